Context: an optimization exercise on an open-source flow, tuned for a short achievable clock period and few clock cycles. The choices shown serve that exercise and are no tape-out recipe.
Where RTL was checked, it was by simulation tests only, not by an equivalence proof against the original.
Order is by start time. A run may have started before the one above it ended, and the first run may already hold edits.
Not every run is shown, and edits may drop behaviour that the tests do not exercise.
Function not checked in run 3: the RTL went through the layout flow alone.
The flow treats the clock pin as an ideal source, which a real chip does not have.
Power and IR drop assume default switching activity.

--- design/flow/config.mk ---
export PLATFORM = sky130hd
export DESIGN_NAME = CPU_top
export DESIGN_NICKNAME = CPU_top
export VERILOG_FILES = /design/flow/design.v
export SDC_FILE = /design/flow/constraint.sdc
export NUM_CORES = 4
export LEC_CHECK = 0
export CAP_MARGIN = 20
export CORE_MARGIN = 2
export CORE_UTILIZATION = 40
export SETUP_SLACK_MARGIN = 3.0
export SLEW_MARGIN = 20
--- design/flow/constraint.sdc ---
create_clock -name core_clock -period 8.0 [get_ports {CLK}]
set_input_delay 1.6000 -clock core_clock [delete_from_list [all_inputs] [get_ports {CLK}]]
set_output_delay 1.6000 -clock core_clock [all_outputs]
set_load 0.01 [all_outputs]
--- design/flow/design.v ---
`timescale 1ns / 1ps
module ControlUnit(
	input [15:0] Instr,
	output MemtoReg,
	output MemWrite,
	output reg Branch,
	output [3:0] ALUControl,
	output reg ALUSrc,
	output reg RegWrite,
	output Jump,
	output Link,
	output FlagWrite,
	output enable,
	output [2:0] rs,
	output reg [2:0] rt,
	output [2:0] rd,
	output reg [15:0] SignImm16
    );
	wire [3:0] Op;
	assign Op = Instr[15:12];   
	wire Halt = (Op == 4'b1111) && (Instr[11:8] == 4'b1111);
	assign rs = Instr[6:4];
	always@(*)
	begin
		if(Op == 4'b1010)
			rt = Instr[10:8];
		else
			rt = Instr[2:0];
	end
	assign rd = Instr[10:8];
	always@(*)
	begin
		if((Op == 4'b1001)
		 ||(Op == 4'b1010)
		 ||(Op == 4'b0110))
			begin
				SignImm16 = { {12{1'b0}}, Instr[3:0]};
				ALUSrc = 1'b1;
			end
		else if((Op == 4'b1000)
		      ||(Op == 4'b1110)
		      ||(Op == 4'b1101)
		      ||(Op == 4'b1011)
		      ||(Op == 4'b1100))
			begin
				SignImm16 = { {8{1'b0}}, Instr[7:0]};
				ALUSrc = 1'b1;
			end
		else
			begin
				SignImm16 = 16'b0;
				ALUSrc = 1'b0;
			end
	end
	assign ALUControl = Op;
	assign MemtoReg = (Op == 4'b1001);
	assign MemWrite = (Op == 4'b1010);
	assign Jump = (Op == 4'b1110) || (Op == 4'b1101) || ((Op == 4'b1111) && !Halt);
	assign Link = (Op == 4'b1101);
	always@(*)
	begin
		if((Op == 4'b1011)
		 ||(Op == 4'b1100))
			Branch = 1'b1;
		else
			Branch = 1'b0;
	end
	always@(*)
	begin
		if((Op == 4'b0000)
		 ||(Op == 4'b0001)
		 ||(Op == 4'b0010)
		 ||(Op == 4'b0011)
		 ||(Op == 4'b0100)
		 ||(Op == 4'b0101)
		 ||(Op == 4'b0110)
		 ||(Op == 4'b1000)
		 ||(Op == 4'b1001)
		 ||(Op == 4'b1101))
			RegWrite = 1'b1;
		else
			RegWrite = 1'b0;
	end
	assign FlagWrite = RegWrite && !MemtoReg && !Link;
	assign enable = ~Halt;
endmodule
`timescale 1ns / 1ps
module ALU(
	input CLK,
	input [3:0] ALUControl,
	input FlagWrite,
	input [15:0] SrcA,
	input [15:0] SrcB,
	output reg [15:0] ALUResult,
	output reg Flag
    );
	wire ZF_temp;
	reg ZF;
	always@(*)
	begin
		case(ALUControl)
			4'b0000:	ALUResult = ( SrcA + SrcB );
			4'b0001:	ALUResult = ( SrcA - SrcB );
			4'b0010:	ALUResult = ( SrcA & SrcB );
			4'b0011:	ALUResult = ( SrcA | SrcB );
			4'b0100:	ALUResult = ( SrcA ^ SrcB );
			4'b0101:	ALUResult = ( ~SrcA );
			4'b0110:	ALUResult = ( SrcA << SrcB[3:0] );
			4'b1000:	ALUResult = SrcB;
			4'b1001:	ALUResult = ( SrcA + SrcB );
			4'b1010:	ALUResult = ( SrcA + SrcB );
			4'b1011:	ALUResult = SrcB;
			4'b1100:	ALUResult = SrcB;
			4'b1101:	ALUResult = SrcB;
			4'b1110:	ALUResult = SrcB;
			4'b1111:	ALUResult = SrcA;
			default:	ALUResult = 16'b0;
		endcase
	end
	assign ZF_temp = (ALUResult == 0);
	always@(posedge CLK)
	begin
		if(FlagWrite)
			ZF <= ZF_temp;
	end
	always@(*)
	begin
		case(ALUControl)
			4'b1110:	Flag = 1'b1;
			4'b1101:	Flag = 1'b1;
			4'b1111:	Flag = 1'b1;
			4'b1011:	Flag = ZF;
			4'b1100:	Flag = ~ZF;
			default:	Flag = 1'b0;
		endcase
	end
endmodule
`timescale 1ns / 1ps
module RegisterFile(
	input CLK,
	input [2:0] A1,
	input [2:0] A2,
	input [2:0] A3,      
	input [15:0] WD3,    
	input WE3,           
	output [15:0] RD1,
	output [15:0] RD2
    );
	reg [15:0] RFmem [7:0];
	always@(posedge CLK)
	begin
		if(WE3)
			RFmem[A3] <= WD3;
	end
	assign RD1 = RFmem[A1];
	assign RD2 = RFmem[A2];
endmodule
`timescale 1ns / 1ps
module CPU_top(
	input CLK,
	input reset,
	output [7:0] OPT_PC,        
	input [15:0] imem_rdata,    
	output [7:0] dmem_addr,     
	output [15:0] dmem_wdata,   
	output dmem_we,             
	input [15:0] dmem_rdata,    
	output halted
    );
	reg [7:0] PC;
	wire [15:0] Instr;
	wire [2:0] rs;
	wire [2:0] rt;
	wire [2:0] rd;
	wire [15:0] SignImm16;
	wire MemtoReg, MemWrite, Branch, ALUSrc, RegWrite, Jump, Link, FlagWrite;
	wire [3:0] ALUControl;
	wire JorB, PCSrc, Flag;
	wire [15:0] RD1_out;
	wire [15:0] RD2_out;
	wire [15:0] SrcA;
	wire [15:0] SrcB;
	wire [15:0] ALUResult;
	wire [15:0] WriteData;
	wire [15:0] ReadData;
	wire [15:0] Result;
	wire [7:0] NextPC;
	wire [7:0] PCPlus1;
	wire enable;
	assign Instr = imem_rdata;
	ControlUnit CU(
		.Instr(Instr),
		.MemtoReg(MemtoReg),
		.MemWrite(MemWrite),
		.Branch(Branch),
		.ALUControl(ALUControl),
		.ALUSrc(ALUSrc),
		.RegWrite(RegWrite),
		.Jump(Jump),
		.Link(Link),
		.FlagWrite(FlagWrite),
		.enable(enable),
		.rs(rs),
		.rt(rt),
		.rd(rd),
		.SignImm16(SignImm16)
	);
	RegisterFile RF(
		.CLK(CLK),
		.A1(rs),
		.A2(rt),
		.A3(rd),
		.WD3(Result),
		.WE3(RegWrite),
		.RD1(RD1_out),
		.RD2(RD2_out)
	);
	assign SrcA = RD1_out;
	assign SrcB = (ALUSrc) ? SignImm16 : RD2_out;
	ALU alu(
		.CLK(CLK),
		.ALUControl(ALUControl),
		.FlagWrite(FlagWrite),
		.SrcA(SrcA),
		.SrcB(SrcB),
		.ALUResult(ALUResult),
		.Flag(Flag)
	);
	assign WriteData = RD2_out;
	assign dmem_addr = ALUResult[7:0];
	assign dmem_wdata = WriteData;
	assign dmem_we = MemWrite;
	assign ReadData = dmem_rdata;
	assign PCPlus1 = PC + 1'b1;
	assign Result = (MemtoReg) ? ReadData : (Link) ? {8'b0, PCPlus1} : ALUResult;
	assign JorB = ( Jump | Branch );  
	assign PCSrc = ( JorB & Flag );   
	assign NextPC = (PCSrc) ? ALUResult[7:0] : PCPlus1;
	always@(posedge CLK)  
	begin
		if(reset)
			PC <= 0;
		else
		begin
			if(enable)
				PC <= NextPC;
			else
				PC <= PC;
		end
	end
	assign OPT_PC = PC;
	assign halted = ~enable;
endmodule
--- design/flow/run.sh ---
#!/bin/bash
# synth_recipe.tcl (not shown) runs the flow's synth.tcl, then flattens the netlist and writes it again
# the make line also repeats each setting of config.mk as NAME=value (left out here)
make -C /OpenROAD-flow-scripts/flow DESIGN_CONFIG=/design/flow/config.mk WORK_HOME=/design/flow/orfs CLKGATE_MAP_FILE= SYNTH_SCRIPT=/design/flow/synth_recipe.tcl finish
==> summary.md, run 1 <==
| Metric | Value |
|---|---|
| Count of flip-flops with a built-in enable after synthesis | ~130 |
| Startpoint of the most critical register-to-register path | RF.RFmem[6][2] |
| Final worst path period share | 0.868 |
| Pins Over Slew Limit | 0 |
| Setup clock skew after layout | 0.00840 ns |
| Leading area contributor after synthesis | sky130_fd_sc_hd__edfxtp_1 |
| Worst Hold Launch | PC[1] |
| Die outline height | between 150 and 200 um |
| Depth of the CTS H-tree | 4 |
| IO buf count | 67 |
| Worst-path clk slew | roughly 0.07 ns |
| Total internal power | 1.84 mW |
| Destination of the worst register-to-register timing path | RF.RFmem[5][15] |
| Proportion of synthesized chip area in sequential cells | 0.390 |
| Power, Total | roughly 2.9 mW |
| Post-layout min period | between 6 and 7 ns |
| Final Hold Viols | 0 |
| Endpoint class of the critical path | primary output |
| Number of filler instances in the final layout | about 2.1k |
| Hold Buf Count CTS | 0 |
| Launching element of the worst setup path | imem_rdata[14] |
| Reg area | 4030 sq um |
| Die Footprint | around 27,000 sq um |
| Number of antenna violations at the first check in global routing | 0 |
| Required time reported for the critical path endpoint | approximately 6.4 ns |
| R2R Setup Slk | slightly below 3 ns |
| Buffer cell driving the clock tree root | sky130_fd_sc_hd__clkbuf_16 |
| Routed wire per std cell | ~26 um |
| Share of flip-flops with an asynchronous set or reset after synthesis | 0 |
| Synthesis-stage register bit count | about 140 |
| Total wire length after detailed routing | 40,900 um |
| Switching share of total power | 0.357 |
| Largest buffer count on any clock path | 2 |
| Post-layout util | 0.583 |
| Combinational share of power | 0.431 |
| Routability-driven placement congestion ratio | 1.01 |
| TritonCTS clock tree | done |
| Static Leakage | roughly 5.7 nW |
| Post-route standard cell area excluding fillers | between 10,000 and 15,000 sq um |
| First-pass iteration count of the detailed router | 5 |
| Sequential share of power | 0.309 |
| Number of vias after detailed routing | about 10k |
| Top cells by area, synth | sky130_fd_sc_hd__edfxtp_1 (37%), sky130_fd_sc_hd__mux4_2 (7.0%), sky130_fd_sc_hd__mux2i_1 (6.9%) |
| CP max stage cell | sky130_fd_sc_hd__fa_2 |
| Largest net degree at the start of global routing | 34 |
| Post-synth cell types | 79 |
| Antenna cells | 0 |
| CORE AREA | roughly 25,000 sq um |
| Smallest setup slack after layout | 1.05 ns |
| Type of the worst setup path | primary input to primary output |
| Global Route Usage Sum | 0.296 |
| Worst endpoint data arrival time | between 5 and 6 ns |
| Antenna-violating nets left | 0 |
| Die width | roughly 160 um |
| Number of warnings reported in the yosys synthesis log | 4 |
| Area of the mapped netlist | approximately 10,000 sq um |
| Clock Power Share | 0.260 |
| DRC viols | 0 |
| Worst slack on hold paths | roughly 0.56 ns |
| Instance area after placement | 12,000 sq um |
| Total Nets Final | 1,322 |
| Most frequent cell after synthesis | sky130_fd_sc_hd__edfxtp_1 |
| Initial core utilization | 0.410 |
| Total net switching power | a little over 1 mW |
| Worst Reg2Reg Path Length in Cells | 24 |
| Maximum net fanout on the critical path | 5 |
| Pwr/cell area | 195 nW/um^2 |
| Half-perimeter wire length after detailed placement | ~27,000 um |
| Worst Hold End | PC[1] |
| Via count of the first global-routing pass | 9,508 |
| Share of final-layout standard cells stronger than drive strength 1 | 0.388 |
| Multi-input combinational cell area | 7140 sq um |
| Max capacitance violation total | 0 |
| Count of non-filler cells in the finished layout | 1,580 |
| Number of vias per cell | 6.33 |
| Total clock sinks | approximately 140 |
| Result of the run | complete, no violations |
| Remaining Overflow, GRT | 0 |
| Area added between synthesis and finish | 42.3% |
| Row Count | 58 |
| Setup repair after global routing missed its margin | yes |
| Post-Synthesis Cells | 1,017 |
| Synth top area share | 0.374 |
| Post-Syn Nets | about 1.1k |
| Clock insertion delay at the later pin of the skew report | between 0.4 and 0.5 ns |
| Sequence of cells on the critical path | buf_6 > nand4bb_4 > buf_12 > a22oi_2 > mux2i_2 > a32oi_2 > a31oi_4 > ha_4 > mux2_4 > fa_2 > a21o_1 > a21oi_4 > o21ai_2 > nor2_2 > xnor2_2 > a21oi_2 > o31ai_2 > buf_2 |
| Relative slew slack | 0.467 |
| IO Pins | 68 |
| Global-route wire length before repair | about 59,000 um |
| Final setup violation count | 0 |
| Biggest cell delay along the critical path | around 0.39 ns |
| Worst slack after detailed placement | between 0.2 and 0.25 ns |
| Setup crit start kind | primary input |
| First DRT Iteration DRCs | 1,222 |
| Type of the most critical hold path | register to register |
| Cell count of the worst hold path | 2 |
| Most frequently used flop master after synthesis | sky130_fd_sc_hd__edfxtp_1 |
| Maximum clock frequency | 144 MHz |
| Tightest Pin Transition | about 0.8 ns |
| Top post-synthesis cells by count | sky130_fd_sc_hd__edfxtp_1 (129), sky130_fd_sc_hd__nand2_1 (102), sky130_fd_sc_hd__nor2_1 (84) |
| Number of clock buffers inserted by TritonCTS | 17 |
| Total negative setup slack | 0 ns |
| Cell Count Post-Placement | 1,420 |
| Synth Area per Inst | 10.2 sq um |
| Worst ir drop on vdd | roughly 0.00021 V |
worst max path at each step:
stage	endpoint	depth (start not counted)
floorplan	dmem_addr[3]	17
detailed placement	dmem_addr[1]	14
global placement	dmem_addr[7]	18
CTS	dmem_addr[3]	18
finish	dmem_addr[6]	18
global route	dmem_addr[6]	18
cells by family (layout without fill, tap and decap cells):
| group | after synthesis | after routing | synth area share |
|---|---|---|---|
| buffers and inverters | 112 | 344 | 0.0431 |
| multiplexers | 127 | 128 | 0.165 |
| AO/OA/AOI/OAI | 243 | 243 | 0.166 |
| XOR/XNOR | 35 | 35 | 0.0296 |
| flip-flops | 137 | 137 | 0.390 |
| AND/OR/NAND/NOR | 312 | 312 | 0.144 |
| adder cells (fa/ha/maj) | 51 | 51 | 0.0624 |
final cells by class:
cell class	instances	area share
Sequential cell	137	0.274
Multi-Input combinational cell	769	0.485
Clock inverter	15	0.00867
Clock buffer	17	0.0289
Inverter	50	0.0139
Tap cell	330	0.0280
Timing Repair Buffer	262	0.162
power by group through the flow:
stage                     clock (mW)  sequential [mW]  combinational (mW)
after global routing           0.778            0.889                1.30
after detailed placement           0            0.899               0.874
after floorplan                    0            0.892               0.559
final                          0.745            0.886                1.24
after global placement             0            0.899               0.874
after CTS                      0.749            0.885                1.05
cells in the final DEF, fill, tap and decap left out, types with 17 or more instances in the layout:
| cell type | Yosys | layout |
|---|---|---|
| sky130_fd_sc_hd__ha_1 | 50 | 39 |
| sky130_fd_sc_hd__mux2_2 | 21 | 19 |
| sky130_fd_sc_hd__a21oi_1 | 56 | 33 |
| sky130_fd_sc_hd__inv_1 | 43 | 41 |
| sky130_fd_sc_hd__o21ai_0 | 39 | 28 |
| sky130_fd_sc_hd__buf_6 | 0 | 38 |
| sky130_fd_sc_hd__a221oi_1 | 24 | 17 |
| sky130_fd_sc_hd__nand3_1 | 23 | 23 |
| sky130_fd_sc_hd__nand2_1 | 102 | 98 |
| sky130_fd_sc_hd__clkbuf_16 | 0 | 18 |
| sky130_fd_sc_hd__mux2i_1 | 71 | 63 |
| sky130_fd_sc_hd__nor2_1 | 84 | 59 |
| sky130_fd_sc_hd__edfxtp_1 | 129 | 129 |
| sky130_fd_sc_hd__buf_4 | 1 | 145 |
| sky130_fd_sc_hd__mux4_2 | 32 | 32 |
| sky130_fd_sc_hd__xnor2_1 | 29 | 23 |
| sky130_fd_sc_hd__clkdlybuf4s50_1 | 0 | 33 |
per-layer routing:
layer | up-vias | share of wire | wire (um) | track usage
li1 | 4371 | - | - | -
met1 | 4902 | 0.40 | 16400 | 0.395
met2 | 606 | 0.47 | 19100 | 0.474
met3 | 128 | 0.087 | 3560 | 0.0507
met4 | 0 | 0.044 | 1790 | 0.128
met5 | - | 0 | 0 | 0
state kept, by name, summed over array words and instances (netlist names):
register	flops
alu.ZF	1
PC	8
RF.RFmem	128
what timing repair did:
item / in CTS / in global routing
setup endpoints to repair: 153 / 151
resized for setup: 214 / 131
pin swaps: 48 / 70
setup buffers: 70 / 53
cloned: 3 / 1
critical path, delay by kind of cell:
family / cells / cell delay [ns]
xor gates and xnor gates: 1 / 0.09
and+or+nand+nor: 2 / 0.46
muxes: 2 / 0.62
adders and majority gates: 2 / 0.63
AOI/OAI and AO/OA: 8 / 1.49
buffers and inverters: 3 / 0.44
Testbench counts, summed over its fixed seeds: cycles 45,700.
==> inputs of run 2 (changes only) <==
==> design/flow/design.v (replaced) <==
`timescale 1ns / 1ps
module CPU_top(
	input CLK,
	input reset,
	output [7:0] OPT_PC,        
	input [15:0] imem_rdata,    
	output [7:0] dmem_addr,     
	output [15:0] dmem_wdata,   
	output dmem_we,             
	input [15:0] dmem_rdata,    
	output halted
    );
	reg [15:0] RF [7:0];
	reg Z;
	reg [7:0] PC;
	wire [15:0] I = imem_rdata;
	wire [3:0] op = I[15:12];
	wire [2:0] rd = I[10:8];
	wire [2:0] rs = I[6:4];
	wire [2:0] rt = I[2:0];
	reg ev;
	reg e_add, e_sub, e_and, e_or, e_xor, e_not, e_sla, e_pass, e_lw, e_sw, e_halt;
	reg e_wr, e_wz;             
	reg [2:0] erd;
	reg [3:0] eimm4;
	reg [15:0] A, B, D;
	reg e_dfwd;                 
	reg e_bz;                   
	reg m_lw, m_sw;
	reg [2:0] m_rd;
	reg [7:0] maddr;
	reg [15:0] mwdata;
	reg halted_r;
	wire [15:0] sla_res = A << eimm4;
	wire [15:0] e_res =
		({16{e_add}}  & (A + B)) |
		({16{e_sub}}  & (A - B)) |
		({16{e_and}}  & (A & B)) |
		({16{e_or}}   & (A | B)) |
		({16{e_xor}}  & (A ^ B)) |
		({16{e_not}}  & (~A)) |
		({16{e_sla}}  & sla_res) |
		({16{e_pass}} & B);
	wire z_add = ~|((A ^ B) ^ {A[14:0] | B[14:0], 1'b0});
	wire z_eq  = (A == B);
	wire z_and = ~|(A & B);
	wire z_or  = ~|(A | B);
	wire z_not = &A;
	wire z_sla = ~|(A & (16'hFFFF >> eimm4));
	wire e_z = (e_add & z_add) | ((e_sub | e_xor) & z_eq) | (e_and & z_and) |
	           (e_or & z_or) | (e_not & z_not) | (e_sla & z_sla) | (e_pass & e_bz);
	wire e_wr_v = ev & e_wr;
	wire e_wz_v = ev & e_wz;
	wire frz = ev & e_halt;
	wire f_halt = (op == 4'b1111) && (I[11:8] == 4'b1111);
	wire uses_rs = (op <= 4'd6) || (op == 4'b1001) || (op == 4'b1010) || (op == 4'b1111 && !f_halt);
	wire uses_rt = (op <= 4'd4);
	wire stall = ev && e_lw && ((uses_rs && rs == erd) || (uses_rt && rt == erd));
	wire Znew = e_wz_v ? e_z : Z;
	wire [15:0] va = (e_wr_v && erd == rs) ? e_res : (m_lw && m_rd == rs) ? dmem_rdata : RF[rs];
	wire [15:0] vb = (e_wr_v && erd == rt) ? e_res : (m_lw && m_rd == rt) ? dmem_rdata : RF[rt];
	wire [15:0] vd = (e_wr_v && erd == rd) ? e_res : (m_lw && m_rd == rd) ? dmem_rdata : RF[rd];
	wire jr = (op == 4'b1111) && !f_halt;
	wire taken = (op == 4'b1110) || (op == 4'b1101) || (op == 4'b1011 && Znew) || (op == 4'b1100 && !Znew);
	wire [7:0] PC1 = PC + 8'd1;
	wire [7:0] npc = jr ? va[7:0] : taken ? I[7:0] : PC1;
	assign OPT_PC = PC;
	assign dmem_addr = maddr;
	assign dmem_wdata = mwdata;
	assign dmem_we = m_sw;
	assign halted = halted_r;
	always @(posedge CLK) begin
		if (m_lw && !(e_wr_v && erd == m_rd))
			RF[m_rd] <= dmem_rdata;
		if (e_wr_v)
			RF[erd] <= e_res;
		if (e_wz_v)
			Z <= e_z;
	end
	always @(posedge CLK) begin
		if (reset) begin
			PC <= 8'd0;
			ev <= 1'b0;
			m_lw <= 1'b0;
			m_sw <= 1'b0;
			halted_r <= 1'b0;
		end else begin
			m_lw <= ev && e_lw && !frz;
			m_sw <= ev && e_sw && !frz;
			m_rd <= erd;
			maddr <= A[7:0] + {4'b0, eimm4};
			mwdata <= e_dfwd ? dmem_rdata : D;
			halted_r <= frz || (!stall && f_halt && !(ev && e_sw));
			if (frz) begin
			end else if (stall) begin
				ev <= 1'b0;
			end else begin
				if (!f_halt)
					PC <= npc;
				ev <= 1'b1;
				e_add  <= (op == 4'b0000);
				e_sub  <= (op == 4'b0001);
				e_and  <= (op == 4'b0010);
				e_or   <= (op == 4'b0011);
				e_xor  <= (op == 4'b0100);
				e_not  <= (op == 4'b0101);
				e_sla  <= (op == 4'b0110);
				e_pass <= (op == 4'b1000) || (op == 4'b1101);
				e_lw   <= (op == 4'b1001);
				e_sw   <= (op == 4'b1010);
				e_halt <= f_halt;
				e_wr   <= (op <= 4'd6) || (op == 4'b1000) || (op == 4'b1101);
				e_wz   <= (op <= 4'd6) || (op == 4'b1000);
				e_bz   <= (I[7:0] == 8'd0);
				erd    <= rd;
				eimm4  <= I[3:0];
				A      <= va;
				B      <= (op == 4'b1000) ? {8'b0, I[7:0]} : (op == 4'b1101) ? {8'b0, PC1} : vb;
				D      <= vd;
				e_dfwd <= ev && e_lw && (erd == rd);
			end
		end
	end
endmodule
--- a/design/flow/config.mk
+++ b/design/flow/config.mk
@@ -8,5 +8,5 @@
 export CAP_MARGIN = 20
 export CORE_MARGIN = 2
 export CORE_UTILIZATION = 40
-export SETUP_SLACK_MARGIN = 3.0
+export SETUP_SLACK_MARGIN = 5.0
 export SLEW_MARGIN = 20
==> summary.md, run 2 <==
| Metric | Value |
|---|---|
| Bufs and invs on worst path | 3 (unchanged) |
| Largest net degree at the start of global routing | 39 (was 34) |
| Post-synthesis mux area share | 0.230 (was 0.165) |
| Row Count | 76 (was 58) |
| Depth of the CTS H-tree | 1 (was 4) |
| Arithmetic-cell share of the synthesized area counting full adders, half adders and majority gates | 0.0449 (was 0.0624) |
| Switching share of total power | 0.320 (was 0.357) |
| Setup clock skew after layout | 0.0290 ns (was 0.00840 ns) |
| Clock Power Share | 0.295 (was 0.260) |
| Synth top area share | 0.386 (was 0.374) |
| CORE AREA | 43,200 sq um (was 25,300 sq um) |
| Complex-gate fraction of the synthesized area | 0.144 (was 0.166) |
| Number of antenna violations at the first check in global routing | 3 (was 0) |
| Share of flip-flops with an asynchronous set or reset after synthesis | 0 (unchanged) |
| Top post-synthesis cells by count | sky130_fd_sc_hd__edfxtp_1 (225), sky130_fd_sc_hd__nor2_1 (134), sky130_fd_sc_hd__nand2_1 (129) (was sky130_fd_sc_hd__edfxtp_1 (129), sky130_fd_sc_hd__nand2_1 (102), sky130_fd_sc_hd__nor2_1 (84)) |
| Required time reported for the critical path endpoint | 8.28 ns (was 6.40 ns) |
| Final Hold Viols | 0 (unchanged) |
| Result of the run | complete, no violations (unchanged) |
| Remaining Overflow, GRT | 0 (unchanged) |
| Max capacitance violation total | 0 (unchanged) |
| Number of warnings reported in the yosys synthesis log | 1 (was 4) |
| Area of the mapped netlist | 17,500 sq um (was 10,300 sq um) |
| Via count of the first global-routing pass | 14.3k (was 9,508) |
| Number of vias after detailed routing | 15.1k (was 10.0k) |
| Combinational share of power | 0.324 (was 0.431) |
| Worst endpoint data arrival time | 3.68 ns (was 5.35 ns) |
| Post-Synthesis Cells | 1,620 (was 1,017) |
| Final worst path period share | 0.425 (was 0.868) |
| Final setup violation count | 0 (unchanged) |
| Total wire length after detailed routing | 63,400 um (was 40,900 um) |
| Setup repair after global routing missed its margin | yes (unchanged) |
| Most frequent cell after synthesis | sky130_fd_sc_hd__edfxtp_1 (unchanged) |
| Total net switching power | 1.27 mW (was 1.02 mW) |
| Post-synthesis share of cell area spent on xor and xnor gates | 0.0265 (was 0.0296) |
| Static Leakage | 8.44 nW (was 5.66 nW) |
| Type of the worst setup path | register to register (was primary input to primary output) |
| Global-route wire length before repair | 91,100 um (was 58,600 um) |
| Main combinational cell family by area after synthesis | multiplexers (was compound AO/OA/AOI/OAI gates) |
| Total negative setup slack | 0 ns (unchanged) |
| Simple-Gate Fraction of Synth Area | 0.103 (was 0.144) |
| Tightest Pin Transition | 0.988 ns (was 0.800 ns) |
| Half-perimeter wire length after detailed placement | 38,100 um (was 27,100 um) |
| Top cells by area, synth | sky130_fd_sc_hd__edfxtp_1 (39%), sky130_fd_sc_hd__mux4_2 (14%), sky130_fd_sc_hd__mux2i_1 (5.3%) (was sky130_fd_sc_hd__edfxtp_1 (37%), sky130_fd_sc_hd__mux4_2 (7.0%), sky130_fd_sc_hd__mux2i_1 (6.9%)) |
| Pwr/cell area | 174 nW/um^2 (was 195 nW/um^2) |
| Synthesis-stage register bit count | 238 (was 137) |
| Die outline height | 213 um (was 165 um) |
| Synth Area per Inst | 10.8 sq um (was 10.2 sq um) |
| Instance area after placement | 18,800 sq um (was 12,000 sq um) |
| Area added between synthesis and finish | 29.9% (was 42.3%) |
| Total clock sinks | 238 (was 137) |
| CP max stage cell | sky130_fd_sc_hd__edfxtp_1 (was sky130_fd_sc_hd__fa_2) |
| Routability-driven placement congestion ratio | 1.00 (was 1.01) |
| First DRT Iteration DRCs | 2,037 (was 1,222) |
| TritonCTS clock tree | done (unchanged) |
| Post-route standard cell area excluding fillers | 22,800 sq um (was 14,700 sq um) |
| Buffer cell driving the clock tree root | sky130_fd_sc_hd__clkbuf_16 (unchanged) |
| Type of the most critical hold path | register to register (unchanged) |
| Most common cell after layout, fill and taps aside | sky130_fd_sc_hd__edfxtp_1 (was sky130_fd_sc_hd__buf_4) |
| Die width | 213 um (was 165 um) |
| Biggest cell delay along the critical path | 0.54 ns (was 0.39 ns) |
| CP delay by family, top | compound AO/OA/AOI/OAI gates (unchanged) |
| Worst-path clk slew | 0.06 ns (was 0.07 ns) |
| Count of flip-flops with a built-in enable after synthesis | 225 (was 129) |
| Post-Syn Nets | 1,715 (was 1,102) |
| Number of clock buffers inserted by TritonCTS | 26 (was 17) |
| Post-synth cell types | 78 (was 79) |
| Hold Buf Count CTS | 0 (unchanged) |
| Most frequent cells in the layout | sky130_fd_sc_hd__edfxtp_1 (225), sky130_fd_sc_hd__buf_4 (149), sky130_fd_sc_hd__nand2_1 (127) (was sky130_fd_sc_hd__buf_4 (145), sky130_fd_sc_hd__edfxtp_1 (129), sky130_fd_sc_hd__nand2_1 (98)) |
| Proportion of synthesized chip area in sequential cells | 0.401 (was 0.390) |
| Leading area contributor after synthesis | sky130_fd_sc_hd__edfxtp_1 (unchanged) |
| Share of final-layout standard cells stronger than drive strength 1 | 0.355 (was 0.388) |
| Total internal power | 2.69 mW (was 1.84 mW) |
| Number of flip-flops in the largest register | 128 (unchanged) |
| Largest register by flop count | RF (was RF.RFmem) |
| Maximum net fanout on the critical path | 6 (was 5) |
| Initial core utilization | 0.406 (was 0.410) |
| First-pass iteration count of the detailed router | 6 (was 5) |
| Total Nets Final | 1,892 (was 1,322) |
| Die Footprint | 45,500 sq um (was 27,200 sq um) |
| Routed wire per std cell | 26.4 um (was 25.9 um) |
| Antenna-violating nets left | 0 (unchanged) |
| Worst slack after detailed placement | 2.92 ns (was 0.212 ns) |
| DRC viols | 0 (unchanged) |
| Clock insertion delay at the later pin of the skew report | 0.57 ns (was 0.43 ns) |
| IO buf count | 67 (unchanged) |
| Post-layout min period | 3.40 ns (was 6.95 ns) |
| Number of filler instances in the final layout | 3,739 (was 2,053) |
| Worst slack on hold paths | 0.540 ns (was 0.565 ns) |
| Relative slew slack | 0.341 (was 0.467) |
| Worst ir drop on vdd | 0.000134 V (was 0.000208 V) |
| Number of vias per cell | 6.29 (was 6.33) |
| Global Route Usage Sum | 0.270 (was 0.296) |
| Most frequently used flop master after synthesis | sky130_fd_sc_hd__edfxtp_1 (unchanged) |
| Endpoint class of the critical path | register (was primary output) |
| Sequence of cells on the critical path | inv_4 > fa_2 > o21bai_1 > a21oi_2 > o31ai_4 > a221oi_4 > a21oi_2 > a221o_1 > mux2_4 > a221oi_4 > buf_6 > buf_12 > mux2i_1 (was buf_6 > nand4bb_4 > buf_12 > a22oi_2 > mux2i_2 > a32oi_2 > a31oi_4 > ha_4 > mux2_4 > fa_2 > a21o_1 > a21oi_4 > o21ai_2 > nor2_2 > xnor2_2 > a21oi_2 > o31ai_2 > buf_2) |
| Largest buffer count on any clock path | 3 (was 2) |
| Post-layout util | 0.527 (was 0.583) |
| Smallest setup slack after layout | 4.60 ns (was 1.05 ns) |
| IO Pins | 68 (unchanged) |
| Maximum clock frequency | 294 MHz (was 144 MHz) |
| Pins Over Slew Limit | 0 (unchanged) |
| Setup crit start kind | register (was primary input) |
| Sequential share of power | 0.380 (was 0.309) |
run 2: cell types whose count changed after synthesis, sizes merged, moves of 16 or more:
cell | before | now
a221oi | 24 | 6
nand2 | 102 | 129
buf | 27 | 58
inv | 48 | 64
mux4 | 32 | 106
o22ai | 6 | 23
mux2 | 21 | 63
o21ai | 40 | 101
clkbuf | 35 | 91
edfxtp | 129 | 225
mux2i | 74 | 92
a21oi | 56 | 123
nor2 | 87 | 134
run 2: stage by stage:
step / instances / power, mW
3_5_place_dp: 2167 / 2.41
6_report: 2400 / 3.95
5_1_grt: 2399 / 4.08
4_1_cts: 2312 / 3.78
2_1_floorplan: 1620 / 2.14
3_3_place_gp: 2167 / 2.40
run 2: layout make-up:
cell class	instances	area (sq um)	share of cell area
multi-input combinational	1171	10800	0.474
sequential	238	7030	0.309
timing repair buffer	295	3150	0.138
tap	585	732	0.0322
clock buffer	32	704	0.0310
inverter	65	255	0.0112
clock inverter	13	95.1	0.00418
antenna	1	2.50	0.000110
run 2: cell families (layout without fill, tap and decap cells):
family,count (synthesis),after routing
DFF,238,238
muxes,261,261
other,0,1
adders and majority gates,61,61
xor gates and xnor gates,53,53
AOI/OAI and AO/OA,395,395
buffers and inverters,214,405
and+or+nand+nor,398,401
run 2: repair_timing:
| item | 4_1_cts | 5_1_grt |
|---|---|---|
| resized for setup | 242 | 135 |
| endpoints found under the setup margin | 274 | 199 |
| pin swaps | 41 | 45 |
| buffers inserted | 83 | 81 |
| gates cloned | 17 | 5 |
run 2: worst paths after layout:
kind / startpoint / to / slack [ns] / depth (start not counted)
worst max-delay path: A[1] / A[14] / 4.60 / 13
worst min-delay path: D[15] / mwdata[15] / 0.54 / 1
worst min register to register: D[15] / mwdata[15] / 0.54 / 1
worst max register to register: A[1] / A[14] / 4.60 / 13
run 2: power groups by stage:
stage / sequential, mW / combinational, mW / clock (mW)
3_5_place_dp: 1.55 / 0.859 / 0
2_1_floorplan: 1.51 / 0.626 / 0
3_3_place_gp: 1.55 / 0.850 / 0
4_1_cts: 1.50 / 1.10 / 1.18
6_report: 1.50 / 1.28 / 1.17
5_1_grt: 1.51 / 1.35 / 1.22
run 2: metal layers:
metal / up-vias / share of wire / GRT usage
li1: 6523 / - / -
met1: 7422 / 0.38 / 0.351
met2: 915 / 0.47 / 0.439
met3: 225 / 0.096 / 0.0493
met4: 0 / 0.056 / 0.124
met5: - / 0 / 0
Testbench counts for the RTL of run 2, summed over its fixed seeds: cycles 46,893.
==> inputs of run 3 (changes only) <==
==> design/flow/design.v (replaced) <==
`timescale 1ns / 1ps
module KSAdd16(
	input [15:0] X,
	input [15:0] Y,
	input CI,
	output [15:0] S
    );
	wire [15:0] p = X ^ Y;
	wire [15:0] g0 = {X[15:1] & Y[15:1], CI ? (X[0] | Y[0]) : (X[0] & Y[0])};
	wire [15:0] p0 = {p[15:1], 1'b0};
	wire [15:0] g1 = g0 | (p0 & {g0[14:0], 1'b0});
	wire [15:0] p1 = p0 & {p0[14:0], 1'b0};
	wire [15:0] g2 = g1 | (p1 & {g1[13:0], 2'b0});
	wire [15:0] p2 = p1 & {p1[13:0], 2'b0};
	wire [15:0] g3 = g2 | (p2 & {g2[11:0], 4'b0});
	wire [15:0] p3 = p2 & {p2[11:0], 4'b0};
	wire [15:0] g4 = g3 | (p3 & {g3[7:0], 8'b0});
	wire [15:0] c = {g4[14:0], CI};
	assign S = p ^ c;
endmodule
`timescale 1ns / 1ps
module CPU_top(
	input CLK,
	input reset,
	output [7:0] OPT_PC,        
	input [15:0] imem_rdata,    
	output [7:0] dmem_addr,     
	output [15:0] dmem_wdata,   
	output dmem_we,             
	input [15:0] dmem_rdata,    
	output halted
    );
	reg [15:0] r0, r1, r2, r3, r4, r5, r6, r7;
	function [15:0] rsel;
		input [2:0] n;
		input [15:0] x0, x1, x2, x3, x4, x5, x6, x7;
		case (n)
			3'd0: rsel = x0;
			3'd1: rsel = x1;
			3'd2: rsel = x2;
			3'd3: rsel = x3;
			3'd4: rsel = x4;
			3'd5: rsel = x5;
			3'd6: rsel = x6;
			default: rsel = x7;
		endcase
	endfunction
	reg Z;
	reg [7:0] PC;
	wire [15:0] I = imem_rdata;
	wire [3:0] op = I[15:12];
	wire [2:0] rd = I[10:8];
	wire [2:0] rs = I[6:4];
	wire [2:0] rt = I[2:0];
	reg ev;
	reg hs;                     
	reg e_add, e_sub, e_and, e_or, e_xor, e_not, e_sla, e_pass, e_lw, e_sw;
	reg e_wr, e_wz;             
	reg [2:0] erd;
	reg [3:0] eimm4;
	reg [15:0] A, B, D, K;      
	reg e_dfwd;                 
	reg e_kz;                   
	reg w_en;
	reg [2:0] w_rd;
	reg [15:0] R;
	reg m_lw, m_sw;
	reg [2:0] m_rd;
	reg [7:0] maddr;
	reg [15:0] mwdata;
	reg halted_r;
	wire [15:0] a = A;
	wire [15:0] b = B;
	wire [15:0] sum, dif;
	KSAdd16 add_u(.X(a), .Y(b), .CI(1'b0), .S(sum));
	KSAdd16 sub_u(.X(a), .Y(~b), .CI(1'b1), .S(dif));
	wire [15:0] rest =
		({16{e_and}}  & (a & b)) |
		({16{e_or}}   & (a | b)) |
		({16{e_xor}}  & (a ^ b)) |
		({16{e_not}}  & (~a)) |
		({16{e_sla}}  & (a << eimm4)) |
		({16{e_pass}} & K);
	wire [15:0] e_res = ({16{e_add}} & sum) | ({16{e_sub}} & dif) | rest;
	wire z_add = ~|((a ^ b) ^ {a[14:0] | b[14:0], 1'b0});
	wire z_eq  = (a == b);
	wire z_and = ~|(a & b);
	wire z_or  = ~|(a | b);
	wire z_not = &a;
	wire z_sla = ~|(a & (16'hFFFF >> eimm4));
	wire e_z = (e_add & z_add) | ((e_sub | e_xor) & z_eq) | (e_and & z_and) |
	           (e_or & z_or) | (e_not & z_not) | (e_sla & z_sla) | (e_pass & e_kz);
	wire e_wr_v = ev & e_wr;
	wire e_wz_v = ev & e_wz;
	wire f_halt = (op == 4'b1111) && (I[11:8] == 4'b1111);
	wire jr = (op == 4'b1111);      
	wire uses_rs = (op <= 4'd6) || (op == 4'b1001) || (op == 4'b1010) || jr;
	wire uses_rt = (op <= 4'd4);
	wire eA = e_wr_v && erd == rs;
	wire eB = e_wr_v && erd == rt;
	wire eD = e_wr_v && erd == rd;
	wire [15:0] va = eA ? e_res : (w_en && w_rd == rs) ? R : (m_lw && m_rd == rs) ? dmem_rdata : rsel(rs, r0, r1, r2, r3, r4, r5, r6, r7);
	wire [15:0] vb = eB ? e_res : (w_en && w_rd == rt) ? R : (m_lw && m_rd == rt) ? dmem_rdata : rsel(rt, r0, r1, r2, r3, r4, r5, r6, r7);
	wire [15:0] vd = eD ? e_res : (w_en && w_rd == rd) ? R : (m_lw && m_rd == rd) ? dmem_rdata : rsel(rd, r0, r1, r2, r3, r4, r5, r6, r7);
	wire ld_stall = ev && e_lw && ((uses_rs && rs == erd) || (uses_rt && rt == erd));
	wire jr_stall = jr && eA && !e_pass;
	wire stall = ld_stall || jr_stall;
	wire Znew = e_wz_v ? e_z : Z;
	wire taken = (op == 4'b1110) || (op == 4'b1101) || (op == 4'b1011 && Znew) || (op == 4'b1100 && !Znew);
	wire [7:0] PC1 = PC + 8'd1;
	wire [7:0] jrt = eA ? K[7:0] : va[7:0];
	wire [7:0] npc = jr ? jrt : taken ? I[7:0] : PC1;
	assign OPT_PC = PC;
	assign dmem_addr = maddr;
	assign dmem_wdata = mwdata;
	assign dmem_we = m_sw;
	assign halted = halted_r;
	wire [15:0] wdat = m_lw ? dmem_rdata : R;
	always @(posedge CLK) begin
		if (m_lw || w_en) begin
			case (m_lw ? m_rd : w_rd)
				3'd0: r0 <= wdat;
				3'd1: r1 <= wdat;
				3'd2: r2 <= wdat;
				3'd3: r3 <= wdat;
				3'd4: r4 <= wdat;
				3'd5: r5 <= wdat;
				3'd6: r6 <= wdat;
				default: r7 <= wdat;
			endcase
		end
		if (e_wz_v)
			Z <= e_z;
	end
	always @(posedge CLK) begin
		if (reset) begin
			PC <= 8'd0;
			ev <= 1'b0;
			hs <= 1'b0;
			m_lw <= 1'b0;
			m_sw <= 1'b0;
			w_en <= 1'b0;
			halted_r <= 1'b0;
		end else begin
			m_lw <= ev && e_lw;
			m_sw <= ev && e_sw;
			w_en <= e_wr_v;
			hs <= hs || f_halt;
			halted_r <= (hs || f_halt) && !(ev && e_sw);
			ev <= !stall && !f_halt && !hs;
			if (!stall)
				PC <= npc;
		end
	end
	always @(posedge CLK) begin
		R      <= e_res;
		w_rd   <= erd;
		m_rd   <= erd;
		maddr  <= a[7:0] + {4'b0, eimm4};
		mwdata <= e_dfwd ? dmem_rdata : D;
		e_add  <= (op == 4'b0000);
		e_sub  <= (op == 4'b0001);
		e_and  <= (op == 4'b0010);
		e_or   <= (op == 4'b0011);
		e_xor  <= (op == 4'b0100);
		e_not  <= (op == 4'b0101);
		e_sla  <= (op == 4'b0110);
		e_pass <= (op == 4'b1000) || (op == 4'b1101);
		e_lw   <= (op == 4'b1001);
		e_sw   <= (op == 4'b1010);
		e_wr   <= (op <= 4'd6) || (op == 4'b1000) || (op == 4'b1101);
		e_wz   <= (op <= 4'd6) || (op == 4'b1000);
		e_kz   <= (I[7:0] == 8'd0);
		erd    <= rd;
		eimm4  <= I[3:0];
		A      <= va;
		B      <= vb;
		D      <= vd;
		K      <= (op == 4'b1000) ? {8'b0, I[7:0]} : {8'b0, PC1};
		e_dfwd <= ev && e_lw && (erd == rd);
	end
endmodule
==> summary.md, run 3 <==
| Metric | Value |
|---|---|
| Cell count of the worst hold path | 2 (was 1) |
| Buffer cell driving the clock tree root | sky130_fd_sc_hd__clkbuf_16 (unchanged) |
| Maximum net fanout on the critical path | 8 (was 6) |
| Relative slew slack | 0.317 (was 0.341) |
| Pwr/cell area | 206 nW/um^2 (was 174 nW/um^2) |
| Endpoint class of the critical path | register (unchanged) |
| Half-perimeter wire length after detailed placement | 38,500 um (was 38,100 um) |
| Startpoint of the most critical register-to-register path | A[2] (was A[1]) |
| Depth of the CTS H-tree | 1 (unchanged) |
| Largest net degree at the start of global routing | 33 (was 39) |
| Routed wire per std cell | 26.1 um (was 26.4 um) |
| Worst slack after detailed placement | 3.28 ns (was 2.92 ns) |
| Die outline height | 205 um (was 213 um) |
| Global-route wire length before repair | 89,200 um (was 91,100 um) |
| Post-layout min period | 3.29 ns (was 3.40 ns) |
| Type of the most critical hold path | register to register (unchanged) |
| Total internal power | 2.91 mW (was 2.69 mW) |
| Destination of the worst register-to-register timing path | PC[6] (was A[14]) |
| Result of the run | complete, no violations (unchanged) |
| Number of antenna violations at the first check in global routing | 0 (was 3) |
| Tightest Pin Transition | 1.02 ns (was 0.988 ns) |
| Post-layout util | 0.521 (was 0.527) |
| Required time reported for the critical path endpoint | 8.46 ns (was 8.28 ns) |
| Initial core utilization | 0.406 (about the same) |
| Share of flip-flops with an asynchronous set or reset after synthesis | 0 (unchanged) |
| Total clock sinks | 263 (was 238) |
| Static Leakage | 7.92 nW (was 8.44 nW) |
| TritonCTS clock tree | done (unchanged) |
| Number of vias after detailed routing | 14.7k (was 15.1k) |
| Max capacitance violation total | 0 (unchanged) |
| Most frequent cells in the layout | sky130_fd_sc_hd__nor2_1 (134), sky130_fd_sc_hd__edfxtp_1 (128), sky130_fd_sc_hd__buf_4 (113) (was sky130_fd_sc_hd__edfxtp_1 (225), sky130_fd_sc_hd__buf_4 (149), sky130_fd_sc_hd__nand2_1 (127)) |
| Post-Synthesis Cells | 1,641 (was 1,620) |
| Smallest setup slack after layout | 4.71 ns (was 4.60 ns) |
| IO Pins | 68 (unchanged) |
| Setup crit start kind | primary input (was register) |
| Worst Hold Launch | e_sw (was D[15]) |
| Total negative setup slack | 0 ns (unchanged) |
| Final setup violation count | 0 (unchanged) |
| Remaining Overflow, GRT | 0 (unchanged) |
| Reg area | 6620 sq um (was 7030 sq um) |
| Die width | 205 um (was 213 um) |
| Area of the mapped netlist | 16,200 sq um (was 17,500 sq um) |
| Maximum clock frequency | 304 MHz (was 294 MHz) |
| Row Count | 73 (was 76) |
| Power, Total | 4.27 mW (was 3.95 mW) |
| Clock insertion delay at the later pin of the skew report | 0.59 ns (was 0.57 ns) |
| Via count of the first global-routing pass | 14.1k (was 14.3k) |
| Final worst path period share | 0.411 (was 0.425) |
| Number of vias per cell | 6.33 (was 6.29) |
| Worst ir drop on vdd | 0.000139 V (was 0.000134 V) |
| Routability-driven placement congestion ratio | 0.950 (was 1.00) |
| Number of warnings reported in the yosys synthesis log | 1 (unchanged) |
| Post-synth cell types | 81 (was 78) |
| Share of final-layout standard cells stronger than drive strength 1 | 0.275 (was 0.355) |
| Count of flip-flops with a built-in enable after synthesis | 128 (was 225) |
| First DRT Iteration DRCs | 1,958 (was 2,037) |
| Die Footprint | 42,000 sq um (was 45,500 sq um) |
| Clock Power Share | 0.325 (was 0.295) |
| Most frequently used flop master after synthesis | sky130_fd_sc_hd__dfxtp_1 (was sky130_fd_sc_hd__edfxtp_1) |
| Proportion of synthesized chip area in sequential cells | 0.405 (was 0.401) |
| Worst-path clk slew | 0.06 ns (about the same) |
| Most common cell after layout, fill and taps aside | sky130_fd_sc_hd__nor2_1 (was sky130_fd_sc_hd__edfxtp_1) |
| Number of filler instances in the final layout | 3,527 (was 3,739) |
| Sequential share of power | 0.386 (was 0.380) |
| Worst Reg2Reg Path Length in Cells | 10 (was 13) |
| Multi-input combinational cell area | 9730 sq um (was 10,800 sq um) |
| Worst Hold End | m_sw (was mwdata[15]) |
| Worst endpoint data arrival time | 3.75 ns (was 3.68 ns) |
| Synth Area per Inst | 9.85 sq um (was 10.8 sq um) |
| Combinational share of power | 0.289 (was 0.324) |
| Switching share of total power | 0.318 (was 0.320) |
| First-pass iteration count of the detailed router | 8 (was 6) |
| Largest buffer count on any clock path | 3 (unchanged) |
| Top post-synthesis cells by count | sky130_fd_sc_hd__nor2_1 (144), sky130_fd_sc_hd__dfxtp_1 (135), sky130_fd_sc_hd__edfxtp_1 (128) (was sky130_fd_sc_hd__edfxtp_1 (225), sky130_fd_sc_hd__nor2_1 (134), sky130_fd_sc_hd__nand2_1 (129)) |
| Number of clock buffers inserted by TritonCTS | 30 (was 26) |
| Total Nets Final | 1,860 (was 1,892) |
| Leading area contributor after synthesis | sky130_fd_sc_hd__edfxtp_1 (unchanged) |
| R2R Setup Slk | 4.78 ns (was 4.60 ns) |
| Global Route Usage Sum | 0.281 (was 0.270) |
| DRC viols | 0 (unchanged) |
| Area added between synthesis and finish | 28.3% (was 29.9%) |
| CORE AREA | 39,800 sq um (was 43,200 sq um) |
| Type of the worst setup path | primary input to register (was register to register) |
| Total wire length after detailed routing | 60,400 um (was 63,400 um) |
| Total net switching power | 1.36 mW (was 1.27 mW) |
| IO buf count | 67 (unchanged) |
| Setup repair after global routing missed its margin | yes (unchanged) |
| Antenna-violating nets left | 0 (unchanged) |
| Post-Syn Nets | 1,731 (was 1,715) |
| Final Hold Viols | 0 (unchanged) |
| Most frequent cell after synthesis | sky130_fd_sc_hd__nor2_1 (was sky130_fd_sc_hd__edfxtp_1) |
| Antenna cells | 0 (was 1) |
| Synthesis-stage register bit count | 263 (was 238) |
| Setup clock skew after layout | 0.0300 ns (was 0.0290 ns) |
| Synth top area share | 0.238 (was 0.386) |
| Pins Over Slew Limit | 0 (unchanged) |
| Top cells by area, synth | sky130_fd_sc_hd__edfxtp_1 (24%), sky130_fd_sc_hd__dfxtp_1 (17%), sky130_fd_sc_hd__mux4_2 (7.8%) (was sky130_fd_sc_hd__edfxtp_1 (39%), sky130_fd_sc_hd__mux4_2 (14%), sky130_fd_sc_hd__mux2i_1 (5.3%)) |
## run 3: cell count changes after synthesis, moves of 28 or more
cell                       delta
sky130_fd_sc_hd__mux4_2      -50
sky130_fd_sc_hd__buf_2       -29
sky130_fd_sc_hd__edfxtp_1    -97
sky130_fd_sc_hd__mux2i_1     -28
sky130_fd_sc_hd__dfxtp_1    +122
sky130_fd_sc_hd__a211oi_1    +55
## run 3: final cells by class
class                   instances  share of cell area
well taps                     525              0.0317
clock buffers                  43              0.0400
clock inverters                12             0.00760
multi-input cells            1172               0.469
inverters                      85              0.0167
repair buffers                218               0.116
flip-flops and latches        263               0.319
## run 3: logic make-up after synthesis
group,after synthesis,synth area share
AOI/OAI and AO/OA,462,0.192
muxes,171,0.155
adders and majority gates,56,0.0447
xor gates and xnor gates,59,0.0320
and+or+nand+nor,422,0.122
buffers and inverters,208,0.0502
DFF,263,0.405
## run 3: power groups by stage
stage	Sequential, mW	Clock (mW)	Combinational (mW)
after floorplan	1.63	0	0.673
after global placement	1.67	0	0.935
after detailed placement	1.67	0	0.942
after CTS	1.64	1.41	1.11
after global routing	1.66	1.46	1.31
final	1.65	1.39	1.24
## run 3: layer usage
layer  vias up  part of all wire  track usage
li1       6437                 -            -
met1      7066              0.38        0.366
met2       952              0.46        0.456
met3       225             0.094       0.0418
met4         0             0.059        0.140
met5         -                 0            0
## run 3: worst max-delay path, stage by stage
cell	delay, ns
sky130_fd_sc_hd__buf_12	0.12
sky130_fd_sc_hd__buf_12	0.14
sky130_fd_sc_hd__buf_4	0.15
sky130_fd_sc_hd__nor2_1	0.33
sky130_fd_sc_hd__a221oi_1	0.15
sky130_fd_sc_hd__a21oi_1	0.22
sky130_fd_sc_hd__a211oi_2	0.10
sky130_fd_sc_hd__nor3_1	0.22
sky130_fd_sc_hd__a211oi_2	0.07
sky130_fd_sc_hd__buf_4	0.16
sky130_fd_sc_hd__o21a_1	0.19
sky130_fd_sc_hd__a311oi_2	0.28
## run 3: what timing repair did
| item | 4_1_cts | 5_1_grt |
|---|---|---|
| setup endpoints to repair | 111 | 51 |
| cloned | 16 | 3 |
| pin swaps | 30 | 44 |
| gates resized for setup | 258 | 82 |
| setup buffers | 56 | 48 |
| hold buffers | 0 | 0 |
## run 3: metrics by stage
step	hold WS, ns	instance area (sq um)	instances
after CTS	0.451	19900	2267
final	0.446	20800	2318
after global routing	0.463	20800	2318
after detailed placement	0.441	17300	2140
after floorplan	0.397	16600	1641
after global placement	0.437	17300	2140
## run 3: worst max-delay path by stage
stage | cells past startpoint | start | to | slack (ns)
2_1_floorplan | 9 | imem_rdata[14] | PC[3] | 4.73
6_report | 12 | imem_rdata[4] | PC[6] | 4.71
3_3_place_gp | 11 | imem_rdata[5] | PC[3] | 3.37
4_1_cts | 10 | eimm4[0] | PC[6] | 4.84
3_5_place_dp | 11 | imem_rdata[5] | PC[3] | 3.28
5_1_grt | 10 | eimm4[0] | PC[6] | 4.71
==> inputs of run 4 (changes only) <==
--- a/design/flow/design.v
+++ b/design/flow/design.v
@@ -54,6 +54,7 @@
 	wire [2:0] rt = I[2:0];
 	reg ev;
 	reg hs;                     
+	reg e_jr;                   
 	reg e_add, e_sub, e_and, e_or, e_xor, e_not, e_sla, e_pass, e_lw, e_sw;
 	reg e_wr, e_wz;             
 	reg [2:0] erd;
@@ -93,42 +94,46 @@
 	wire e_wr_v = ev & e_wr;
 	wire e_wz_v = ev & e_wz;
 	wire f_halt = (op == 4'b1111) && (I[11:8] == 4'b1111);
-	wire jr = (op == 4'b1111);      
+	wire jr = (op == 4'b1111) && !f_halt;
 	wire uses_rs = (op <= 4'd6) || (op == 4'b1001) || (op == 4'b1010) || jr;
 	wire uses_rt = (op <= 4'd4);
 	wire eA = e_wr_v && erd == rs;
 	wire eB = e_wr_v && erd == rt;
 	wire eD = e_wr_v && erd == rd;
-	wire [15:0] va = eA ? e_res : (w_en && w_rd == rs) ? R : (m_lw && m_rd == rs) ? dmem_rdata : rsel(rs, r0, r1, r2, r3, r4, r5, r6, r7);
-	wire [15:0] vb = eB ? e_res : (w_en && w_rd == rt) ? R : (m_lw && m_rd == rt) ? dmem_rdata : rsel(rt, r0, r1, r2, r3, r4, r5, r6, r7);
-	wire [15:0] vd = eD ? e_res : (w_en && w_rd == rd) ? R : (m_lw && m_rd == rd) ? dmem_rdata : rsel(rd, r0, r1, r2, r3, r4, r5, r6, r7);
+	wire [7:0] wsel = (w_en ? (8'd1 << w_rd) : 8'd0) | (m_lw ? (8'd1 << m_rd) : 8'd0);
+	wire [15:0] wdat = m_lw ? dmem_rdata : R;
+	wire [15:0] n0 = wsel[0] ? wdat : r0;
+	wire [15:0] n1 = wsel[1] ? wdat : r1;
+	wire [15:0] n2 = wsel[2] ? wdat : r2;
+	wire [15:0] n3 = wsel[3] ? wdat : r3;
+	wire [15:0] n4 = wsel[4] ? wdat : r4;
+	wire [15:0] n5 = wsel[5] ? wdat : r5;
+	wire [15:0] n6 = wsel[6] ? wdat : r6;
+	wire [15:0] n7 = wsel[7] ? wdat : r7;
+	wire [15:0] va = eA ? e_res : rsel(rs, n0, n1, n2, n3, n4, n5, n6, n7);
+	wire [15:0] vb = eB ? e_res : rsel(rt, n0, n1, n2, n3, n4, n5, n6, n7);
+	wire [15:0] vd = eD ? e_res : rsel(rd, n0, n1, n2, n3, n4, n5, n6, n7);
 	wire ld_stall = ev && e_lw && ((uses_rs && rs == erd) || (uses_rt && rt == erd));
-	wire jr_stall = jr && eA && !e_pass;
-	wire stall = ld_stall || jr_stall;
+	wire e_jr_v = ev && e_jr;    
+	wire stall = ld_stall;
 	wire Znew = e_wz_v ? e_z : Z;
 	wire taken = (op == 4'b1110) || (op == 4'b1101) || (op == 4'b1011 && Znew) || (op == 4'b1100 && !Znew);
 	wire [7:0] PC1 = PC + 8'd1;
-	wire [7:0] jrt = eA ? K[7:0] : va[7:0];
-	wire [7:0] npc = jr ? jrt : taken ? I[7:0] : PC1;
+	wire [7:0] npc = taken ? I[7:0] : PC1;
 	assign OPT_PC = PC;
 	assign dmem_addr = maddr;
 	assign dmem_wdata = mwdata;
 	assign dmem_we = m_sw;
 	assign halted = halted_r;
-	wire [15:0] wdat = m_lw ? dmem_rdata : R;
 	always @(posedge CLK) begin
-		if (m_lw || w_en) begin
-			case (m_lw ? m_rd : w_rd)
-				3'd0: r0 <= wdat;
-				3'd1: r1 <= wdat;
-				3'd2: r2 <= wdat;
-				3'd3: r3 <= wdat;
-				3'd4: r4 <= wdat;
-				3'd5: r5 <= wdat;
-				3'd6: r6 <= wdat;
-				default: r7 <= wdat;
-			endcase
-		end
+		r0 <= n0;
+		r1 <= n1;
+		r2 <= n2;
+		r3 <= n3;
+		r4 <= n4;
+		r5 <= n5;
+		r6 <= n6;
+		r7 <= n7;
 		if (e_wz_v)
 			Z <= e_z;
 	end
@@ -145,10 +150,12 @@
 			m_lw <= ev && e_lw;
 			m_sw <= ev && e_sw;
 			w_en <= e_wr_v;
-			hs <= hs || f_halt;
-			halted_r <= (hs || f_halt) && !(ev && e_sw);
-			ev <= !stall && !f_halt && !hs;
-			if (!stall)
+			hs <= hs || (f_halt && !e_jr_v);
+			halted_r <= (hs || (f_halt && !e_jr_v)) && !(ev && e_sw);
+			ev <= !stall && !f_halt && !hs && !e_jr_v;
+			if (e_jr_v)
+				PC <= A[7:0];
+			else if (!stall)
 				PC <= npc;
 		end
 	end
@@ -168,6 +175,7 @@
 		e_pass <= (op == 4'b1000) || (op == 4'b1101);
 		e_lw   <= (op == 4'b1001);
 		e_sw   <= (op == 4'b1010);
+		e_jr   <= jr;
 		e_wr   <= (op <= 4'd6) || (op == 4'b1000) || (op == 4'b1101);
 		e_wz   <= (op <= 4'd6) || (op == 4'b1000);
 		e_kz   <= (I[7:0] == 8'd0);
==> summary.md, run 4 <==
| Metric | Value |
|---|---|
| Result of the run | complete, no violations (unchanged) |
| Final Hold Viols | 0 (unchanged) |
| Maximum clock frequency | 325 MHz (was 304 MHz) |
| Biggest cell delay along the critical path | 0.32 ns (was 0.33 ns) |
| Required time reported for the critical path endpoint | 8.43 ns (was 8.46 ns) |
| Proportion of synthesized chip area in sequential cells | 0.344 (was 0.405) |
| Pins Over Slew Limit | 0 (unchanged) |
| IO buf count | 67 (unchanged) |
| Setup repair after global routing missed its margin | yes (unchanged) |
| Share of flip-flops with an asynchronous set or reset after synthesis | 0 (unchanged) |
| Top cells by area, synth | sky130_fd_sc_hd__dfxtp_1 (34%), sky130_fd_sc_hd__mux2i_1 (5.3%), sky130_fd_sc_hd__o21ai_0 (5.3%) (was sky130_fd_sc_hd__edfxtp_1 (24%), sky130_fd_sc_hd__dfxtp_1 (17%), sky130_fd_sc_hd__mux4_2 (7.8%)) |
| First-pass iteration count of the detailed router | 6 (was 8) |
| Number of filler instances in the final layout | 3,522 (was 3,527) |
| Main combinational cell family by area after synthesis | compound AO/OA/AOI/OAI gates (unchanged) |
| Remaining Overflow, GRT | 0 (unchanged) |
| Post-synthesis share of cell area spent on xor and xnor gates | 0.0296 (was 0.0320) |
| Most common cell after layout, fill and taps aside | sky130_fd_sc_hd__dfxtp_1 (was sky130_fd_sc_hd__nor2_1) |
| Half-perimeter wire length after detailed placement | 40,700 um (was 38,500 um) |
| CP max stage cell | sky130_fd_sc_hd__dlygate4sd2_1 (was sky130_fd_sc_hd__nor2_1) |
| Area of the mapped netlist | 15,400 sq um (was 16,200 sq um) |
| Arithmetic-cell share of the synthesized area counting full adders, half adders and majority gates | 0.0471 (was 0.0447) |
| Number of antenna violations at the first check in global routing | 0 (unchanged) |
| Leading area contributor after synthesis | sky130_fd_sc_hd__dfxtp_1 (was sky130_fd_sc_hd__edfxtp_1) |
| Bufs and invs on worst path | 1 (was 4) |
| Dominant cell type by count on the critical path | sky130_fd_sc_hd__mux2_2 |
| Number of vias after detailed routing | 15.5k (was 14.7k) |
| Type of the most critical hold path | register to register (unchanged) |
| Reg area | 5360 sq um (was 6620 sq um) |
| IO Pins | 68 (unchanged) |
| Sequence of cells on the critical path | dlygate4sd2_1 > mux2i_4 > a21oi_1 > mux2_2 > a221oi_1 > o21ai_0 > mux2_2 (was buf_12 > buf_12 > buf_4 > nor2_1 > a221oi_1 > a21oi_1 > a211oi_2 > nor3_1 > a211oi_2 > buf_4 > o21a_1 > a311oi_2) |
| Final worst path period share | 0.385 (was 0.411) |
| Routed wire per std cell | 24.9 um (was 26.1 um) |
| Metal1 wirelength | 24,700 um (was 23,300 um) |
| Die width | 200 um (was 205 um) |
| Die outline height | 200 um (was 205 um) |
| Most frequently used flop master after synthesis | sky130_fd_sc_hd__dfxtp_1 (unchanged) |
| Worst slack on hold paths | 0.447 ns (was 0.446 ns) |
| Worst endpoint data arrival time | 3.51 ns (was 3.75 ns) |
| Count of flip-flops with a built-in enable after synthesis | 0 (was 128) |
| Largest net degree at the start of global routing | 58 (was 33) |
| Most frequent cells in the layout | sky130_fd_sc_hd__dfxtp_1 (237), sky130_fd_sc_hd__nor2_1 (194), sky130_fd_sc_hd__nand2_1 (177) (was sky130_fd_sc_hd__nor2_1 (134), sky130_fd_sc_hd__edfxtp_1 (128), sky130_fd_sc_hd__buf_4 (113)) |
| Static Leakage | 8.07 nW (was 7.92 nW) |
| Depth of the CTS H-tree | 1 (unchanged) |
| Routability-driven placement congestion ratio | 1.03 (was 0.950) |
| Number of vias per cell | 6.14 (was 6.33) |
| Clock insertion delay at the later pin of the skew report | 0.56 ns (was 0.59 ns) |
| Die Footprint | 40,000 sq um (was 42,000 sq um) |
| Routed wl met2 | 28,400 um (was 27,900 um) |
| Antenna-violating nets left | 0 (unchanged) |
| Pwr/cell area | 298 nW/um^2 (was 206 nW/um^2) |
| Area added between synthesis and finish | 27.9% (was 28.3%) |
| Top layer used by detailed routing | met4 (unchanged) |
| CP delay by family, top | multiplexers (was compound AO/OA/AOI/OAI gates) |
| First DRT Iteration DRCs | 1,904 (was 1,958) |
| Max capacitance violation total | 0 (unchanged) |
| Relative slew slack | 0.213 (was 0.317) |
| Setup crit start kind | primary input (unchanged) |
| Power, Total | 5.85 mW (was 4.27 mW) |
| Post-synth cell types | 77 (was 81) |
| Setup clock skew after layout | 0.0182 ns (was 0.0300 ns) |
| Worst ir drop on vdd | 0.000190 V (was 0.000139 V) |
| Synth top area share | 0.344 (was 0.238) |
| Maximum net fanout on the critical path | 7 (was 8) |
| Global Route Usage Sum | 0.304 (was 0.281) |
| Simple-Gate Fraction of Synth Area | 0.148 (was 0.122) |
| Worst-path clk slew | 0.06 ns (about the same) |
| Synthesis-stage register bit count | 264 (was 263) |
| Final setup violation count | 0 (unchanged) |
| Type of the worst setup path | primary input to register (unchanged) |
| Post-Synthesis Cells | 1,893 (was 1,641) |
| Post-Syn Nets | 1,983 (was 1,731) |
| Initial core utilization | 0.407 (was 0.406) |
| Number of clock buffers inserted by TritonCTS | 30 (unchanged) |
| Synth Area per Inst | 8.12 sq um (was 9.85 sq um) |
| Global-route wire length before repair | 91,900 um (was 89,200 um) |
| TritonCTS clock tree | done (unchanged) |
| Endpoint class of the critical path | register (unchanged) |
| Total clock sinks | 264 (was 263) |
| DRC viols | 0 (unchanged) |
| Tightest Pin Transition | 1.17 ns (was 1.02 ns) |
| Total negative setup slack | 0 ns (unchanged) |
| Row Count | 71 (was 73) |
| Buffer cell driving the clock tree root | sky130_fd_sc_hd__clkbuf_16 (unchanged) |
| Number of warnings reported in the yosys synthesis log | 1 (unchanged) |
| Share of final-layout standard cells stronger than drive strength 1 | 0.237 (was 0.275) |
| Total Nets Final | 2,080 (was 1,860) |
| Most frequent cell after synthesis | sky130_fd_sc_hd__dfxtp_1 (was sky130_fd_sc_hd__nor2_1) |
| Largest buffer count on any clock path | 3 (unchanged) |
| Total wire length after detailed routing | 62,700 um (was 60,400 um) |
| Top post-synthesis cells by count | sky130_fd_sc_hd__dfxtp_1 (264), sky130_fd_sc_hd__nor2_1 (203), sky130_fd_sc_hd__nand2_1 (177) (was sky130_fd_sc_hd__nor2_1 (144), sky130_fd_sc_hd__dfxtp_1 (135), sky130_fd_sc_hd__edfxtp_1 (128)) |
| Met3 wire len | 5730 um (was 5680 um) |
| CORE AREA | 37,800 sq um (was 39,800 sq um) |
| Post-synthesis mux area share | 0.117 (was 0.155) |
| Post-layout min period | 3.08 ns (was 3.29 ns) |
| Multi-input combinational cell area | 10,200 sq um (was 9730 sq um) |
| Complex-gate fraction of the synthesized area | 0.246 (was 0.192) |
| Antenna cells | 0 (unchanged) |
| Via count of the first global-routing pass | 14.7k (was 14.1k) |
run 4: cell types whose count changed after synthesis, moves of 21 or more:
cell / delta
sky130_fd_sc_hd__a211oi_1: -40
sky130_fd_sc_hd__a21o_1: +21
sky130_fd_sc_hd__a21oi_1: +27
sky130_fd_sc_hd__dfxtp_1: +129
sky130_fd_sc_hd__edfxtp_1: -128
sky130_fd_sc_hd__inv_1: +50
sky130_fd_sc_hd__mux4_2: -29
sky130_fd_sc_hd__nand2_1: +69
sky130_fd_sc_hd__nor2_1: +59
sky130_fd_sc_hd__o21ai_0: +80
sky130_fd_sc_hd__xor2_1: -22
run 4: cell families after synthesis:
logic type | count (synthesis)
compound gates | 587
xor+xnor | 52
fa+ha+maj | 56
buf+inv | 273
flops | 264
mux | 142
simple gates | 519
run 4: power breakdown:
part	switching (mW)	total [mW]	leakage [nW]	internal [mW]
sequential	0.200	1.88	2.22	1.68
clock	0.558	1.39	0.492	0.828
combinational	1.47	2.59	5.36	1.12
total	2.23	5.85	8.07	3.62
run 4: area by class of cell:
class / count / share of cell area
multi-input combinational: 1357 / 0.519
clock buffer: 41 / 0.0449
sequential: 264 / 0.273
timing repair inverter: 1 / 0.000382
timing repair buffer: 203 / 0.0974
clock inverter: 11 / 0.00579
inverter: 133 / 0.0268
tap: 511 / 0.0325
run 4: per-stage QoR:
| step | utilization | std cells | worst slack, ns | instance area, sq um |
|---|---|---|---|---|
| after floorplan | - | 1893 | 4.85 | 15500 |
| after global placement | 0.434 | 2358 | 3.65 | 16400 |
| after detailed placement | 0.434 | 2358 | 3.62 | 16400 |
| after CTS | 0.500 | 2480 | 4.98 | 18900 |
| after global routing | 0.521 | 2521 | 4.88 | 19700 |
| final | 0.521 | 2521 | 4.92 | 19700 |
run 4: metal layers:
layer,global-route usage,vias up
met5,0,-
met4,0.146,0
met3,0.0475,247
met2,0.495,896
met1,0.394,7371
li1,-,6954
run 4: final timing paths:
path | startpoint | end | slack (ns) | depth (start not counted)
max | dmem_rdata[10] | B[10] | 4.92 | 7
min | erd[2] | m_rd[2] | 0.45 | 0
max reg2reg | A[2] | B[10] | 4.95 | 11
min reg2reg | erd[2] | m_rd[2] | 0.45 | 0
run 4: what timing repair did:
item | 4_1_cts | 5_1_grt
setup buffers | 66 | 36
cloned | 4 | 5
resized for setup | 290 | 113
pin swaps | 28 | 27
hold buffers | 0 | 0
endpoints found under the setup margin | 105 | 60
Testbench counts for the RTL of run 4, summed over its fixed seeds: cycles 47,270.
==> inputs of run 5 (changes only) <==
==> design/flow/design.v (replaced) <==
`timescale 1ns / 1ps
module KSAdd16(
	input [15:0] X,
	input [15:0] Y,
	input CI,
	output [15:0] S
    );
	wire [15:0] p = X ^ Y;
	wire [15:0] g0 = {X[15:1] & Y[15:1], CI ? (X[0] | Y[0]) : (X[0] & Y[0])};
	wire [15:0] p0 = {p[15:1], 1'b0};
	wire [15:0] g1 = g0 | (p0 & {g0[14:0], 1'b0});
	wire [15:0] p1 = p0 & {p0[14:0], 1'b0};
	wire [15:0] g2 = g1 | (p1 & {g1[13:0], 2'b0});
	wire [15:0] p2 = p1 & {p1[13:0], 2'b0};
	wire [15:0] g3 = g2 | (p2 & {g2[11:0], 4'b0});
	wire [15:0] p3 = p2 & {p2[11:0], 4'b0};
	wire [15:0] g4 = g3 | (p3 & {g3[7:0], 8'b0});
	wire [15:0] c = {g4[14:0], CI};
	assign S = p ^ c;
endmodule
`timescale 1ns / 1ps
module CPU_top(
	input CLK,
	input reset,
	output [7:0] OPT_PC,        
	input [15:0] imem_rdata,    
	output [7:0] dmem_addr,     
	output [15:0] dmem_wdata,   
	output dmem_we,             
	input [15:0] dmem_rdata,    
	output halted
    );
	reg [15:0] r0, r1, r2, r3, r4, r5, r6, r7;
	function [15:0] rsel;
		input [2:0] n;
		input [15:0] x0, x1, x2, x3, x4, x5, x6, x7;
		case (n)
			3'd0: rsel = x0;
			3'd1: rsel = x1;
			3'd2: rsel = x2;
			3'd3: rsel = x3;
			3'd4: rsel = x4;
			3'd5: rsel = x5;
			3'd6: rsel = x6;
			default: rsel = x7;
		endcase
	endfunction
	reg Z;
	reg [7:0] PC;
	reg hs;                     
	wire [15:0] I = imem_rdata;
	wire [3:0] op = I[15:12];
	wire [2:0] rd = I[10:8];
	wire [2:0] rs = I[6:4];
	wire [2:0] rt = I[2:0];
	reg ev;
	reg e_add, e_sub, e_and, e_or, e_xor, e_not, e_sla, e_pass, e_lw;
	reg e_wr, e_wz;             
	reg [2:0] erd;
	reg [3:0] eimm4;
	reg [15:0] A, B, K;         
	reg e_kz;                   
	reg [4:0] a_lo;             
	reg [3:0] a_hi0, a_hi1;     
	reg [15:0] mwdata;
	reg m_we;
	reg w_en;
	reg [2:0] w_rd;
	reg [15:0] R;
	reg halted_r;
	wire [15:0] sum, dif;
	KSAdd16 add_u(.X(A), .Y(B), .CI(1'b0), .S(sum));
	KSAdd16 sub_u(.X(A), .Y(~B), .CI(1'b1), .S(dif));
	wire [15:0] rest =
		({16{e_and}}  & (A & B)) |
		({16{e_or}}   & (A | B)) |
		({16{e_xor}}  & (A ^ B)) |
		({16{e_not}}  & (~A)) |
		({16{e_sla}}  & (A << eimm4)) |
		({16{e_pass}} & K) |
		({16{e_lw}}   & dmem_rdata);
	wire [15:0] e_res = ({16{e_add}} & sum) | ({16{e_sub}} & dif) | rest;
	wire z_add = ~|((A ^ B) ^ {A[14:0] | B[14:0], 1'b0});
	wire z_eq  = (A == B);
	wire z_and = ~|(A & B);
	wire z_or  = ~|(A | B);
	wire z_not = &A;
	wire z_sla = ~|(A & (16'hFFFF >> eimm4));
	wire e_z = (e_add & z_add) | ((e_sub | e_xor) & z_eq) | (e_and & z_and) |
	           (e_or & z_or) | (e_not & z_not) | (e_sla & z_sla) | (e_pass & e_kz);
	wire e_wr_v = ev & e_wr;
	wire e_wz_v = ev & e_wz;
	wire f_halt = (op == 4'b1111) && (I[11:8] == 4'b1111);
	wire jr = (op == 4'b1111) && !f_halt;
	wire f_lw = (op == 4'b1001);
	wire f_sw = (op == 4'b1010);
	wire eA = e_wr_v && erd == rs;
	wire eB = e_wr_v && erd == rt;
	wire eD = e_wr_v && erd == rd;
	wire [15:0] n0 = (w_en && w_rd == 3'd0) ? R : r0;
	wire [15:0] n1 = (w_en && w_rd == 3'd1) ? R : r1;
	wire [15:0] n2 = (w_en && w_rd == 3'd2) ? R : r2;
	wire [15:0] n3 = (w_en && w_rd == 3'd3) ? R : r3;
	wire [15:0] n4 = (w_en && w_rd == 3'd4) ? R : r4;
	wire [15:0] n5 = (w_en && w_rd == 3'd5) ? R : r5;
	wire [15:0] n6 = (w_en && w_rd == 3'd6) ? R : r6;
	wire [15:0] n7 = (w_en && w_rd == 3'd7) ? R : r7;
	wire [15:0] ns = rsel(rs, n0, n1, n2, n3, n4, n5, n6, n7);
	wire [15:0] va = eA ? e_res : ns;
	wire [15:0] vb = eB ? e_res : rsel(rt, n0, n1, n2, n3, n4, n5, n6, n7);
	wire [15:0] vd = eD ? e_res : rsel(rd, n0, n1, n2, n3, n4, n5, n6, n7);
	wire [3:0] im = I[3:0];
	wire [7:0] e_base = K[7:0];
	wire [7:0] eoh = e_wr_v ? (8'd1 << erd) : 8'd0;
	function [4:0] add4;
		input [3:0] x;
		input [3:0] c;
		reg [3:0] p, g;
		reg [4:1] k;
		begin
			p = x ^ c;
			g = x & c;
			k[1] = g[0];
			k[2] = g[1] | (p[1] & g[0]);
			k[3] = g[2] | (p[2] & g[1]) | (p[2] & p[1] & g[0]);
			k[4] = g[3] | (p[3] & g[2]) | (p[3] & p[2] & g[1]) | (p[3] & p[2] & p[1] & g[0]);
			add4 = {k[4], p ^ {k[3:1], 1'b0}};
		end
	endfunction
	wire [4:0] ek = add4(K[3:0], im);
	wire [15:0] alo = rsel(rs,
		{11'b0, eoh[0] ? ek : add4(n0[3:0], im)}, {11'b0, eoh[1] ? ek : add4(n1[3:0], im)},
		{11'b0, eoh[2] ? ek : add4(n2[3:0], im)}, {11'b0, eoh[3] ? ek : add4(n3[3:0], im)},
		{11'b0, eoh[4] ? ek : add4(n4[3:0], im)}, {11'b0, eoh[5] ? ek : add4(n5[3:0], im)},
		{11'b0, eoh[6] ? ek : add4(n6[3:0], im)}, {11'b0, eoh[7] ? ek : add4(n7[3:0], im)});
	wire [3:0] kh1 = K[7:4] + 4'd1;
	function [7:0] hpair;
		input sel_e;
		input [3:0] kh, kh1, xh;
		hpair = sel_e ? {kh1, kh} : {xh + 4'd1, xh};
	endfunction
	wire [15:0] hp = rsel(rs,
		{8'b0, hpair(eoh[0], K[7:4], kh1, n0[7:4])}, {8'b0, hpair(eoh[1], K[7:4], kh1, n1[7:4])},
		{8'b0, hpair(eoh[2], K[7:4], kh1, n2[7:4])}, {8'b0, hpair(eoh[3], K[7:4], kh1, n3[7:4])},
		{8'b0, hpair(eoh[4], K[7:4], kh1, n4[7:4])}, {8'b0, hpair(eoh[5], K[7:4], kh1, n5[7:4])},
		{8'b0, hpair(eoh[6], K[7:4], kh1, n6[7:4])}, {8'b0, hpair(eoh[7], K[7:4], kh1, n7[7:4])});
	wire [15:0] base16 = rsel(rs,
		{8'b0, eoh[0] ? K[7:0] : n0[7:0]}, {8'b0, eoh[1] ? K[7:0] : n1[7:0]},
		{8'b0, eoh[2] ? K[7:0] : n2[7:0]}, {8'b0, eoh[3] ? K[7:0] : n3[7:0]},
		{8'b0, eoh[4] ? K[7:0] : n4[7:0]}, {8'b0, eoh[5] ? K[7:0] : n5[7:0]},
		{8'b0, eoh[6] ? K[7:0] : n6[7:0]}, {8'b0, eoh[7] ? K[7:0] : n7[7:0]});
	wire [7:0] base = base16[7:0];      
	wire stall = (f_lw || f_sw || jr) && eA && !e_pass;
	wire go = !stall && !hs;
	wire Znew = e_wz_v ? e_z : Z;
	wire taken = (op == 4'b1110) || (op == 4'b1101) || (op == 4'b1011 && Znew) || (op == 4'b1100 && !Znew);
	wire [7:0] PC1 = PC + 8'd1;
	wire [7:0] npc = jr ? base : taken ? I[7:0] : PC1;
	assign OPT_PC = PC;
	assign dmem_addr = {a_lo[4] ? a_hi1 : a_hi0, a_lo[3:0]};
	assign dmem_wdata = mwdata;
	assign dmem_we = m_we;
	assign halted = halted_r;
	always @(posedge CLK) begin
		r0 <= n0;
		r1 <= n1;
		r2 <= n2;
		r3 <= n3;
		r4 <= n4;
		r5 <= n5;
		r6 <= n6;
		r7 <= n7;
		if (e_wz_v)
			Z <= e_z;
	end
	always @(posedge CLK) begin
		if (reset) begin
			PC <= 8'd0;
			ev <= 1'b0;
			hs <= 1'b0;
			m_we <= 1'b0;
			w_en <= 1'b0;
			halted_r <= 1'b0;
		end else begin
			w_en <= e_wr_v;
			hs <= hs || f_halt;
			halted_r <= hs || f_halt;
			ev <= go && !f_halt;
			m_we <= go && f_sw;
			if (!stall)
				PC <= npc;
		end
	end
	always @(posedge CLK) begin
		R      <= e_res;
		w_rd   <= erd;
		a_lo   <= alo[4:0];
		a_hi0  <= hp[3:0];
		a_hi1  <= hp[7:4];
		mwdata <= vd;
		e_add  <= (op == 4'b0000);
		e_sub  <= (op == 4'b0001);
		e_and  <= (op == 4'b0010);
		e_or   <= (op == 4'b0011);
		e_xor  <= (op == 4'b0100);
		e_not  <= (op == 4'b0101);
		e_sla  <= (op == 4'b0110);
		e_pass <= (op == 4'b1000) || (op == 4'b1101);
		e_lw   <= f_lw;
		e_wr   <= (op <= 4'd6) || (op == 4'b1000) || (op == 4'b1101) || f_lw;
		e_wz   <= (op <= 4'd6) || (op == 4'b1000);
		e_kz   <= (I[7:0] == 8'd0);
		erd    <= rd;
		eimm4  <= I[3:0];
		A      <= va;
		B      <= vb;
		K      <= (op == 4'b1000) ? {8'b0, I[7:0]} : {8'b0, PC1};
	end
endmodule
==> summary.md, run 5 <==
| Metric | Value |
|---|---|
| Share of final-layout standard cells stronger than drive strength 1 | 0.259 (was 0.237) |
| Total wire length after detailed routing | 77,800 um (was 62,700 um) |
| Count of non-filler cells in the finished layout | 2,771 (was 2,521) |
| Worst endpoint data arrival time | 3.55 ns (was 3.51 ns) |
| Largest net degree at the start of global routing | 39 (was 58) |
| Tightest Pin Transition | 0.890 ns (was 1.17 ns) |
| IO Pins | 68 (unchanged) |
| Share of flip-flops with an asynchronous set or reset after synthesis | 0 (unchanged) |
| Via count of the first global-routing pass | 16.7k (was 14.7k) |
| Most frequent cells in the layout | sky130_fd_sc_hd__dfxtp_1 (217), sky130_fd_sc_hd__inv_1 (153), sky130_fd_sc_hd__nand2_1 (141) (was sky130_fd_sc_hd__dfxtp_1 (237), sky130_fd_sc_hd__nor2_1 (194), sky130_fd_sc_hd__nand2_1 (177)) |
| Top post-synthesis cells by count | sky130_fd_sc_hd__dfxtp_1 (248), sky130_fd_sc_hd__inv_1 (162), sky130_fd_sc_hd__nand2_1 (152) (was sky130_fd_sc_hd__dfxtp_1 (264), sky130_fd_sc_hd__nor2_1 (203), sky130_fd_sc_hd__nand2_1 (177)) |
| Required time reported for the critical path endpoint | 8.44 ns (was 8.43 ns) |
| Count of flip-flops with a built-in enable after synthesis | 0 (unchanged) |
| Top cells by area, synth | sky130_fd_sc_hd__dfxtp_1 (29%), sky130_fd_sc_hd__ha_1 (6.7%), sky130_fd_sc_hd__mux2i_1 (6.5%) (was sky130_fd_sc_hd__dfxtp_1 (34%), sky130_fd_sc_hd__mux2i_1 (5.3%), sky130_fd_sc_hd__o21ai_0 (5.3%)) |
| Static Leakage | 9.43 nW (was 8.07 nW) |
| Bufs and invs on worst path | 0 (was 1) |
| Area added between synthesis and finish | 29.6% (was 27.9%) |
| Final setup violation count | 0 (unchanged) |
| Most frequent cell after synthesis | sky130_fd_sc_hd__dfxtp_1 (unchanged) |
| Type of the worst setup path | register to register (was primary input to register) |
| Maximum net fanout on the critical path | 8 (was 7) |
| First DRT Iteration DRCs | 2,669 (was 1,904) |
| Launching element of the worst setup path | ev (was dmem_rdata[10]) |
| Synthesis-stage register bit count | 248 (was 264) |
| Number of antenna violations at the first check in global routing | 2 (was 0) |
| Destination of the worst register-to-register timing path | PC[7] (was B[10]) |
| Most common cell after layout, fill and taps aside | sky130_fd_sc_hd__dfxtp_1 (unchanged) |
| Result of the run | complete, no violations (unchanged) |
| Biggest cell delay along the critical path | 0.71 ns (was 0.32 ns) |
| Cell Count Post-Placement | 2,575 (was 2,358) |
| Critical path endpoint | PC[7] (was B[10]) |
| Total Nets Final | 2,302 (was 2,080) |
| Row Count | 76 (was 71) |
| Total clock sinks | 248 (was 264) |
| Die outline height | 212 um (was 200 um) |
| Global-route wire length before repair | 111,000 um (was 91,900 um) |
| First-pass iteration count of the detailed router | 6 (unchanged) |
| Synth top area share | 0.287 (was 0.344) |
| Post-layout min period | 3.11 ns (was 3.08 ns) |
| Worst-path clk slew | 0.06 ns (about the same) |
| Max capacitance violation total | 0 (unchanged) |
| Number of filler instances in the final layout | 3,886 (was 3,522) |
| Initial core utilization | 0.404 (was 0.407) |
| Pins Over Slew Limit | 0 (unchanged) |
| Type of the most critical hold path | register to register (unchanged) |
| Most frequently used flop master after synthesis | sky130_fd_sc_hd__dfxtp_1 (unchanged) |
| Synth Area per Inst | 8.49 sq um (was 8.12 sq um) |
| Endpoint class of the critical path | register (unchanged) |
| Antenna-violating nets left | 0 (unchanged) |
| CORE AREA | 42,900 sq um (was 37,800 sq um) |
| Final worst path period share | 0.388 (was 0.385) |
| R2R Setup Slk | 4.89 ns (was 4.95 ns) |
| Half-perimeter wire length after detailed placement | 52,300 um (was 40,700 um) |
| Depth of the CTS H-tree | 1 (unchanged) |
| Total negative setup slack | 0 ns (unchanged) |
| Setup clock skew after layout | 0.0335 ns (was 0.0182 ns) |
| Buffer cell driving the clock tree root | sky130_fd_sc_hd__clkbuf_16 (unchanged) |
| Die width | 212 um (was 200 um) |
| Post-Synthesis Cells | 2,040 (was 1,893) |
| Setup crit start kind | register (was primary input) |
| Global Route Usage Sum | 0.331 (was 0.304) |
| CP delay by family, top | simple AND/OR/NAND/NOR gates (was multiplexers) |
| Number of warnings reported in the yosys synthesis log | 1 (unchanged) |
| Die Footprint | 45,000 sq um (was 40,000 sq um) |
| Pwr/cell area | 264 nW/um^2 (was 298 nW/um^2) |
| Remaining Overflow, GRT | 0 (unchanged) |
| Leading area contributor after synthesis | sky130_fd_sc_hd__dfxtp_1 (unchanged) |
| Sequence of cells on the critical path | and3b_1 > nand3_1 > o21ai_0 > o32ai_1 > or4_1 > a21oi_1 > a211oi_1 (was dlygate4sd2_1 > mux2i_4 > a21oi_1 > mux2_2 > a221oi_1 > o21ai_0 > mux2_2) |
| Worst Reg2Reg Path Length in Cells | 7 (was 11) |
| Proportion of synthesized chip area in sequential cells | 0.287 (was 0.344) |
| CP max stage cell | sky130_fd_sc_hd__or4_1 (was sky130_fd_sc_hd__dlygate4sd2_1) |
| Routability-driven placement congestion ratio | 1.03 (about the same) |
| Largest buffer count on any clock path | 3 (unchanged) |
| Relative slew slack | 0.406 (was 0.213) |
| Maximum clock frequency | 322 MHz (was 325 MHz) |
| Clock insertion delay at the later pin of the skew report | 0.59 ns (was 0.56 ns) |
| Number of clock buffers inserted by TritonCTS | 28 (was 30) |
| IO buf count | 67 (unchanged) |
| TritonCTS clock tree | done (unchanged) |
| Final Hold Viols | 0 (unchanged) |
| Area of the mapped netlist | 17,300 sq um (was 15,400 sq um) |
| Crit. path cell count | 7 (unchanged) |
| Worst ir drop on vdd | 0.000205 V (was 0.000190 V) |
| Number of vias per cell | 6.50 (was 6.14) |
| DRC viols | 0 (unchanged) |
| Startpoint of the most critical register-to-register path | ev (was A[2]) |
| Post-Syn Nets | 2,178 (was 1,983) |
| Number of vias after detailed routing | 18.0k (was 15.5k) |
| Setup repair after global routing missed its margin | yes (unchanged) |
| Routed wire per std cell | 28.1 um (was 24.9 um) |
| Post-synth cell types | 87 (was 77) |
-- run 5: cell count changes after synthesis, sizes merged, moves of 20 or more --
cell / change
ha: +40
inv: +33
nand2: -25
mux2: +42
o21ai: -60
nor3: +20
clkbuf: -29
buf: +36
xor2: +33
mux2i: +30
nor2: -66
o22ai: +27
-- run 5: logic make-up (layout without fill, tap and decap cells) --
kind of cell | Yosys count | count (layout) | synth area share
simple gates | 484 | 486 | 0.133
xor+xnor | 74 | 74 | 0.0374
mux | 221 | 221 | 0.158
buf+inv | 315 | 458 | 0.0732
fa+ha+maj | 104 | 104 | 0.0799
other cells | 0 | 1 | 0
flops | 248 | 248 | 0.287
compound gates | 594 | 594 | 0.232
-- run 5: worst min-delay path, cell delays in order (launching register included) --
cell and delay, ns:
sky130_fd_sc_hd__dfxtp_1 0.31, sky130_fd_sc_hd__mux2i_1 0.09, sky130_fd_sc_hd__inv_1 0.07
-- run 5: what timing repair did --
| item | CTS | global route |
|---|---|---|
| resized for setup | 285 | 124 |
| setup buffers | 68 | 61 |
| pin swaps | 34 | 36 |
| gates cloned | 9 | 6 |
| endpoints found under the setup margin | 116 | 50 |
| hold buffers | 0 | 0 |
-- run 5: routing by layer --
metal  GRT usage  part of all wire  vias to the layer above
met5           0           0.00021                        -
met4       0.169             0.066                        2
met3      0.0827              0.12                      357
met2       0.514              0.43                     1353
met1       0.427              0.39                     8550
li1            -                 -                     7763
-- run 5: power by group --
part | internal, mW | switching, mW
combinational | 1.17 | 1.64
clock | 0.742 | 0.562
sequential | 1.55 | 0.265
-- run 5: stage by stage --
step	util	instance area, sq um	hold WS [ns]	setup WS [ns]	total power, mW
floorplan	-	17700	0.326	4.71	3.28
global placement	0.433	18600	0.477	3.43	4.06
detailed placement	0.433	18600	0.484	3.36	4.08
CTS	0.496	21300	0.493	4.86	5.64
global route	0.524	22500	0.527	4.86	6.16
finish	0.524	22500	0.507	4.89	5.93
-- run 5: final cells by class --
type / count / area (sq um) / share of cell area
sequential: 248 / 5040 / 0.225
inverter: 168 / 676 / 0.0301
timing repair buffer: 239 / 2580 / 0.115
antenna: 1 / 2.50 / 0.000111
clock buffer: 37 / 806 / 0.0359
clock inverter: 14 / 120 / 0.00535
multi-input combinational: 1479 / 12500 / 0.557
tap: 585 / 732 / 0.0326
-- run 5: worst min-delay path by stage --
stage / startpoint / endpoint / slack, ns / cells after the start
after global placement: r6[15] / r6[15] / 0.48 / 1
final: r1[14] / r1[14] / 0.51 / 2
after CTS: erd[2] / w_rd[2] / 0.49 / 0
after global routing: r6[8] / r6[8] / 0.53 / 1
after detailed placement: r1[14] / r1[14] / 0.48 / 2
after floorplan: erd[2] / w_rd[2] / 0.33 / 0
Testbench counts for the RTL of run 5, summed over its fixed seeds: cycles 46,486.
==> inputs of run 6 (changes only) <==
--- a/design/flow/design.v
+++ b/design/flow/design.v
@@ -150,7 +150,8 @@
 		{8'b0, eoh[4] ? K[7:0] : n4[7:0]}, {8'b0, eoh[5] ? K[7:0] : n5[7:0]},
 		{8'b0, eoh[6] ? K[7:0] : n6[7:0]}, {8'b0, eoh[7] ? K[7:0] : n7[7:0]});
 	wire [7:0] base = base16[7:0];      
-	wire stall = (f_lw || f_sw || jr) && eA && !e_pass;
+	wire [7:0] late = e_pass ? 8'd0 : eoh;
+	wire stall = (f_lw || f_sw || jr) && late[rs];
 	wire go = !stall && !hs;
 	wire Znew = e_wz_v ? e_z : Z;
 	wire taken = (op == 4'b1110) || (op == 4'b1101) || (op == 4'b1011 && Znew) || (op == 4'b1100 && !Znew);
==> summary.md, run 6 <==
| Metric | Value |
|---|---|
| Result of the run | complete, no violations (unchanged) |
| First-pass iteration count of the detailed router | 8 (was 6) |
| Post-synth cell types | 93 (was 87) |
| R2R Setup Slk | 4.84 ns (was 4.89 ns) |
| Total negative setup slack | 0 ns (unchanged) |
| Metal1 wirelength | 32,100 um (was 30,300 um) |
| CP max stage cell | sky130_fd_sc_hd__a222oi_1 (was sky130_fd_sc_hd__or4_1) |
| Buffer cell driving the clock tree root | sky130_fd_sc_hd__clkbuf_16 (unchanged) |
| Required time reported for the critical path endpoint | 8.43 ns (was 8.44 ns) |
| Sequence of cells on the critical path | buf_12 > buf_12 > or3b_4 > a21oi_4 > a222oi_1 > o2111ai_1 > nor2_1 > nor2_1 > o221a_2 > a211oi_2 > a211oi_1 (was and3b_1 > nand3_1 > o21ai_0 > o32ai_1 > or4_1 > a21oi_1 > a211oi_1) |
| Tightest Pin Transition | 0.865 ns (was 0.890 ns) |
| Total clock sinks | 248 (unchanged) |
| Die Footprint | 45,500 sq um (was 45,000 sq um) |
| Count of non-filler cells in the finished layout | 2,832 (was 2,771) |
| IO buf count | 67 (unchanged) |
| TritonCTS clock tree | done (unchanged) |
| CORE AREA | 43,200 sq um (was 42,900 sq um) |
| Share of flip-flops with an asynchronous set or reset after synthesis | 0 (unchanged) |
| Worst ir drop on vdd | 0.000174 V (was 0.000205 V) |
| Routability-driven placement congestion ratio | 0.989 (was 1.03) |
| Maximum clock frequency | 316 MHz (was 322 MHz) |
| Number of vias after detailed routing | 18.8k (was 18.0k) |
| Total wire length after detailed routing | 83,300 um (was 77,800 um) |
| Total internal power | 3.68 mW (was 3.46 mW) |
| Pins Over Slew Limit | 0 (unchanged) |
| Leading area contributor after synthesis | sky130_fd_sc_hd__dfxtp_1 (unchanged) |
| Worst endpoint data arrival time | 3.60 ns (was 3.55 ns) |
| Die outline height | 213 um (was 212 um) |
| Area of the mapped netlist | 17,500 sq um (was 17,300 sq um) |
| Routed wire per std cell | 29.4 um (was 28.1 um) |
| Post-layout util | 0.529 (was 0.524) |
| Max capacitance violation total | 0 (unchanged) |
| Remaining Overflow, GRT | 0 (unchanged) |
| Power, Total | 6.33 mW (was 5.93 mW) |
| Worst Hold Launch | erd[2] (was r1[14]) |
| Biggest cell delay along the critical path | 0.41 ns (was 0.71 ns) |
| Most common cell after layout, fill and taps aside | sky130_fd_sc_hd__dfxtp_1 (unchanged) |
| Cell Count Post-Placement | 2,620 (was 2,575) |
| Antenna cells | 0 (was 1) |
| Type of the most critical hold path | register to register (unchanged) |
| Met3 wire len | 10,100 um (was 9050 um) |
| Via count of the first global-routing pass | 17.9k (was 16.7k) |
| Share of final-layout standard cells stronger than drive strength 1 | 0.272 (was 0.259) |
| Setup crit start kind | primary input (was register) |
| Total net switching power | 2.65 mW (was 2.47 mW) |
| Type of the worst setup path | primary input to register (was register to register) |
| Combinational share of power | 0.484 (was 0.473) |
| Largest buffer count on any clock path | 3 (unchanged) |
| Worst Hold End | w_rd[2] (was r1[14]) |
| Largest net degree at the start of global routing | 58 (was 39) |
| DRC viols | 0 (unchanged) |
| Area added between synthesis and finish | 30.5% (was 29.6%) |
| Synth top area share | 0.283 (was 0.287) |
| Smallest setup slack after layout | 4.83 ns (was 4.89 ns) |
| Destination of the worst register-to-register timing path | PC[7] (unchanged) |
| Half-perimeter wire length after detailed placement | 55,000 um (was 52,300 um) |
| Sequential share of power | 0.292 (was 0.307) |
| Cell count of the worst hold path | 0 (was 2) |
| Startpoint of the most critical register-to-register path | erd[0] (was ev) |
| Total Nets Final | 2,364 (was 2,302) |
| Switching share of total power | 0.418 (was 0.416) |
| Row Count | 76 (unchanged) |
| Relative slew slack | 0.422 (was 0.406) |
| Final Hold Viols | 0 (unchanged) |
| Pwr/cell area | 277 nW/um^2 (was 264 nW/um^2) |
| Antenna-violating nets left | 0 (unchanged) |
| Clock insertion delay at the later pin of the skew report | 0.59 ns (about the same) |
| CP delay by family, top | compound AO/OA/AOI/OAI gates (was simple AND/OR/NAND/NOR gates) |
| Top post-synthesis cells by count | sky130_fd_sc_hd__dfxtp_1 (248), sky130_fd_sc_hd__nand2_1 (175), sky130_fd_sc_hd__nor2_1 (167) (was sky130_fd_sc_hd__dfxtp_1 (248), sky130_fd_sc_hd__inv_1 (162), sky130_fd_sc_hd__nand2_1 (152)) |
| Die width | 213 um (was 212 um) |
| Number of antenna violations at the first check in global routing | 1 (was 2) |
| Number of warnings reported in the yosys synthesis log | 1 (unchanged) |
| Global Route Usage Sum | 0.356 (was 0.331) |
| Bufs and invs on worst path | 2 (was 0) |
| Top layer used by detailed routing | met5 (unchanged) |
| Depth of the CTS H-tree | 1 (unchanged) |
| Routed wl met2 | 35,600 um (was 33,300 um) |
| Endpoint class of the critical path | register (unchanged) |
| Number of vias per cell | 6.63 (was 6.50) |
| Most frequently used flop master after synthesis | sky130_fd_sc_hd__dfxtp_1 (unchanged) |
| Proportion of synthesized chip area in sequential cells | 0.283 (was 0.287) |
| Post-Synthesis Cells | 2,090 (was 2,040) |
| Global-route wire length before repair | 119,000 um (was 111,000 um) |
| Most frequent cells in the layout | sky130_fd_sc_hd__dfxtp_1 (213), sky130_fd_sc_hd__nand2_1 (168), sky130_fd_sc_hd__nor2_1 (158) (was sky130_fd_sc_hd__dfxtp_1 (217), sky130_fd_sc_hd__inv_1 (153), sky130_fd_sc_hd__nand2_1 (141)) |
| Post-layout min period | 3.17 ns (was 3.11 ns) |
| Final worst path period share | 0.396 (was 0.388) |
| Synthesis-stage register bit count | 248 (unchanged) |
| Top cells by area, synth | sky130_fd_sc_hd__dfxtp_1 (28%), sky130_fd_sc_hd__ha_1 (6.6%), sky130_fd_sc_hd__mux2_2 (5.8%) (was sky130_fd_sc_hd__dfxtp_1 (29%), sky130_fd_sc_hd__ha_1 (6.7%), sky130_fd_sc_hd__mux2i_1 (6.5%)) |
| Worst-path clk slew | 0.06 ns (about the same) |
| First DRT Iteration DRCs | 2,887 (was 2,669) |
| Clock Power Share | 0.224 (was 0.220) |
| Post-Syn Nets | 2,228 (was 2,178) |
| Worst slack after detailed placement | 2.88 ns (was 3.36 ns) |
| Initial core utilization | 0.406 (was 0.404) |
| Maximum net fanout on the critical path | 6 (was 8) |
| Worst Reg2Reg Path Length in Cells | 7 (unchanged) |
| Number of filler instances in the final layout | 4,033 (was 3,886) |
| Synth Area per Inst | 8.38 sq um (was 8.49 sq um) |
| Static Leakage | 9.56 nW (was 9.43 nW) |
| Number of clock buffers inserted by TritonCTS | 30 (was 28) |
| IO Pins | 68 (unchanged) |
| Final setup violation count | 0 (unchanged) |
| Most frequent cell after synthesis | sky130_fd_sc_hd__dfxtp_1 (unchanged) |
| Count of flip-flops with a built-in enable after synthesis | 0 (unchanged) |
| Setup clock skew after layout | 0.0354 ns (was 0.0335 ns) |
| Setup repair after global routing missed its margin | yes (unchanged) |
[run 6: final cells by class]
type	count	area [sq um]	area share
multi-input combinational	1540	12600	0.553
sequential	248	5060	0.221
timing repair buffer	253	2780	0.122
clock buffer	40	858	0.0376
tap	585	732	0.0320
inverter	152	596	0.0261
clock inverter	13	173	0.00756
timing repair inverter	1	7.51	0.000328
[run 6: worst max-delay path by stage]
stage                        startpoint    end  slack [ns]  depth (start not counted)
after floorplan           imem_rdata[6]  PC[5]        4.63                         10
after global placement    imem_rdata[5]  PC[4]        2.93                          9
after detailed placement  imem_rdata[5]  PC[4]        2.88                          9
after CTS                        erd[1]  PC[7]        4.85                          7
after global routing               A[2]  PC[6]        4.82                         12
final                     imem_rdata[5]  PC[6]        4.83                         11
[run 6: logic make-up (layout without fill, tap and decap cells)]
group | after synthesis | count (layout) | share of synthesized area
DFF | 248 | 248 | 0.283
buffers and inverters | 304 | 459 | 0.0706
muxes | 219 | 219 | 0.155
adders and majority gates | 104 | 104 | 0.0790
xor gates and xnor gates | 65 | 65 | 0.0325
AOI/OAI and AO/OA | 622 | 623 | 0.237
and+or+nand+nor | 528 | 529 | 0.143
[run 6: power by group through the flow]
stage               Clock (mW)  Combinational (mW)  Sequential, mW
finish                    1.42                3.07            1.85
global route              1.47                3.22            1.88
CTS                       1.43                2.80            1.83
detailed placement           0                2.45            1.85
global placement             0                2.44            1.84
floorplan                    0                1.69            1.72
[run 6: repair_timing]
| item | in CTS | in global routing |
|---|---|---|
| setup buffers | 90 | 52 |
| gates cloned | 15 | 2 |
| hold buffers | 0 | 0 |
| pin swaps | 38 | 53 |
| setup endpoints to repair | 115 | 63 |
| resized for setup | 341 | 105 |
[run 6: worst register-to-register path, stage by stage, from the launching register on]
cell and delay (ns):
sky130_fd_sc_hd__dfxtp_1 0.52, sky130_fd_sc_hd__nor2_1 0.69, sky130_fd_sc_hd__nand2_1 0.37, sky130_fd_sc_hd__mux2i_1 0.29, sky130_fd_sc_hd__o22ai_1 0.11, sky130_fd_sc_hd__or4_1 0.73, sky130_fd_sc_hd__a21oi_1 0.23, sky130_fd_sc_hd__a211oi_1 0.09
[run 6: through the flow]
step	instance area [sq um]	hold slack (ns)
after floorplan	17800	0.326
after global placement	18600	0.414
after detailed placement	18600	0.412
after CTS	22000	0.421
after global routing	22900	0.456
final	22900	0.425
[run 6: routing by layer]
metal,vias up,track usage
li1,7942,-
met1,9005,0.461
met2,1460,0.543
met3,376,0.0878
met4,2,0.198
met5,-,0
Testbench counts for the RTL of run 6, summed over its fixed seeds: cycles 46,486.
==> inputs of run 7 (changes only) <==
==> design/flow/design.v (replaced) <==
`timescale 1ns / 1ps
module KSAdd16(
	input [15:0] X,
	input [15:0] Y,
	input CI,
	output [15:0] S
    );
	wire [15:0] p = X ^ Y;
	wire [15:0] g0 = {X[15:1] & Y[15:1], CI ? (X[0] | Y[0]) : (X[0] & Y[0])};
	wire [15:0] p0 = {p[15:1], 1'b0};
	wire [15:0] g1 = g0 | (p0 & {g0[14:0], 1'b0});
	wire [15:0] p1 = p0 & {p0[14:0], 1'b0};
	wire [15:0] g2 = g1 | (p1 & {g1[13:0], 2'b0});
	wire [15:0] p2 = p1 & {p1[13:0], 2'b0};
	wire [15:0] g3 = g2 | (p2 & {g2[11:0], 4'b0});
	wire [15:0] p3 = p2 & {p2[11:0], 4'b0};
	wire [15:0] g4 = g3 | (p3 & {g3[7:0], 8'b0});
	wire [15:0] c = {g4[14:0], CI};
	assign S = p ^ c;
endmodule
`timescale 1ns / 1ps
module CPU_top(
	input CLK,
	input reset,
	output [7:0] OPT_PC,        
	input [15:0] imem_rdata,    
	output [7:0] dmem_addr,     
	output [15:0] dmem_wdata,   
	output dmem_we,             
	input [15:0] dmem_rdata,    
	output halted
    );
	reg [15:0] r0, r1, r2, r3, r4, r5, r6, r7;
	function [15:0] rsel;
		input [2:0] n;
		input [15:0] x0, x1, x2, x3, x4, x5, x6, x7;
		case (n)
			3'd0: rsel = x0;
			3'd1: rsel = x1;
			3'd2: rsel = x2;
			3'd3: rsel = x3;
			3'd4: rsel = x4;
			3'd5: rsel = x5;
			3'd6: rsel = x6;
			default: rsel = x7;
		endcase
	endfunction
	reg Z;
	reg [7:0] PC;
	wire [15:0] I = imem_rdata;
	wire [3:0] op = I[15:12];
	wire [2:0] rd = I[10:8];
	wire [2:0] rs = I[6:4];
	wire [2:0] rt = I[2:0];
	reg ev;
	reg hs;                     
	reg e_jr;                   
	reg e_add, e_sub, e_and, e_or, e_xor, e_not, e_sla, e_pass, e_lw, e_sw;
	reg e_wr, e_wz;             
	reg [2:0] erd;
	reg [3:0] eimm4;
	reg [15:0] A, B, D, K;      
	reg e_dfwd;                 
	reg e_kz;                   
	reg w_en;
	reg [2:0] w_rd;
	reg [15:0] R;
	reg m_lw, m_sw;
	reg [2:0] m_rd;
	reg [7:0] maddr;
	reg [15:0] mwdata;
	reg halted_r;
	wire [15:0] a = A;
	wire [15:0] b = B;
	wire [15:0] sum, dif;
	KSAdd16 add_u(.X(a), .Y(b), .CI(1'b0), .S(sum));
	KSAdd16 sub_u(.X(a), .Y(~b), .CI(1'b1), .S(dif));
	wire [15:0] rest =
		({16{e_and}}  & (a & b)) |
		({16{e_or}}   & (a | b)) |
		({16{e_xor}}  & (a ^ b)) |
		({16{e_not}}  & (~a)) |
		({16{e_sla}}  & (a << eimm4)) |
		({16{e_pass}} & K);
	wire [15:0] e_res = ({16{e_add}} & sum) | ({16{e_sub}} & dif) | rest;
	wire z_add = ~|((a ^ b) ^ {a[14:0] | b[14:0], 1'b0});
	wire z_eq  = (a == b);
	wire z_and = ~|(a & b);
	wire z_or  = ~|(a | b);
	wire z_not = &a;
	wire z_sla = ~|(a & (16'hFFFF >> eimm4));
	wire e_z = (e_add & z_add) | ((e_sub | e_xor) & z_eq) | (e_and & z_and) |
	           (e_or & z_or) | (e_not & z_not) | (e_sla & z_sla) | (e_pass & e_kz);
	wire e_wr_v = ev & e_wr;
	wire e_wz_v = ev & e_wz;
	wire f_halt = (op == 4'b1111) && (I[11:8] == 4'b1111);
	wire jr = (op == 4'b1111) && !f_halt;
	wire uses_rs = (op <= 4'd6) || (op == 4'b1001) || (op == 4'b1010) || jr;
	wire uses_rt = (op <= 4'd4);
	wire eA = e_wr_v && erd == rs;
	wire eB = e_wr_v && erd == rt;
	wire eD = e_wr_v && erd == rd;
	wire [7:0] msel = m_lw ? (8'd1 << m_rd) : 8'd0;
	wire [7:0] wsel = w_en ? (8'd1 << w_rd) : 8'd0;
	wire [15:0] n0 = msel[0] ? dmem_rdata : wsel[0] ? R : r0;
	wire [15:0] n1 = msel[1] ? dmem_rdata : wsel[1] ? R : r1;
	wire [15:0] n2 = msel[2] ? dmem_rdata : wsel[2] ? R : r2;
	wire [15:0] n3 = msel[3] ? dmem_rdata : wsel[3] ? R : r3;
	wire [15:0] n4 = msel[4] ? dmem_rdata : wsel[4] ? R : r4;
	wire [15:0] n5 = msel[5] ? dmem_rdata : wsel[5] ? R : r5;
	wire [15:0] n6 = msel[6] ? dmem_rdata : wsel[6] ? R : r6;
	wire [15:0] n7 = msel[7] ? dmem_rdata : wsel[7] ? R : r7;
	wire [15:0] va = eA ? e_res : rsel(rs, n0, n1, n2, n3, n4, n5, n6, n7);
	wire [15:0] vb = eB ? e_res : rsel(rt, n0, n1, n2, n3, n4, n5, n6, n7);
	wire [15:0] vd = eD ? e_res : rsel(rd, n0, n1, n2, n3, n4, n5, n6, n7);
	wire [7:0] lsel = (ev && e_lw) ? (8'd1 << erd) : 8'd0;
	wire ld_stall = (uses_rs && lsel[rs]) || (uses_rt && lsel[rt]);
	wire e_jr_v = ev && e_jr;    
	wire stall = ld_stall;
	wire Znew = e_wz_v ? e_z : Z;
	wire taken = (op == 4'b1110) || (op == 4'b1101) || (op == 4'b1011 && Znew) || (op == 4'b1100 && !Znew);
	wire [7:0] PC1 = PC + 8'd1;
	wire [7:0] npc = taken ? I[7:0] : PC1;
	assign OPT_PC = PC;
	assign dmem_addr = maddr;
	assign dmem_wdata = mwdata;
	assign dmem_we = m_sw;
	assign halted = halted_r;
	always @(posedge CLK) begin
		r0 <= n0;
		r1 <= n1;
		r2 <= n2;
		r3 <= n3;
		r4 <= n4;
		r5 <= n5;
		r6 <= n6;
		r7 <= n7;
		if (e_wz_v)
			Z <= e_z;
	end
	always @(posedge CLK) begin
		if (reset) begin
			PC <= 8'd0;
			ev <= 1'b0;
			hs <= 1'b0;
			m_lw <= 1'b0;
			m_sw <= 1'b0;
			w_en <= 1'b0;
			halted_r <= 1'b0;
		end else begin
			m_lw <= ev && e_lw;
			m_sw <= ev && e_sw;
			w_en <= e_wr_v;
			hs <= hs || (f_halt && !e_jr_v);
			halted_r <= (hs || (f_halt && !e_jr_v)) && !(ev && e_sw);
			ev <= !stall && !f_halt && !hs && !e_jr_v;
			if (e_jr_v)
				PC <= A[7:0];
			else if (!stall)
				PC <= npc;
		end
	end
	always @(posedge CLK) begin
		R      <= e_res;
		w_rd   <= erd;
		m_rd   <= erd;
		maddr  <= a[7:0] + {4'b0, eimm4};
		mwdata <= e_dfwd ? dmem_rdata : D;
		e_add  <= (op == 4'b0000);
		e_sub  <= (op == 4'b0001);
		e_and  <= (op == 4'b0010);
		e_or   <= (op == 4'b0011);
		e_xor  <= (op == 4'b0100);
		e_not  <= (op == 4'b0101);
		e_sla  <= (op == 4'b0110);
		e_pass <= (op == 4'b1000) || (op == 4'b1101);
		e_lw   <= (op == 4'b1001);
		e_sw   <= (op == 4'b1010);
		e_jr   <= jr;
		e_wr   <= (op <= 4'd6) || (op == 4'b1000) || (op == 4'b1101);
		e_wz   <= (op <= 4'd6) || (op == 4'b1000);
		e_kz   <= (I[7:0] == 8'd0);
		erd    <= rd;
		eimm4  <= I[3:0];
		A      <= va;
		B      <= vb;
		D      <= vd;
		K      <= (op == 4'b1000) ? {8'b0, I[7:0]} : {8'b0, PC1};
		e_dfwd <= ev && e_lw && (erd == rd);
	end
endmodule
==> summary.md, run 7 <==
| Metric | Value |
|---|---|
| Result of the run | complete, no violations (unchanged) |
| Maximum clock frequency | 327 MHz (was 316 MHz) |
| Global-route wire length before repair | 98,800 um (was 119,000 um) |
| Pwr/cell area | 301 nW/um^2 (was 277 nW/um^2) |
| Count of non-filler cells in the finished layout | 2,539 (was 2,832) |
| Sequential share of power | 0.326 (was 0.292) |
| Share of flip-flops with an asynchronous set or reset after synthesis | 0 (unchanged) |
| Switching share of total power | 0.388 (was 0.418) |
| Worst ir drop on vdd | 0.000181 V (was 0.000174 V) |
| Number of antenna violations at the first check in global routing | 1 (unchanged) |
| Synth top area share | 0.314 (was 0.283) |
| Synth Area per Inst | 8.54 sq um (was 8.38 sq um) |
| Type of the worst setup path | register to register (was primary input to register) |
| Most frequent cells in the layout | sky130_fd_sc_hd__dfxtp_1 (229), sky130_fd_sc_hd__mux2i_1 (221), sky130_fd_sc_hd__nand2_1 (157) (was sky130_fd_sc_hd__dfxtp_1 (213), sky130_fd_sc_hd__nand2_1 (168), sky130_fd_sc_hd__nor2_1 (158)) |
| Smallest setup slack after layout | 4.95 ns (was 4.83 ns) |
| Final setup violation count | 0 (unchanged) |
| Number of vias per cell | 6.27 (was 6.63) |
| Antenna-violating nets left | 0 (unchanged) |
| Cell count of the worst hold path | 1 (was 0) |
| Post-layout min period | 3.05 ns (was 3.17 ns) |
| Bufs and invs on worst path | 0 (was 2) |
| Largest net degree at the start of global routing | 57 (was 58) |
| IO Pins | 68 (unchanged) |
| Endpoint class of the critical path | register (unchanged) |
| CORE AREA | 41,800 sq um (was 43,200 sq um) |
| Worst Hold End | ev (was w_rd[2]) |
| Post-route standard cell area excluding fillers | 20,100 sq um (was 22,900 sq um) |
| Worst Reg2Reg Path Length in Cells | 10 (was 7) |
| Total Nets Final | 2,069 (was 2,364) |
| Share of final-layout standard cells stronger than drive strength 1 | 0.187 (was 0.272) |
| First-pass iteration count of the detailed router | 6 (was 8) |
| Die Footprint | 43,700 sq um (was 45,500 sq um) |
| Tightest Pin Transition | 1.08 ns (was 0.865 ns) |
| Combinational share of power | 0.441 (was 0.484) |
| Final worst path period share | 0.382 (was 0.396) |
| Initial core utilization | 0.403 (was 0.406) |
| Startpoint of the most critical register-to-register path | B[0] (was erd[0]) |
| Synthesis-stage register bit count | 264 (was 248) |
| Total net switching power | 2.35 mW (was 2.65 mW) |
| Setup crit start kind | register (was primary input) |
| Half-perimeter wire length after detailed placement | 43,100 um (was 55,000 um) |
| Number of vias after detailed routing | 15.9k (was 18.8k) |
| Total clock sinks | 264 (was 248) |
| Area added between synthesis and finish | 19.2% (was 30.5%) |
| Top cells by area, synth | sky130_fd_sc_hd__dfxtp_1 (31%), sky130_fd_sc_hd__mux2i_1 (13%), sky130_fd_sc_hd__a21oi_1 (4.3%) (was sky130_fd_sc_hd__dfxtp_1 (28%), sky130_fd_sc_hd__ha_1 (6.6%), sky130_fd_sc_hd__mux2_2 (5.8%)) |
| Biggest cell delay along the critical path | 0.39 ns (was 0.41 ns) |
| DRC viols | 0 (unchanged) |
| Remaining Overflow, GRT | 0 (unchanged) |
| Global Route Usage Sum | 0.296 (was 0.356) |
| CP delay by family, top | compound AO/OA/AOI/OAI gates (unchanged) |
| CP max stage cell | sky130_fd_sc_hd__a311o_1 (was sky130_fd_sc_hd__a222oi_1) |
| TritonCTS clock tree | done (unchanged) |
| Post-Syn Nets | 2,062 (was 2,228) |
| Required time reported for the critical path endpoint | 8.45 ns (was 8.43 ns) |
| Die width | 209 um (was 213 um) |
| First DRT Iteration DRCs | 1,713 (was 2,887) |
| Proportion of synthesized chip area in sequential cells | 0.314 (was 0.283) |
| Clock insertion delay at the later pin of the skew report | 0.59 ns (about the same) |
| Routability-driven placement congestion ratio | 0.966 (was 0.989) |
| Pins Over Slew Limit | 0 (unchanged) |
| Most common cell after layout, fill and taps aside | sky130_fd_sc_hd__dfxtp_1 (unchanged) |
| Max capacitance violation total | 0 (unchanged) |
| Via count of the first global-routing pass | 15.4k (was 17.9k) |
| Total negative setup slack | 0 ns (unchanged) |
| Destination of the worst register-to-register timing path | D[14] (was PC[7]) |
| Leading area contributor after synthesis | sky130_fd_sc_hd__dfxtp_1 (unchanged) |
| Sequence of cells on the critical path | ha_4 > fa_2 > a21o_1 > a31o_2 > a311o_1 > o41ai_4 > o21ai_2 > a221o_1 > a21oi_4 > mux2i_1 (was buf_12 > buf_12 > or3b_4 > a21oi_4 > a222oi_1 > o2111ai_1 > nor2_1 > nor2_1 > o221a_2 > a211oi_2 > a211oi_1) |
| Total wire length after detailed routing | 66,100 um (was 83,300 um) |
| Cell Count Post-Placement | 2,431 (was 2,620) |
| Most frequent cell after synthesis | sky130_fd_sc_hd__dfxtp_1 (unchanged) |
| Row Count | 75 (was 76) |
| Worst Hold Launch | hs (was erd[2]) |
| Relative slew slack | 0.273 (was 0.422) |
| Maximum net fanout on the critical path | 4 (was 6) |
| Total internal power | 3.70 mW (was 3.68 mW) |
| Count of flip-flops with a built-in enable after synthesis | 0 (unchanged) |
| Setup clock skew after layout | 0.0377 ns (was 0.0354 ns) |
| Post-synth cell types | 82 (was 93) |
| Buffer cell driving the clock tree root | sky130_fd_sc_hd__clkbuf_16 (unchanged) |
| Area of the mapped netlist | 16,800 sq um (was 17,500 sq um) |
| Worst slack after detailed placement | 3.25 ns (was 2.88 ns) |
| Largest buffer count on any clock path | 3 (unchanged) |
| Clock Power Share | 0.233 (was 0.224) |
| Hold Buf Count CTS | 0 (unchanged) |
| Routed wire per std cell | 26.0 um (was 29.4 um) |
| Number of warnings reported in the yosys synthesis log | 1 (unchanged) |
| Top post-synthesis cells by count | sky130_fd_sc_hd__dfxtp_1 (264), sky130_fd_sc_hd__mux2i_1 (225), sky130_fd_sc_hd__nor2_1 (166) (was sky130_fd_sc_hd__dfxtp_1 (248), sky130_fd_sc_hd__nand2_1 (175), sky130_fd_sc_hd__nor2_1 (167)) |
| IO buf count | 67 (unchanged) |
| Antenna cells | 0 (unchanged) |
| Final Hold Viols | 0 (unchanged) |
| Type of the most critical hold path | register to register (unchanged) |
| Power, Total | 6.05 mW (was 6.33 mW) |
| Instance area after placement | 17,700 sq um (was 18,600 sq um) |
| Most frequently used flop master after synthesis | sky130_fd_sc_hd__dfxtp_1 (unchanged) |
| Worst endpoint data arrival time | 3.50 ns (was 3.60 ns) |
| Post-Synthesis Cells | 1,972 (was 2,090) |
| Number of clock buffers inserted by TritonCTS | 29 (was 30) |
| R2R Setup Slk | 4.95 ns (was 4.84 ns) |
| Worst-path clk slew | 0.07 ns (was 0.06 ns) |
| Static Leakage | 8.33 nW (was 9.56 nW) |
| Setup repair after global routing missed its margin | yes (unchanged) |
| Die outline height | 209 um (was 213 um) |
| Depth of the CTS H-tree | 1 (unchanged) |
run 7: worst max path at each step:
stage	cells past startpoint	endpoint	from	slack, ns
after global routing	10	D[14]	A[0]	4.85
final	10	D[14]	B[0]	4.95
after CTS	10	D[14]	A[0]	4.91
after detailed placement	7	A[1]	imem_rdata[5]	3.25
after global placement	7	A[1]	imem_rdata[5]	3.35
after floorplan	8	PC[2]	imem_rdata[13]	4.93
run 7: metal layers:
metal,wire length (um),vias to the layer above,global-route usage,part of all wire
li1,-,7137,-,-
met1,27400,7608,0.396,0.42
met2,28600,930,0.450,0.43
met3,6150,236,0.0568,0.093
met4,3900,0,0.165,0.059
met5,0,-,0,0
run 7: repair_timing:
item,4_1_cts,5_1_grt
pin swaps,16,16
buffers inserted,30,18
setup endpoints to repair,101,59
resized for setup,212,69
cloned,8,0
run 7: cell families (layout without fill, tap and decap cells):
logic type                 count (synthesis)  after routing  synth area share
AOI/OAI and AO/OA                        546            546             0.209
xor gates and xnor gates                  53             53            0.0276
adders and majority gates                 56             56            0.0430
buffers and inverters                    278            306            0.0675
DFF                                      264            264             0.314
muxes                                    309            309             0.211
and+or+nand+nor                          466            466             0.128
run 7: final cells by class:
class | instances | area (sq um)
repair buffers | 153 | 1570
clock inverters | 14 | 194
repair inverters | 1 | 7.51
multi-input cells | 1430 | 11000
fillers | 3935 | 21700
well taps | 539 | 674
flip-flops and latches | 264 | 5370
inverters | 100 | 433
clock buffers | 38 | 800
run 7: power groups by stage:
stage               registers [mW]  clock network [mW]  logic, mW
floorplan                     1.87                   0       1.68
global placement              1.99                   0       2.26
detailed placement            2.00                   0       2.28
CTS                           1.97                1.43       2.50
global route                  2.00                1.47       2.87
finish                        1.97                1.41       2.67
run 7: metrics by stage:
step	utilization	hold slack, ns
floorplan	-	0.399
global placement	0.424	0.418
detailed placement	0.424	0.419
CTS	0.472	0.423
global route	0.480	0.440
finish	0.480	0.424
run 7: worst register-to-register path: stages, from the launching register on:
cell and delay, ns:
sky130_fd_sc_hd__dfxtp_4 0.37, sky130_fd_sc_hd__ha_4 0.17, sky130_fd_sc_hd__fa_2 0.34, sky130_fd_sc_hd__a21o_1 0.19
sky130_fd_sc_hd__a31o_2 0.28, sky130_fd_sc_hd__a311o_1 0.39, sky130_fd_sc_hd__o41ai_4 0.33, sky130_fd_sc_hd__o21ai_2 0.10
sky130_fd_sc_hd__a221o_1 0.36, sky130_fd_sc_hd__a21oi_4 0.25, sky130_fd_sc_hd__mux2i_1 0.14
Testbench counts for the RTL of run 7, summed over its fixed seeds: cycles 47,270.
==> inputs of run 8 (changes only) <==
==> design/flow/flow/run.sh (new file) <==
#!/bin/bash
# Standard layout, with extra setup-repair passes after clock tree synthesis.
# Each tool's output goes to a log file of its own in the work folder.
set -euo pipefail
bash standard.sh cts > standard_cts.log 2>&1
openroad -no_init -exit flow/extra_repair.tcl > extra_repair.log 2>&1
bash standard.sh finish > standard_finish.log 2>&1
test -f out/final.def
==> design/flow/flow/extra_repair.tcl (new file) <==
# Extra setup repair on the CTS result, in place: the standard flow's
# repair_timing stops early; running it again (same settings: margin and
# footprint matching as ORFS uses on sky130hd) recovers more slack. The cells
# are then legalized the way cts.tcl does.
set P $::env(FLOW_HOME)/platforms/sky130hd
set R orfs/results/sky130hd/CPU_top/base
read_liberty $P/lib/sky130_fd_sc_hd__tt_025C_1v80.lib
read_db $R/4_cts.odb
read_sdc $R/4_cts.sdc
source $P/setRC.tcl
set_dont_use [list sky130_fd_sc_hd__probe_p_8 sky130_fd_sc_hd__probec_p_8 sky130_fd_sc_hd__lpflow_*]
set_propagated_clock [all_clocks]
estimate_parasitics -placement
puts "worst slack before [worst_slack -max]"
for {set i 0} {$i < 3} {incr i} {
  set before [worst_slack -max]
  repair_timing -setup -setup_margin 5.0 -repair_tns 100 -match_cell_footprint -verbose
  set_placement_padding -global -left 0 -right 0
  detailed_placement
  estimate_parasitics -placement
  set after [worst_slack -max]
  puts "pass $i: worst slack $before -> $after"
  if {$after <= $before + 0.005} { break }
}
check_placement -verbose
write_db $R/4_cts.odb
==> design/flow/standard.sh (new file) <==
#!/bin/bash
# synth_recipe.tcl (not shown) runs the flow's synth.tcl, then flattens the netlist and writes it again
# the make line also repeats each setting of config.mk as NAME=value (left out here)
make -C /OpenROAD-flow-scripts/flow DESIGN_CONFIG=/design/flow/config.mk WORK_HOME=/design/flow/orfs CLKGATE_MAP_FILE= SYNTH_SCRIPT=/design/flow/synth_recipe.tcl "${@:-finish}"
removed: design/flow/run.sh
==> summary.md, run 8 <==
| Metric | Value |
|---|---|
| Largest net degree at the start of global routing | 57 (unchanged) |
| Global routing met1 resource utilization | 0.394 (was 0.396) |
| GR Util met3 | 0.0591 (was 0.0568) |
| Post-Synthesis Cells | 1,972 (unchanged) |
| Share of final-layout standard cells stronger than drive strength 1 | 0.181 (was 0.187) |
| Die Footprint | 43,700 sq um (unchanged) |
| Most frequent cell after synthesis | sky130_fd_sc_hd__dfxtp_1 (unchanged) |
| Maximum clock frequency | 328 MHz (was 327 MHz) |
| DRC viols | 0 (unchanged) |
| Count of flip-flops with a built-in enable after synthesis | 0 (unchanged) |
| Setup repair after global routing missed its margin | yes (unchanged) |
| Number of vias per cell | 6.30 (was 6.27) |
| Total clock sinks | 264 (unchanged) |
| Post-Syn Nets | 2,062 (unchanged) |
| Largest buffer count on any clock path | 3 (unchanged) |
| Depth of the CTS H-tree | 1 (unchanged) |
| Number of antenna violations at the first check in global routing | 1 (unchanged) |
| Final Hold Viols | 0 (unchanged) |
| R2R Setup Slk | 4.95 ns (about the same) |
| Type of the most critical hold path | register to register (unchanged) |
| Setup crit start kind | register (unchanged) |
| Startpoint of the most critical register-to-register path | A[0] (was B[0]) |
| Area added between synthesis and finish | 18.7% (was 19.2%) |
| Static Leakage | 8.30 nW (was 8.33 nW) |
| Total wire length after detailed routing | 66,000 um (was 66,100 um) |
| Endpoint class of the critical path | register (unchanged) |
| Synth Area per Inst | 8.54 sq um (unchanged) |
| Leading area contributor after synthesis | sky130_fd_sc_hd__dfxtp_1 (unchanged) |
| Top cells by area, synth | sky130_fd_sc_hd__dfxtp_1 (31%), sky130_fd_sc_hd__mux2i_1 (13%), sky130_fd_sc_hd__a21oi_1 (4.3%) (unchanged) |
| Type of the worst setup path | register to register (unchanged) |
| CORE AREA | 41,800 sq um (unchanged) |
| Most frequently used flop master after synthesis | sky130_fd_sc_hd__dfxtp_1 (unchanged) |
| Total negative setup slack | 0 ns (unchanged) |
| Routability-driven placement congestion ratio | 0.966 (unchanged) |
| Required time reported for the critical path endpoint | 8.44 ns (was 8.45 ns) |
| Via count of the first global-routing pass | 15.4k (about the same) |
| Layer with the highest usage | met2 (unchanged) |
| Result of the run | complete, no violations (unchanged) |
| Synth top area share | 0.314 (unchanged) |
| Total Nets Final | 2,065 (was 2,069) |
| Remaining Overflow, GRT | 0 (unchanged) |
| IO Pins | 68 (unchanged) |
| Post-layout min period | 3.05 ns (about the same) |
| Number of clock buffers inserted by TritonCTS | 29 (unchanged) |
| Top post-synthesis cells by count | sky130_fd_sc_hd__dfxtp_1 (264), sky130_fd_sc_hd__mux2i_1 (225), sky130_fd_sc_hd__nor2_1 (166) (unchanged) |
| Launching element of the worst setup path | A[0] (was B[0]) |
| First-pass iteration count of the detailed router | 6 (unchanged) |
| Final worst path period share | 0.382 (about the same) |
| Synthesis-stage register bit count | 264 (unchanged) |
| Post-synth cell types | 82 (unchanged) |
| Share of flip-flops with an asynchronous set or reset after synthesis | 0 (unchanged) |
| First DRT Iteration DRCs | 1,700 (was 1,713) |
| Maximum net fanout on the critical path | 4 (unchanged) |
| Worst endpoint data arrival time | 3.50 ns (about the same) |
| Global-route wire length before repair | 98,700 um (was 98,800 um) |
| Destination of the worst register-to-register timing path | D[14] (unchanged) |
| Number of warnings reported in the yosys synthesis log | 1 (unchanged) |
| Instance area after placement | 17,700 sq um (unchanged) |
| Post-route standard cell area excluding fillers | 20,000 sq um (was 20,100 sq um) |
| Worst slack on hold paths | 0.429 ns (was 0.424 ns) |
| Die outline height | 209 um (unchanged) |
| Buffer cell driving the clock tree root | sky130_fd_sc_hd__clkbuf_16 (unchanged) |
| Pwr/cell area | 302 nW/um^2 (was 301 nW/um^2) |
| Row Count | 75 (unchanged) |
| Global Route Usage Sum | 0.296 (about the same) |
| Pins Over Slew Limit | 0 (unchanged) |
| TritonCTS clock tree | done (unchanged) |
| Tightest Pin Transition | 1.07 ns (was 1.08 ns) |
| Initial core utilization | 0.403 (unchanged) |
| Worst ir drop on vdd | 0.000180 V (was 0.000181 V) |
| Power, Total | 6.03 mW (was 6.05 mW) |
| IO buf count | 67 (unchanged) |
| Final setup violation count | 0 (unchanged) |
| Worst Reg2Reg Path Length in Cells | 10 (unchanged) |
| Number of filler instances in the final layout | 3,937 (was 3,935) |
| Relative slew slack | 0.279 (was 0.273) |
| Antenna cells | 0 (unchanged) |
| Post-layout util | 0.479 (was 0.480) |
| Die width | 209 um (unchanged) |
| Clock insertion delay at the later pin of the skew report | 0.59 ns (about the same) |
| Most common cell after layout, fill and taps aside | sky130_fd_sc_hd__dfxtp_1 (unchanged) |
| Setup clock skew after layout | 0.0378 ns (was 0.0377 ns) |
| Max capacitance violation total | 0 (unchanged) |
| Number of vias after detailed routing | 16.0k (was 15.9k) |
| Critical path endpoint | D[14] (unchanged) |
| Worst-path clk slew | 0.07 ns (about the same) |
| Antenna-violating nets left | 0 (unchanged) |
| Routed wire per std cell | 26.1 um (was 26.0 um) |
| Area of the mapped netlist | 16,800 sq um (unchanged) |
| Half-perimeter wire length after detailed placement | 43,100 um (unchanged) |
| Most frequent cells in the layout | sky130_fd_sc_hd__dfxtp_1 (231), sky130_fd_sc_hd__mux2i_1 (223), sky130_fd_sc_hd__nand2_1 (157) (was sky130_fd_sc_hd__dfxtp_1 (229), sky130_fd_sc_hd__mux2i_1 (221), sky130_fd_sc_hd__nand2_1 (157)) |
| Proportion of synthesized chip area in sequential cells | 0.314 (unchanged) |
| Global-route met2 utilization | 0.451 (was 0.450) |
run 8: changes by cell type in the layout (fill, tap and decap cells not counted), sizes merged:
cell           previous run  this run
buf                      80        76
clkdlybuf4s15             4         2
dlygate4sd2              45        47
run 8: how the worst min path moves through the flow:
stage,endpoint,cells after the start,from,slack [ns]
after global placement,ev,1,hs,0.42
after global routing,m_rd[0],0,erd[0],0.44
after floorplan,m_rd[0],0,erd[0],0.40
after detailed placement,ev,1,hs,0.42
final,ev,1,hs,0.43
after CTS,ev,1,hs,0.42
run 8: cells by family after synthesis:
kind of cell             count (synthesis)  share of synthesized area
AO/OA/AOI/OAI                          546                      0.209
AND/OR/NAND/NOR                        466                      0.128
multiplexers                           309                      0.211
buffers and inverters                  278                     0.0675
flip-flops                             264                      0.314
adder cells (fa/ha/maj)                 56                     0.0430
XOR/XNOR                                53                     0.0276
run 8: layout make-up:
cell class | instances | area [sq um] | share of cell area
Multi-Input combinational cell | 1430 | 11000 | 0.550
Timing Repair Buffer | 149 | 1540 | 0.0768
Clock inverter | 14 | 194 | 0.00970
Clock buffer | 38 | 800 | 0.0400
Inverter | 100 | 433 | 0.0217
Tap cell | 539 | 674 | 0.0337
Timing Repair inverter | 1 | 7.51 | 0.000375
Sequential cell | 264 | 5360 | 0.268
run 8: through the flow:
| stage | std cells | setup slack (ns) |
|---|---|---|
| 2_1_floorplan | 1972 | 4.93 |
| 3_3_place_gp | 2431 | 3.35 |
| 3_5_place_dp | 2431 | 3.25 |
| 4_1_cts | 2521 | 4.91 |
| 5_1_grt | 2535 | 4.85 |
| 6_report | 2535 | 4.95 |
run 8: timing repair:
item                       4_1_cts  5_1_grt
pin swaps                       16        5
gates cloned                     8        0
setup buffers                   30       12
gates resized for setup        212       54
setup endpoints to repair      101       59
hold buffers                     0        0
run 8: where the power goes:
part           switching [mW]  total [mW]  internal [mW]
logic                    1.52        2.65           1.13
clock network           0.576        1.41          0.834
registers               0.257        1.97           1.72
run 8: worst max-delay path, stage by stage (launching register included):
cell	delay (ns)
sky130_fd_sc_hd__dfxtp_4	0.37
sky130_fd_sc_hd__ha_4	0.17
sky130_fd_sc_hd__fa_2	0.34
sky130_fd_sc_hd__a21o_1	0.19
sky130_fd_sc_hd__a31o_2	0.28
sky130_fd_sc_hd__a311o_1	0.39
sky130_fd_sc_hd__o41ai_4	0.33
sky130_fd_sc_hd__o21ai_2	0.10
sky130_fd_sc_hd__a221o_1	0.36
sky130_fd_sc_hd__a21oi_4	0.25
sky130_fd_sc_hd__mux2i_1	0.14
run 8: per-layer routing:
metal,routed length [um],vias to the layer above
li1,-,7130
met3,5850,245
met5,0,-
met2,28600,923
met4,3920,0
met1,27700,7683
==> inputs of run 9 (changes only) <==
--- a/design/flow/design.v
+++ b/design/flow/design.v
@@ -59,8 +59,7 @@
 	reg e_wr, e_wz;             
 	reg [2:0] erd;
 	reg [3:0] eimm4;
-	reg [15:0] A, B, D, K;      
-	reg e_dfwd;                 
+	reg [15:0] A, B, K;         
 	reg e_kz;                   
 	reg w_en;
 	reg [2:0] w_rd;
@@ -99,7 +98,6 @@
 	wire uses_rt = (op <= 4'd4);
 	wire eA = e_wr_v && erd == rs;
 	wire eB = e_wr_v && erd == rt;
-	wire eD = e_wr_v && erd == rd;
 	wire [7:0] msel = m_lw ? (8'd1 << m_rd) : 8'd0;
 	wire [7:0] wsel = w_en ? (8'd1 << w_rd) : 8'd0;
 	wire [15:0] n0 = msel[0] ? dmem_rdata : wsel[0] ? R : r0;
@@ -112,7 +110,6 @@
 	wire [15:0] n7 = msel[7] ? dmem_rdata : wsel[7] ? R : r7;
 	wire [15:0] va = eA ? e_res : rsel(rs, n0, n1, n2, n3, n4, n5, n6, n7);
 	wire [15:0] vb = eB ? e_res : rsel(rt, n0, n1, n2, n3, n4, n5, n6, n7);
-	wire [15:0] vd = eD ? e_res : rsel(rd, n0, n1, n2, n3, n4, n5, n6, n7);
 	wire [7:0] lsel = (ev && e_lw) ? (8'd1 << erd) : 8'd0;
 	wire ld_stall = (uses_rs && lsel[rs]) || (uses_rt && lsel[rt]);
 	wire e_jr_v = ev && e_jr;    
@@ -165,7 +162,7 @@
 		w_rd   <= erd;
 		m_rd   <= erd;
 		maddr  <= a[7:0] + {4'b0, eimm4};
-		mwdata <= e_dfwd ? dmem_rdata : D;
+		mwdata <= rsel(erd, n0, n1, n2, n3, n4, n5, n6, n7);
 		e_add  <= (op == 4'b0000);
 		e_sub  <= (op == 4'b0001);
 		e_and  <= (op == 4'b0010);
@@ -184,8 +181,6 @@
 		eimm4  <= I[3:0];
 		A      <= va;
 		B      <= vb;
-		D      <= vd;
 		K      <= (op == 4'b1000) ? {8'b0, I[7:0]} : {8'b0, PC1};
-		e_dfwd <= ev && e_lw && (erd == rd);
 	end
 endmodule
==> design/flow/run.sh (new file) <==
#!/bin/bash
# synth_recipe.tcl (not shown) runs the flow's synth.tcl, then flattens the netlist and writes it again
# the make line also repeats each setting of config.mk as NAME=value (left out here)
make -C /OpenROAD-flow-scripts/flow DESIGN_CONFIG=/design/flow/config.mk WORK_HOME=/design/flow/orfs CLKGATE_MAP_FILE= SYNTH_SCRIPT=/design/flow/synth_recipe.tcl finish
removed: design/flow/flow/run.sh
removed: design/flow/flow/extra_repair.tcl
removed: design/flow/standard.sh
==> summary.md, run 9 <==
| Metric | Value |
|---|---|
| Result of the run | complete, no violations (unchanged) |
| Pwr/cell area | 322 nW/um^2 (was 302 nW/um^2) |
| Count of flip-flops with a built-in enable after synthesis | 0 (unchanged) |
| Number of vias after detailed routing | 15.2k (was 16.0k) |
| Leading area contributor after synthesis | sky130_fd_sc_hd__dfxtp_1 (unchanged) |
| CP delay by family, top | simple AND/OR/NAND/NOR gates (was compound AO/OA/AOI/OAI gates) |
| Switching share of total power | 0.394 (was 0.390) |
| Number of vias per cell | 6.25 (was 6.30) |
| Row Count | 72 (was 75) |
| Reg area | 5030 sq um (was 5360 sq um) |
| Launching element of the worst setup path | A[4] (was A[0]) |
| Required time reported for the critical path endpoint | 8.48 ns (was 8.44 ns) |
| Largest net degree at the start of global routing | 44 (was 57) |
| IO Pins | 68 (unchanged) |
| Synthesis-stage register bit count | 247 (was 264) |
| Number of clock buffers inserted by TritonCTS | 29 (unchanged) |
| Die width | 201 um (was 209 um) |
| Most common cell after layout, fill and taps aside | sky130_fd_sc_hd__dfxtp_1 (unchanged) |
| Via count of the first global-routing pass | 14.2k (was 15.4k) |
| Endpoint class of the critical path | register (unchanged) |
| Worst Hold Launch | Z (was hs) |
| Tightest Pin Transition | 1.12 ns (was 1.07 ns) |
| Static Leakage | 7.81 nW (was 8.30 nW) |
| Worst ir drop on vdd | 0.000194 V (was 0.000180 V) |
| Total negative setup slack | 0 ns (unchanged) |
| Half-perimeter wire length after detailed placement | 39,200 um (was 43,100 um) |
| Final worst path period share | 0.402 (was 0.382) |
| Global-route wire length before repair | 90,900 um (was 98,700 um) |
| CORE AREA | 38,500 sq um (was 41,800 sq um) |
| Buffer cell driving the clock tree root | sky130_fd_sc_hd__clkbuf_16 (unchanged) |
| Clock Power Share | 0.218 (was 0.234) |
| Hold Buf Count CTS | 0 (unchanged) |
| Worst endpoint data arrival time | 3.70 ns (was 3.50 ns) |
| Share of final-layout standard cells stronger than drive strength 1 | 0.195 (was 0.181) |
| Die Footprint | 40,400 sq um (was 43,700 sq um) |
| Total wire length after detailed routing | 61,300 um (was 66,000 um) |
| Worst-path clk slew | 0.06 ns (was 0.07 ns) |
| Antenna-violating nets left | 0 (unchanged) |
| Final Hold Viols | 0 (unchanged) |
| Number of filler instances in the final layout | 3,658 (was 3,937) |
| Routability-driven placement congestion ratio | 0.963 (was 0.966) |
| Final setup violation count | 0 (unchanged) |
| Most frequently used flop master after synthesis | sky130_fd_sc_hd__dfxtp_1 (unchanged) |
| Largest buffer count on any clock path | 3 (unchanged) |
| Synth Area per Inst | 8.35 sq um (was 8.54 sq um) |
| Routed wire per std cell | 25.2 um (was 26.1 um) |
| CP max stage cell | sky130_fd_sc_hd__or4_4 (was sky130_fd_sc_hd__a311o_1) |
| Bufs and invs on worst path | 1 (was 0) |
| Initial core utilization | 0.403 (about the same) |
| Post-Syn Nets | 1,947 (was 2,062) |
| Post-Synthesis Cells | 1,857 (was 1,972) |
| Most frequent cell after synthesis | sky130_fd_sc_hd__dfxtp_1 (unchanged) |
| Multi-input combinational cell area | 10,200 sq um (was 11,000 sq um) |
| Post-layout util | 0.493 (was 0.479) |
| Setup repair after global routing missed its margin | yes (unchanged) |
| Total Nets Final | 1,981 (was 2,065) |
| Startpoint of the most critical register-to-register path | A[4] (was A[0]) |
| IO buf count | 67 (unchanged) |
| Top cells by area, synth | sky130_fd_sc_hd__dfxtp_1 (32%), sky130_fd_sc_hd__mux2i_1 (11%), sky130_fd_sc_hd__mux4_2 (4.6%) (was sky130_fd_sc_hd__dfxtp_1 (31%), sky130_fd_sc_hd__mux2i_1 (13%), sky130_fd_sc_hd__a21oi_1 (4.3%)) |
| Maximum clock frequency | 311 MHz (was 328 MHz) |
| Total internal power | 3.70 mW (was 3.68 mW) |
| Total net switching power | 2.40 mW (was 2.35 mW) |
| TritonCTS clock tree | done (unchanged) |
| Most frequent cells in the layout | sky130_fd_sc_hd__dfxtp_1 (212), sky130_fd_sc_hd__mux2i_1 (165), sky130_fd_sc_hd__nand2_1 (165) (was sky130_fd_sc_hd__dfxtp_1 (231), sky130_fd_sc_hd__mux2i_1 (223), sky130_fd_sc_hd__nand2_1 (157)) |
| Relative slew slack | 0.248 (was 0.279) |
| Number of warnings reported in the yosys synthesis log | 1 (unchanged) |
| First DRT Iteration DRCs | 1,730 (was 1,700) |
| Synth top area share | 0.319 (was 0.314) |
| Type of the worst setup path | register to register (unchanged) |
| Depth of the CTS H-tree | 1 (unchanged) |
| Maximum net fanout on the critical path | 7 (was 4) |
| Area added between synthesis and finish | 22.3% (was 18.7%) |
| First-pass iteration count of the detailed router | 12 (was 6) |
| Share of flip-flops with an asynchronous set or reset after synthesis | 0 (unchanged) |
| Biggest cell delay along the critical path | 0.52 ns (was 0.39 ns) |
| Sequence of cells on the critical path | buf_4 > ha_4 > or4_4 > nor4_4 > nand4_1 > nand3_1 > a211oi_2 > or4_4 > o21ai_4 > mux2_4 > a211oi_2 (was ha_4 > fa_2 > a21o_1 > a31o_2 > a311o_1 > o41ai_4 > o21ai_2 > a221o_1 > a21oi_4 > mux2i_1) |
| Global Route Usage Sum | 0.293 (was 0.296) |
| Remaining Overflow, GRT | 0 (unchanged) |
| Type of the most critical hold path | register to register (unchanged) |
| Setup crit start kind | register (unchanged) |
| Die outline height | 201 um (was 209 um) |
| Proportion of synthesized chip area in sequential cells | 0.319 (was 0.314) |
| Post-layout min period | 3.21 ns (was 3.05 ns) |
| Top post-synthesis cells by count | sky130_fd_sc_hd__dfxtp_1 (247), sky130_fd_sc_hd__nand2_1 (170), sky130_fd_sc_hd__mux2i_1 (167) (was sky130_fd_sc_hd__dfxtp_1 (264), sky130_fd_sc_hd__mux2i_1 (225), sky130_fd_sc_hd__nor2_1 (166)) |
| Post-synth cell types | 81 (was 82) |
| Max capacitance violation total | 0 (unchanged) |
| Number of antenna violations at the first check in global routing | 1 (unchanged) |
| Area of the mapped netlist | 15,500 sq um (was 16,800 sq um) |
| Total clock sinks | 247 (was 264) |
| Setup clock skew after layout | 0.0236 ns (was 0.0378 ns) |
| Sequential share of power | 0.309 (was 0.327) |
| Pins Over Slew Limit | 0 (unchanged) |
| Combinational share of power | 0.472 (was 0.439) |
| Clock insertion delay at the later pin of the skew report | 0.58 ns (was 0.59 ns) |
| DRC viols | 0 (unchanged) |
==> run 9: changes by cell type in the layout (fill, tap and decap cells not counted), sizes merged, moves of 11 or more <==
cell / change
nor2: -12
a31oi: +14
o221ai: +15
o2bb2ai: -11
mux2i: -58
dfxtp: -17
o21ai: -17
buf: +25
mux2: -21
==> run 9: repair_timing <==
item | in CTS | in global routing
cloned | 6 | 0
endpoints found under the setup margin | 108 | 45
endpoints found under the hold margin | 0 | 0
setup buffers | 42 | 22
pin swaps | 29 | 39
resized for setup | 194 | 86
==> run 9: cells by family (layout without fill, tap and decap cells) <==
logic type	after synthesis	in the layout	share of synthesized area
compound gates	533	533	0.220
xor+xnor	52	52	0.0294
fa+ha+maj	56	56	0.0466
buf+inv	264	318	0.0680
flops	247	247	0.319
mux	230	230	0.177
other cells	0	1	0
simple gates	475	475	0.141
==> run 9: worst reg2reg max path, delay by kind of cell, from the launching register on <==
kind / cells / cell delay (ns)
flops: 1 / 0.38
simple gates: 5 / 1.65
buf+inv: 1 / 0.17
compound gates: 3 / 0.42
mux: 1 / 0.34
fa+ha+maj: 1 / 0.18
==> run 9: power by group through the flow <==
stage	Combinational, mW	Clock, mW	Sequential (mW)
6_report	2.89	1.33	1.89
5_1_grt	3.08	1.40	1.92
4_1_cts	2.64	1.34	1.87
3_5_place_dp	2.31	0	1.92
3_3_place_gp	2.29	0	1.91
2_1_floorplan	1.73	0	1.78
==> run 9: stage by stage <==
step,std cells,setup WS [ns],cell area [sq um],total power [mW],hold WS (ns)
global placement,2308,3.82,16600,4.20,0.453
CTS,2407,4.85,18600,5.85,0.479
finish,2430,4.79,19000,6.11,0.477
floorplan,1857,4.94,15700,3.51,0.329
global route,2429,4.76,19000,6.40,0.544
detailed placement,2308,3.84,16600,4.23,0.462
==> run 9: area by class of cell <==
cell class / instances / area share
Antenna cell: 1 / 0.000132
Clock inverter: 9 / 0.00554
Inverter: 94 / 0.0220
Timing Repair Buffer: 172 / 0.0885
Clock buffer: 42 / 0.0445
Timing Repair inverter: 1 / 0.000396
Sequential cell: 247 / 0.265
Multi-Input combinational cell: 1346 / 0.540
Tap cell: 518 / 0.0342
==> run 9: layer usage <==
metal	track usage	share of wire
met2	0.458	0.44
met3	0.0451	0.092
met5	0	0
met1	0.387	0.41
met4	0.163	0.058
==> run 9: worst paths after layout <==
path,end,slack (ns),cells after the start
worst max-delay path,PC[6],4.79,11
worst max register to register,PC[6],4.79,11
worst min-delay path,Z,0.48,2
worst min register to register,Z,0.48,2
Testbench counts for the RTL of run 9, summed over its fixed seeds: cycles 47,270.
==> inputs of run 10 (changes only) <==
==> design/flow/flow/run.sh (new file) <==
#!/bin/bash
# The standard layout, with the port buffers that buffer_ports inserts at
# global placement made sky130_fd_sc_hd__buf_8 instead of the default cell.
# Each tool's output goes to a log file of its own in the work folder.
set -euo pipefail
export BUFFER_PORTS_ARGS="-buffer_cell sky130_fd_sc_hd__buf_8"
bash standard.sh finish > standard_finish.log 2>&1
test -f out/final.def
==> design/flow/standard.sh (new file) <==
#!/bin/bash
# synth_recipe.tcl (not shown) runs the flow's synth.tcl, then flattens the netlist and writes it again
# the make line also repeats each setting of config.mk as NAME=value (left out here)
make -C /OpenROAD-flow-scripts/flow DESIGN_CONFIG=/design/flow/config.mk WORK_HOME=/design/flow/orfs CLKGATE_MAP_FILE= SYNTH_SCRIPT=/design/flow/synth_recipe.tcl "${@:-finish}"
removed: design/flow/run.sh
==> summary.md, run 10 <==
| Metric | Value |
|---|---|
| Result of the run | complete, no violations (unchanged) |
| Type of the worst setup path | register to register (unchanged) |
| Worst ir drop on vdd | 0.000196 V (was 0.000194 V) |
| Post-Syn Nets | 1,947 (unchanged) |
| Worst slack after detailed placement | 4.21 ns (was 3.84 ns) |
| Proportion of synthesized chip area in sequential cells | 0.319 (unchanged) |
| Initial core utilization | 0.403 (unchanged) |
| Total negative setup slack | 0 ns (unchanged) |
| Share of final-layout standard cells stronger than drive strength 1 | 0.200 (was 0.195) |
| Share of flip-flops with an asynchronous set or reset after synthesis | 0 (unchanged) |
| Leading area contributor after synthesis | sky130_fd_sc_hd__dfxtp_1 (unchanged) |
| Final Hold Viols | 0 (unchanged) |
| Relative slew slack | 0.270 (was 0.248) |
| Hold Buf Count CTS | 0 (unchanged) |
| Worst Hold Launch | e_sw (was Z) |
| Half-perimeter wire length after detailed placement | 40,500 um (was 39,200 um) |
| Clock insertion delay at the later pin of the skew report | 0.58 ns (about the same) |
| Worst endpoint data arrival time | 3.62 ns (was 3.70 ns) |
| Setup clock skew after layout | 0.0391 ns (was 0.0236 ns) |
| Largest buffer count on any clock path | 3 (unchanged) |
| Pins Over Slew Limit | 0 (unchanged) |
| Required time reported for the critical path endpoint | 8.47 ns (was 8.48 ns) |
| First-pass iteration count of the detailed router | 8 (was 12) |
| Area added between synthesis and finish | 20.6% (was 22.3%) |
| Largest net degree at the start of global routing | 44 (unchanged) |
| Post-Synthesis Cells | 1,857 (unchanged) |
| IO buf count | 67 (unchanged) |
| Count of flip-flops with a built-in enable after synthesis | 0 (unchanged) |
| Number of clock buffers inserted by TritonCTS | 29 (unchanged) |
| CORE AREA | 38,500 sq um (unchanged) |
| Worst-path clk slew | 0.06 ns (about the same) |
| IO Pins | 68 (unchanged) |
| TritonCTS clock tree | done (unchanged) |
| Worst slack on hold paths | 0.447 ns (was 0.477 ns) |
| Maximum clock frequency | 317 MHz (was 311 MHz) |
| Pwr/cell area | 317 nW/um^2 (was 322 nW/um^2) |
| Static Leakage | 7.59 nW (was 7.81 nW) |
| Most frequently used flop master after synthesis | sky130_fd_sc_hd__dfxtp_1 (unchanged) |
| Post-synth cell types | 81 (unchanged) |
| Row Count | 72 (unchanged) |
| Total wire length after detailed routing | 60,800 um (was 61,300 um) |
| Top post-synthesis cells by count | sky130_fd_sc_hd__dfxtp_1 (247), sky130_fd_sc_hd__nand2_1 (170), sky130_fd_sc_hd__mux2i_1 (167) (unchanged) |
| Number of vias per cell | 6.23 (was 6.25) |
| Remaining Overflow, GRT | 0 (unchanged) |
| Die Footprint | 40,400 sq um (unchanged) |
| Most frequent cells in the layout | sky130_fd_sc_hd__dfxtp_1 (219), sky130_fd_sc_hd__nand2_1 (168), sky130_fd_sc_hd__mux2i_1 (167) (was sky130_fd_sc_hd__dfxtp_1 (212), sky130_fd_sc_hd__mux2i_1 (165), sky130_fd_sc_hd__nand2_1 (165)) |
| Antenna cells | 0 (was 1) |
| Post-layout min period | 3.16 ns (was 3.21 ns) |
| Global-route wire length before repair | 91,400 um (was 90,900 um) |
| Most common cell after layout, fill and taps aside | sky130_fd_sc_hd__dfxtp_1 (unchanged) |
| Synth Area per Inst | 8.35 sq um (unchanged) |
| Total clock sinks | 247 (unchanged) |
| Buffer cell driving the clock tree root | sky130_fd_sc_hd__clkbuf_16 (unchanged) |
| First DRT Iteration DRCs | 1,840 (was 1,730) |
| Number of vias after detailed routing | 15.0k (was 15.2k) |
| Routability-driven placement congestion ratio | 0.998 (was 0.963) |
| Setup crit start kind | register (unchanged) |
| Type of the most critical hold path | register to register (unchanged) |
| Die width | 201 um (unchanged) |
| Depth of the CTS H-tree | 1 (unchanged) |
| Antenna-violating nets left | 0 (unchanged) |
| Synthesis-stage register bit count | 247 (unchanged) |
| Global Route Usage Sum | 0.291 (was 0.293) |
| Maximum net fanout on the critical path | 5 (was 7) |
| Max capacitance violation total | 0 (unchanged) |
| Total Nets Final | 1,958 (was 1,981) |
| Setup repair after global routing missed its margin | yes (unchanged) |
| R2R Setup Slk | 4.84 ns (was 4.79 ns) |
| Startpoint of the most critical register-to-register path | B[7] (was A[4]) |
| Routed wire per std cell | 25.3 um (was 25.2 um) |
| Via count of the first global-routing pass | 14.3k (was 14.2k) |
| Endpoint class of the critical path | register (unchanged) |
| Final worst path period share | 0.394 (was 0.402) |
| Launching element of the worst setup path | B[7] (was A[4]) |
| Most frequent cell after synthesis | sky130_fd_sc_hd__dfxtp_1 (unchanged) |
| Die outline height | 201 um (unchanged) |
| Final setup violation count | 0 (unchanged) |
| Top cells by area, synth | sky130_fd_sc_hd__dfxtp_1 (32%), sky130_fd_sc_hd__mux2i_1 (11%), sky130_fd_sc_hd__mux4_2 (4.6%) (unchanged) |
| Number of antenna violations at the first check in global routing | 2 (was 1) |
| Area of the mapped netlist | 15,500 sq um (unchanged) |
| Number of warnings reported in the yosys synthesis log | 1 (unchanged) |
| Smallest setup slack after layout | 4.84 ns (was 4.79 ns) |
| DRC viols | 0 (unchanged) |
| Synth top area share | 0.319 (unchanged) |
| Number of filler instances in the final layout | 3,669 (was 3,658) |
| Power, Total | 5.93 mW (was 6.11 mW) |
| Tightest Pin Transition | 1.09 ns (was 1.12 ns) |
-- run 10: cell types whose count changed in the layout (fill, tap and decap cells not counted), sizes merged, moves of 3 or more --
cell / change
clkbuf: -6
buf: +47
clkinvlp: -3
dlygate4sd2: -40
clkdlybuf4s50: -8
dlymetal6s2s: -12
bufbuf: -5
-- run 10: final timing paths --
check	to	depth (start not counted)
worst max-delay path	PC[7]	11
worst min-delay path	m_sw	2
worst max register to register	PC[7]	11
worst min register to register	m_sw	2
-- run 10: layer usage --
metal | share of wire | vias to the layer above | GRT usage
met1 | 0.42 | 7163 | 0.389
met4 | 0.050 | 2 | 0.137
met2 | 0.45 | 874 | 0.457
met3 | 0.088 | 209 | 0.0521
met5 | 0.00012 | - | 0
li1 | - | 6727 | -
-- run 10: cells by family (layout without fill, tap and decap cells) --
kind of cell / count (synthesis) / after routing / share of synthesized area
compound gates: 533 / 534 / 0.220
xor+xnor: 52 / 52 / 0.0294
fa+ha+maj: 56 / 56 / 0.0466
buf+inv: 264 / 293 / 0.0680
flops: 247 / 247 / 0.319
mux: 230 / 230 / 0.177
simple gates: 475 / 475 / 0.141
-- run 10: layout make-up --
type / count / area (sq um) / share of cell area
clock buffers: 40 / 827 / 0.0442
flip-flops and latches: 247 / 5020 / 0.269
inverters: 94 / 378 / 0.0202
clock inverters: 10 / 96.3 / 0.00515
well taps: 518 / 648 / 0.0347
multi-input cells: 1347 / 10100 / 0.538
repair buffers: 149 / 1670 / 0.0893
-- run 10: power breakdown --
part	switching [mW]	leakage [nW]	total [mW]	internal, mW
clock network	0.543	0.458	1.29	0.752
logic	1.52	5.06	2.73	1.20
registers	0.273	2.08	1.91	1.63
total	2.34	7.59	5.93	3.59
-- run 10: what timing repair did --
action | in CTS | in global routing
endpoints found under the setup margin | 59 | 31
gates cloned | 1 | 0
pin swaps | 20 | 15
setup buffers | 36 | 14
resized for setup | 92 | 42
-- run 10: stage by stage --
| stage | cell area (sq um) | util | cells |
|---|---|---|---|
| global route | 18700 | 0.486 | 2405 |
| detailed placement | 16900 | 0.440 | 2304 |
| floorplan | 15700 | - | 1857 |
| CTS | 18400 | 0.479 | 2391 |
| global placement | 16900 | 0.440 | 2304 |
| finish | 18700 | 0.486 | 2405 |
-- run 10: critical path: stages (launching register included) --
cell,delay (ns)
sky130_fd_sc_hd__dfxtp_4,0.39
sky130_fd_sc_hd__inv_4,0.05
sky130_fd_sc_hd__ha_4,0.23
sky130_fd_sc_hd__or4_4,0.57
sky130_fd_sc_hd__nor4_4,0.23
sky130_fd_sc_hd__o211ai_1,0.12
sky130_fd_sc_hd__nand3_1,0.17
sky130_fd_sc_hd__a211oi_4,0.08
sky130_fd_sc_hd__or4_4,0.54
sky130_fd_sc_hd__o21ai_4,0.15
sky130_fd_sc_hd__mux2_4,0.34
sky130_fd_sc_hd__a211oi_2,0.17
==> inputs of run 11 (changes only) <==
--- a/design/flow/design.v
+++ b/design/flow/design.v
@@ -59,7 +59,8 @@
 	reg e_wr, e_wz;             
 	reg [2:0] erd;
 	reg [3:0] eimm4;
-	reg [15:0] A, B, K;         
+	reg [15:0] A, B, D, K;      
+	reg e_dfwd;                 
 	reg e_kz;                   
 	reg w_en;
 	reg [2:0] w_rd;
@@ -98,6 +99,7 @@
 	wire uses_rt = (op <= 4'd4);
 	wire eA = e_wr_v && erd == rs;
 	wire eB = e_wr_v && erd == rt;
+	wire eD = e_wr_v && erd == rd;
 	wire [7:0] msel = m_lw ? (8'd1 << m_rd) : 8'd0;
 	wire [7:0] wsel = w_en ? (8'd1 << w_rd) : 8'd0;
 	wire [15:0] n0 = msel[0] ? dmem_rdata : wsel[0] ? R : r0;
@@ -110,6 +112,7 @@
 	wire [15:0] n7 = msel[7] ? dmem_rdata : wsel[7] ? R : r7;
 	wire [15:0] va = eA ? e_res : rsel(rs, n0, n1, n2, n3, n4, n5, n6, n7);
 	wire [15:0] vb = eB ? e_res : rsel(rt, n0, n1, n2, n3, n4, n5, n6, n7);
+	wire [15:0] vd = eD ? e_res : rsel(rd, n0, n1, n2, n3, n4, n5, n6, n7);
 	wire [7:0] lsel = (ev && e_lw) ? (8'd1 << erd) : 8'd0;
 	wire ld_stall = (uses_rs && lsel[rs]) || (uses_rt && lsel[rt]);
 	wire e_jr_v = ev && e_jr;    
@@ -162,7 +165,7 @@
 		w_rd   <= erd;
 		m_rd   <= erd;
 		maddr  <= a[7:0] + {4'b0, eimm4};
-		mwdata <= rsel(erd, n0, n1, n2, n3, n4, n5, n6, n7);
+		mwdata <= e_dfwd ? dmem_rdata : D;
 		e_add  <= (op == 4'b0000);
 		e_sub  <= (op == 4'b0001);
 		e_and  <= (op == 4'b0010);
@@ -181,6 +184,8 @@
 		eimm4  <= I[3:0];
 		A      <= va;
 		B      <= vb;
+		D      <= vd;
 		K      <= (op == 4'b1000) ? {8'b0, I[7:0]} : {8'b0, PC1};
+		e_dfwd <= ev && e_lw && (erd == rd);
 	end
 endmodule
==> summary.md, run 11 <==
| Metric | Value |
|---|---|
| Synth top area share | 0.314 (was 0.319) |
| Bufs and invs on worst path | 0 (was 1) |
| Share of flip-flops with an asynchronous set or reset after synthesis | 0 (unchanged) |
| Final worst path period share | 0.382 (was 0.394) |
| Post-layout util | 0.479 (was 0.486) |
| Top post-synthesis cells by count | sky130_fd_sc_hd__dfxtp_1 (264), sky130_fd_sc_hd__mux2i_1 (225), sky130_fd_sc_hd__nor2_1 (166) (was sky130_fd_sc_hd__dfxtp_1 (247), sky130_fd_sc_hd__nand2_1 (170), sky130_fd_sc_hd__mux2i_1 (167)) |
| Sequence of cells on the critical path | and4bb_4 > mux2_2 > mux2i_1 > nor2_1 > o21ai_0 > o211ai_1 > o21ai_0 > mux2i_1 (was inv_4 > ha_4 > or4_4 > nor4_4 > o211ai_1 > nand3_1 > a211oi_4 > or4_4 > o21ai_4 > mux2_4 > a211oi_2) |
| Relative slew slack | 0.247 (was 0.270) |
| Worst slack on hold paths | 0.424 ns (was 0.447 ns) |
| Static Leakage | 8.16 nW (was 7.59 nW) |
| Half-perimeter wire length after detailed placement | 43,100 um (was 40,500 um) |
| Tightest Pin Transition | 1.13 ns (was 1.09 ns) |
| Main combinational cell family by area after synthesis | multiplexers (was compound AO/OA/AOI/OAI gates) |
| First-pass iteration count of the detailed router | 6 (was 8) |
| Remaining Overflow, GRT | 0 (unchanged) |
| Count of flip-flops with a built-in enable after synthesis | 0 (unchanged) |
| Setup crit start kind | register (unchanged) |
| Type of the most critical hold path | register to register (unchanged) |
| Area of the mapped netlist | 16,800 sq um (was 15,500 sq um) |
| Final setup violation count | 0 (unchanged) |
| Simple-Gate Fraction of Synth Area | 0.128 (was 0.141) |
| Number of vias per cell | 6.18 (was 6.23) |
| Die Footprint | 43,700 sq um (was 40,400 sq um) |
| Endpoint class of the critical path | register (unchanged) |
| Setup repair after global routing missed its margin | yes (unchanged) |
| Worst ir drop on vdd | 0.000201 V (was 0.000196 V) |
| Total wire length after detailed routing | 63,400 um (was 60,800 um) |
| Synth Area per Inst | 8.54 sq um (was 8.35 sq um) |
| Post-Syn Nets | 2,062 (was 1,947) |
| First DRT Iteration DRCs | 1,790 (was 1,840) |
| Area added between synthesis and finish | 18.7% (was 20.6%) |
| Via count of the first global-routing pass | 14.7k (was 14.3k) |
| Largest net degree at the start of global routing | 57 (was 44) |
| Biggest cell delay along the critical path | 0.59 ns (was 0.57 ns) |
| Most frequent cell after synthesis | sky130_fd_sc_hd__dfxtp_1 (unchanged) |
| Number of antenna violations at the first check in global routing | 0 (was 2) |
| Largest buffer count on any clock path | 3 (unchanged) |
| Post-layout min period | 3.05 ns (was 3.16 ns) |
| Die outline height | 209 um (was 201 um) |
| Result of the run | complete, no violations (unchanged) |
| IO Pins | 68 (unchanged) |
| Post-synthesis mux area share | 0.211 (was 0.177) |
| Most frequently used flop master after synthesis | sky130_fd_sc_hd__dfxtp_1 (unchanged) |
| Number of vias after detailed routing | 15.5k (was 15.0k) |
| Worst endpoint data arrival time | 3.46 ns (was 3.62 ns) |
| Antenna cells | 0 (unchanged) |
| Global Route Usage Sum | 0.283 (was 0.291) |
| Arithmetic-cell share of the synthesized area counting full adders, half adders and majority gates | 0.0430 (was 0.0466) |
| Most common cell after layout, fill and taps aside | sky130_fd_sc_hd__dfxtp_1 (unchanged) |
| Maximum net fanout on the critical path | 17 (was 5) |
| Die width | 209 um (was 201 um) |
| Total clock sinks | 264 (was 247) |
| Total negative setup slack | 0 ns (unchanged) |
| Post-synth cell types | 82 (was 81) |
| Setup clock skew after layout | 0.0348 ns (was 0.0391 ns) |
| Leading area contributor after synthesis | sky130_fd_sc_hd__dfxtp_1 (unchanged) |
| Proportion of synthesized chip area in sequential cells | 0.314 (was 0.319) |
| Final Hold Viols | 0 (unchanged) |
| Pwr/cell area | 311 nW/um^2 (was 317 nW/um^2) |
| Post-synthesis share of cell area spent on xor and xnor gates | 0.0276 (was 0.0294) |
| Most frequent cells in the layout | sky130_fd_sc_hd__dfxtp_1 (242), sky130_fd_sc_hd__mux2i_1 (223), sky130_fd_sc_hd__nand2_1 (158) (was sky130_fd_sc_hd__dfxtp_1 (219), sky130_fd_sc_hd__nand2_1 (168), sky130_fd_sc_hd__mux2i_1 (167)) |
| Routed wire per std cell | 25.3 um (about the same) |
| Buffer cell driving the clock tree root | sky130_fd_sc_hd__clkbuf_16 (unchanged) |
| Antenna-violating nets left | 0 (unchanged) |
| IO buf count | 67 (unchanged) |
| Max capacitance violation total | 0 (unchanged) |
| Total Nets Final | 2,039 (was 1,958) |
| Maximum clock frequency | 327 MHz (was 317 MHz) |
| Global-route wire length before repair | 94,700 um (was 91,400 um) |
| Number of clock buffers inserted by TritonCTS | 30 (was 29) |
| Required time reported for the critical path endpoint | 8.41 ns (was 8.47 ns) |
| Clock insertion delay at the later pin of the skew report | 0.59 ns (was 0.58 ns) |
| Top cells by area, synth | sky130_fd_sc_hd__dfxtp_1 (31%), sky130_fd_sc_hd__mux2i_1 (13%), sky130_fd_sc_hd__a21oi_1 (4.3%) (was sky130_fd_sc_hd__dfxtp_1 (32%), sky130_fd_sc_hd__mux2i_1 (11%), sky130_fd_sc_hd__mux4_2 (4.6%)) |
| CORE AREA | 41,800 sq um (was 38,500 sq um) |
| DRC viols | 0 (unchanged) |
| CP max stage cell | sky130_fd_sc_hd__and4bb_4 (was sky130_fd_sc_hd__or4_4) |
| Worst-path clk slew | 0.06 ns (about the same) |
| TritonCTS clock tree | done (unchanged) |
| Share of final-layout standard cells stronger than drive strength 1 | 0.193 (was 0.200) |
| Number of warnings reported in the yosys synthesis log | 1 (unchanged) |
| Initial core utilization | 0.403 (about the same) |
| Type of the worst setup path | register to register (unchanged) |
| Synthesis-stage register bit count | 264 (was 247) |
| Power, Total | 6.22 mW (was 5.93 mW) |
| Depth of the CTS H-tree | 1 (unchanged) |
| Routability-driven placement congestion ratio | 0.975 (was 0.998) |
| Complex-gate fraction of the synthesized area | 0.209 (was 0.220) |
| CP delay by family, top | multiplexers (was simple AND/OR/NAND/NOR gates) |
| Row Count | 75 (was 72) |
| Pins Over Slew Limit | 0 (unchanged) |
| Post-Synthesis Cells | 1,972 (was 1,857) |
run 11: cell types whose count changed in the layout (fill, tap and decap cells not counted), moves of 9 or more:
cell,delta
sky130_fd_sc_hd__a221oi_1,-10
sky130_fd_sc_hd__o221ai_1,-15
sky130_fd_sc_hd__inv_1,+9
sky130_fd_sc_hd__o21ai_0,+21
sky130_fd_sc_hd__o2bb2ai_1,+11
sky130_fd_sc_hd__nand2_1,-10
sky130_fd_sc_hd__mux2_2,+18
sky130_fd_sc_hd__a31oi_1,-12
sky130_fd_sc_hd__mux2i_1,+56
sky130_fd_sc_hd__buf_4,-20
sky130_fd_sc_hd__dfxtp_1,+23
run 11: logic make-up (layout without fill, tap and decap cells):
group / after synthesis / in the layout
AO/OA/AOI/OAI: 546 / 546
XOR/XNOR: 53 / 53
adder cells (fa/ha/maj): 56 / 56
buffers and inverters: 278 / 276
flip-flops: 264 / 264
multiplexers: 309 / 309
AND/OR/NAND/NOR: 466 / 466
run 11: layer usage:
layer,part of all wire,up-vias,global-route usage
li1,-,7055,-
met1,0.43,7497,0.384
met2,0.45,767,0.457
met3,0.079,181,0.0383
met4,0.043,0,0.112
met5,0,-,0
run 11: final cells by class:
type | instances | area [sq um]
Inverter | 100 | 409
Multi-Input combinational cell | 1430 | 11000
Sequential cell | 264 | 5350
Timing Repair Buffer | 123 | 1460
Clock buffer | 37 | 797
Clock inverter | 16 | 280
Tap cell | 539 | 674
Fill cell | 3912 | 21800
run 11: per-stage QoR:
| step | setup slack (ns) | instances | area [sq um] |
|---|---|---|---|
| detailed placement | 3.92 | 2424 | 18000 |
| CTS | 4.92 | 2491 | 19500 |
| global route | 4.85 | 2509 | 20000 |
| finish | 4.95 | 2509 | 20000 |
| floorplan | 4.93 | 1972 | 17000 |
| global placement | 3.94 | 2424 | 18000 |
run 11: worst paths after layout:
path,start,cells past startpoint,endpoint,slack [ns]
setup / recovery,m_rd[2],8,A[7],4.95
hold / removal,erd[0],0,m_rd[0],0.42
setup reg to reg,m_rd[2],8,A[7],4.95
hold reg to reg,erd[0],0,m_rd[0],0.42
run 11: report_power, final:
part | internal (mW) | total (mW) | switching, mW
sequential | 1.72 | 2.01 | 0.287
combinational | 1.21 | 2.71 | 1.50
clock | 0.932 | 1.50 | 0.573
run 11: what timing repair did:
item / CTS / global route
resized for setup: 85 / 62
endpoints found under the setup margin: 67 / 55
cloned: 0 / 0
hold buffers: 0 / 0
pin swaps: 13 / 17
setup buffers: 14 / 18
Testbench counts for the RTL of run 11, summed over its fixed seeds: cycles 47,270.
==> inputs of run 12 (changes only) <==
--- a/design/flow/design.v
+++ b/design/flow/design.v
@@ -55,6 +55,8 @@
 	reg ev;
 	reg hs;                     
 	reg e_jr;                   
+	reg [7:0] e_jt;             
+	reg [7:0] RA;               
 	reg e_add, e_sub, e_and, e_or, e_xor, e_not, e_sla, e_pass, e_lw, e_sw;
 	reg e_wr, e_wz;             
 	reg [2:0] erd;
@@ -115,12 +117,12 @@
 	wire [15:0] vd = eD ? e_res : rsel(rd, n0, n1, n2, n3, n4, n5, n6, n7);
 	wire [7:0] lsel = (ev && e_lw) ? (8'd1 << erd) : 8'd0;
 	wire ld_stall = (uses_rs && lsel[rs]) || (uses_rt && lsel[rt]);
-	wire e_jr_v = ev && e_jr;    
+	wire e_jr_v = ev && e_jr && (A[7:0] != e_jt);
 	wire stall = ld_stall;
 	wire Znew = e_wz_v ? e_z : Z;
 	wire taken = (op == 4'b1110) || (op == 4'b1101) || (op == 4'b1011 && Znew) || (op == 4'b1100 && !Znew);
 	wire [7:0] PC1 = PC + 8'd1;
-	wire [7:0] npc = taken ? I[7:0] : PC1;
+	wire [7:0] npc = jr ? RA : taken ? I[7:0] : PC1;
 	assign OPT_PC = PC;
 	assign dmem_addr = maddr;
 	assign dmem_wdata = mwdata;
@@ -141,6 +143,7 @@
 	always @(posedge CLK) begin
 		if (reset) begin
 			PC <= 8'd0;
+			RA <= 8'd0;
 			ev <= 1'b0;
 			hs <= 1'b0;
 			m_lw <= 1'b0;
@@ -151,6 +154,8 @@
 			m_lw <= ev && e_lw;
 			m_sw <= ev && e_sw;
 			w_en <= e_wr_v;
+			if (op == 4'b1101)
+				RA <= PC1;
 			hs <= hs || (f_halt && !e_jr_v);
 			halted_r <= (hs || (f_halt && !e_jr_v)) && !(ev && e_sw);
 			ev <= !stall && !f_halt && !hs && !e_jr_v;
@@ -177,6 +182,7 @@
 		e_lw   <= (op == 4'b1001);
 		e_sw   <= (op == 4'b1010);
 		e_jr   <= jr;
+		e_jt   <= RA;
 		e_wr   <= (op <= 4'd6) || (op == 4'b1000) || (op == 4'b1101);
 		e_wz   <= (op <= 4'd6) || (op == 4'b1000);
 		e_kz   <= (I[7:0] == 8'd0);
==> design/flow/run.sh (new file) <==
#!/bin/bash
# synth_recipe.tcl (not shown) runs the flow's synth.tcl, then flattens the netlist and writes it again
# the make line also repeats each setting of config.mk as NAME=value (left out here)
make -C /OpenROAD-flow-scripts/flow DESIGN_CONFIG=/design/flow/config.mk WORK_HOME=/design/flow/orfs CLKGATE_MAP_FILE= SYNTH_SCRIPT=/design/flow/synth_recipe.tcl finish
removed: design/flow/flow/run.sh
removed: design/flow/standard.sh
==> summary.md, run 12 <==
| Metric | Value |
|---|---|
| Result of the run | complete, no violations (unchanged) |
| Clock Power Share | 0.257 (was 0.242) |
| Depth of the CTS H-tree | 2 (was 1) |
| Complex-gate fraction of the synthesized area | 0.221 (was 0.209) |
| Sequential share of power | 0.319 (was 0.322) |
| Post-synth cell types | 94 (was 82) |
| Row Count | 76 (was 75) |
| Synth Area per Inst | 8.59 sq um (was 8.54 sq um) |
| Global routing met1 resource utilization | 0.397 (was 0.384) |
| Final worst path period share | 0.373 (was 0.382) |
| Maximum net fanout on the critical path | 15 (was 17) |
| Leading area contributor after synthesis | sky130_fd_sc_hd__dfxtp_1 (unchanged) |
| Type of the worst setup path | primary input to register (was register to register) |
| Largest net degree at the start of global routing | 47 (was 57) |
| Remaining Overflow, GRT | 0 (unchanged) |
| Antenna-violating nets left | 0 (unchanged) |
| Proportion of synthesized chip area in sequential cells | 0.319 (was 0.314) |
| Worst ir drop on vdd | 0.000115 V (was 0.000201 V) |
| Post-synthesis mux area share | 0.192 (was 0.211) |
| Synthesis-stage register bit count | 280 (was 264) |
| Area of the mapped netlist | 17,600 sq um (was 16,800 sq um) |
| Worst slack after detailed placement | 3.59 ns (was 3.92 ns) |
| Setup repair after global routing missed its margin | yes (unchanged) |
| Instance area after placement | 18,500 sq um (was 18,000 sq um) |
| Post-route standard cell area excluding fillers | 21,400 sq um (was 20,000 sq um) |
| Most frequently used flop master after synthesis | sky130_fd_sc_hd__dfxtp_1 (unchanged) |
| CORE AREA | 43,300 sq um (was 41,800 sq um) |
| Most frequent cell after synthesis | sky130_fd_sc_hd__dfxtp_1 (unchanged) |
| Total Nets Final | 2,173 (was 2,039) |
| Total internal power | 3.97 mW (was 3.86 mW) |
| Buffer cell driving the clock tree root | sky130_fd_sc_hd__clkbuf_16 (unchanged) |
| Share of flip-flops with an asynchronous set or reset after synthesis | 0 (unchanged) |
| Number of antenna violations at the first check in global routing | 4 (was 0) |
| Post-synthesis share of cell area spent on xor and xnor gates | 0.0294 (was 0.0276) |
| Synth top area share | 0.319 (was 0.314) |
| DRC viols | 0 (unchanged) |
| Worst Hold Launch | RA[3] (was erd[0]) |
| Number of clock buffers inserted by TritonCTS | 34 (was 30) |
| Static Leakage | 8.71 nW (was 8.16 nW) |
| Number of warnings reported in the yosys synthesis log | 1 (unchanged) |
| Arithmetic-cell share of the synthesized area counting full adders, half adders and majority gates | 0.0411 (was 0.0430) |
| Half-perimeter wire length after detailed placement | 44,800 um (was 43,100 um) |
| Maximum clock frequency | 335 MHz (was 327 MHz) |
| Global-route met2 utilization | 0.454 (was 0.457) |
| Worst Hold End | e_jt[3] (was m_rd[0]) |
| Total clock sinks | 280 (was 264) |
| Number of vias per cell | 6.22 (was 6.18) |
| Worst endpoint data arrival time | 3.33 ns (was 3.46 ns) |
| Clock insertion delay at the later pin of the skew report | 0.54 ns (was 0.59 ns) |
| Most common cell after layout, fill and taps aside | sky130_fd_sc_hd__dfxtp_1 (unchanged) |
| Number of vias after detailed routing | 16.8k (was 15.5k) |
| Top cells by area, synth | sky130_fd_sc_hd__dfxtp_1 (32%), sky130_fd_sc_hd__mux2i_1 (12%), sky130_fd_sc_hd__a21oi_1 (4.4%) (was sky130_fd_sc_hd__dfxtp_1 (31%), sky130_fd_sc_hd__mux2i_1 (13%), sky130_fd_sc_hd__a21oi_1 (4.3%)) |
| IO buf count | 67 (unchanged) |
| TritonCTS clock tree | done (unchanged) |
| Die Footprint | 45,700 sq um (was 43,700 sq um) |
| Routed wire per std cell | 25.7 um (was 25.3 um) |
| Total wire length after detailed routing | 69,300 um (was 63,400 um) |
| IO Pins | 68 (unchanged) |
| Post-layout util | 0.494 (was 0.479) |
| Combinational share of power | 0.424 (was 0.436) |
| Setup clock skew after layout | 0.0213 ns (was 0.0348 ns) |
| Count of flip-flops with a built-in enable after synthesis | 0 (unchanged) |
| Required time reported for the critical path endpoint | 8.35 ns (was 8.41 ns) |
| Simple-Gate Fraction of Synth Area | 0.131 (was 0.128) |
| Post-Synthesis Cells | 2,048 (was 1,972) |
| Switching share of total power | 0.377 (was 0.380) |
| Tightest Pin Transition | 0.968 ns (was 1.13 ns) |
| Via count of the first global-routing pass | 15.8k (was 14.7k) |
| Smallest setup slack after layout | 5.02 ns (was 4.95 ns) |
| Relative slew slack | 0.351 (was 0.247) |
| Max capacitance violation total | 0 (unchanged) |
| Post-Syn Nets | 2,138 (was 2,062) |
| First-pass iteration count of the detailed router | 6 (unchanged) |
| Endpoint class of the critical path | register (unchanged) |
| Final Hold Viols | 0 (unchanged) |
| Initial core utilization | 0.406 (was 0.403) |
| Startpoint of the most critical register-to-register path | A[13] (was m_rd[2]) |
| Final setup violation count | 0 (unchanged) |
| Die width | 214 um (was 209 um) |
| Largest buffer count on any clock path | 3 (unchanged) |
| Power, Total | 6.38 mW (was 6.22 mW) |
| Cell Count Post-Placement | 2,549 (was 2,424) |
| Post-layout min period | 2.98 ns (was 3.05 ns) |
| Worst slack on hold paths | 0.357 ns (was 0.424 ns) |
| Worst-path clk slew | 0.06 ns (about the same) |
| Routability-driven placement congestion ratio | 1.00 (was 0.975) |
| Count of non-filler cells in the finished layout | 2,694 (was 2,509) |
| Area added between synthesis and finish | 21.6% (was 18.7%) |
| Total negative setup slack | 0 ns (unchanged) |
| Type of the most critical hold path | register to register (unchanged) |
| Share of final-layout standard cells stronger than drive strength 1 | 0.213 (was 0.193) |
| First DRT Iteration DRCs | 1,878 (was 1,790) |
| Total net switching power | 2.41 mW (was 2.36 mW) |
| Global-route wire length before repair | 102,000 um (was 94,700 um) |
| GR Util met3 | 0.0596 (was 0.0383) |
| Worst Reg2Reg Path Length in Cells | 10 (was 8) |
| Die outline height | 214 um (was 209 um) |
| Cell count of the worst hold path | 0 (unchanged) |
| Pwr/cell area | 298 nW/um^2 (was 311 nW/um^2) |
| Setup crit start kind | primary input (was register) |
| Global Route Usage Sum | 0.296 (was 0.283) |
| Most frequent cells in the layout | sky130_fd_sc_hd__dfxtp_1 (249), sky130_fd_sc_hd__mux2i_1 (208), sky130_fd_sc_hd__nor2_1 (164) (was sky130_fd_sc_hd__dfxtp_1 (242), sky130_fd_sc_hd__mux2i_1 (223), sky130_fd_sc_hd__nand2_1 (158)) |
| Main combinational cell family by area after synthesis | compound AO/OA/AOI/OAI gates (was multiplexers) |
| Layer with the highest usage | met2 (unchanged) |
| Destination of the worst register-to-register timing path | PC[2] (was A[7]) |
| Top post-synthesis cells by count | sky130_fd_sc_hd__dfxtp_1 (280), sky130_fd_sc_hd__mux2i_1 (210), sky130_fd_sc_hd__nor2_1 (172) (was sky130_fd_sc_hd__dfxtp_1 (264), sky130_fd_sc_hd__mux2i_1 (225), sky130_fd_sc_hd__nor2_1 (166)) |
| Pins Over Slew Limit | 0 (unchanged) |
| R2R Setup Slk | 5.04 ns (was 4.95 ns) |
-- run 12: repair_timing --
item                       in CTS  in global routing
pin swaps                      13                 28
setup endpoints to repair      92                 56
hold buffers                    0                  0
gates resized for setup       173                109
cloned                          4                  3
setup buffers                   7                 67
-- run 12: power groups by stage --
stage / logic, mW / clock network, mW / registers [mW]
floorplan: 1.61 / 0 / 1.95
finish: 2.70 / 1.64 / 2.04
global placement: 2.17 / 0 / 2.07
CTS: 2.32 / 1.67 / 2.06
detailed placement: 2.19 / 0 / 2.08
global route: 2.89 / 1.72 / 2.07
-- run 12: cell families after synthesis --
family,Yosys count
DFF,280
AOI/OAI and AO/OA,586
adders and majority gates,56
and+or+nand+nor,490
buffers and inverters,278
xor gates and xnor gates,59
muxes,299
-- run 12: cell type report --
class                           count  area, sq um
Tap cell                          585          732
Inverter                           90          360
Sequential cell                   280         5680
Fill cell                        4034        21900
Timing Repair Buffer              187         1850
Clock buffer                       45          942
Clock inverter                     16          235
Antenna cell                        1         2.50
Multi-Input combinational cell   1490        11600
-- run 12: how the worst max path moves through the flow --
stage                  startpoint     to  slack [ns]  cells after the start
floorplan           imem_rdata[8]  PC[7]        4.94                      8
global placement    imem_rdata[9]  D[15]        3.59                      6
detailed placement  imem_rdata[4]   A[1]        3.59                      7
CTS                          A[8]  PC[7]        4.93                     11
global route                 B[7]  PC[3]        4.95                     11
finish              imem_rdata[4]   A[1]        5.02                      6
-- run 12: routing by layer --
metal  vias up  part of all wire
met2       988              0.44
met4         2             0.054
li1       7518                 -
met1      8023              0.42
met5         -           0.00019
met3       234             0.094
-- run 12: worst max-delay path, stage by stage --
cell                              delay [ns]
sky130_fd_sc_hd__clkdlybuf4s15_2        0.26
sky130_fd_sc_hd__buf_12                 0.17
sky130_fd_sc_hd__buf_4                  0.13
sky130_fd_sc_hd__nand3_2                0.47
sky130_fd_sc_hd__o22ai_1                0.47
sky130_fd_sc_hd__mux2i_2                0.21
Testbench counts for the RTL of run 12, summed over its fixed seeds: cycles 47,070.
==> inputs of run 13 (changes only) <==
==> design/flow/design.v (replaced) <==
`timescale 1ns / 1ps
module KSAdd16(
	input [15:0] X,
	input [15:0] Y,
	input CI,
	output [15:0] S
    );
	wire [15:0] p = X ^ Y;
	wire [15:0] g0 = {X[15:1] & Y[15:1], CI ? (X[0] | Y[0]) : (X[0] & Y[0])};
	wire [15:0] p0 = {p[15:1], 1'b0};
	wire [15:0] g1 = g0 | (p0 & {g0[14:0], 1'b0});
	wire [15:0] p1 = p0 & {p0[14:0], 1'b0};
	wire [15:0] g2 = g1 | (p1 & {g1[13:0], 2'b0});
	wire [15:0] p2 = p1 & {p1[13:0], 2'b0};
	wire [15:0] g3 = g2 | (p2 & {g2[11:0], 4'b0});
	wire [15:0] p3 = p2 & {p2[11:0], 4'b0};
	wire [15:0] g4 = g3 | (p3 & {g3[7:0], 8'b0});
	wire [15:0] c = {g4[14:0], CI};
	assign S = p ^ c;
endmodule
`timescale 1ns / 1ps
module CPU_top(
	input CLK,
	input reset,
	output [7:0] OPT_PC,        
	input [15:0] imem_rdata,    
	output [7:0] dmem_addr,     
	output [15:0] dmem_wdata,   
	output dmem_we,             
	input [15:0] dmem_rdata,    
	output halted
    );
	reg [15:0] r0, r1, r2, r3, r4, r5, r6, r7;
	function [15:0] rsel;
		input [2:0] n;
		input [15:0] x0, x1, x2, x3, x4, x5, x6, x7;
		case (n)
			3'd0: rsel = x0;
			3'd1: rsel = x1;
			3'd2: rsel = x2;
			3'd3: rsel = x3;
			3'd4: rsel = x4;
			3'd5: rsel = x5;
			3'd6: rsel = x6;
			default: rsel = x7;
		endcase
	endfunction
	reg Z;
	reg [7:0] PC;
	reg hs;                     
	wire [15:0] I = imem_rdata;
	wire [3:0] op = I[15:12];
	wire [2:0] rd = I[10:8];
	wire [2:0] rs = I[6:4];
	wire [2:0] rt = I[2:0];
	reg ev;
	reg e_add, e_sub, e_and, e_or, e_xor, e_not, e_sla, e_pass, e_lw;
	reg e_wr, e_wz;             
	reg [2:0] erd;
	reg [3:0] eimm4;
	reg [15:0] A, B, K;         
	reg e_kz;                   
	reg [4:0] a_lo;             
	reg [3:0] a_hi0, a_hi1;     
	reg [15:0] mwdata;
	reg m_we;
	reg w_en;
	reg [2:0] w_rd;
	reg [15:0] R;
	reg halted_r;
	reg e_jr;                   
	reg [7:0] e_jt;             
	reg [7:0] RA;               
	wire [15:0] sum, dif;
	KSAdd16 add_u(.X(A), .Y(B), .CI(1'b0), .S(sum));
	KSAdd16 sub_u(.X(A), .Y(~B), .CI(1'b1), .S(dif));
	wire [15:0] rest =
		({16{e_and}}  & (A & B)) |
		({16{e_or}}   & (A | B)) |
		({16{e_xor}}  & (A ^ B)) |
		({16{e_not}}  & (~A)) |
		({16{e_sla}}  & (A << eimm4)) |
		({16{e_pass}} & K) |
		({16{e_lw}}   & dmem_rdata);
	wire [15:0] e_res = ({16{e_add}} & sum) | ({16{e_sub}} & dif) | rest;
	wire z_add = ~|((A ^ B) ^ {A[14:0] | B[14:0], 1'b0});
	wire z_eq  = (A == B);
	wire z_and = ~|(A & B);
	wire z_or  = ~|(A | B);
	wire z_not = &A;
	wire z_sla = ~|(A & (16'hFFFF >> eimm4));
	wire e_z = (e_add & z_add) | ((e_sub | e_xor) & z_eq) | (e_and & z_and) |
	           (e_or & z_or) | (e_not & z_not) | (e_sla & z_sla) | (e_pass & e_kz);
	wire e_wr_v = ev & e_wr;
	wire e_wz_v = ev & e_wz;
	wire f_halt = (op == 4'b1111) && (I[11:8] == 4'b1111);
	wire jr = (op == 4'b1111) && !f_halt;
	wire f_lw = (op == 4'b1001);
	wire f_sw = (op == 4'b1010);
	wire eA = e_wr_v && erd == rs;
	wire eB = e_wr_v && erd == rt;
	wire eD = e_wr_v && erd == rd;
	wire [15:0] n0 = (w_en && w_rd == 3'd0) ? R : r0;
	wire [15:0] n1 = (w_en && w_rd == 3'd1) ? R : r1;
	wire [15:0] n2 = (w_en && w_rd == 3'd2) ? R : r2;
	wire [15:0] n3 = (w_en && w_rd == 3'd3) ? R : r3;
	wire [15:0] n4 = (w_en && w_rd == 3'd4) ? R : r4;
	wire [15:0] n5 = (w_en && w_rd == 3'd5) ? R : r5;
	wire [15:0] n6 = (w_en && w_rd == 3'd6) ? R : r6;
	wire [15:0] n7 = (w_en && w_rd == 3'd7) ? R : r7;
	wire [15:0] ns = rsel(rs, n0, n1, n2, n3, n4, n5, n6, n7);
	wire [15:0] va = eA ? e_res : ns;
	wire [15:0] vb = eB ? e_res : rsel(rt, n0, n1, n2, n3, n4, n5, n6, n7);
	wire [15:0] vd = eD ? e_res : rsel(rd, n0, n1, n2, n3, n4, n5, n6, n7);
	wire [3:0] im = I[3:0];
	wire [7:0] e_base = K[7:0];
	wire [7:0] eoh = e_wr_v ? (8'd1 << erd) : 8'd0;
	function [4:0] add4;
		input [3:0] x;
		input [3:0] c;
		reg [3:0] p, g;
		reg [4:1] k;
		begin
			p = x ^ c;
			g = x & c;
			k[1] = g[0];
			k[2] = g[1] | (p[1] & g[0]);
			k[3] = g[2] | (p[2] & g[1]) | (p[2] & p[1] & g[0]);
			k[4] = g[3] | (p[3] & g[2]) | (p[3] & p[2] & g[1]) | (p[3] & p[2] & p[1] & g[0]);
			add4 = {k[4], p ^ {k[3:1], 1'b0}};
		end
	endfunction
	wire [4:0] ek = add4(K[3:0], im);
	wire [15:0] alo = rsel(rs,
		{11'b0, eoh[0] ? ek : add4(n0[3:0], im)}, {11'b0, eoh[1] ? ek : add4(n1[3:0], im)},
		{11'b0, eoh[2] ? ek : add4(n2[3:0], im)}, {11'b0, eoh[3] ? ek : add4(n3[3:0], im)},
		{11'b0, eoh[4] ? ek : add4(n4[3:0], im)}, {11'b0, eoh[5] ? ek : add4(n5[3:0], im)},
		{11'b0, eoh[6] ? ek : add4(n6[3:0], im)}, {11'b0, eoh[7] ? ek : add4(n7[3:0], im)});
	wire [3:0] kh1 = K[7:4] + 4'd1;
	function [7:0] hpair;
		input sel_e;
		input [3:0] kh, kh1, xh;
		hpair = sel_e ? {kh1, kh} : {xh + 4'd1, xh};
	endfunction
	wire [15:0] hp = rsel(rs,
		{8'b0, hpair(eoh[0], K[7:4], kh1, n0[7:4])}, {8'b0, hpair(eoh[1], K[7:4], kh1, n1[7:4])},
		{8'b0, hpair(eoh[2], K[7:4], kh1, n2[7:4])}, {8'b0, hpair(eoh[3], K[7:4], kh1, n3[7:4])},
		{8'b0, hpair(eoh[4], K[7:4], kh1, n4[7:4])}, {8'b0, hpair(eoh[5], K[7:4], kh1, n5[7:4])},
		{8'b0, hpair(eoh[6], K[7:4], kh1, n6[7:4])}, {8'b0, hpair(eoh[7], K[7:4], kh1, n7[7:4])});
	wire sq = ev && e_jr && (A[7:0] != e_jt);
	wire stall = (f_lw || f_sw) && eA && !e_pass;
	wire go = !stall && !hs && !sq;
	wire Znew = e_wz_v ? e_z : Z;
	wire taken = (op == 4'b1110) || (op == 4'b1101) || (op == 4'b1011 && Znew) || (op == 4'b1100 && !Znew);
	wire [7:0] PC1 = PC + 8'd1;
	wire [7:0] npc = jr ? RA : taken ? I[7:0] : PC1;
	assign OPT_PC = PC;
	assign dmem_addr = {a_lo[4] ? a_hi1 : a_hi0, a_lo[3:0]};
	assign dmem_wdata = mwdata;
	assign dmem_we = m_we;
	assign halted = halted_r;
	always @(posedge CLK) begin
		r0 <= n0;
		r1 <= n1;
		r2 <= n2;
		r3 <= n3;
		r4 <= n4;
		r5 <= n5;
		r6 <= n6;
		r7 <= n7;
		if (e_wz_v)
			Z <= e_z;
	end
	always @(posedge CLK) begin
		if (reset) begin
			PC <= 8'd0;
			RA <= 8'd0;
			ev <= 1'b0;
			hs <= 1'b0;
			m_we <= 1'b0;
			w_en <= 1'b0;
			halted_r <= 1'b0;
		end else begin
			w_en <= e_wr_v;
			hs <= hs || (f_halt && !sq);
			halted_r <= hs || (f_halt && !sq);
			ev <= go && !f_halt;
			m_we <= go && f_sw;
			if (op == 4'b1101)
				RA <= PC1;
			if (sq)
				PC <= A[7:0];
			else if (!stall)
				PC <= npc;
		end
	end
	always @(posedge CLK) begin
		R      <= e_res;
		w_rd   <= erd;
		a_lo   <= alo[4:0];
		a_hi0  <= hp[3:0];
		a_hi1  <= hp[7:4];
		mwdata <= vd;
		e_add  <= (op == 4'b0000);
		e_sub  <= (op == 4'b0001);
		e_and  <= (op == 4'b0010);
		e_or   <= (op == 4'b0011);
		e_xor  <= (op == 4'b0100);
		e_not  <= (op == 4'b0101);
		e_sla  <= (op == 4'b0110);
		e_pass <= (op == 4'b1000) || (op == 4'b1101);
		e_lw   <= f_lw;
		e_jr   <= jr;
		e_jt   <= RA;
		e_wr   <= (op <= 4'd6) || (op == 4'b1000) || (op == 4'b1101) || f_lw;
		e_wz   <= (op <= 4'd6) || (op == 4'b1000);
		e_kz   <= (I[7:0] == 8'd0);
		erd    <= rd;
		eimm4  <= I[3:0];
		A      <= va;
		B      <= vb;
		K      <= (op == 4'b1000) ? {8'b0, I[7:0]} : {8'b0, PC1};
	end
endmodule
==> summary.md, run 13 <==
| Metric | Value |
|---|---|
| Result of the run | complete, no violations (unchanged) |
| Routability-driven placement congestion ratio | 1.02 (was 1.00) |
| Startpoint of the most critical register-to-register path | A[5] (was A[13]) |
| Launching element of the worst setup path | imem_rdata[5] (was imem_rdata[4]) |
| Clock Power Share | 0.249 (was 0.257) |
| Post-synth cell types | 85 (was 94) |
| Die Footprint | 46,800 sq um (was 45,700 sq um) |
| DRC viols | 0 (unchanged) |
| CP delay by family, top | simple AND/OR/NAND/NOR gates (was buffers and inverters) |
| Switching share of total power | 0.402 (was 0.377) |
| CORE AREA | 44,300 sq um (was 43,300 sq um) |
| Worst Hold Launch | RA[0] (was RA[3]) |
| Maximum net fanout on the critical path | 20 (was 15) |
| Pins Over Slew Limit | 0 (unchanged) |
| Destination of the worst register-to-register timing path | mwdata[12] (was PC[2]) |
| Hold Buf Count CTS | 0 (unchanged) |
| Proportion of synthesized chip area in sequential cells | 0.294 (was 0.319) |
| CP max stage cell | sky130_fd_sc_hd__nor4_4 (was sky130_fd_sc_hd__nand3_2) |
| Biggest cell delay along the critical path | 0.37 ns (was 0.47 ns) |
| Max capacitance violation total | 0 (unchanged) |
| Multi-input combinational cell area | 12,600 sq um (was 11,600 sq um) |
| Total net switching power | 2.55 mW (was 2.41 mW) |
| Endpoint class of the critical path | register (unchanged) |
| Tightest Pin Transition | 0.857 ns (was 0.968 ns) |
| Die width | 216 um (was 214 um) |
| Smallest setup slack after layout | 4.95 ns (was 5.02 ns) |
| Type of the worst setup path | primary input to register (unchanged) |
| Met3 wire len | 7090 um (was 6490 um) |
| Total Nets Final | 2,345 (was 2,173) |
| Combinational share of power | 0.449 (was 0.424) |
| Final setup violation count | 0 (unchanged) |
| Top layer used by detailed routing | met4 (was met5) |
| Area added between synthesis and finish | 26.1% (was 21.6%) |
| Setup clock skew after layout | 0.0381 ns (was 0.0213 ns) |
| Post-layout min period | 3.05 ns (was 2.98 ns) |
| Worst-path clk slew | 0.06 ns (about the same) |
| Total internal power | 3.80 mW (was 3.97 mW) |
| Worst slack after detailed placement | 3.53 ns (was 3.59 ns) |
| Share of final-layout standard cells stronger than drive strength 1 | 0.241 (was 0.213) |
| Number of filler instances in the final layout | 4,132 (was 4,034) |
| R2R Setup Slk | 4.98 ns (was 5.04 ns) |
| Row Count | 77 (was 76) |
| Total clock sinks | 265 (was 280) |
| Total wire length after detailed routing | 78,400 um (was 69,300 um) |
| Number of antenna violations at the first check in global routing | 0 (was 4) |
| Number of clock buffers inserted by TritonCTS | 34 (unchanged) |
| Final worst path period share | 0.381 (was 0.373) |
| Count of flip-flops with a built-in enable after synthesis | 0 (unchanged) |
| IO buf count | 67 (unchanged) |
| Sequential share of power | 0.301 (was 0.319) |
| Largest buffer count on any clock path | 3 (unchanged) |
| Buffer cell driving the clock tree root | sky130_fd_sc_hd__clkbuf_16 (unchanged) |
| Maximum clock frequency | 328 MHz (was 335 MHz) |
| Post-layout util | 0.512 (was 0.494) |
| Type of the most critical hold path | register to register (unchanged) |
| Total negative setup slack | 0 ns (unchanged) |
| IO Pins | 68 (unchanged) |
| Number of vias after detailed routing | 17.9k (was 16.8k) |
| Final Hold Viols | 0 (unchanged) |
| Global Route Usage Sum | 0.318 (was 0.296) |
| Global-route wire length before repair | 112,000 um (was 102,000 um) |
| Most frequent cells in the layout | sky130_fd_sc_hd__dfxtp_1 (231), sky130_fd_sc_hd__nor2_1 (171), sky130_fd_sc_hd__nand2_1 (156) (was sky130_fd_sc_hd__dfxtp_1 (249), sky130_fd_sc_hd__mux2i_1 (208), sky130_fd_sc_hd__nor2_1 (164)) |
| Synthesis-stage register bit count | 265 (was 280) |
| Top cells by area, synth | sky130_fd_sc_hd__dfxtp_1 (29%), sky130_fd_sc_hd__ha_1 (6.5%), sky130_fd_sc_hd__mux2i_1 (5.9%) (was sky130_fd_sc_hd__dfxtp_1 (32%), sky130_fd_sc_hd__mux2i_1 (12%), sky130_fd_sc_hd__a21oi_1 (4.4%)) |
| Top post-synthesis cells by count | sky130_fd_sc_hd__dfxtp_1 (265), sky130_fd_sc_hd__nor2_1 (184), sky130_fd_sc_hd__nand2_1 (161) (was sky130_fd_sc_hd__dfxtp_1 (280), sky130_fd_sc_hd__mux2i_1 (210), sky130_fd_sc_hd__nor2_1 (172)) |
| Depth of the CTS H-tree | 2 (unchanged) |
| Relative slew slack | 0.427 (was 0.351) |
| Setup crit start kind | primary input (unchanged) |
| Worst Hold End | e_jt[0] (was e_jt[3]) |
| Synth Area per Inst | 8.46 sq um (was 8.59 sq um) |
| Number of vias per cell | 6.33 (was 6.22) |
| Routed wire per std cell | 27.8 um (was 25.7 um) |
| Share of flip-flops with an asynchronous set or reset after synthesis | 0 (unchanged) |
| Dominant cell type by count on the critical path | sky130_fd_sc_hd__buf_12 |
| Worst Reg2Reg Path Length in Cells | 12 (was 10) |
| Post-Synthesis Cells | 2,129 (was 2,048) |
| Worst ir drop on vdd | 0.000159 V (was 0.000115 V) |
| Post-Syn Nets | 2,267 (was 2,138) |
| First-pass iteration count of the detailed router | 6 (unchanged) |
| Area of the mapped netlist | 18,000 sq um (was 17,600 sq um) |
| Worst endpoint data arrival time | 3.46 ns (was 3.33 ns) |
| Setup repair after global routing missed its margin | yes (unchanged) |
| Remaining Overflow, GRT | 0 (unchanged) |
| Most frequently used flop master after synthesis | sky130_fd_sc_hd__dfxtp_1 (unchanged) |
| Reg area | 5390 sq um (was 5680 sq um) |
| Number of warnings reported in the yosys synthesis log | 1 (unchanged) |
| Required time reported for the critical path endpoint | 8.41 ns (was 8.35 ns) |
| Bufs and invs on worst path | 3 (unchanged) |
| Cell count of the worst hold path | 0 (unchanged) |
| Half-perimeter wire length after detailed placement | 53,500 um (was 44,800 um) |
| Most frequent cell after synthesis | sky130_fd_sc_hd__dfxtp_1 (unchanged) |
| Sequence of cells on the critical path | buf_2 > buf_12 > xor2_2 > nor4_4 > buf_12 > and2_4 > a31oi_1 > a21boi_0 > a221oi_1 (was clkdlybuf4s15_2 > buf_12 > buf_4 > nand3_2 > o22ai_1 > mux2i_2) |
| Static Leakage | 9.43 nW (was 8.71 nW) |
| Clock insertion delay at the later pin of the skew report | 0.55 ns (was 0.54 ns) |
| Via count of the first global-routing pass | 16.9k (was 15.8k) |
| Synth top area share | 0.294 (was 0.319) |
| Most common cell after layout, fill and taps aside | sky130_fd_sc_hd__dfxtp_1 (unchanged) |
| Largest net degree at the start of global routing | 41 (was 47) |
| Routed wl met2 | 35,000 um (was 30,200 um) |
| Pwr/cell area | 280 nW/um^2 (was 298 nW/um^2) |
| Antenna-violating nets left | 0 (unchanged) |
| First DRT Iteration DRCs | 2,297 (was 1,878) |
| Initial core utilization | 0.407 (was 0.406) |
| Die outline height | 216 um (was 214 um) |
| Metal1 wirelength | 32,000 um (was 28,900 um) |
| Leading area contributor after synthesis | sky130_fd_sc_hd__dfxtp_1 (unchanged) |
| TritonCTS clock tree | done (unchanged) |
## run 13: routing by layer
layer	GRT usage	vias up
li1	-	7939
met1	0.430	8577
met2	0.495	1099
met3	0.0469	264
met4	0.159	0
met5	0	-
## run 13: what timing repair did
item / in CTS / in global routing
cloned: 3 / 10
buffers inserted: 26 / 61
setup endpoints to repair: 121 / 61
pin swaps: 15 / 36
hold endpoints to repair: 0 / 0
gates resized for setup: 272 / 121
## run 13: layout make-up
| cell class | count | area share |
|---|---|---|
| multi-input combinational | 1554 | 0.555 |
| sequential | 265 | 0.237 |
| timing repair buffer | 202 | 0.0984 |
| clock buffer | 41 | 0.0404 |
| tap | 592 | 0.0326 |
| inverter | 150 | 0.0270 |
| clock inverter | 18 | 0.00942 |
| antenna | 1 | 0.000110 |
## run 13: worst max-delay path by stage
stage | cells past startpoint | end | slack (ns)
finish | 9 | PC[7] | 4.95
global route | 9 | PC[7] | 4.87
detailed placement | 9 | PC[2] | 3.53
floorplan | 8 | a_lo[1] | 4.80
CTS | 2 | dmem_addr[5] | 4.98
global placement | 9 | PC[0] | 3.62
## run 13: power groups by stage
stage / Clock (mW) / Combinational (mW) / Sequential [mW]
3_5_place_dp: 0 / 2.35 / 1.90
2_1_floorplan: 0 / 1.64 / 1.78
4_1_cts: 1.59 / 2.56 / 1.90
6_report: 1.58 / 2.85 / 1.91
5_1_grt: 1.65 / 3.02 / 1.94
3_3_place_gp: 0 / 2.34 / 1.89
## run 13: cells by family (layout without fill, tap and decap cells)
group           Yosys count  count (layout)  synth area share
compound gates          621             621             0.232
xor+xnor                 84              84            0.0408
fa+ha+maj               104             104            0.0768
buf+inv                 310             411            0.0692
flops                   265             265             0.294
mux                     224             224             0.153
other cells               0               1                 0
simple gates            521             521             0.134
## run 13: worst reg2reg max path: stages (launching register included)
cell,delay (ns)
sky130_fd_sc_hd__dfxtp_2,0.33
sky130_fd_sc_hd__buf_6,0.14
sky130_fd_sc_hd__clkinvlp_4,0.17
sky130_fd_sc_hd__ha_4,0.35
sky130_fd_sc_hd__clkbuf_2,0.17
sky130_fd_sc_hd__nor2b_1,0.07
sky130_fd_sc_hd__o21bai_2,0.17
sky130_fd_sc_hd__a21oi_1,0.12
sky130_fd_sc_hd__or2_4,0.29
sky130_fd_sc_hd__a2111o_1,0.39
sky130_fd_sc_hd__a32o_1,0.27
sky130_fd_sc_hd__o211a_4,0.27
sky130_fd_sc_hd__mux2i_2,0.21
## run 13: metrics by stage
stage               cell area (sq um)  std cells  hold slack, ns  power [mW]
floorplan                       18400       2129           0.326        3.42
global placement                19200       2663           0.360        4.24
detailed placement              19200       2663           0.365        4.25
CTS                             21500       2751           0.361        6.05
global route                    22700       2822           0.375        6.61
finish                          22700       2823           0.362        6.35
Testbench counts for the RTL of run 13, summed over its fixed seeds: cycles 46,663.

-- separate check: timing with driven ports --
In the flow no input, the clock included, has a driving cell. The finished layouts below were timed again as built, in two steps. Step 1, drivers: a clkbuf_16 drives CLK and a buf_2 each remaining input, both assumed. Step 2, shift: input delay + t, output delay - t, t = (earliest + latest rising clock arrival at the registers) / 2. This alone moves slack from input paths to output paths. a / b / c = no drivers / after step 1 / after step 2; a / b = the first two.
| run | t, ns | setup WS [ns] | worst setup path at the end | worst data-port slew with drivers (ns) |
|---|---|---|---|---|
| run 1 | 0.468 | 1.054 / 1.020 / 0.858 | input to register | 0.04 |
| run 2 | 0.608 | 4.601 / 4.601 / 4.202 | input to register | 0.18 |
| run 3 | 0.630 | 4.714 / 4.723 / 4.093 | input to register | 0.06 |
| run 4 | 0.609 | 4.920 / 4.951 / 4.345 | input to register | 0.04 |
| run 5 | 0.627 | 4.893 / 4.845 / 4.257 | input to register | 0.24 |
| run 6 | 0.639 | 4.834 / 4.832 / 4.193 | input to register | 0.08 |
| run 7 | 0.626 | 4.945 / 4.945 / 4.391 | input to register | 0.08 |
| run 8 | 0.627 | 4.947 / 4.947 / 4.418 | input to register | 0.08 |
| run 9 | 0.622 | 4.785 / 4.785 / 4.272 | input to register | 0.11 |
| run 10 | 0.612 | 4.845 / 4.845 / 4.250 | input to register | 0.07 |
| run 11 | 0.621 | 4.946 / 4.946 / 4.381 | input to register | 0.09 |
| run 12 | 0.589 | 5.016 / 4.966 / 4.425 | input to register | 0.10 |
| run 13 | 0.587 | 4.949 / 4.943 / 4.365 | input to register | 0.15 |
After both steps setup and hold are still met in every run listed. For run 6, which loses most, drivers alone change the setup slack by -0.002 ns; drivers and shift together by -0.641 ns.
